From an optimization exercise on the open Yosys and OpenROAD flow, aimed at small area and a short achievable clock period; shortcuts taken in it are not production practice.
RTL that was checked went through simulation tests only; none was proved equivalent to the original.
Runs are listed by start time; runs that overlapped did not see each other's results, and the first one shown may already differ from the original design.
Not every run is shown, and edits may drop behaviour that the tests do not exercise.
Only the layout flow was run in runs 2 and 3; the RTL was not checked for function there.

$ cat design/flow/config.mk
export PLATFORM = sky130hd
export DESIGN_NAME = mips_full_processor
export DESIGN_NICKNAME = mips_full_processor
export VERILOG_FILES = /design/flow/design.v
export SDC_FILE = /design/flow/constraint.sdc
export NUM_CORES = 4
export LEC_CHECK = 0
export CAP_MARGIN = 20
export CORE_MARGIN = 2
export CORE_UTILIZATION = 30
export SLEW_MARGIN = 20
$ cat design/flow/constraint.sdc
create_clock -name core_clock -period 25.0 [get_ports {i_clk}]
set_input_delay 5.0000 -clock core_clock [delete_from_list [all_inputs] [get_ports {i_clk}]]
set_output_delay 5.0000 -clock core_clock [all_outputs]
set_load 0.01 [all_outputs]
$ cat design/flow/design.v
module mips_full_processor(i_clk, i_reset,
			   o_imem_addr, i_imem_data,
			   o_dmem_addr, o_dmem_wdata, o_dmem_we, i_dmem_rdata);
input i_clk ;
input i_reset;
output [31:0] o_imem_addr;	 
input  [31:0] i_imem_data;	 
output [31:0] o_dmem_addr;	 
output [31:0] o_dmem_wdata;	 
output        o_dmem_we;	 
input  [31:0] i_dmem_rdata;	 
wire [31:0] I = i_imem_data;
wire [5:0] op    = I[31:26];
wire [4:0] rs    = I[25:21];
wire [4:0] rt    = I[20:16];
wire [4:0] rd    = I[15:11];
wire [5:0] funct = I[5:0];
wire [31:0] imm  = {{16{I[15]}}, I[15:0]};
wire is_r    = (op == 6'b000000);
wire is_addi = (op == 6'b001000);
wire is_lw   = (op == 6'b100011);
wire is_sw   = (op == 6'b101011);
wire is_beq  = (op == 6'b000100);
wire is_j    = (op == 6'b000010);
wire f_sll = (funct == 6'h00);
wire f_srl = (funct == 6'h02);
wire f_sra = (funct == 6'h03);
wire f_sub = (funct == 6'h22);
wire f_and = (funct == 6'h24);
wire f_or  = (funct == 6'h25);
wire f_xor = (funct == 6'h26);
wire f_nor = (funct == 6'h27);
wire f_slt = (funct == 6'h2A);
wire f_shift = f_sll | f_srl | f_sra;
wire f_logic = f_and | f_or | f_xor | f_nor;
wire f_arith = ~(f_shift | f_logic | f_slt);	 
reg  [31:2] pc;
wire [31:0] rf [0:31];
assign rf[0] = 32'd0;
reg [31:0] A, B;
integer k;
always @* begin
	A = 32'd0;
	B = 32'd0;
	for (k = 1; k < 32; k = k + 1) begin
		A = A | ({32{rs == k}} & rf[k]);
		B = B | ({32{rt == k}} & rf[k]);
	end
end
assign o_dmem_addr  = A + imm;
assign o_dmem_wdata = B;
assign o_dmem_we    = is_sw;
wire        sub_mode = f_sub | f_slt;
wire [32:0] addsub   = {1'b0, A} + {1'b0, B ^ {32{sub_mode}}} + {32'd0, sub_mode};
wire        a_lt_b   = ~addsub[32];		 
wire [4:0]  sh = B[4:0];
reg  [31:0] a_rev, y_rev;
wire [31:0] sh_in = f_sll ? a_rev : {A[31] & ~f_sra, A[30:0]};
wire [31:0] sh_y  = sh_in >> sh;
integer m;
always @* begin
	for (m = 0; m < 32; m = m + 1) begin
		a_rev[m] = A[31-m];
		y_rev[m] = sh_y[31-m];
	end
end
wire [31:0] shift_res = f_sll ? y_rev : {f_sra ? A[31] : sh_y[31], sh_y[30:0]};
reg [31:0] logic_res;
always @* begin
	case (funct[1:0])
		2'b00:   logic_res = A & B;
		2'b01:   logic_res = A | B;
		2'b10:   logic_res = A ^ B;
		default: logic_res = ~(A | B);
	endcase
end
wire [31:0] r_res = ({32{f_arith}} & addsub[31:0])
		  | ({32{f_shift}} & shift_res)
		  | ({32{f_logic}} & logic_res)
		  | {31'd0, f_slt & a_lt_b};
wire [31:0] wb   = is_lw ? i_dmem_rdata : (is_addi ? o_dmem_addr : r_res);
wire        wen  = is_r | is_addi | is_lw;
wire [4:0]  wa   = is_r ? rd : rt;
wire [31:0] wd   = i_reset ? 32'd0 : wb;
genvar g;
generate
	for (g = 1; g < 32; g = g + 1) begin : reg_g
		reg [31:0] r;
		wire we_g = i_reset | (wen & (wa == g));
		always @(posedge i_clk)
			if (we_g)
				r <= wd;
		assign rf[g] = r;
	end
endgenerate
wire [31:2] pc4    = pc + 30'd1;
wire [31:2] bt     = pc4 + imm[29:0];
wire        taken  = is_beq & (A == B);
wire [31:2] jt     = {pc4[31:28], I[25:0]};
always @(posedge i_clk) begin
	if (i_reset)
		pc <= 30'd0;
	else if (taken)
		pc <= bt;
	else if (is_j)
		pc <= jt;
	else
		pc <= pc4;
end
assign o_imem_addr = {pc, 2'b00};
endmodule
$ cat design/flow/run.sh
#!/bin/bash
# synth_recipe.tcl (not shown) runs the flow's synth.tcl, then flattens the netlist and writes it again
# the make line also repeats each setting of config.mk as NAME=value (left out here)
make -C /OpenROAD-flow-scripts/flow DESIGN_CONFIG=/design/flow/config.mk WORK_HOME=/design/flow/orfs CLKGATE_MAP_FILE= SYNTH_SCRIPT=/design/flow/synth_recipe.tcl finish
==> results by group, run 1 <==
Run status
  • Status: no timing/DRC/antenna violations

CTS
  • CTS tree: yes
  • Postcts setup bufs: 0
  • H-Tree Depth: 3
  • Max clock buf depth: 3
  • Clock buffer count from CTS: 104
  • Clock root cell: clkbuf_16
  • TritonCTS Sinks: 1022
  • PostCTS Resize Cnt: 0
  • Reg clk slew, reported paths: 60 ps
  • Hold_buf cts: 0
  • Clk Latency, worst-skew pair: 790 ps

Setup path
  • Worst Setup Start Kind: input port
  • Crit path capture type: output pin
  • Worst r2r dst: reg_g[24].r[0]
  • Crit Path Max Fanout: 22
  • Worst Path Arrival: 12520 ps
  • CP max-delay cell: clkdlybuf4s50_1
  • Buf+Inv Stages, Crit Path: 4
  • R2R setup slack: 17250 ps
  • R2R depth: 21
  • Worst-path cell chain: clkdlybuf4s50_1 > nand3b_2 > nor2_4 > buf_4 > a2111oi_0 > nand4_1 > nor4_4 > inv_1 > ha_1 > a21o_1 > a31oi_1 > o21ai_0 > or3b_2 > o21ba_2 > a211o_1 > a21oi_1 > nor2b_1 > o21ai_0 > nand2b_1 > a21oi_1 > xnor2_1 > clkdlybuf4s50_1
  • CP endpoint: o_dmem_addr[30]
  • RR Startpoint: reg_g[11].r[11]
  • Crit. Startpoint: i_imem_data[24]
  • WP depth: 22
  • Slowest cell delay on critical path: 930 ps
  • Crit path max-delay family: simple AND/OR/NAND/NOR gates
  • Required @ worst endpoint: 20000 ps
  • Critical path type: in2out

Synthesis
  • Synth Area in Simple Gates: 0.132
  • Cells after Synth: 4729
  • Post-synthesis sequential area ratio: 0.552
  • Synth top area share: 0.541
  • Mux contribution to synthesized area: 0.0319
  • Post-Synth Adder-Cell Area: 0.0365
  • Ys async rst share: 0
  • Count leader, synth: edfxtp_1
  • Synth Warn #: 1
  • Largest family of logic cells by synthesized area: compound AO/OA/AOI/OAI gates
  • Top cells by area, synth: edfxtp_1 54%, a22oi_1 7.7%, ha_1 3.5%
  • Synth Area in Compound Gates: 0.193
  • Synth cell count leaders: 992 x edfxtp_1, 564 x a22oi_1, 295 x and3_1
  • EDFF count, synth: 992
  • Mapped Area: 55100 sq um
  • Synth Area in XOR/XNOR: 0.0216
  • Yosys reg bits: 1022
  • Most common flop cell mapped by yosys: edfxtp_1
  • Synthesized area per cell: 11.6 sq um
  • Unique masters post-synth: 94
  • Synth area leader: edfxtp_1

Global route
  • Grt met3 use: 0.150
  • GRT Max-Usage Layer: met2
  • Largest net degree at the start of global routing: 65
  • Vias in the first global route: 46700
  • Tot GR Track Use: 0.302
  • Met1 usage: 0.370
  • GR Layer Usage met2: 0.415
  • First-pass GRT wire length: 392000 um
  • Antenna violations before repair: 10
  • Grt total ovfl: 0

STA
  • Final TNS setup: 0 ps
  • Max Slew Vio Count: 0
  • Final period utilization: 0.701
  • Rel. slew slack: 0.177
  • Worst slew pin tran: 1230 ps
  • RSZ-0062 raised after global routing: false
  • Minimum clock period after layout: 17520 ps
  • Hold Violations, Final: 0
  • Final setup fails: 0
  • Layout Skew: 96.5 ps
  • Fmax: 57.1 MHz

Floorplan
  • Area of the core: 183000 sq um
  • Die Y: 432 um
  • Die area: 187000 sq um
  • Initial Utilization: 0.301
  • Die X: 432 um
  • I/O pin count: 163
  • # rows: 157

Cells and area
  • Synth-to-layout area growth: 16.7%
  • Filler cells: 17800
  • Reg area: 30400 sq um
  • Layout cells sized above 1: 0.118
  • Area used by multi-input combinational logic: 23800 sq um
  • Fin util: 0.352
  • Nets@finish: 5083

Route
  • Vias per std cell: 7.05
  • DRC violations left: 0
  • Via count: 51800
  • Post-detailed-route wirelength per cell: 40.2 um
  • Starting DRT DRC Count: 12900
  • Drt total wl: 295000 um
  • First-pass DRT Iterations: 15
  • Post-DRT Antenna Nets: 0

Job
  • Max_cap viols: 0

Place
  • RD Place Congestion: 1.01
  • Dpl hpwl: 175000 um
  • Port buffer count: 160

Worst hold path
  • Hold crit path type: reg2reg
## cells in the final DEF (no fill, tap or decap), types with 16 or more instances in the layout
| master | n |
|---|---|
| a222oi_1 | 28 |
| edfxtp_1 | 992 |
| nor3_1 | 41 |
| a22o_1 | 86 |
| ha_1 | 156 |
| nor4_1 | 22 |
| a221oi_1 | 117 |
| and3_1 | 295 |
| a21o_1 | 48 |
| clkinv_2 | 20 |
| o21bai_1 | 16 |
| buf_4 | 197 |
| nand2_1 | 249 |
| o21a_1 | 16 |
| or3_1 | 19 |
| nor2_1 | 189 |
| nor2b_1 | 21 |
| bufinv_16 | 16 |
| clkdlybuf4s50_1 | 154 |
| dfxtp_1 | 30 |
| inv_1 | 111 |
| nand3_1 | 127 |
| mux2_2 | 16 |
| a21oi_1 | 147 |
| o22ai_1 | 29 |
| a211oi_1 | 17 |
| xor2_1 | 40 |
| clkbuf_1 | 19 |
| nand2b_1 | 23 |
| o21ai_0 | 151 |
| nand3b_1 | 26 |
| nand2_2 | 19 |
| nor2_4 | 51 |
| xnor2_1 | 96 |
| a2111oi_0 | 67 |
| clkbuf_16 | 105 |
| mux2i_1 | 154 |
| nand4_1 | 132 |
| a22oi_1 | 564 |
## layer usage
| layer | routed length [um] | up-vias |
|---|---|---|
| met5 | 515 | - |
| met4 | 27600 | 10 |
| met3 | 53500 | 1872 |
| met2 | 112000 | 5900 |
| met1 | 101000 | 24700 |
| li1 | - | 19200 |
## worst reg2reg max path, cell delays in order (launching register included)
cell and delay (ps):
edfxtp_1 450, nand3_1 120, o22ai_1 80, a221oi_1 460
nand3_1 200, nor4_2 830, inv_1 270, ha_1 460
and3_1 320, and3_1 230, a211o_1 270, a21oi_1 580
a211oi_1 230, a211o_1 370, or4_1 470, a221o_1 360
a21oi_1 430, nor2b_1 130, o211ai_1 180, nand3_1 250
a31oi_2 350, buf_4 390
## cell type report
class,instances,area share
sequential,1022,0.473
multi-input combinational,3254,0.370
timing repair buffer,358,0.0477
tap,2385,0.0464
clock buffer,124,0.0420
clock inverter,67,0.0137
inverter,118,0.00689
antenna,9,0.000351
## worst min-delay path by stage
stage / slack, ps / from / cells past startpoint / end
CTS: 660 / pc[31] / 3 / pc[31]
floorplan: 670 / pc[2] / 2 / pc[2]
global placement: 630 / pc[31] / 3 / pc[31]
global route: 700 / pc[31] / 3 / pc[31]
detailed placement: 640 / pc[31] / 3 / pc[31]
finish: 660 / pc[31] / 3 / pc[31]
## cell families (layout without fill, tap and decap cells)
logic type      after synthesis  after routing
buf+inv                     454            667
mux                         172            172
xor+xnor                    136            136
fa+ha+maj                   159            159
compound gates             1444           1444
simple gates               1341           1341
flops                      1022           1022
other cells                   1             11
## registers in the layout (all words and copies together), names as in the netlist
| register | cells |
|---|---|
| pc | 30 |
| reg_g.r | 992 |
## per-stage QoR
step / area (sq um) / std cells / hold slack, ps / setup WS, ps
finish: 64200 / 7337 / 660 / 7480
detailed placement: 60600 / 7136 / 640 / 7610
global route: 64200 / 7328 / 704 / 7310
floorplan: 55100 / 4730 / 668 / 10680
CTS: 64200 / 7327 / 659 / 7600
global placement: 60600 / 7136 / 632 / 7770
Power of run 1 is not shown: the default activity estimate is doubtful for this run.
==> run 2, diff against run 1 <==
--- a/design/flow/design.v
+++ b/design/flow/design.v
@@ -1 +1,30 @@
+module rf_wr_bit (we, nwe, wd, q, d);
+input we, nwe, wd, q;
+output d;
+assign d = (we & wd) | (nwe & q);
+endmodule
+module rf_aoi222 (s, d, y);
+input [2:0] s, d;
+output y;
+assign y = ~(|(s & d));
+endmodule
+module rf_nand2 (s, d, y);
+input s, d;
+output y;
+assign y = ~(s & d);
+endmodule
+module rf_rd_bit (sel, d, y);
+input [30:0] sel;	 
+input [30:0] d;
+output y;
+wire [10:0] n;
+genvar i;
+generate
+	for (i = 0; i < 10; i = i + 1) begin : t
+		rf_aoi222 g (.s(sel[3*i +: 3]), .d(d[3*i +: 3]), .y(n[i]));
+	end
+endgenerate
+rf_nand2 g30 (.s(sel[30]), .d(d[30]), .y(n[10]));
+assign y = ~&n;
+endmodule
 module mips_full_processor(i_clk, i_reset,
@@ -39,12 +68,22 @@
 assign rf[0] = 32'd0;
-reg [31:0] A, B;
+reg [30:0] sel_a, sel_b;
 integer k;
 always @* begin
-	A = 32'd0;
-	B = 32'd0;
 	for (k = 1; k < 32; k = k + 1) begin
-		A = A | ({32{rs == k}} & rf[k]);
-		B = B | ({32{rt == k}} & rf[k]);
+		sel_a[k-1] = (rs == k);
+		sel_b[k-1] = (rt == k);
 	end
 end
+wire [31:0] A, B;
+genvar g, b;
+generate
+	for (b = 0; b < 32; b = b + 1) begin : rd_g
+		wire [30:0] col;
+		for (g = 1; g < 32; g = g + 1) begin : c
+			assign col[g-1] = rf[g][b];
+		end
+		rf_rd_bit ra (.sel(sel_a), .d(col), .y(A[b]));
+		rf_rd_bit rb (.sel(sel_b), .d(col), .y(B[b]));
+	end
+endgenerate
 assign o_dmem_addr  = A + imm;
@@ -84,10 +123,13 @@
 wire [31:0] wd   = i_reset ? 32'd0 : wb;
-genvar g;
 generate
 	for (g = 1; g < 32; g = g + 1) begin : reg_g
-		reg [31:0] r;
+		reg  [31:0] r;
+		wire [31:0] d;
 		wire we_g = i_reset | (wen & (wa == g));
+		wire nwe_g = ~we_g;
+		for (b = 0; b < 32; b = b + 1) begin : bit_g
+			rf_wr_bit w (.we(we_g), .nwe(nwe_g), .wd(wd[b]), .q(r[b]), .d(d[b]));
+		end
 		always @(posedge i_clk)
-			if (we_g)
-				r <= wd;
+			r <= d;
 		assign rf[g] = r;
==> design/flow/flow/run.sh (new file) <==
#!/bin/bash
# The standard layout with two changes to how it is made:
# - the port buffers are buf_2 cells (the standard flow picks a slow delay
#   buffer, clkdlybuf4s50_1, for every input and output port);
# - timing repair is asked for a setup slack margin well above zero, so that
#   it sizes and buffers the critical paths instead of stopping once the
#   25 ns clock is met.
# The clock, the I/O delays and every other constraint are the design's.
set -euo pipefail
bash standard.sh "BUFFER_PORTS_ARGS=-buffer_cell sky130_fd_sc_hd__buf_2" \
	SETUP_SLACK_MARGIN=11 TNS_END_PERCENT=10 finish > run_standard.log 2>&1
==> design/flow/standard.sh (new file) <==
#!/bin/bash
# synth_recipe.tcl (not shown) runs the flow's synth.tcl, then flattens the netlist and writes it again
# the make line also repeats each setting of config.mk as NAME=value (left out here)
make -C /OpenROAD-flow-scripts/flow DESIGN_CONFIG=/design/flow/config.mk WORK_HOME=/design/flow/orfs CLKGATE_MAP_FILE= SYNTH_SCRIPT=/design/flow/synth_recipe.tcl "${@:-finish}"
--- a/design/flow/config.mk
+++ b/design/flow/config.mk
@@ -11 +11,3 @@
 export SLEW_MARGIN = 20
+export SYNTH_HIERARCHICAL = 1
+export SYNTH_MINIMUM_KEEP_SIZE = 0
removed: design/flow/run.sh
==> run 2 against run 1 <==
Compared with the run above:
- largest cell class is now multi-input combinational cells
- critical endpoint unchanged
- global-route usage is 0.61 points lower
- critical path depth is 2 lower
- wire length is 9.7% lower
- synthesized area is 9.3% lower
==> results by group, run 2 <==
Run status
  • Status: no timing/DRC/antenna violations (unchanged)

CTS
  • Clock root cell: clkbuf_16 (unchanged)
  • TritonCTS Sinks: 1022 (unchanged)
  • Clk Latency, worst-skew pair: 770 ps (was 790 ps)
  • Clock buffer count from CTS: 103 (was 104)
  • CTS tree: yes (unchanged)
  • Hold_buf cts: 0 (unchanged)
  • Reg clk slew, reported paths: 60 ps (about the same)
  • H-Tree Depth: 3 (unchanged)
  • Max clock buf depth: 3 (unchanged)

Synthesis
  • Mapped Area: 50000 sq um (was 55100 sq um)
  • Synth Area in XOR/XNOR: 0.0245 (was 0.0216)
  • EDFF count, synth: 0 (was 992)
  • Unique masters post-synth: 85 (was 94)
  • Synth area leader: dfxtp_1 (was edfxtp_1)
  • Synth Area in Compound Gates: 0.373 (was 0.193)
  • Synth Area in Simple Gates: 0.0977 (was 0.132)
  • Synth cell count leaders: 1022 x dfxtp_1, 993 x a22o_1, 641 x a222oi_1 (was 992 x edfxtp_1, 564 x a22oi_1, 295 x and3_1)
  • Post-synthesis sequential area ratio: 0.410 (was 0.552)
  • Synthesized area per cell: 10.2 sq um (was 11.6 sq um)
  • Mux contribution to synthesized area: 0.0311 (was 0.0319)
  • Ys async rst share: 0 (unchanged)
  • Post-Synth Adder-Cell Area: 0.0423 (was 0.0365)
  • Synth Warn #: 7 (was 1)
  • Yosys reg bits: 1022 (unchanged)
  • Count leader, synth: dfxtp_1 (was edfxtp_1)
  • Most common flop cell mapped by yosys: dfxtp_1 (was edfxtp_1)
  • Largest family of logic cells by synthesized area: compound AO/OA/AOI/OAI gates (unchanged)
  • Synth top area share: 0.410 (was 0.541)
  • Top cells by area, synth: dfxtp_1 41%, a22o_1 17%, a222oi_1 13% (was edfxtp_1 54%, a22oi_1 7.7%, ha_1 3.5%)
  • Cells after Synth: 4893 (was 4729)

STA
  • Fmax: 67.8 MHz (was 57.1 MHz)
  • Final TNS setup: 0 ps (unchanged)
  • Worst slew pin tran: 1270 ps (was 1230 ps)
  • Final period utilization: 0.590 (was 0.701)
  • Minimum clock period after layout: 14740 ps (was 17520 ps)
  • Hold Violations, Final: 0 (unchanged)
  • Max Slew Vio Count: 0 (unchanged)
  • Rel. slew slack: 0.152 (was 0.177)
  • Final hold slack: 494 ps (was 660 ps)
  • Layout Skew: 40.1 ps (was 96.5 ps)
  • Final setup fails: 0 (unchanged)
  • Final setup margin: 10260 ps (was 7480 ps)
  • RSZ-0062 raised after global routing: true (was false)

Floorplan
  • Die Y: 412 um (was 432 um)
  • # rows: 149 (was 157)
  • Initial Utilization: 0.302 (was 0.301)
  • Die area: 170000 sq um (was 187000 sq um)
  • Area of the core: 165000 sq um (was 183000 sq um)
  • I/O pin count: 163 (unchanged)
  • Die X: 412 um (was 432 um)

Global route
  • Grt total ovfl: 0 (unchanged)
  • Largest net degree at the start of global routing: 65 (unchanged)
  • Antenna violations before repair: 25 (was 10)
  • Vias in the first global route: 48900 (was 46700)
  • First-pass GRT wire length: 370000 um (was 392000 um)
  • Tot GR Track Use: 0.296 (was 0.302)

Place
  • Pre-CTS setup slack: 9100 ps (was 7610 ps)
  • Port buffer count: 160 (unchanged)
  • RD Place Congestion: 1.03 (was 1.01)
  • Dpl hpwl: 165000 um (was 175000 um)

Setup path
  • R2R depth: 17 (was 21)
  • Worst Path Arrival: 9740 ps (was 12520 ps)
  • Worst Setup Start Kind: input port (unchanged)
  • Buf+Inv Stages, Crit Path: 7 (was 4)
  • Required @ worst endpoint: 20000 ps (about the same)
  • Crit path max-delay family: simple AND/OR/NAND/NOR gates (unchanged)
  • Crit Path Max Fanout: 32 (was 22)
  • Worst-path cell chain: buf_16 > nand2b_4 > buf_12 > buf_12 > nor2_4 > buf_6 > a222oi_1 > nand4_1 > or3_1 > buf_6 > ha_4 > and3_1 > o2111ai_2 > o211ai_1 > buf_4 > o31a_1 > a311oi_2 > a21oi_2 > xor2_1 > buf_2 (was clkdlybuf4s50_1 > nand3b_2 > nor2_4 > buf_4 > a2111oi_0 > nand4_1 > nor4_4 > inv_1 > ha_1 > a21o_1 > a31oi_1 > o21ai_0 > or3b_2 > o21ba_2 > a211o_1 > a21oi_1 > nor2b_1 > o21ai_0 > nand2b_1 > a21oi_1 > xnor2_1 > clkdlybuf4s50_1)
  • Critical path type: in2out (unchanged)
  • WP depth: 20 (was 22)
  • Slowest cell delay on critical path: 580 ps (was 930 ps)
  • CP max-delay cell: nand4_1 (was clkdlybuf4s50_1)
  • Crit path capture type: output pin (unchanged)

Route
  • Starting DRT DRC Count: 13700 (was 12900)
  • Met2 wire length: 108000 um (was 112000 um)
  • Via count: 53500 (was 51800)
  • Metal-1 WL: 96800 um (was 101000 um)
  • First-pass DRT Iterations: 17 (was 15)
  • DRC violations left: 0 (unchanged)
  • Post-DRT Antenna Nets: 0 (unchanged)
  • Vias per std cell: 7.02 (was 7.05)
  • Drt total wl: 266000 um (was 295000 um)
  • Post-detailed-route wirelength per cell: 34.9 um (was 40.2 um)
  • Met3 WL: 38300 um (was 53500 um)
  • Top sig layer: met5 (unchanged)

Cells and area
  • Reg area: 20500 sq um (was 30400 sq um)
  • Synth-to-layout area growth: 21.9% (was 16.7%)
  • Nets@finish: 5562 (was 5083)
  • Commonest cells after routing, fill and taps aside: 1022 x dfxtp_1, 993 x a22o_1, 641 x a222oi_1 (was 992 x edfxtp_1, 564 x a22oi_1, 295 x and3_1)
  • Commonest non-fill, non-tap cell in the layout: dfxtp_1 (was edfxtp_1)
  • Register bank with the most flops: reg_g.r (unchanged)
  • Layout cells sized above 1: 0.163 (was 0.118)
  • Fin util: 0.369 (was 0.352)
  • Area used by multi-input combinational logic: 29800 sq um (was 23800 sq um)
  • Largest regs: reg_g.r (992), pc (30) (unchanged)
  • Max reg flops: 992 (unchanged)
  • Filler cells: 16300 (was 17800)

Job
  • Max_cap viols: 0 (unchanged)

Worst hold path
  • Hold path depth: 1 (was 3)
  • Hold crit path type: reg2reg (unchanged)
[run 2: cell count changes in the layout (fill, tap and decap cells not counted), moves of 41 or more]
cell             delta
and3_1            -278
clkdlybuf4s50_1   -154
a2111oi_0          -64
a221oi_1           -92
a22oi_1           -559
inv_1              +41
edfxtp_1          -992
buf_2             +149
a22o_1            +907
mux2i_1            -98
a222oi_1          +613
dfxtp_1           +992
[run 2: stage by stage]
stage | std cells | area, sq um
after global routing | 7611 | 60800
after global placement | 7317 | 55300
after detailed placement | 7318 | 55300
after CTS | 7580 | 60500
final | 7624 | 60900
after floorplan | 4894 | 50200
[run 2: area by class of cell]
cell class / instances / share of cell area
flip-flops and latches: 1022 / 0.336
inverters: 157 / 0.00968
multi-input cells: 3604 / 0.490
repair buffers: 441 / 0.0591
clock inverters: 46 / 0.00978
diodes: 19 / 0.000781
clock buffers: 146 / 0.0496
well taps: 2189 / 0.0450
[run 2: worst paths after layout]
path / end / start / slack (ps)
max: o_dmem_addr[30] / i_imem_data[24] / 10260
min: reg_g[2].r[26] / reg_g[2].r[26] / 490
max reg2reg: reg_g[3].r[0] / reg_g[28].r[15] / 18110
min reg2reg: reg_g[2].r[26] / reg_g[2].r[26] / 490
[run 2: repair_timing]
item                       CTS  global route
pin swaps                  105            68
cloned                      16             0
buffers inserted            54            25
setup endpoints to repair   30            23
resized for setup          168            34
[run 2: layer usage]
layer,global-route usage,vias up
li1,-,21900
met1,0.368,26000
met2,0.425,4602
met3,0.101,989
met4,0.207,26
met5,0.00876,-
[run 2: cell families (layout without fill, tap and decap cells)]
group / Yosys count / after routing
AO/OA/AOI/OAI: 2188 / 2188
flip-flops: 1022 / 1022
AND/OR/NAND/NOR: 994 / 1000
buffers and inverters: 274 / 790
adder cells (fa/ha/maj): 167 / 167
XOR/XNOR: 140 / 140
multiplexers: 107 / 107
other: 1 / 21
[run 2: worst reg2reg max path, cell delays in order, from the launching register on]
cell,delay (ps)
dfxtp_1,320
a222oi_1,440
nand4_1,730
or3_1,830
xnor2_1,260
ha_1,380
nor2_1,80
o31ai_1,890
a31oi_1,270
a31o_2,280
o21a_1,200
o21ai_0,270
a21o_1,200
a41oi_1,210
a221oi_1,750
nor4_2,60
buf_4,280
a22o_1,320
[run 2: modules after synthesis, one instance, submodules excluded]
module,cell area [sq um],copies in the design,flops+latches,cells inside
rf_rd_bit,23.8,64,0,4
rf_aoi222,10.0,640,0,1
mips_full_processor,33100,1,1022,2941
rf_nand2,3.75,64,0,1
rf_wr_bit,8.76,992,0,1
Power of run 2 is not shown: the default activity estimate is doubtful for this run.
==> run 3, diff against run 2 <==
--- a/design/flow/design.v
+++ b/design/flow/design.v
@@ -1 +1,95 @@
+module sh_mx2i (s, a, b, y);
+input s, a, b;
+output y;
+assign y = ~(s ? b : a);
+endmodule
+module barrel_shifter (a, sh, f_sll, f_sra, y);
+input  [31:0] a;
+input  [4:0]  sh;
+input         f_sll, f_sra;
+output [31:0] y;	 
+wire [31:0] st [0:5];	 
+genvar i, k;
+generate
+	for (i = 0; i < 31; i = i + 1) begin : in_g
+		sh_mx2i m (.s(f_sll), .a(a[i]), .b(a[31-i]), .y(st[0][i]));
+	end
+	assign st[0][31] = ~(f_sll ? a[0] : (a[31] & ~f_sra));
+	for (k = 0; k < 5; k = k + 1) begin : s_g
+		for (i = 0; i < 32; i = i + 1) begin : b_g
+			if (i + (1 << k) < 32) begin : m
+				sh_mx2i mm (.s(sh[k]), .a(st[k][i]), .b(st[k][i + (1 << k)]), .y(st[k+1][i]));
+			end else if (k % 2 == 0) begin : zi
+				assign st[k+1][i] = ~(st[k][i] | sh[k]);
+			end else begin : zt
+				assign st[k+1][i] = ~(st[k][i] & ~sh[k]);
+			end
+		end
+	end
+endgenerate
+assign y = st[5];
+endmodule
+module add_p (a_n, b, p);	 
+input a_n, b;
+output p;
+assign p = ~(a_n ^ b);
+endmodule
+module add_g (a_n, b, g);	 
+input a_n, b;
+output g;
+assign g = ~a_n & b;
+endmodule
+module add_gg (gh, ph, gl, g);	 
+input gh, ph, gl;
+output g;
+assign g = gh | (ph & gl);
+endmodule
+module add_pp (ph, pl, p);	 
+input ph, pl;
+output p;
+assign p = ph & pl;
+endmodule
+module add_x (p, c, s);		 
+input p, c;
+output s;
+assign s = p ^ c;
+endmodule
+module addr_adder (a_n, b, s);
+input  [31:0] a_n;
+input  [31:0] b;
+output [31:0] s;
+wire [31:0] p0, g0;
+wire [31:0] G [0:5];
+wire [31:0] P [0:5];
+genvar i, l;
+generate
+	for (i = 0; i < 32; i = i + 1) begin : pg
+		add_p up (.a_n(a_n[i]), .b(b[i]), .p(p0[i]));
+		add_g ug (.a_n(a_n[i]), .b(b[i]), .g(g0[i]));
+	end
+	assign G[0] = g0;
+	assign P[0] = p0;
+	for (l = 0; l < 5; l = l + 1) begin : lv
+		for (i = 0; i < 32; i = i + 1) begin : b
+			if ((i >> l) & 1) begin : n
+				localparam integer J = ((i >> l) << l) - 1;
+				localparam integer START = (i >> (l + 1)) << (l + 1);
+				add_gg ng (.gh(G[l][i]), .ph(P[l][i]), .gl(G[l][J]), .g(G[l+1][i]));
+				if (START > 0) begin : pp
+					add_pp np (.ph(P[l][i]), .pl(P[l][J]), .p(P[l+1][i]));
+				end else begin : np
+					assign P[l+1][i] = 1'b0;	 
+				end
+			end else begin : t
+				assign G[l+1][i] = G[l][i];
+				assign P[l+1][i] = P[l][i];
+			end
+		end
+	end
+	assign s[0] = p0[0];
+	for (i = 1; i < 32; i = i + 1) begin : sum
+		add_x ux (.p(p0[i]), .c(G[5][i-1]), .s(s[i]));
+	end
+endgenerate
+endmodule
 module rf_wr_bit (we, nwe, wd, q, d);
@@ -15,6 +109,6 @@
 endmodule
-module rf_rd_bit (sel, d, y);
+module rf_rd_bit (sel, d, y_n);
 input [30:0] sel;	 
 input [30:0] d;
-output y;
+output y_n;
 wire [10:0] n;
@@ -27,3 +121,116 @@
 rf_nand2 g30 (.s(sel[30]), .d(d[30]), .y(n[10]));
-assign y = ~&n;
+assign y_n = &n;
+endmodule
+module pc_fa (a, b, c, s, co);
+input a, b, c;
+output s, co;
+assign s  = a ^ b ^ c;
+assign co = (a & b) | (c & (a ^ b));
+endmodule
+module pc_ha (a, b, s, co);
+input a, b;
+output s, co;
+assign s  = a ^ b;
+assign co = a & b;
+endmodule
+module pc_xnor2 (a, b, y);
+input a, b;
+output y;
+assign y = ~(a ^ b);
+endmodule
+module pc_xor2 (a, b, y);
+input a, b;
+output y;
+assign y = a ^ b;
+endmodule
+module pc_or2 (a, b, y);
+input a, b;
+output y;
+assign y = a | b;
+endmodule
+module pc_andn (a, b, y);	 
+input a, b;
+output y;
+assign y = ~a & b;
+endmodule
+module pc_fa1 (a, b, s, co);
+input a, b;
+output s, co;
+pc_xnor2 x (.a(a), .b(b), .y(s));
+pc_or2   o (.a(a), .b(b), .y(co));
+endmodule
+module pc_rca #(parameter N = 8, parameter CIN = 0) (a, b, s, co);
+input  [N-1:0] a, b;
+output [N-1:0] s;
+output co;
+wire [N:0] c;
+genvar i;
+generate
+	if (CIN) begin : c1
+		pc_fa1 f0 (.a(a[0]), .b(b[0]), .s(s[0]), .co(c[1]));
+	end else begin : c0
+		pc_ha  h0 (.a(a[0]), .b(b[0]), .s(s[0]), .co(c[1]));
+	end
+	for (i = 1; i < N; i = i + 1) begin : r
+		pc_fa f (.a(a[i]), .b(b[i]), .c(c[i]), .s(s[i]), .co(c[i+1]));
+	end
+endgenerate
+assign co = c[N];
+endmodule
+module pc_inc #(parameter N = 8) (a, s, co);
+input  [N-1:0] a;
+output [N-1:0] s;
+output co;
+wire [N:0] c;
+assign s[0] = ~a[0];
+assign c[1] = a[0];
+genvar i;
+generate
+	for (i = 1; i < N; i = i + 1) begin : r
+		pc_ha h (.a(a[i]), .b(c[i]), .s(s[i]), .co(c[i+1]));
+	end
+endgenerate
+assign co = c[N];
+endmodule
+module pc_hs (a, b, d, bo);
+input a, b;
+output d, bo;
+pc_xor2 x (.a(a), .b(b), .y(d));
+pc_andn n (.a(a), .b(b), .y(bo));
+endmodule
+module pc_dec #(parameter N = 8) (a, s);
+input  [N-1:0] a;
+output [N-1:0] s;
+wire [N:0] b;
+assign s[0] = ~a[0];
+assign b[1] = ~a[0];
+genvar i;
+generate
+	for (i = 1; i < N; i = i + 1) begin : r
+		pc_hs h (.a(a[i]), .b(b[i]), .d(s[i]), .bo(b[i+1]));
+	end
+endgenerate
+endmodule
+module program_counter_mips (pc, imm, pc4, bt);
+input  [29:0] pc;
+input  [15:0] imm;
+output [29:0] pc4;
+output [29:0] bt;
+wire [15:0] inc_lo;
+wire        c_lo;
+wire [13:0] hi_p1, hi_m1;
+wire        unused_c;
+pc_inc #(.N(16)) u_inc_lo (.a(pc[15:0]),  .s(inc_lo), .co(c_lo));
+pc_inc #(.N(14)) u_inc_hi (.a(pc[29:16]), .s(hi_p1),  .co(unused_c));
+pc_dec #(.N(14)) u_dec_hi (.a(pc[29:16]), .s(hi_m1));
+assign pc4 = {c_lo ? hi_p1 : pc[29:16], inc_lo};
+wire [7:0] s0, s1a, s1b;
+wire       c8, c16a, c16b;
+pc_rca #(.N(8), .CIN(1)) u_a0 (.a(pc[7:0]),  .b(imm[7:0]),  .s(s0),  .co(c8));
+pc_rca #(.N(8), .CIN(0)) u_a1 (.a(pc[15:8]), .b(imm[15:8]), .s(s1a), .co(c16a));
+pc_rca #(.N(8), .CIN(1)) u_a2 (.a(pc[15:8]), .b(imm[15:8]), .s(s1b), .co(c16b));
+wire c16 = c8 ? c16b : c16a;
+wire up = c16 & ~imm[15];
+wire dn = ~c16 & imm[15];
+assign bt = {up ? hi_p1 : (dn ? hi_m1 : pc[29:16]), c8 ? s1b : s1a, s0};
 endmodule
@@ -62,8 +269,5 @@
 wire f_slt = (funct == 6'h2A);
-wire f_shift = f_sll | f_srl | f_sra;
-wire f_logic = f_and | f_or | f_xor | f_nor;
-wire f_arith = ~(f_shift | f_logic | f_slt);	 
+wire f_arith = ~(f_sll | f_srl | f_sra | f_and | f_or | f_xor | f_nor | f_slt);
 reg  [31:2] pc;
-wire [31:0] rf [0:31];
-assign rf[0] = 32'd0;
+wire [31:0] rf [1:31];
 reg [30:0] sel_a, sel_b;
@@ -76,3 +280,3 @@
 end
-wire [31:0] A, B;
+wire [31:0] A_n, B_n;	 
 genvar g, b;
@@ -84,7 +288,11 @@
 		end
-		rf_rd_bit ra (.sel(sel_a), .d(col), .y(A[b]));
-		rf_rd_bit rb (.sel(sel_b), .d(col), .y(B[b]));
-	end
-endgenerate
-assign o_dmem_addr  = A + imm;
+		rf_rd_bit ra (.sel(sel_a), .d(col), .y_n(A_n[b]));
+		rf_rd_bit rb (.sel(sel_b), .d(col), .y_n(B_n[b]));
+	end
+endgenerate
+wire [31:0] A = ~A_n;
+wire [31:0] B = ~B_n;
+wire [31:0] dsum;
+addr_adder dadd (.a_n(A_n), .b(imm), .s(dsum));
+assign o_dmem_addr  = dsum;
 assign o_dmem_wdata = B;
@@ -94,31 +302,32 @@
 wire        a_lt_b   = ~addsub[32];		 
-wire [4:0]  sh = B[4:0];
-reg  [31:0] a_rev, y_rev;
-wire [31:0] sh_in = f_sll ? a_rev : {A[31] & ~f_sra, A[30:0]};
-wire [31:0] sh_y  = sh_in >> sh;
+wire [31:0] sy;		 
+barrel_shifter shifter (.a(A), .sh(B[4:0]), .f_sll(f_sll), .f_sra(f_sra), .y(sy));
+reg [31:0] sy_rev;
 integer m;
-always @* begin
-	for (m = 0; m < 32; m = m + 1) begin
-		a_rev[m] = A[31-m];
-		y_rev[m] = sh_y[31-m];
-	end
-end
-wire [31:0] shift_res = f_sll ? y_rev : {f_sra ? A[31] : sh_y[31], sh_y[30:0]};
-reg [31:0] logic_res;
-always @* begin
-	case (funct[1:0])
-		2'b00:   logic_res = A & B;
-		2'b01:   logic_res = A | B;
-		2'b10:   logic_res = A ^ B;
-		default: logic_res = ~(A | B);
-	endcase
-end
-wire [31:0] r_res = ({32{f_arith}} & addsub[31:0])
-		  | ({32{f_shift}} & shift_res)
-		  | ({32{f_logic}} & logic_res)
-		  | {31'd0, f_slt & a_lt_b};
-wire [31:0] wb   = is_lw ? i_dmem_rdata : (is_addi ? o_dmem_addr : r_res);
-wire        wen  = is_r | is_addi | is_lw;
-wire [4:0]  wa   = is_r ? rd : rt;
-wire [31:0] wd   = i_reset ? 32'd0 : wb;
+always @* for (m = 0; m < 32; m = m + 1) sy_rev[m] = sy[31-m];
+wire rn = ~i_reset;
+wire s_r     = rn & is_r;
+wire s_add   = s_r & f_arith;
+wire s_slt   = s_r & f_slt;
+wire s_sll   = s_r & f_sll;
+wire s_sr    = s_r & (f_srl | f_sra);
+wire s_and   = s_r & f_and;
+wire s_or    = s_r & f_or;
+wire s_xor   = s_r & f_xor;
+wire s_nor   = s_r & f_nor;
+wire s_lw    = rn & is_lw;
+wire s_addi  = rn & is_addi;
+wire [31:0] sr_res = {(f_sra ? A[31] : sy[31]), sy[30:0]};
+wire [31:0] wd = ({32{s_add}}  & addsub[31:0])
+	       | {31'd0, s_slt & a_lt_b}
+	       | ({32{s_sll}}  & sy_rev)
+	       | ({32{s_sr}}   & sr_res)
+	       | ({32{s_and}}  & (A & B))
+	       | ({32{s_or}}   & (A | B))
+	       | ({32{s_xor}}  & (A ^ B))
+	       | ({32{s_nor}}  & ~(A | B))
+	       | ({32{s_lw}}   & i_dmem_rdata)
+	       | ({32{s_addi}} & dsum);
+wire       wen = is_r | is_addi | is_lw;
+wire [4:0] wa  = is_r ? rd : rt;
 generate
@@ -127,3 +336,3 @@
 		wire [31:0] d;
-		wire we_g = i_reset | (wen & (wa == g));
+		wire we_g  = i_reset | (wen & (wa == g));
 		wire nwe_g = ~we_g;
@@ -137,6 +346,5 @@
 endgenerate
-wire [31:2] pc4    = pc + 30'd1;
-wire [31:2] bt     = pc4 + imm[29:0];
-wire        taken  = is_beq & (A == B);
-wire [31:2] jt     = {pc4[31:28], I[25:0]};
+wire [31:2] pc4, bt;
+program_counter_mips pc_arith (.pc(pc), .imm(I[15:0]), .pc4(pc4), .bt(bt));
+wire taken = is_beq & (A == B);
 always @(posedge i_clk) begin
@@ -147,3 +355,3 @@
 	else if (is_j)
-		pc <= jt;
+		pc <= {pc4[31:28], I[25:0]};
 	else
--- a/design/flow/config.mk
+++ b/design/flow/config.mk
@@ -9,3 +9,4 @@
 export CORE_MARGIN = 2
-export CORE_UTILIZATION = 30
+export CORE_UTILIZATION = 50
+export CTS_BUF_LIST = sky130_fd_sc_hd__clkbuf_8
 export SLEW_MARGIN = 20
==> run 3 against run 2 <==
Compared with the run above:
- synthesized cell count shrank 4.6%
- setup slack better by 590 ps
- via count shrank 3.4%
- still clean on timing, DRC and antenna
- wire length shrank 7.9%
- first-iteration DRC count down 6.7%
- register-to-register slack gained 870 ps
- non-clock buffer count down 19
- sequential share of layout area is 0.91 points higher
==> results by group, run 3 <==
Route
  • Drt total wl: 245000 um (was 266000 um)
  • Via count: 51700 (was 53500)
  • Vias per std cell: 7.85 (was 7.02)
  • Starting DRT DRC Count: 12800 (was 13700)
  • Post-detailed-route wirelength per cell: 37.2 um (was 34.9 um)
  • First-pass DRT Iterations: 20 (was 17)
  • DRC violations left: 0 (unchanged)
  • Post-DRT Antenna Nets: 0 (unchanged)

Global route
  • Grt total ovfl: 0 (unchanged)
  • Vias in the first global route: 46800 (was 48900)
  • First-pass GRT wire length: 340000 um (was 370000 um)
  • Antenna violations before repair: 2 (was 25)
  • Largest net degree at the start of global routing: 66 (was 65)
  • Tot GR Track Use: 0.449 (was 0.296)

CTS
  • Max clock buf depth: 3 (unchanged)
  • Reg clk slew, reported paths: 60 ps (about the same)
  • Clock root cell: clkbuf_8 (was clkbuf_16)
  • Clk Latency, worst-skew pair: 920 ps (was 770 ps)
  • Clock buffer count from CTS: 168 (was 103)
  • H-Tree Depth: 4 (was 3)
  • TritonCTS Sinks: 1022 (unchanged)
  • CTS tree: yes (unchanged)

Cells and area
  • Area used by multi-input combinational logic: 30500 sq um (was 29800 sq um)
  • Commonest cells after routing, fill and taps aside: 1022 x dfxtp_1, 999 x a22o_1, 660 x a222oi_1 (was 1022 x dfxtp_1, 993 x a22o_1, 641 x a222oi_1)
  • Register bank with the most flops: reg_g.r (unchanged)
  • Filler cells: 8651 (was 16300)
  • Largest regs: reg_g.r (992), pc (30) (unchanged)
  • Nets@finish: 5374 (was 5562)
  • Commonest non-fill, non-tap cell in the layout: dfxtp_1 (unchanged)
  • Max reg flops: 992 (unchanged)
  • Synth-to-layout area growth: 17.6% (was 21.9%)
  • Reg area: 20500 sq um (unchanged)
  • Layout cells sized above 1: 0.183 (was 0.163)

STA
  • RSZ-0062 raised after global routing: true (unchanged)
  • Layout Skew: 73.9 ps (was 40.1 ps)
  • Rel. slew slack: 0.163 (was 0.152)
  • Fmax: 70.6 MHz (was 67.8 MHz)
  • Final period utilization: 0.566 (was 0.590)
  • Worst slew pin tran: 1250 ps (was 1270 ps)
  • Minimum clock period after layout: 14160 ps (was 14740 ps)
  • Final setup fails: 0 (unchanged)
  • Final TNS setup: 0 ps (unchanged)
  • Max Slew Vio Count: 0 (unchanged)
  • Hold Violations, Final: 0 (unchanged)

Synthesis
  • Mapped Area: 50400 sq um (was 50000 sq um)
  • Cells after Synth: 4668 (was 4893)
  • Synthesized area per cell: 10.8 sq um (was 10.2 sq um)
  • Synth Warn #: 9 (was 7)

Setup path
  • Worst Path Arrival: 9160 ps (was 9740 ps)
  • Crit Path Max Fanout: 32 (unchanged)
  • Required @ worst endpoint: 20000 ps (about the same)
  • Critical path type: in2out (unchanged)
  • R2R depth: 15 (was 17)
  • Crit path capture type: output pin (unchanged)
  • Worst Setup Start Kind: input port (unchanged)

Worst hold path
  • Hold path depth: 1 (unchanged)
  • Hold crit path type: reg2reg (unchanged)

Floorplan
  • Die X: 321 um (was 412 um)
  • # rows: 116 (was 149)
  • Die area: 103000 sq um (was 170000 sq um)
  • I/O pin count: 163 (unchanged)
  • Area of the core: 100000 sq um (was 165000 sq um)
  • Initial Utilization: 0.504 (was 0.302)
  • Die Y: 321 um (was 412 um)

Place
  • Dpl hpwl: 149000 um (was 165000 um)
  • RD Place Congestion: 1.02 (was 1.03)
  • Port buffer count: 160 (unchanged)

Job
  • Max_cap viols: 0 (unchanged)

Run status
  • Status: no timing/DRC/antenna violations (unchanged)
run 3: what timing repair did:
item,CTS,global route
gates cloned,4,2
setup buffers,41,40
setup endpoints to repair,27,22
hold buffers,0,0
gates resized for setup,55,38
pin swaps,45,43
run 3: final timing paths:
| check | from | endpoint | slack [ps] |
|---|---|---|---|
| hold / removal | reg_g[31].r[28] | reg_g[31].r[28] | 500 |
| hold reg to reg | reg_g[31].r[28] | reg_g[31].r[28] | 500 |
| setup / recovery | i_imem_data[21] | o_dmem_addr[28] | 10840 |
| setup reg to reg | reg_g[28].r[31] | reg_g[29].r[15] | 18980 |
run 3: final cells by class:
cell class | count | share of cell area
Multi-Input combinational cell | 3460 | 0.515
Sequential cell | 1022 | 0.345
Clock buffer | 213 | 0.0495
Tap cell | 1298 | 0.0274
Inverter | 88 | 0.00557
Clock inverter | 82 | 0.00692
Antenna cell | 1 | 0.0000422
Timing Repair Buffer | 422 | 0.0507
run 3: per-stage QoR:
stage	worst slack [ps]	instances	hold WS (ps)	utilization	cell area, sq um
after floorplan	11270	4669	460	-	50400
after global placement	9960	6198	472	0.547	54700
after detailed placement	9830	6201	475	0.548	54800
after CTS	11010	6541	497	0.587	58700
after global routing	10920	6586	507	0.593	59300
final	10840	6586	497	0.593	59300
run 3: per-layer routing:
layer	routed length, um	track usage
met2	96500	0.617
met3	38200	0.176
met5	333	0.000946
met1	91000	0.581
met4	18900	0.288
run 3: critical path: stages:
cell	delay, ps
buf_6	160
nand3b_1	170
buf_6	150
nor2_4	40
buf_12	190
a222oi_1	530
nand4_1	820
nor3_4	390
buf_6	170
buf_4	140
nor2b_4	40
a21o_1	150
a21o_1	190
a21o_4	270
a21o_1	170
a21o_1	180
xor2_2	180
buf_2	170
Power of run 3 is not shown: the default activity estimate is doubtful for this run.
==> run 4, diff against run 3 <==
--- a/design/flow/design.v
+++ b/design/flow/design.v
@@ -94,2 +94,83 @@
 endmodule
+module alu_fa (a, b, c, s, co);
+input a, b, c;
+output s, co;
+assign s  = a ^ b ^ c;
+assign co = (a & b) | (c & (a ^ b));
+endmodule
+module alu_ha (a, b, s, co);
+input a, b;
+output s, co;
+assign s  = a ^ b;
+assign co = a & b;
+endmodule
+module alu_and2 (a, b, y);
+input a, b;
+output y;
+assign y = a & b;
+endmodule
+module alu_xor2 (a, b, y);
+input a, b;
+output y;
+assign y = a ^ b;
+endmodule
+module alu_ao21 (a, b, c, y);	 
+input a, b, c;
+output y;
+assign y = a | (b & c);
+endmodule
+module alu_cib (a, b, ci, s, co);
+input  [7:0] a, b;
+input  ci;
+output [7:0] s;
+output co;
+wire [7:0] s0;
+wire [8:0] c;
+wire [8:1] pre;		 
+wire [7:1] inc;
+genvar i;
+generate
+	alu_ha h0 (.a(a[0]), .b(b[0]), .s(s0[0]), .co(c[1]));
+	for (i = 1; i < 8; i = i + 1) begin : r
+		alu_fa f (.a(a[i]), .b(b[i]), .c(c[i]), .s(s0[i]), .co(c[i+1]));
+	end
+	assign pre[1] = s0[0];
+	for (i = 2; i < 9; i = i + 1) begin : p
+		alu_and2 n (.a(pre[i-1]), .b(s0[i-1]), .y(pre[i]));
+	end
+	alu_xor2 x0 (.a(s0[0]), .b(ci), .y(s[0]));
+	for (i = 1; i < 8; i = i + 1) begin : x
+		alu_and2 n (.a(ci), .b(pre[i]), .y(inc[i]));
+		alu_xor2 x (.a(s0[i]), .b(inc[i]), .y(s[i]));
+	end
+endgenerate
+alu_ao21 o (.a(c[8]), .b(ci), .c(pre[8]), .y(co));
+endmodule
+module alu_addsub (a, b, ci, s, co);
+input  [31:0] a, b;
+input  ci;
+output [31:0] s;
+output co;
+wire [4:0] c;
+wire [8:0] r;
+assign c[0] = ci;
+genvar i;
+generate
+	assign r[0] = ci;
+	for (i = 0; i < 8; i = i + 1) begin : r0
+		alu_fa f (.a(a[i]), .b(b[i]), .c(r[i]), .s(s[i]), .co(r[i+1]));
+	end
+	assign c[1] = r[8];
+	for (i = 1; i < 4; i = i + 1) begin : blk
+		alu_cib u (.a(a[8*i +: 8]), .b(b[8*i +: 8]), .ci(c[i]), .s(s[8*i +: 8]), .co(c[i+1]));
+	end
+endgenerate
+assign co = c[4];
+endmodule
+module alu_lut2 (a, b, k, y);
+input a, b;
+input [3:0] k;
+output y;
+assign y = a ? (b ? k[3] : k[2]) : (b ? k[1] : k[0]);
+endmodule
 module rf_wr_bit (we, nwe, wd, q, d);
@@ -300,4 +381,6 @@
 wire        sub_mode = f_sub | f_slt;
-wire [32:0] addsub   = {1'b0, A} + {1'b0, B ^ {32{sub_mode}}} + {32'd0, sub_mode};
-wire        a_lt_b   = ~addsub[32];		 
+wire [31:0] addsub;
+wire        add_co;
+alu_addsub asu (.a(A), .b(B ^ {32{sub_mode}}), .ci(sub_mode), .s(addsub), .co(add_co));
+wire        a_lt_b   = ~add_co;		 
 wire [31:0] sy;		 
@@ -320,3 +403,10 @@
 wire [31:0] sr_res = {(f_sra ? A[31] : sy[31]), sy[30:0]};
-wire [31:0] wd = ({32{s_add}}  & addsub[31:0])
+wire [3:0] lk = {s_and | s_or, s_or | s_xor, s_or | s_xor, s_nor};
+wire [31:0] logic_res;
+generate
+	for (b = 0; b < 32; b = b + 1) begin : lg_g
+		alu_lut2 l (.a(A[b]), .b(B[b]), .k(lk), .y(logic_res[b]));
+	end
+endgenerate
+wire [31:0] wd = ({32{s_add}}  & addsub)
 	       | {31'd0, s_slt & a_lt_b}
@@ -324,6 +414,3 @@
 	       | ({32{s_sr}}   & sr_res)
-	       | ({32{s_and}}  & (A & B))
-	       | ({32{s_or}}   & (A | B))
-	       | ({32{s_xor}}  & (A ^ B))
-	       | ({32{s_nor}}  & ~(A | B))
+	       | logic_res
 	       | ({32{s_lw}}   & i_dmem_rdata)
--- a/design/flow/config.mk
+++ b/design/flow/config.mk
@@ -10,3 +10,5 @@
 export CORE_UTILIZATION = 50
-export CTS_BUF_LIST = sky130_fd_sc_hd__clkbuf_8
+export CTS_BUF_LIST = sky130_fd_sc_hd__clkbuf_16
+export CTS_CLUSTER_DIAMETER = 80
+export CTS_CLUSTER_SIZE = 30
 export SLEW_MARGIN = 20
==> run 4 against run 3 <==
Compared with the run above:
- cell count down 7.3%
- count of clock-buffer cells in the layout shrank 165
- global-route usage down 2.3 points
- clock skew grew 10 ps
- utilization decreased by 1.8 points
- first-iteration DRC count fell by 4.4%
- non-clock buffer count down 5
- cell area down 4.9%
==> results by group, run 4 <==
Place
  • RD Place Congestion: 0.951 (was 1.02)
  • Port buffer count: 160 (unchanged)
  • Dpl hpwl: 134000 um (was 149000 um)

Route
  • Drt total wl: 228000 um (was 245000 um)
  • DRC violations left: 0 (unchanged)
  • Vias per std cell: 7.92 (was 7.85)
  • Post-DRT Antenna Nets: 0 (unchanged)
  • Post-detailed-route wirelength per cell: 37.4 um (was 37.2 um)
  • First-pass DRT Iterations: 11 (was 20)
  • Starting DRT DRC Count: 12300 (was 12800)
  • Via count: 48400 (was 51700)

Setup path
  • Critical path type: in2out (unchanged)
  • CP max-delay cell: nand4_1 (unchanged)
  • Worst Setup Start Kind: input port (unchanged)
  • Crit path capture type: output pin (unchanged)
  • Required @ worst endpoint: 20000 ps (about the same)
  • Slowest cell delay on critical path: 590 ps (was 820 ps)
  • Crit Path Max Fanout: 32 (unchanged)
  • Worst-path cell chain: buf_4 > nor2_1 > nand2_4 > nor2_4 > buf_4 > a222oi_1 > nand4_1 > nor3_4 > xnor2_1 > and2_1 > a21o_1 > a21o_2 > a21o_2 > a21o_1 > xor2_1 > buf_2 (was buf_6 > nand3b_1 > buf_6 > nor2_4 > buf_12 > a222oi_1 > nand4_1 > nor3_4 > buf_6 > buf_4 > nor2b_4 > a21o_1 > a21o_1 > a21o_4 > a21o_1 > a21o_1 > xor2_2 > buf_2)
  • Worst Path Arrival: 9060 ps (was 9160 ps)

CTS
  • Max clock buf depth: 3 (unchanged)
  • H-Tree Depth: 2 (was 4)
  • Clock root cell: clkbuf_16 (was clkbuf_8)
  • Clock buffer count from CTS: 48 (was 168)
  • TritonCTS Sinks: 1022 (unchanged)
  • Reg clk slew, reported paths: 110 ps (was 60 ps)
  • Clk Latency, worst-skew pair: 750 ps (was 920 ps)
  • CTS tree: yes (unchanged)

STA
  • Minimum clock period after layout: 14060 ps (was 14160 ps)
  • Rel. slew slack: 0.264 (was 0.163)
  • Final TNS setup: 0 ps (unchanged)
  • Final hold slack: 509 ps (was 497 ps)
  • Layout Skew: 83.9 ps (was 73.9 ps)
  • Final setup fails: 0 (unchanged)
  • Worst slew pin tran: 1100 ps (was 1250 ps)
  • Hold Violations, Final: 0 (unchanged)
  • Final period utilization: 0.562 (was 0.566)
  • Fmax: 71.1 MHz (was 70.6 MHz)
  • Max Slew Vio Count: 0 (unchanged)
  • RSZ-0062 raised after global routing: false (was true)

Cells and area
  • Register bank with the most flops: reg_g.r (unchanged)
  • Max reg flops: 992 (unchanged)
  • Nets@finish: 4933 (was 5374)
  • Layout cells sized above 1: 0.176 (was 0.183)
  • Synth-to-layout area growth: 14.4% (was 17.6%)
  • Filler cells: 8460 (was 8651)
  • Commonest cells after routing, fill and taps aside: 1022 x dfxtp_1, 992 x a22o_1, 640 x a222oi_1 (was 1022 x dfxtp_1, 999 x a22o_1, 660 x a222oi_1)
  • Largest regs: reg_g.r (992), pc (30) (unchanged)
  • Commonest non-fill, non-tap cell in the layout: dfxtp_1 (unchanged)

Global route
  • Tot GR Track Use: 0.426 (was 0.449)
  • Antenna violations before repair: 5 (was 2)
  • Largest net degree at the start of global routing: 69 (was 66)
  • Grt total ovfl: 0 (unchanged)
  • First-pass GRT wire length: 320000 um (was 340000 um)
  • Vias in the first global route: 44300 (was 46800)

Synthesis
  • Cells after Synth: 4390 (was 4668)
  • Synthesized area per cell: 11.2 sq um (was 10.8 sq um)
  • Synth Warn #: 9 (unchanged)
  • Mapped Area: 49300 sq um (was 50400 sq um)

Floorplan
  • Die X: 318 um (was 321 um)
  • Area of the core: 98000 sq um (was 100000 sq um)
  • # rows: 115 (was 116)
  • Die Y: 318 um (was 321 um)
  • I/O pin count: 163 (unchanged)
  • Initial Utilization: 0.503 (was 0.504)
  • Die area: 101000 sq um (was 103000 sq um)

Worst hold path
  • Hold crit path type: reg2reg (unchanged)

Run status
  • Status: no timing/DRC/antenna violations (unchanged)

Job
  • Max_cap viols: 0 (unchanged)
[run 4: routing by layer]
metal  track usage  share of wire
met1         0.566           0.37
met2         0.593           0.40
met3         0.134           0.15
met4         0.276          0.075
met5       0.00236        0.00012
[run 4: cell type report]
cell class	instances	area [sq um]	share of cell area
diodes	1	2.50	0.0000444
clock buffers	48	1200	0.0213
clock inverters	32	405	0.00719
inverters	69	259	0.00460
multi-input cells	3227	29400	0.522
flip-flops and latches	1022	20500	0.363
well taps	1287	1610	0.0286
repair buffers	417	2990	0.0530
[run 4: through the flow]
stage	util	setup WS, ps	cell area [sq um]	cells
floorplan	-	11050	49300	4391
global placement	0.545	9950	53400	5920
detailed placement	0.546	9800	53500	5923
CTS	0.572	11020	56000	6077
global route	0.575	10970	56400	6102
finish	0.575	10940	56400	6103
[run 4: worst paths after layout]
check	slack [ps]	startpoint	depth (start not counted)	end
setup / recovery	10940	i_imem_data[24]	16	o_dmem_addr[17]
hold / removal	510	reg_g[20].r[13]	1	reg_g[20].r[13]
setup reg to reg	16780	reg_g[7].r[0]	22	reg_g[10].r[0]
hold reg to reg	510	reg_g[20].r[13]	1	reg_g[20].r[13]
[run 4: what timing repair did]
action	4_1_cts	5_1_grt
pin swaps	51	31
setup buffers	62	24
setup endpoints to repair	29	21
gates cloned	12	1
hold buffers	0	0
hold endpoints to repair	0	0
resized for setup	63	27
[run 4: worst max-delay path: cells and delay by family]
family	cells	cell delay (ps)
AND/OR/NAND/NOR	6	1520
AO/OA/AOI/OAI	5	1470
buffers and inverters	3	670
XOR/XNOR	2	350
Power of run 4 is not shown: the default activity estimate is doubtful for this run.
==> run 5, diff against run 4 <==
--- a/design/flow/flow/run.sh
+++ b/design/flow/flow/run.sh
@@ -10,2 +10,2 @@
 bash standard.sh "BUFFER_PORTS_ARGS=-buffer_cell sky130_fd_sc_hd__buf_2" \
-	SETUP_SLACK_MARGIN=11 TNS_END_PERCENT=10 finish > run_standard.log 2>&1
+	SETUP_SLACK_MARGIN=12.5 TNS_END_PERCENT=10 finish > run_standard.log 2>&1
==> run 5 against run 4 <==
Compared with the run above:
- still clean on timing, DRC and antenna
- hold slack about the same
- utilization increased by 2.7 points
- sequential share of layout area decreased by 1.6 points
- maximum frequency increased by 1.9%
- cell area increased by 4.6%
- clock skew decreased by 12 ps
- critical path depth increased by 1
- via count increased by 2.2%
- critical path type unchanged
==> results by group, run 5 <==
Route
  • Post-DRT Antenna Nets: 0 (unchanged)
  • Starting DRT DRC Count: 13200 (was 12300)
  • Drt total wl: 238000 um (was 228000 um)
  • Via count: 49400 (was 48400)
  • Post-detailed-route wirelength per cell: 38.3 um (was 37.4 um)
  • First-pass DRT Iterations: 17 (was 11)
  • DRC violations left: 0 (unchanged)
  • Vias per std cell: 7.95 (was 7.92)

Synthesis
  • Cells after Synth: 4390 (unchanged)
  • Synthesized area per cell: 11.2 sq um (unchanged)
  • Synth Warn #: 9 (unchanged)
  • Mapped Area: 49300 sq um (unchanged)

Cells and area
  • Fin util: 0.602 (was 0.575)
  • Register bank with the most flops: reg_g.r (unchanged)
  • Commonest non-fill, non-tap cell in the layout: dfxtp_1 (unchanged)
  • Antenna Cells: 0 (was 1)
  • Synth-to-layout area growth: 19.7% (was 14.4%)
  • Commonest cells after routing, fill and taps aside: 1022 x dfxtp_1, 992 x a22o_1, 640 x a222oi_1 (unchanged)
  • Max reg flops: 992 (unchanged)
  • Filler cells: 8160 (was 8460)
  • Layout cells sized above 1: 0.207 (was 0.176)
  • Largest regs: reg_g.r (992), pc (30) (unchanged)
  • Nets@finish: 5045 (was 4933)

Setup path
  • Worst r2r dst: reg_g[26].r[0] (was reg_g[10].r[0])
  • RR Startpoint: reg_g[28].r[0] (was reg_g[7].r[0])
  • Worst Path Arrival: 8800 ps (was 9060 ps)
  • Worst Setup Start Kind: input port (unchanged)
  • Crit path capture type: output pin (unchanged)
  • Crit. Startpoint: i_imem_data[22] (was i_imem_data[24])
  • R2R setup slack: 17010 ps (was 16780 ps)
  • R2R depth: 23 (was 22)
  • Required @ worst endpoint: 20000 ps (about the same)
  • Critical path type: in2out (unchanged)
  • Crit Path Max Fanout: 8 (was 32)

Floorplan
  • Die X: 318 um (unchanged)
  • Die Y: 318 um (unchanged)
  • Area of the core: 98000 sq um (unchanged)
  • Initial Utilization: 0.503 (unchanged)
  • # rows: 115 (unchanged)
  • I/O pin count: 163 (unchanged)
  • Die area: 101000 sq um (unchanged)

STA
  • RSZ-0062 raised after global routing: true (was false)
  • Max Slew Vio Count: 0 (unchanged)
  • Final setup fails: 0 (unchanged)
  • Hold Violations, Final: 0 (unchanged)
  • Layout Skew: 71.7 ps (was 83.9 ps)
  • Rel. slew slack: 0.288 (was 0.264)
  • Minimum clock period after layout: 13800 ps (was 14060 ps)
  • Fmax: 72.5 MHz (was 71.1 MHz)
  • Final TNS setup: 0 ps (unchanged)
  • Final period utilization: 0.552 (was 0.562)
  • Worst slew pin tran: 1070 ps (was 1100 ps)

Global route
  • Grt total ovfl: 0 (unchanged)
  • Tot GR Track Use: 0.444 (was 0.426)
  • Vias in the first global route: 45600 (was 44300)
  • First-pass GRT wire length: 332000 um (was 320000 um)
  • Largest net degree at the start of global routing: 82 (was 69)
  • Antenna violations before repair: 4 (was 5)

Place
  • Dpl hpwl: 136000 um (was 134000 um)
  • RD Place Congestion: 0.938 (was 0.951)
  • Port buffer count: 160 (unchanged)

Run status
  • Status: no timing/DRC/antenna violations (unchanged)

CTS
  • Hold_buf cts: 0 (unchanged)
  • Max clock buf depth: 3 (unchanged)
  • Reg clk slew, reported paths: 110 ps (about the same)
  • H-Tree Depth: 2 (unchanged)
  • Clock buffer count from CTS: 49 (was 48)
  • Clock root cell: clkbuf_16 (unchanged)
  • TritonCTS Sinks: 1022 (unchanged)
  • CTS tree: yes (unchanged)
  • Clk Latency, worst-skew pair: 730 ps (was 750 ps)

Worst hold path
  • Hold Crit Endpoint: reg_g[17].r[0] (was reg_g[20].r[13])
  • Hold path start: reg_g[17].r[0] (was reg_g[20].r[13])
  • Hold path depth: 1 (unchanged)
  • Hold crit path type: reg2reg (unchanged)

Job
  • Max_cap viols: 0 (unchanged)
==> run 5: stage by stage <==
stage,hold WS [ps],worst slack (ps),std cells,cell area [sq um]
detailed placement,475,10180,5931,53800
floorplan,460,12030,4391,50000
CTS,504,11470,6179,58400
global placement,473,10240,5928,53700
global route,514,11210,6213,59000
finish,509,11200,6213,59000
==> run 5: area by class of cell <==
| type | count | area, sq um | share of cell area |
|---|---|---|---|
| clock buffer | 49 | 1230 | 0.0208 |
| clock inverter | 31 | 459 | 0.00779 |
| inverter | 69 | 267 | 0.00452 |
| multi-input combinational | 3221 | 29900 | 0.507 |
| sequential | 1022 | 20500 | 0.347 |
| tap | 1287 | 1610 | 0.0273 |
| timing repair buffer | 534 | 5030 | 0.0853 |
==> run 5: worst max-delay path, stage by stage <==
cell and delay, ps:
buf_16 110, nand2b_4 170, nor3_4 80, buf_6 150
a222oi_1 590, nand4_1 590, nor3_2 370, buf_6 210
buf_6 140, nor2b_4 40, a21o_1 180, a21o_1 200
a21o_4 260, a21o_1 160, a21o_1 180, xor2_2 180
buf_2 160
==> run 5: worst max path at each step <==
stage                 endpoint  slack (ps)  cells after the start
6_report       o_dmem_addr[26]       11200                     17
2_1_floorplan  o_dmem_addr[18]       12030                     13
4_1_cts        o_dmem_addr[31]       11470                     17
3_3_place_gp   o_dmem_addr[31]       10240                     15
5_1_grt        o_dmem_addr[26]       11210                     17
3_5_place_dp   o_dmem_addr[31]       10180                     15
==> run 5: layer usage <==
metal,part of all wire,GRT usage,routed length [um],vias to the layer above
met5,0.00019,0.00426,45,-
met1,0.37,0.583,88200,24100
li1,-,-,-,20000
met3,0.15,0.152,36600,814
met4,0.073,0.276,17300,4
met2,0.40,0.623,95800,4430
==> run 5: timing repair <==
item	4_1_cts	5_1_grt
endpoints found under the setup margin	591	188
pin swaps	171	60
buffers inserted	143	29
gates cloned	25	3
resized for setup	224	43
Power of run 5 is not shown: the default activity estimate is doubtful for this run.
==> run 6, diff against run 5 <==
--- a/design/flow/design.v
+++ b/design/flow/design.v
@@ -190,2 +190,7 @@
 endmodule
+module rf_nor3 (a, b, c, y);
+input a, b, c;
+output y;
+assign y = ~(a | b | c);
+endmodule
 module rf_rd_bit (sel, d, y_n);
@@ -204,2 +209,20 @@
 endmodule
+module rf_rd_bit2 (sel, d, y_n, y2_n);
+input [30:0] sel;
+input [30:0] d;
+output y_n, y2_n;
+wire [10:0] n;
+genvar i;
+generate
+	for (i = 0; i < 10; i = i + 1) begin : t
+		rf_aoi222 g (.s(sel[3*i +: 3]), .d(d[3*i +: 3]), .y(n[i]));
+	end
+endgenerate
+rf_nand2 g30 (.s(sel[30]), .d(d[30]), .y(n[10]));
+wire h0 = ~&n[3:0];
+wire h1 = ~&n[7:4];
+wire h2 = ~&n[10:8];
+rf_nor3 o1 (.a(h0), .b(h1), .c(h2), .y(y_n));
+rf_nor3 o2 (.a(h0), .b(h1), .c(h2), .y(y2_n));
+endmodule
 module pc_fa (a, b, c, s, co);
@@ -362,2 +385,3 @@
 wire [31:0] A_n, B_n;	 
+wire [31:0] Aa_n;	 
 genvar g, b;
@@ -369,4 +393,4 @@
 		end
-		rf_rd_bit ra (.sel(sel_a), .d(col), .y_n(A_n[b]));
-		rf_rd_bit rb (.sel(sel_b), .d(col), .y_n(B_n[b]));
+		rf_rd_bit2 ra (.sel(sel_a), .d(col), .y_n(Aa_n[b]), .y2_n(A_n[b]));
+		rf_rd_bit  rb (.sel(sel_b), .d(col), .y_n(B_n[b]));
 	end
@@ -376,3 +400,3 @@
 wire [31:0] dsum;
-addr_adder dadd (.a_n(A_n), .b(imm), .s(dsum));
+addr_adder dadd (.a_n(Aa_n), .b(imm), .s(dsum));
 assign o_dmem_addr  = dsum;
--- a/design/flow/flow/run.sh
+++ b/design/flow/flow/run.sh
@@ -10,2 +10,2 @@
 bash standard.sh "BUFFER_PORTS_ARGS=-buffer_cell sky130_fd_sc_hd__buf_2" \
-	SETUP_SLACK_MARGIN=12.5 TNS_END_PERCENT=10 finish > run_standard.log 2>&1
+	SETUP_SLACK_MARGIN=11 TNS_END_PERCENT=10 finish > run_standard.log 2>&1
--- a/design/flow/config.mk
+++ b/design/flow/config.mk
@@ -11,4 +11,4 @@
 export CTS_BUF_LIST = sky130_fd_sc_hd__clkbuf_16
-export CTS_CLUSTER_DIAMETER = 80
-export CTS_CLUSTER_SIZE = 30
+export CTS_CLUSTER_DIAMETER = 70
+export CTS_CLUSTER_SIZE = 27
 export SLEW_MARGIN = 20
==> run 6 against run 5 <==
Compared with the run above:
- cell count is 1.3% lower
- synthesized cell count grew 0.73%
- via count decreased by 1.4%
- highest routed layer unchanged
- largest cell class unchanged
- first-iteration DRC count is 0.68% higher
- still clean on timing, DRC and antenna
==> results by group, run 6 <==
Run status
  • Status: no timing/DRC/antenna violations (unchanged)

CTS
  • Clk Latency, worst-skew pair: 730 ps (about the same)
  • Clock buffer count from CTS: 60 (was 49)
  • TritonCTS Sinks: 1022 (unchanged)
  • Clock root cell: clkbuf_16 (unchanged)
  • H-Tree Depth: 2 (unchanged)
  • Hold_buf cts: 0 (unchanged)
  • CTS tree: yes (unchanged)
  • Max clock buf depth: 3 (unchanged)
  • Reg clk slew, reported paths: 90 ps (was 110 ps)

STA
  • Final hold slack: 505 ps (was 509 ps)
  • Hold Violations, Final: 0 (unchanged)
  • Minimum clock period after layout: 14050 ps (was 13800 ps)
  • Rel. slew slack: 0.0675 (was 0.288)
  • Layout Skew: 39.6 ps (was 71.7 ps)
  • Final setup fails: 0 (unchanged)
  • Max Slew Vio Count: 0 (unchanged)
  • Fmax: 71.2 MHz (was 72.5 MHz)
  • Final period utilization: 0.562 (was 0.552)
  • Final TNS setup: 0 ps (unchanged)
  • Worst slew pin tran: 1400 ps (was 1070 ps)
  • RSZ-0062 raised after global routing: false (was true)

Route
  • Vias per std cell: 7.94 (was 7.95)
  • First-pass DRT Iterations: 17 (unchanged)
  • DRC violations left: 0 (unchanged)
  • Via count: 48700 (was 49400)
  • Post-DRT Antenna Nets: 0 (unchanged)
  • Post-detailed-route wirelength per cell: 38.1 um (was 38.3 um)
  • Starting DRT DRC Count: 13300 (was 13200)
  • Drt total wl: 233000 um (was 238000 um)

Setup path
  • Required @ worst endpoint: 20000 ps (about the same)
  • Worst Setup Start Kind: input port (unchanged)
  • Worst r2r dst: reg_g[3].r[0] (was reg_g[26].r[0])
  • Slowest cell delay on critical path: 630 ps (was 590 ps)
  • R2R setup slack: 16570 ps (was 17010 ps)
  • Buf+Inv Stages, Crit Path: 3 (was 5)
  • CP most frequent cell: a21o_1 (unchanged)
  • Crit. Startpoint: i_imem_data[25] (was i_imem_data[22])
  • Crit path max-delay family: simple AND/OR/NAND/NOR gates (was compound AO/OA/AOI/OAI gates)
  • WP depth: 15 (was 17)
  • Worst-path cell chain: buf_8 > or3_1 > nor2_2 > buf_4 > a222oi_1 > nand4_1 > nor3_2 > xnor2_1 > and2_1 > a21o_1 > a21o_1 > a21o_1 > a21o_1 > xor2_2 > buf_2 (was buf_16 > nand2b_4 > nor3_4 > buf_6 > a222oi_1 > nand4_1 > nor3_2 > buf_6 > buf_6 > nor2b_4 > a21o_1 > a21o_1 > a21o_4 > a21o_1 > a21o_1 > xor2_2 > buf_2)
  • Critical path type: in2out (unchanged)
  • R2R depth: 22 (was 23)
  • RR Startpoint: reg_g[19].r[0] (was reg_g[28].r[0])
  • Worst Path Arrival: 9050 ps (was 8800 ps)
  • Crit Path Max Fanout: 32 (was 8)
  • Crit path capture type: output pin (unchanged)
  • CP max-delay cell: a222oi_1 (unchanged)
  • CP endpoint: o_dmem_addr[31] (was o_dmem_addr[26])

Job
  • Max_cap viols: 0 (unchanged)

Cells and area
  • Synth-to-layout area growth: 13.9% (was 19.7%)
  • Max reg flops: 992 (unchanged)
  • Largest regs: reg_g.r (992), pc (30) (unchanged)
  • Commonest cells after routing, fill and taps aside: 1022 x dfxtp_1, 992 x a22o_1, 640 x a222oi_1 (unchanged)
  • Nets@finish: 4940 (was 5045)
  • Layout cells sized above 1: 0.183 (was 0.207)
  • Register bank with the most flops: reg_g.r (unchanged)
  • Commonest non-fill, non-tap cell in the layout: dfxtp_1 (unchanged)

Global route
  • Vias in the first global route: 43200 (was 45600)
  • First-pass GRT wire length: 327000 um (was 332000 um)
  • Grt total ovfl: 0 (unchanged)
  • Met1 usage: 0.577 (was 0.583)
  • GR Layer Usage met2: 0.635 (was 0.623)
  • Grt met3 use: 0.178 (was 0.152)
  • Antenna violations before repair: 6 (was 4)
  • Largest net degree at the start of global routing: 72 (was 82)
  • GRT Max-Usage Layer: met2 (unchanged)
  • Tot GR Track Use: 0.432 (was 0.444)

Floorplan
  • I/O pin count: 163 (unchanged)
  • Die X: 319 um (was 318 um)
  • Initial Utilization: 0.505 (was 0.503)
  • Area of the core: 98300 sq um (was 98000 sq um)
  • Die Y: 319 um (was 318 um)
  • Die area: 102000 sq um (was 101000 sq um)
  • # rows: 115 (unchanged)

Place
  • Port buffer count: 160 (unchanged)
  • Dpl hpwl: 154000 um (was 136000 um)
  • RD Place Congestion: 1.01 (was 0.938)

Worst hold path
  • Hold crit path type: reg2reg (unchanged)

Synthesis
  • Synth Warn #: 9 (unchanged)
  • Cells after Synth: 4422 (was 4390)
  • Mapped Area: 49600 sq um (was 49300 sq um)
  • Synthesized area per cell: 11.2 sq um (about the same)
run 6: cell count changes in the layout (fill, tap and decap cells not counted), sizes merged, moves of 6 or more:
cell / change
buf: -131
nor3: +32
clkbuf: +11
inv: +11
bufbuf: -9
diode: +6
run 6: what timing repair did:
| action | 4_1_cts | 5_1_grt |
|---|---|---|
| pin swaps | 41 | 41 |
| setup buffers | 36 | 34 |
| gates cloned | 0 | 1 |
| resized for setup | 35 | 42 |
| endpoints found under the setup margin | 28 | 26 |
run 6: layer usage:
metal,routed length [um],share of wire
met3,37900,0.16
met4,10200,0.044
met5,246,0.0011
met2,97100,0.42
met1,88000,0.38
run 6: how the worst min path moves through the flow:
| stage | from | end | slack [ps] | depth (start not counted) |
|---|---|---|---|---|
| final | reg_g[29].r[12] | reg_g[29].r[12] | 510 | 1 |
| after global routing | reg_g[26].r[26] | reg_g[26].r[26] | 520 | 1 |
| after CTS | reg_g[12].r[3] | reg_g[12].r[3] | 510 | 1 |
| after detailed placement | reg_g[19].r[15] | reg_g[19].r[15] | 470 | 1 |
| after global placement | reg_g[7].r[21] | reg_g[7].r[21] | 470 | 1 |
| after floorplan | reg_g[10].r[0] | reg_g[10].r[0] | 460 | 1 |
run 6: area by class of cell:
class / instances / area, sq um
antenna: 6 / 15.0
clock buffer: 62 / 1550
clock inverter: 46 / 609
fill: 8584 / 41800
inverter: 69 / 259
multi-input combinational: 3247 / 29400
sequential: 1022 / 20500
tap: 1287 / 1610
timing repair buffer: 392 / 2620
run 6: through the flow:
step | cells | instance area [sq um] | utilization | setup WS (ps)
after CTS | 6090 | 56000 | 0.570 | 10990
after global routing | 6126 | 56500 | 0.575 | 11000
after floorplan | 4423 | 49600 | - | 11040
final | 6131 | 56500 | 0.575 | 10950
after detailed placement | 5946 | 53400 | 0.543 | 10060
after global placement | 5946 | 53400 | 0.543 | 10140
Power of run 6 is not shown: the default activity estimate is doubtful for this run.
==> run 7, diff against run 6 <==
--- a/design/flow/design.v
+++ b/design/flow/design.v
@@ -190,7 +190,2 @@
 endmodule
-module rf_nor3 (a, b, c, y);
-input a, b, c;
-output y;
-assign y = ~(a | b | c);
-endmodule
 module rf_rd_bit (sel, d, y_n);
@@ -209,20 +204,2 @@
 endmodule
-module rf_rd_bit2 (sel, d, y_n, y2_n);
-input [30:0] sel;
-input [30:0] d;
-output y_n, y2_n;
-wire [10:0] n;
-genvar i;
-generate
-	for (i = 0; i < 10; i = i + 1) begin : t
-		rf_aoi222 g (.s(sel[3*i +: 3]), .d(d[3*i +: 3]), .y(n[i]));
-	end
-endgenerate
-rf_nand2 g30 (.s(sel[30]), .d(d[30]), .y(n[10]));
-wire h0 = ~&n[3:0];
-wire h1 = ~&n[7:4];
-wire h2 = ~&n[10:8];
-rf_nor3 o1 (.a(h0), .b(h1), .c(h2), .y(y_n));
-rf_nor3 o2 (.a(h0), .b(h1), .c(h2), .y(y2_n));
-endmodule
 module pc_fa (a, b, c, s, co);
@@ -385,3 +362,2 @@
 wire [31:0] A_n, B_n;	 
-wire [31:0] Aa_n;	 
 genvar g, b;
@@ -393,4 +369,4 @@
 		end
-		rf_rd_bit2 ra (.sel(sel_a), .d(col), .y_n(Aa_n[b]), .y2_n(A_n[b]));
-		rf_rd_bit  rb (.sel(sel_b), .d(col), .y_n(B_n[b]));
+		rf_rd_bit ra (.sel(sel_a), .d(col), .y_n(A_n[b]));
+		rf_rd_bit rb (.sel(sel_b), .d(col), .y_n(B_n[b]));
 	end
@@ -400,3 +376,3 @@
 wire [31:0] dsum;
-addr_adder dadd (.a_n(Aa_n), .b(imm), .s(dsum));
+addr_adder dadd (.a_n(A_n), .b(imm), .s(dsum));
 assign o_dmem_addr  = dsum;
--- a/design/flow/flow/run.sh
+++ b/design/flow/flow/run.sh
@@ -10,2 +10,2 @@
 bash standard.sh "BUFFER_PORTS_ARGS=-buffer_cell sky130_fd_sc_hd__buf_2" \
-	SETUP_SLACK_MARGIN=11 TNS_END_PERCENT=10 finish > run_standard.log 2>&1
+	SETUP_SLACK_MARGIN=11 TNS_END_PERCENT=5 finish > run_standard.log 2>&1
--- a/design/flow/config.mk
+++ b/design/flow/config.mk
@@ -7,3 +7,3 @@
 export LEC_CHECK = 0
-export CAP_MARGIN = 20
+export CAP_MARGIN = 10
 export CORE_MARGIN = 2
@@ -13,3 +13,3 @@
 export CTS_CLUSTER_SIZE = 27
-export SLEW_MARGIN = 20
+export SLEW_MARGIN = 10
 export SYNTH_HIERARCHICAL = 1
==> run 7 against run 6 <==
Compared with the run above:
- still clean on timing, DRC and antenna
- synthesized cell count is 0.72% lower
- hold slack worse by 1.1 ps
- count of clock-buffer cells in the layout is 1 higher
- critical endpoint is now o_dmem_addr[27]
- register-to-register slack better by 40 ps
==> results by group, run 7 <==
STA
  • Final TNS setup: 0 ps (unchanged)
  • Fmax: 71.1 MHz (was 71.2 MHz)
  • Hold Violations, Final: 0 (unchanged)
  • Final setup margin: 10930 ps (was 10950 ps)
  • Rel. slew slack: 0.213 (was 0.0675)
  • Worst slew pin tran: 1180 ps (was 1400 ps)
  • Max Slew Vio Count: 0 (unchanged)
  • Layout Skew: 32.9 ps (was 39.6 ps)
  • RSZ-0062 raised after global routing: false (unchanged)
  • Final setup fails: 0 (unchanged)
  • Final period utilization: 0.563 (was 0.562)
  • Minimum clock period after layout: 14070 ps (was 14050 ps)

Floorplan
  • Die X: 318 um (was 319 um)
  • # rows: 115 (unchanged)
  • Die area: 101000 sq um (was 102000 sq um)
  • Initial Utilization: 0.503 (was 0.505)
  • Die Y: 318 um (was 319 um)
  • Area of the core: 98000 sq um (was 98300 sq um)
  • I/O pin count: 163 (unchanged)

Run status
  • Status: no timing/DRC/antenna violations (unchanged)

Global route
  • Largest net degree at the start of global routing: 69 (was 72)
  • Grt total ovfl: 0 (unchanged)
  • First-pass GRT wire length: 323000 um (was 327000 um)
  • Tot GR Track Use: 0.430 (was 0.432)
  • Antenna violations before repair: 1 (was 6)
  • Vias in the first global route: 44400 (was 43200)

Setup path
  • Crit path capture type: output pin (unchanged)
  • Required @ worst endpoint: 20000 ps (about the same)
  • Critical path type: in2out (unchanged)
  • Worst Setup Start Kind: input port (unchanged)
  • Worst Path Arrival: 9070 ps (was 9050 ps)
  • CP max-delay cell: nand4_1 (was a222oi_1)
  • Worst-path cell chain: buf_8 > nand3b_1 > buf_4 > nor2_4 > buf_4 > buf_4 > a222oi_1 > nand4_1 > nor3_2 > buf_6 > xnor2_2 > and2_1 > a21o_1 > a21o_4 > a21o_1 > a21o_1 > xor2_1 > buf_2 (was buf_8 > or3_1 > nor2_2 > buf_4 > a222oi_1 > nand4_1 > nor3_2 > xnor2_1 > and2_1 > a21o_1 > a21o_1 > a21o_1 > a21o_1 > xor2_2 > buf_2)
  • Crit Path Max Fanout: 10 (was 32)
  • Slowest cell delay on critical path: 650 ps (was 630 ps)
  • R2R setup slack: 16610 ps (was 16570 ps)

CTS
  • Clk Latency, worst-skew pair: 740 ps (was 730 ps)
  • Reg clk slew, reported paths: 90 ps (about the same)
  • H-Tree Depth: 2 (unchanged)
  • TritonCTS Sinks: 1022 (unchanged)
  • Clock root cell: clkbuf_16 (unchanged)
  • Max clock buf depth: 3 (unchanged)
  • CTS tree: yes (unchanged)
  • Clock buffer count from CTS: 61 (was 60)
  • Hold_buf cts: 0 (unchanged)

Cells and area
  • Max reg flops: 992 (unchanged)
  • Layout cells sized above 1: 0.186 (was 0.183)
  • Antenna Cells: 0 (was 6)
  • Synth-to-layout area growth: 16.2% (was 13.9%)
  • Nets@finish: 4965 (was 4940)
  • Final cell count without fillers: 6153 (was 6131)
  • Register bank with the most flops: reg_g.r (unchanged)
  • Largest regs: reg_g.r (992), pc (30) (unchanged)
  • Commonest non-fill, non-tap cell in the layout: dfxtp_1 (unchanged)
  • Commonest cells after routing, fill and taps aside: 1022 x dfxtp_1, 992 x a22o_1, 640 x a222oi_1 (unchanged)
  • Fin util: 0.584 (was 0.575)
  • Filler cells: 8340 (was 8584)

Place
  • Pre-CTS setup slack: 9820 ps (was 10060 ps)
  • Dpl hpwl: 134000 um (was 154000 um)
  • Dpl cells: 5920 (was 5946)
  • Port buffer count: 160 (unchanged)
  • RD Place Congestion: 0.951 (was 1.01)

Job
  • Max_cap viols: 0 (unchanged)

Synthesis
  • Mapped Area: 49300 sq um (was 49600 sq um)
  • Cells after Synth: 4390 (was 4422)
  • Synth Warn #: 9 (unchanged)
  • Synthesized area per cell: 11.2 sq um (about the same)

Route
  • Drt total wl: 230000 um (was 233000 um)
  • Post-detailed-route wirelength per cell: 37.4 um (was 38.1 um)
  • Via count: 48500 (was 48700)
  • Starting DRT DRC Count: 13000 (was 13300)
  • DRC violations left: 0 (unchanged)
  • Metal-1 WL: 86000 um (was 88000 um)
  • Top sig layer: met4 (was met5)
  • Vias per std cell: 7.88 (was 7.94)
  • Met2 wire length: 92700 um (was 97100 um)
  • Post-DRT Antenna Nets: 0 (unchanged)
  • First-pass DRT Iterations: 15 (was 17)
  • Met3 WL: 34800 um (was 37900 um)

Worst hold path
  • Hold crit path type: reg2reg (unchanged)
==> run 7: critical path: cells and delay by family <==
| family | cells | cell delay (ps) |
|---|---|---|
| AND/OR/NAND/NOR | 5 | 1470 |
| AO/OA/AOI/OAI | 5 | 1240 |
| buffers and inverters | 6 | 1020 |
| XOR/XNOR | 2 | 310 |
==> run 7: per-stage QoR <==
step           hold WS (ps)  instance area [sq um]
3_3_place_gp            474                  53400
3_5_place_dp            477                  53400
5_1_grt                 514                  57200
2_1_floorplan           460                  49300
4_1_cts                 503                  56800
6_report                504                  57200
==> run 7: layout make-up <==
class	count	area, sq um	area share
Tap cell	1287	1610	0.0281
Clock buffer	63	1580	0.0275
Timing Repair Buffer	435	3160	0.0551
Clock inverter	49	686	0.0120
Multi-Input combinational cell	3228	29500	0.515
Sequential cell	1022	20500	0.357
Inverter	69	259	0.00453
==> run 7: path summary, 6_finish.rpt <==
kind / endpoint / start / depth (start not counted)
min: reg_g[29].r[26] / reg_g[29].r[26] / 1
max reg2reg: reg_g[20].r[0] / reg_g[7].r[0] / 22
max: o_dmem_addr[27] / i_imem_data[21] / 18
min reg2reg: reg_g[29].r[26] / reg_g[29].r[26] / 1
==> run 7: per-layer routing <==
| metal | vias to the layer above | global-route usage |
|---|---|---|
| met1 | 23600 | 0.569 |
| met2 | 4186 | 0.600 |
| met5 | - | 0.00142 |
| met4 | 0 | 0.265 |
| li1 | 19900 | - |
| met3 | 781 | 0.144 |
==> run 7: what timing repair did <==
action,in CTS,in global routing
cloned,13,1
resized for setup,63,43
setup endpoints to repair,28,19
pin swaps,52,26
buffers inserted,76,31
Power of run 7 is not shown: the default activity estimate is doubtful for this run.
==> run 8, diff against run 7 <==
--- a/design/flow/design.v
+++ b/design/flow/design.v
@@ -1 +1,561 @@
+module ad_p (a_n, b, y);
+input a_n, b;
+output y;
+assign y = ~(a_n ^ b);
+endmodule
+module ad_g (a_n, b, y);
+input a_n, b;
+output y;
+assign y = ~a_n & b;
+endmodule
+module ad_aoi (gh, ph, gl, y);
+input gh, ph, gl;
+output y;
+assign y = ~(gh | (ph & gl));
+endmodule
+module ad_oai (gh, ph, gl, y);
+input gh, ph, gl;
+output y;
+assign y = ~(gh & (ph | gl));
+endmodule
+module ad_nand (a, b, y);
+input a, b;
+output y;
+assign y = ~(a & b);
+endmodule
+module ad_nor (a, b, y);
+input a, b;
+output y;
+assign y = ~(a | b);
+endmodule
+module ad_inv (a, y);
+input a;
+output y;
+assign y = ~a;
+endmodule
+module ad_xor (a, b, y);
+input a, b;
+output y;
+assign y = a ^ b;
+endmodule
+module ad_xnor (a, b, y);
+input a, b;
+output y;
+assign y = ~(a ^ b);
+endmodule
+module addr_adder (a_n, b, s);
+input  [31:0] a_n;
+input  [31:0] b;
+output [31:0] s;
+wire p0_0;
+wire g0_0;
+wire p0_1;
+wire g0_1;
+wire p0_2;
+wire g0_2;
+wire p0_3;
+wire g0_3;
+wire p0_4;
+wire g0_4;
+wire p0_5;
+wire g0_5;
+wire p0_6;
+wire g0_6;
+wire p0_7;
+wire g0_7;
+wire p0_8;
+wire g0_8;
+wire p0_9;
+wire g0_9;
+wire p0_10;
+wire g0_10;
+wire p0_11;
+wire g0_11;
+wire p0_12;
+wire g0_12;
+wire p0_13;
+wire g0_13;
+wire p0_14;
+wire g0_14;
+wire p0_15;
+wire g0_15;
+wire p0_16;
+wire g0_16;
+wire p0_17;
+wire g0_17;
+wire p0_18;
+wire g0_18;
+wire p0_19;
+wire g0_19;
+wire p0_20;
+wire g0_20;
+wire p0_21;
+wire g0_21;
+wire p0_22;
+wire g0_22;
+wire p0_23;
+wire g0_23;
+wire p0_24;
+wire g0_24;
+wire p0_25;
+wire g0_25;
+wire p0_26;
+wire g0_26;
+wire p0_27;
+wire g0_27;
+wire p0_28;
+wire g0_28;
+wire p0_29;
+wire g0_29;
+wire p0_30;
+wire g0_30;
+wire p0_31;
+wire g0_31;
+wire w65;
+wire w67;
+wire w69;
+wire w71;
+wire w73;
+wire w75;
+wire w77;
+wire w79;
+wire w81;
+wire w83;
+wire w85;
+wire w87;
+wire w89;
+wire w91;
+wire w93;
+wire w95;
+wire w97;
+wire w99;
+wire w101;
+wire w103;
+wire w105;
+wire w107;
+wire w109;
+wire w111;
+wire w113;
+wire w115;
+wire w117;
+wire w119;
+wire w121;
+wire w123;
+wire w125;
+wire w127;
+wire w129;
+wire w131;
+wire w133;
+wire w135;
+wire w137;
+wire w139;
+wire w141;
+wire w143;
+wire w145;
+wire w147;
+wire w149;
+wire w151;
+wire w153;
+wire w155;
+wire w157;
+wire w159;
+wire w161;
+wire w163;
+wire w165;
+wire w167;
+wire w169;
+wire w171;
+wire w173;
+wire w175;
+wire w177;
+wire w179;
+wire w181;
+wire w183;
+wire w185;
+wire w187;
+wire w189;
+wire w191;
+wire w193;
+wire w195;
+wire w197;
+wire w199;
+wire w201;
+wire w203;
+wire w205;
+wire w207;
+wire w209;
+wire w211;
+wire w213;
+wire w215;
+wire w217;
+wire w219;
+wire w221;
+wire w223;
+wire w225;
+wire w227;
+wire w229;
+wire w231;
+wire w233;
+wire w235;
+wire w237;
+wire w239;
+wire w241;
+wire w243;
+wire w245;
+wire w247;
+wire w249;
+wire w251;
+wire w253;
+wire w255;
+wire w257;
+wire w259;
+wire w261;
+wire w263;
+wire w265;
+wire w267;
+wire w269;
+wire w271;
+wire w273;
+wire w275;
+wire w277;
+wire w279;
+wire w281;
+wire w283;
+wire w285;
+wire w287;
+wire w289;
+wire w291;
+wire w293;
+wire w295;
+wire w297;
+wire w299;
+wire w301;
+wire w303;
+wire w305;
+wire w307;
+wire w309;
+wire w311;
+wire w313;
+wire w315;
+wire w317;
+wire w319;
+wire w321;
+wire w323;
+wire w325;
+wire w327;
+wire w329;
+wire w331;
+wire w333;
+wire w335;
+wire w337;
+wire w339;
+wire w341;
+wire w343;
+wire w345;
+wire w347;
+wire w349;
+wire w351;
+wire w353;
+wire w355;
+wire w357;
+wire w359;
+wire w361;
+wire w363;
+wire w365;
+wire w367;
+wire w369;
+wire w371;
+wire w373;
+wire w375;
+wire w377;
+wire w379;
+wire w381;
+wire w383;
+wire w385;
+wire w387;
+wire w389;
+wire w391;
+wire w393;
+wire w395;
+wire w397;
+wire w399;
+wire w401;
+wire w403;
+wire w405;
+wire w407;
+wire w409;
+wire w411;
+wire w413;
+ad_p u1 (.a_n(a_n[0]), .b(b[0]), .y(p0_0));
+ad_g u2 (.a_n(a_n[0]), .b(b[0]), .y(g0_0));
+ad_p u3 (.a_n(a_n[1]), .b(b[1]), .y(p0_1));
+ad_g u4 (.a_n(a_n[1]), .b(b[1]), .y(g0_1));
+ad_p u5 (.a_n(a_n[2]), .b(b[2]), .y(p0_2));
+ad_g u6 (.a_n(a_n[2]), .b(b[2]), .y(g0_2));
+ad_p u7 (.a_n(a_n[3]), .b(b[3]), .y(p0_3));
+ad_g u8 (.a_n(a_n[3]), .b(b[3]), .y(g0_3));
+ad_p u9 (.a_n(a_n[4]), .b(b[4]), .y(p0_4));
+ad_g u10 (.a_n(a_n[4]), .b(b[4]), .y(g0_4));
+ad_p u11 (.a_n(a_n[5]), .b(b[5]), .y(p0_5));
+ad_g u12 (.a_n(a_n[5]), .b(b[5]), .y(g0_5));
+ad_p u13 (.a_n(a_n[6]), .b(b[6]), .y(p0_6));
+ad_g u14 (.a_n(a_n[6]), .b(b[6]), .y(g0_6));
+ad_p u15 (.a_n(a_n[7]), .b(b[7]), .y(p0_7));
+ad_g u16 (.a_n(a_n[7]), .b(b[7]), .y(g0_7));
+ad_p u17 (.a_n(a_n[8]), .b(b[8]), .y(p0_8));
+ad_g u18 (.a_n(a_n[8]), .b(b[8]), .y(g0_8));
+ad_p u19 (.a_n(a_n[9]), .b(b[9]), .y(p0_9));
+ad_g u20 (.a_n(a_n[9]), .b(b[9]), .y(g0_9));
+ad_p u21 (.a_n(a_n[10]), .b(b[10]), .y(p0_10));
+ad_g u22 (.a_n(a_n[10]), .b(b[10]), .y(g0_10));
+ad_p u23 (.a_n(a_n[11]), .b(b[11]), .y(p0_11));
+ad_g u24 (.a_n(a_n[11]), .b(b[11]), .y(g0_11));
+ad_p u25 (.a_n(a_n[12]), .b(b[12]), .y(p0_12));
+ad_g u26 (.a_n(a_n[12]), .b(b[12]), .y(g0_12));
+ad_p u27 (.a_n(a_n[13]), .b(b[13]), .y(p0_13));
+ad_g u28 (.a_n(a_n[13]), .b(b[13]), .y(g0_13));
+ad_p u29 (.a_n(a_n[14]), .b(b[14]), .y(p0_14));
+ad_g u30 (.a_n(a_n[14]), .b(b[14]), .y(g0_14));
+ad_p u31 (.a_n(a_n[15]), .b(b[15]), .y(p0_15));
+ad_g u32 (.a_n(a_n[15]), .b(b[15]), .y(g0_15));
+ad_p u33 (.a_n(a_n[16]), .b(b[16]), .y(p0_16));
+ad_g u34 (.a_n(a_n[16]), .b(b[16]), .y(g0_16));
+ad_p u35 (.a_n(a_n[17]), .b(b[17]), .y(p0_17));
+ad_g u36 (.a_n(a_n[17]), .b(b[17]), .y(g0_17));
+ad_p u37 (.a_n(a_n[18]), .b(b[18]), .y(p0_18));
+ad_g u38 (.a_n(a_n[18]), .b(b[18]), .y(g0_18));
+ad_p u39 (.a_n(a_n[19]), .b(b[19]), .y(p0_19));
+ad_g u40 (.a_n(a_n[19]), .b(b[19]), .y(g0_19));
+ad_p u41 (.a_n(a_n[20]), .b(b[20]), .y(p0_20));
+ad_g u42 (.a_n(a_n[20]), .b(b[20]), .y(g0_20));
+ad_p u43 (.a_n(a_n[21]), .b(b[21]), .y(p0_21));
+ad_g u44 (.a_n(a_n[21]), .b(b[21]), .y(g0_21));
+ad_p u45 (.a_n(a_n[22]), .b(b[22]), .y(p0_22));
+ad_g u46 (.a_n(a_n[22]), .b(b[22]), .y(g0_22));
+ad_p u47 (.a_n(a_n[23]), .b(b[23]), .y(p0_23));
+ad_g u48 (.a_n(a_n[23]), .b(b[23]), .y(g0_23));
+ad_p u49 (.a_n(a_n[24]), .b(b[24]), .y(p0_24));
+ad_g u50 (.a_n(a_n[24]), .b(b[24]), .y(g0_24));
+ad_p u51 (.a_n(a_n[25]), .b(b[25]), .y(p0_25));
+ad_g u52 (.a_n(a_n[25]), .b(b[25]), .y(g0_25));
+ad_p u53 (.a_n(a_n[26]), .b(b[26]), .y(p0_26));
+ad_g u54 (.a_n(a_n[26]), .b(b[26]), .y(g0_26));
+ad_p u55 (.a_n(a_n[27]), .b(b[27]), .y(p0_27));
+ad_g u56 (.a_n(a_n[27]), .b(b[27]), .y(g0_27));
+ad_p u57 (.a_n(a_n[28]), .b(b[28]), .y(p0_28));
+ad_g u58 (.a_n(a_n[28]), .b(b[28]), .y(g0_28));
+ad_p u59 (.a_n(a_n[29]), .b(b[29]), .y(p0_29));
+ad_g u60 (.a_n(a_n[29]), .b(b[29]), .y(g0_29));
+ad_p u61 (.a_n(a_n[30]), .b(b[30]), .y(p0_30));
+ad_g u62 (.a_n(a_n[30]), .b(b[30]), .y(g0_30));
+ad_p u63 (.a_n(a_n[31]), .b(b[31]), .y(p0_31));
+ad_g u64 (.a_n(a_n[31]), .b(b[31]), .y(g0_31));
+ad_aoi u66 (.gh(g0_1), .ph(p0_1), .gl(g0_0), .y(w65));
+ad_aoi u68 (.gh(g0_3), .ph(p0_3), .gl(g0_2), .y(w67));
+ad_nand u70 (.a(p0_3), .b(p0_2), .y(w69));
+ad_aoi u72 (.gh(g0_5), .ph(p0_5), .gl(g0_4), .y(w71));
+ad_nand u74 (.a(p0_5), .b(p0_4), .y(w73));
+ad_aoi u76 (.gh(g0_7), .ph(p0_7), .gl(g0_6), .y(w75));
+ad_nand u78 (.a(p0_7), .b(p0_6), .y(w77));
+ad_aoi u80 (.gh(g0_9), .ph(p0_9), .gl(g0_8), .y(w79));
+ad_nand u82 (.a(p0_9), .b(p0_8), .y(w81));
+ad_aoi u84 (.gh(g0_11), .ph(p0_11), .gl(g0_10), .y(w83));
+ad_nand u86 (.a(p0_11), .b(p0_10), .y(w85));
+ad_aoi u88 (.gh(g0_13), .ph(p0_13), .gl(g0_12), .y(w87));
+ad_nand u90 (.a(p0_13), .b(p0_12), .y(w89));
+ad_aoi u92 (.gh(g0_15), .ph(p0_15), .gl(g0_14), .y(w91));
+ad_nand u94 (.a(p0_15), .b(p0_14), .y(w93));
+ad_aoi u96 (.gh(g0_17), .ph(p0_17), .gl(g0_16), .y(w95));
+ad_nand u98 (.a(p0_17), .b(p0_16), .y(w97));
+ad_aoi u100 (.gh(g0_19), .ph(p0_19), .gl(g0_18), .y(w99));
+ad_nand u102 (.a(p0_19), .b(p0_18), .y(w101));
+ad_aoi u104 (.gh(g0_21), .ph(p0_21), .gl(g0_20), .y(w103));
+ad_nand u106 (.a(p0_21), .b(p0_20), .y(w105));
+ad_aoi u108 (.gh(g0_23), .ph(p0_23), .gl(g0_22), .y(w107));
+ad_nand u110 (.a(p0_23), .b(p0_22), .y(w109));
+ad_aoi u112 (.gh(g0_25), .ph(p0_25), .gl(g0_24), .y(w111));
+ad_nand u114 (.a(p0_25), .b(p0_24), .y(w113));
+ad_aoi u116 (.gh(g0_27), .ph(p0_27), .gl(g0_26), .y(w115));
+ad_nand u118 (.a(p0_27), .b(p0_26), .y(w117));
+ad_aoi u120 (.gh(g0_29), .ph(p0_29), .gl(g0_28), .y(w119));
+ad_nand u122 (.a(p0_29), .b(p0_28), .y(w121));
+ad_aoi u124 (.gh(g0_31), .ph(p0_31), .gl(g0_30), .y(w123));
+ad_nand u126 (.a(p0_31), .b(p0_30), .y(w125));
+ad_inv u128 (.a(g0_2), .y(w127));
+ad_inv u130 (.a(p0_2), .y(w129));
+ad_oai u132 (.gh(w127), .ph(w129), .gl(w65), .y(w131));
+ad_oai u134 (.gh(w67), .ph(w69), .gl(w65), .y(w133));
+ad_inv u136 (.a(g0_6), .y(w135));
+ad_inv u138 (.a(p0_6), .y(w137));
+ad_oai u140 (.gh(w135), .ph(w137), .gl(w71), .y(w139));
+ad_nor u142 (.a(w137), .b(w73), .y(w141));
+ad_oai u144 (.gh(w75), .ph(w77), .gl(w71), .y(w143));
+ad_nor u146 (.a(w77), .b(w73), .y(w145));
+ad_inv u148 (.a(g0_10), .y(w147));
+ad_inv u150 (.a(p0_10), .y(w149));
+ad_oai u152 (.gh(w147), .ph(w149), .gl(w79), .y(w151));
+ad_nor u154 (.a(w149), .b(w81), .y(w153));
+ad_oai u156 (.gh(w83), .ph(w85), .gl(w79), .y(w155));
+ad_nor u158 (.a(w85), .b(w81), .y(w157));
+ad_inv u160 (.a(g0_14), .y(w159));
+ad_inv u162 (.a(p0_14), .y(w161));
+ad_oai u164 (.gh(w159), .ph(w161), .gl(w87), .y(w163));
+ad_nor u166 (.a(w161), .b(w89), .y(w165));
+ad_oai u168 (.gh(w91), .ph(w93), .gl(w87), .y(w167));
+ad_nor u170 (.a(w93), .b(w89), .y(w169));
+ad_inv u172 (.a(g0_18), .y(w171));
+ad_inv u174 (.a(p0_18), .y(w173));
+ad_oai u176 (.gh(w171), .ph(w173), .gl(w95), .y(w175));
+ad_nor u178 (.a(w173), .b(w97), .y(w177));
+ad_oai u180 (.gh(w99), .ph(w101), .gl(w95), .y(w179));
+ad_nor u182 (.a(w101), .b(w97), .y(w181));
+ad_inv u184 (.a(g0_22), .y(w183));
+ad_inv u186 (.a(p0_22), .y(w185));
+ad_oai u188 (.gh(w183), .ph(w185), .gl(w103), .y(w187));
+ad_nor u190 (.a(w185), .b(w105), .y(w189));
+ad_oai u192 (.gh(w107), .ph(w109), .gl(w103), .y(w191));
+ad_nor u194 (.a(w109), .b(w105), .y(w193));
+ad_inv u196 (.a(g0_26), .y(w195));
+ad_inv u198 (.a(p0_26), .y(w197));
+ad_oai u200 (.gh(w195), .ph(w197), .gl(w111), .y(w199));
+ad_nor u202 (.a(w197), .b(w113), .y(w201));
+ad_oai u204 (.gh(w115), .ph(w117), .gl(w111), .y(w203));
+ad_nor u206 (.a(w117), .b(w113), .y(w205));
+ad_inv u208 (.a(g0_30), .y(w207));
+ad_inv u210 (.a(p0_30), .y(w209));
+ad_oai u212 (.gh(w207), .ph(w209), .gl(w119), .y(w211));
+ad_nor u214 (.a(w209), .b(w121), .y(w213));
+ad_oai u216 (.gh(w123), .ph(w125), .gl(w119), .y(w215));
+ad_nor u218 (.a(w125), .b(w121), .y(w217));
+ad_aoi u220 (.gh(g0_4), .ph(p0_4), .gl(w133), .y(w219));
+ad_inv u222 (.a(w71), .y(w221));
+ad_inv u224 (.a(w73), .y(w223));
+ad_aoi u226 (.gh(w221), .ph(w223), .gl(w133), .y(w225));
+ad_aoi u228 (.gh(w139), .ph(w141), .gl(w133), .y(w227));
+ad_aoi u230 (.gh(w143), .ph(w145), .gl(w133), .y(w229));
+ad_aoi u232 (.gh(g0_12), .ph(p0_12), .gl(w155), .y(w231));
+ad_nand u234 (.a(p0_12), .b(w157), .y(w233));
+ad_inv u236 (.a(w87), .y(w235));
+ad_inv u238 (.a(w89), .y(w237));
+ad_aoi u240 (.gh(w235), .ph(w237), .gl(w155), .y(w239));
+ad_nand u242 (.a(w237), .b(w157), .y(w241));
+ad_aoi u244 (.gh(w163), .ph(w165), .gl(w155), .y(w243));
+ad_nand u246 (.a(w165), .b(w157), .y(w245));
+ad_aoi u248 (.gh(w167), .ph(w169), .gl(w155), .y(w247));
+ad_nand u250 (.a(w169), .b(w157), .y(w249));
+ad_aoi u252 (.gh(g0_20), .ph(p0_20), .gl(w179), .y(w251));
+ad_nand u254 (.a(p0_20), .b(w181), .y(w253));
+ad_inv u256 (.a(w103), .y(w255));
+ad_inv u258 (.a(w105), .y(w257));
+ad_aoi u260 (.gh(w255), .ph(w257), .gl(w179), .y(w259));
+ad_nand u262 (.a(w257), .b(w181), .y(w261));
+ad_aoi u264 (.gh(w187), .ph(w189), .gl(w179), .y(w263));
+ad_nand u266 (.a(w189), .b(w181), .y(w265));
+ad_aoi u268 (.gh(w191), .ph(w193), .gl(w179), .y(w267));
+ad_nand u270 (.a(w193), .b(w181), .y(w269));
+ad_aoi u272 (.gh(g0_28), .ph(p0_28), .gl(w203), .y(w271));
+ad_nand u274 (.a(p0_28), .b(w205), .y(w273));
+ad_inv u276 (.a(w119), .y(w275));
+ad_inv u278 (.a(w121), .y(w277));
+ad_aoi u280 (.gh(w275), .ph(w277), .gl(w203), .y(w279));
+ad_nand u282 (.a(w277), .b(w205), .y(w281));
+ad_aoi u284 (.gh(w211), .ph(w213), .gl(w203), .y(w283));
+ad_nand u286 (.a(w213), .b(w205), .y(w285));
+ad_aoi u288 (.gh(w215), .ph(w217), .gl(w203), .y(w287));
+ad_nand u290 (.a(w217), .b(w205), .y(w289));
+ad_inv u292 (.a(g0_8), .y(w291));
+ad_inv u294 (.a(p0_8), .y(w293));
+ad_oai u296 (.gh(w291), .ph(w293), .gl(w229), .y(w295));
+ad_oai u298 (.gh(w79), .ph(w81), .gl(w229), .y(w297));
+ad_inv u300 (.a(w151), .y(w299));
+ad_inv u302 (.a(w153), .y(w301));
+ad_oai u304 (.gh(w299), .ph(w301), .gl(w229), .y(w303));
+ad_inv u306 (.a(w155), .y(w305));
+ad_inv u308 (.a(w157), .y(w307));
+ad_oai u310 (.gh(w305), .ph(w307), .gl(w229), .y(w309));
+ad_oai u312 (.gh(w231), .ph(w233), .gl(w229), .y(w311));
+ad_oai u314 (.gh(w239), .ph(w241), .gl(w229), .y(w313));
+ad_oai u316 (.gh(w243), .ph(w245), .gl(w229), .y(w315));
+ad_oai u318 (.gh(w247), .ph(w249), .gl(w229), .y(w317));
+ad_inv u320 (.a(g0_24), .y(w319));
+ad_inv u322 (.a(p0_24), .y(w321));
+ad_oai u324 (.gh(w319), .ph(w321), .gl(w267), .y(w323));
+ad_nor u326 (.a(w321), .b(w269), .y(w325));
+ad_oai u328 (.gh(w111), .ph(w113), .gl(w267), .y(w327));
+ad_nor u330 (.a(w113), .b(w269), .y(w329));
+ad_inv u332 (.a(w199), .y(w331));
+ad_inv u334 (.a(w201), .y(w333));
+ad_oai u336 (.gh(w331), .ph(w333), .gl(w267), .y(w335));
+ad_nor u338 (.a(w333), .b(w269), .y(w337));
+ad_inv u340 (.a(w203), .y(w339));
+ad_inv u342 (.a(w205), .y(w341));
+ad_oai u344 (.gh(w339), .ph(w341), .gl(w267), .y(w343));
+ad_nor u346 (.a(w341), .b(w269), .y(w345));
+ad_oai u348 (.gh(w271), .ph(w273), .gl(w267), .y(w347));
+ad_nor u350 (.a(w273), .b(w269), .y(w349));
+ad_oai u352 (.gh(w279), .ph(w281), .gl(w267), .y(w351));
+ad_nor u354 (.a(w281), .b(w269), .y(w353));
+ad_oai u356 (.gh(w283), .ph(w285), .gl(w267), .y(w355));
+ad_nor u358 (.a(w285), .b(w269), .y(w357));
+ad_oai u360 (.gh(w287), .ph(w289), .gl(w267), .y(w359));
+ad_nor u362 (.a(w289), .b(w269), .y(w361));
+ad_aoi u364 (.gh(g0_16), .ph(p0_16), .gl(w317), .y(w363));
+ad_inv u366 (.a(w95), .y(w365));
+ad_inv u368 (.a(w97), .y(w367));
+ad_aoi u370 (.gh(w365), .ph(w367), .gl(w317), .y(w369));
+ad_aoi u372 (.gh(w175), .ph(w177), .gl(w317), .y(w371));
+ad_aoi u374 (.gh(w179), .ph(w181), .gl(w317), .y(w373));
+ad_inv u376 (.a(w251), .y(w375));
+ad_inv u378 (.a(w253), .y(w377));
+ad_aoi u380 (.gh(w375), .ph(w377), .gl(w317), .y(w379));
+ad_inv u382 (.a(w259), .y(w381));
+ad_inv u384 (.a(w261), .y(w383));
+ad_aoi u386 (.gh(w381), .ph(w383), .gl(w317), .y(w385));
+ad_inv u388 (.a(w263), .y(w387));
+ad_inv u390 (.a(w265), .y(w389));
+ad_aoi u392 (.gh(w387), .ph(w389), .gl(w317), .y(w391));
+ad_inv u394 (.a(w267), .y(w393));
+ad_inv u396 (.a(w269), .y(w395));
+ad_aoi u398 (.gh(w393), .ph(w395), .gl(w317), .y(w397));
+ad_aoi u400 (.gh(w323), .ph(w325), .gl(w317), .y(w399));
+ad_aoi u402 (.gh(w327), .ph(w329), .gl(w317), .y(w401));
+ad_aoi u404 (.gh(w335), .ph(w337), .gl(w317), .y(w403));
+ad_aoi u406 (.gh(w343), .ph(w345), .gl(w317), .y(w405));
+ad_aoi u408 (.gh(w347), .ph(w349), .gl(w317), .y(w407));
+ad_aoi u410 (.gh(w351), .ph(w353), .gl(w317), .y(w409));
+ad_aoi u412 (.gh(w355), .ph(w357), .gl(w317), .y(w411));
+ad_aoi u414 (.gh(w359), .ph(w361), .gl(w317), .y(w413));
+assign s[0] = p0_0;
+ad_xor u415 (.a(p0_1), .b(g0_0), .y(s[1]));
+ad_xnor u416 (.a(p0_2), .b(w65), .y(s[2]));
+ad_xor u417 (.a(p0_3), .b(w131), .y(s[3]));
+ad_xor u418 (.a(p0_4), .b(w133), .y(s[4]));
+ad_xnor u419 (.a(p0_5), .b(w219), .y(s[5]));
+ad_xnor u420 (.a(p0_6), .b(w225), .y(s[6]));
+ad_xnor u421 (.a(p0_7), .b(w227), .y(s[7]));
+ad_xnor u422 (.a(p0_8), .b(w229), .y(s[8]));
+ad_xor u423 (.a(p0_9), .b(w295), .y(s[9]));
+ad_xor u424 (.a(p0_10), .b(w297), .y(s[10]));
+ad_xor u425 (.a(p0_11), .b(w303), .y(s[11]));
+ad_xor u426 (.a(p0_12), .b(w309), .y(s[12]));
+ad_xor u427 (.a(p0_13), .b(w311), .y(s[13]));
+ad_xor u428 (.a(p0_14), .b(w313), .y(s[14]));
+ad_xor u429 (.a(p0_15), .b(w315), .y(s[15]));
+ad_xor u430 (.a(p0_16), .b(w317), .y(s[16]));
+ad_xnor u431 (.a(p0_17), .b(w363), .y(s[17]));
+ad_xnor u432 (.a(p0_18), .b(w369), .y(s[18]));
+ad_xnor u433 (.a(p0_19), .b(w371), .y(s[19]));
+ad_xnor u434 (.a(p0_20), .b(w373), .y(s[20]));
+ad_xnor u435 (.a(p0_21), .b(w379), .y(s[21]));
+ad_xnor u436 (.a(p0_22), .b(w385), .y(s[22]));
+ad_xnor u437 (.a(p0_23), .b(w391), .y(s[23]));
+ad_xnor u438 (.a(p0_24), .b(w397), .y(s[24]));
+ad_xnor u439 (.a(p0_25), .b(w399), .y(s[25]));
+ad_xnor u440 (.a(p0_26), .b(w401), .y(s[26]));
+ad_xnor u441 (.a(p0_27), .b(w403), .y(s[27]));
+ad_xnor u442 (.a(p0_28), .b(w405), .y(s[28]));
+ad_xnor u443 (.a(p0_29), .b(w407), .y(s[29]));
+ad_xnor u444 (.a(p0_30), .b(w409), .y(s[30]));
+ad_xnor u445 (.a(p0_31), .b(w411), .y(s[31]));
+endmodule
 module sh_mx2i (s, a, b, y);
@@ -31,65 +591,2 @@
 endmodule
-module add_p (a_n, b, p);	 
-input a_n, b;
-output p;
-assign p = ~(a_n ^ b);
-endmodule
-module add_g (a_n, b, g);	 
-input a_n, b;
-output g;
-assign g = ~a_n & b;
-endmodule
-module add_gg (gh, ph, gl, g);	 
-input gh, ph, gl;
-output g;
-assign g = gh | (ph & gl);
-endmodule
-module add_pp (ph, pl, p);	 
-input ph, pl;
-output p;
-assign p = ph & pl;
-endmodule
-module add_x (p, c, s);		 
-input p, c;
-output s;
-assign s = p ^ c;
-endmodule
-module addr_adder (a_n, b, s);
-input  [31:0] a_n;
-input  [31:0] b;
-output [31:0] s;
-wire [31:0] p0, g0;
-wire [31:0] G [0:5];
-wire [31:0] P [0:5];
-genvar i, l;
-generate
-	for (i = 0; i < 32; i = i + 1) begin : pg
-		add_p up (.a_n(a_n[i]), .b(b[i]), .p(p0[i]));
-		add_g ug (.a_n(a_n[i]), .b(b[i]), .g(g0[i]));
-	end
-	assign G[0] = g0;
-	assign P[0] = p0;
-	for (l = 0; l < 5; l = l + 1) begin : lv
-		for (i = 0; i < 32; i = i + 1) begin : b
-			if ((i >> l) & 1) begin : n
-				localparam integer J = ((i >> l) << l) - 1;
-				localparam integer START = (i >> (l + 1)) << (l + 1);
-				add_gg ng (.gh(G[l][i]), .ph(P[l][i]), .gl(G[l][J]), .g(G[l+1][i]));
-				if (START > 0) begin : pp
-					add_pp np (.ph(P[l][i]), .pl(P[l][J]), .p(P[l+1][i]));
-				end else begin : np
-					assign P[l+1][i] = 1'b0;	 
-				end
-			end else begin : t
-				assign G[l+1][i] = G[l][i];
-				assign P[l+1][i] = P[l][i];
-			end
-		end
-	end
-	assign s[0] = p0[0];
-	for (i = 1; i < 32; i = i + 1) begin : sum
-		add_x ux (.p(p0[i]), .c(G[5][i-1]), .s(s[i]));
-	end
-endgenerate
-endmodule
 module alu_fa (a, b, c, s, co);
--- a/design/flow/flow/run.sh
+++ b/design/flow/flow/run.sh
@@ -10,2 +10,2 @@
 bash standard.sh "BUFFER_PORTS_ARGS=-buffer_cell sky130_fd_sc_hd__buf_2" \
-	SETUP_SLACK_MARGIN=11 TNS_END_PERCENT=5 finish > run_standard.log 2>&1
+	SETUP_SLACK_MARGIN=11 TNS_END_PERCENT=10 finish > run_standard.log 2>&1
--- a/design/flow/config.mk
+++ b/design/flow/config.mk
@@ -7,3 +7,3 @@
 export LEC_CHECK = 0
-export CAP_MARGIN = 10
+export CAP_MARGIN = 20
 export CORE_MARGIN = 2
@@ -11,5 +11,5 @@
 export CTS_BUF_LIST = sky130_fd_sc_hd__clkbuf_16
-export CTS_CLUSTER_DIAMETER = 70
-export CTS_CLUSTER_SIZE = 27
-export SLEW_MARGIN = 10
+export CTS_CLUSTER_DIAMETER = 80
+export CTS_CLUSTER_SIZE = 30
+export SLEW_MARGIN = 20
 export SYNTH_HIERARCHICAL = 1
==> run 8 against run 7 <==
Compared with the run above:
- sequential cell count stayed put
- critical path depth decreased by 2
- first-iteration DRC count shrank 5.4%
- synthesized cell count increased by 1.0%
- utilization is 1.1 points lower
- critical endpoint unchanged
- cell area down 1.7%
- hold slack better by 5.0 ps
- wire length fell by 2.6%
- via count fell by 1.4%
- setup slack improved by 99 ps
- largest cell class unchanged
- sequential share of layout area rose by 0.63 points
- global-route usage down 0.90 points
==> results by group, run 8 <==
STA
  • Layout Skew: 62.3 ps (was 32.9 ps)
  • Max Slew Vio Count: 0 (unchanged)
  • Rel. slew slack: 0.142 (was 0.213)
  • Fmax: 71.6 MHz (was 71.1 MHz)
  • RSZ-0062 raised after global routing: true (was false)
  • Final hold slack: 509 ps (was 504 ps)
  • Final TNS setup: 0 ps (unchanged)
  • Final setup fails: 0 (unchanged)
  • Worst slew pin tran: 1280 ps (was 1180 ps)
  • Hold Violations, Final: 0 (unchanged)
  • Minimum clock period after layout: 13970 ps (was 14070 ps)
  • Final period utilization: 0.559 (was 0.563)

Setup path
  • Worst Setup Start Kind: input port (unchanged)
  • R2R depth: 22 (unchanged)
  • R2R setup slack: 16790 ps (was 16610 ps)
  • Crit path capture type: output pin (unchanged)
  • Worst Path Arrival: 8970 ps (was 9070 ps)
  • Crit Path Max Fanout: 32 (was 10)
  • Required @ worst endpoint: 20000 ps (about the same)
  • Worst r2r dst: reg_g[31].r[0] (was reg_g[20].r[0])
  • Critical path type: in2out (unchanged)
  • RR Startpoint: reg_g[19].r[0] (was reg_g[7].r[0])

Cells and area
  • Filler cells: 8466 (was 8340)
  • Layout cells sized above 1: 0.180 (was 0.186)
  • Reg area: 20500 sq um (unchanged)
  • Antenna Cells: 0 (unchanged)
  • Area used by multi-input combinational logic: 29300 sq um (was 29500 sq um)
  • Commonest cells after routing, fill and taps aside: 1022 x dfxtp_1, 992 x a22o_1, 640 x a222oi_1 (unchanged)
  • Register bank with the most flops: reg_g.r (unchanged)
  • Synth-to-layout area growth: 14.1% (was 16.2%)
  • Nets@finish: 4950 (was 4965)
  • Max reg flops: 992 (unchanged)
  • Largest regs: reg_g.r (992), pc (30) (unchanged)
  • Commonest non-fill, non-tap cell in the layout: dfxtp_1 (unchanged)
  • Final cell count without fillers: 6118 (was 6153)

Route
  • Starting DRT DRC Count: 12300 (was 13000)
  • Post-DRT Antenna Nets: 0 (unchanged)
  • Vias per std cell: 7.82 (was 7.88)
  • DRC violations left: 0 (unchanged)
  • First-pass DRT Iterations: 17 (was 15)
  • Drt total wl: 224000 um (was 230000 um)
  • Post-detailed-route wirelength per cell: 36.6 um (was 37.4 um)
  • Via count: 47800 (was 48500)

CTS
  • Clk Latency, worst-skew pair: 720 ps (was 740 ps)
  • H-Tree Depth: 2 (unchanged)
  • Clock root cell: clkbuf_16 (unchanged)
  • Reg clk slew, reported paths: 110 ps (was 90 ps)
  • Clock buffer count from CTS: 49 (was 61)
  • Max clock buf depth: 3 (unchanged)
  • Hold_buf cts: 0 (unchanged)
  • TritonCTS Sinks: 1022 (unchanged)
  • CTS tree: yes (unchanged)

Floorplan
  • # rows: 115 (unchanged)
  • Area of the core: 98100 sq um (was 98000 sq um)
  • I/O pin count: 163 (unchanged)
  • Die X: 318 um (about the same)
  • Die area: 101000 sq um (about the same)
  • Initial Utilization: 0.502 (was 0.503)
  • Die Y: 318 um (about the same)

Global route
  • Tot GR Track Use: 0.421 (was 0.430)
  • First-pass GRT wire length: 317000 um (was 323000 um)
  • Antenna violations before repair: 0 (was 1)
  • Vias in the first global route: 44500 (was 44400)
  • Grt total ovfl: 0 (unchanged)
  • Largest net degree at the start of global routing: 90 (was 69)

Worst hold path
  • Hold crit path type: reg2reg (unchanged)
  • Hold path depth: 1 (unchanged)
  • Hold path start: reg_g[26].r[24] (was reg_g[29].r[26])
  • Hold Crit Endpoint: reg_g[26].r[24] (was reg_g[29].r[26])

Place
  • Dpl hpwl: 133000 um (was 134000 um)
  • RD Place Congestion: 0.985 (was 0.951)
  • Port buffer count: 160 (unchanged)
  • Dpl cells: 5972 (was 5920)

Job
  • Max_cap viols: 0 (unchanged)

Run status
  • Status: no timing/DRC/antenna violations (unchanged)

Synthesis
  • Cells after Synth: 4436 (was 4390)
  • Mapped Area: 49300 sq um (about the same)
  • Synthesized area per cell: 11.1 sq um (was 11.2 sq um)
  • Synth Warn #: 8 (was 9)
-- run 8: cell count changes in the layout (fill, tap and decap cells not counted), sizes merged, moves of 25 or more --
cell,before,now
inv,89,125
o21ai,6,36
a21oi,69,114
and2,91,46
a21o,111,35
buf,435,395
nand2,128,153
-- run 8: final cells by class --
cell class / instances / share of cell area
clock buffers: 50 / 0.0222
clock inverters: 30 / 0.00814
inverters: 115 / 0.00768
multi-input cells: 3218 / 0.521
flip-flops and latches: 1022 / 0.364
well taps: 1287 / 0.0286
repair buffers: 396 / 0.0489
-- run 8: stage by stage --
step                cell area, sq um  worst slack, ps  utilization
floorplan                      49400            11090            -
global placement               53500             9900        0.545
detailed placement             53500             9840        0.545
CTS                            55800            11000        0.569
global route                   56200            10960        0.573
finish                         56200            11030        0.573
-- run 8: how the worst max path moves through the flow --
stage / start / end / slack (ps) / cells after the start
final: i_imem_data[22] / o_dmem_addr[27] / 11030 / 16
after global routing: i_imem_data[21] / o_dmem_addr[27] / 10960 / 19
after CTS: i_imem_data[25] / o_dmem_addr[23] / 11000 / 16
after detailed placement: i_imem_data[25] / o_dmem_addr[31] / 9840 / 15
after global placement: i_imem_data[24] / o_dmem_addr[31] / 9900 / 15
after floorplan: i_imem_data[25] / o_dmem_addr[17] / 11090 / 14
-- run 8: what timing repair did --
action / in CTS / in global routing
setup buffers: 39 / 22
pin swaps: 29 / 36
resized for setup: 49 / 36
gates cloned: 4 / 0
endpoints found under the setup margin: 28 / 23
-- run 8: critical path: stages --
cell,delay (ps)
buf_4,240
nand3b_1,330
nor2_4,40
buf_4,310
a222oi_1,380
nand4_1,620
nor3_4,360
buf_4,210
xnor2_1,240
nand2_1,200
nor2_2,220
nand2_2,160
nor2_1,170
a21oi_2,80
xnor2_1,220
buf_2,170
-- run 8: metal layers --
| layer | vias up | GRT usage | part of all wire |
|---|---|---|---|
| met5 | - | 0.00757 | 0.00021 |
| met4 | 2 | 0.239 | 0.065 |
| met3 | 679 | 0.144 | 0.15 |
| met2 | 4011 | 0.600 | 0.41 |
| met1 | 23300 | 0.553 | 0.38 |
| li1 | 19900 | - | - |
Power of run 8 is not shown: the default activity estimate is doubtful for this run.
==> run 9, diff against run 8 <==
==> design/flow/design.v: back to that of run 6 <==
==> design/flow/flow/run.sh (replaced) <==
#!/bin/bash
# The standard layout with two changes to how it is made:
# - the port buffers are buf_1 cells (the standard flow picks a slow delay
#   buffer, clkdlybuf4s50_1, for every input and output port);
# - timing repair is asked for a setup slack margin well above zero, so that
#   it sizes and buffers the critical paths instead of stopping once the
#   25 ns clock is met.
# The clock, the I/O delays and every other constraint are the design's.
set -euo pipefail
bash standard.sh "BUFFER_PORTS_ARGS=-buffer_cell sky130_fd_sc_hd__buf_1" \
	SETUP_SLACK_MARGIN=11.3 TNS_END_PERCENT=10 finish > run_standard.log 2>&1
--- a/design/flow/config.mk
+++ b/design/flow/config.mk
@@ -11,4 +11,4 @@
 export CTS_BUF_LIST = sky130_fd_sc_hd__clkbuf_16
-export CTS_CLUSTER_DIAMETER = 80
-export CTS_CLUSTER_SIZE = 30
+export CTS_CLUSTER_DIAMETER = 70
+export CTS_CLUSTER_SIZE = 27
 export SLEW_MARGIN = 20
==> run 9 against run 8 <==
Compared with the run above:
- non-clock buffer count rose by 36
- maximum frequency rose by 0.47%
- die area rose by 0.56%
- largest cell class unchanged
==> results by group, run 9 <==
Job
  • Max_cap viols: 0 (unchanged)

Cells and area
  • Max reg flops: 992 (unchanged)
  • Nets@finish: 4980 (was 4950)
  • Filler cells: 8477 (was 8466)
  • Commonest cells after routing, fill and taps aside: 1022 x dfxtp_1, 992 x a22o_1, 640 x a222oi_1 (unchanged)
  • Final instance area: 57000 sq um (was 56200 sq um)
  • Commonest non-fill, non-tap cell in the layout: dfxtp_1 (unchanged)
  • Largest regs: reg_g.r (992), pc (30) (unchanged)
  • Reg area: 20500 sq um (unchanged)
  • Register bank with the most flops: reg_g.r (unchanged)
  • Area used by multi-input combinational logic: 29500 sq um (was 29300 sq um)
  • Layout cells sized above 1: 0.165 (was 0.180)
  • Synth-to-layout area growth: 15.0% (was 14.1%)
  • Fin util: 0.580 (was 0.573)

Route
  • Drt total wl: 233000 um (was 224000 um)
  • Post-detailed-route wirelength per cell: 37.7 um (was 36.6 um)
  • Via count: 49000 (was 47800)
  • DRC violations left: 0 (unchanged)
  • Starting DRT DRC Count: 12900 (was 12300)
  • Vias per std cell: 7.95 (was 7.82)
  • Post-DRT Antenna Nets: 0 (unchanged)
  • First-pass DRT Iterations: 17 (unchanged)

Floorplan
  • Die area: 102000 sq um (was 101000 sq um)
  • # rows: 115 (unchanged)
  • Die X: 319 um (was 318 um)
  • I/O pin count: 163 (unchanged)
  • Initial Utilization: 0.505 (was 0.502)
  • Area of the core: 98300 sq um (was 98100 sq um)
  • Die Y: 319 um (was 318 um)

STA
  • Rel. slew slack: 0.0882 (was 0.142)
  • Fmax: 71.9 MHz (was 71.6 MHz)
  • Max Slew Vio Count: 0 (unchanged)
  • Final period utilization: 0.556 (was 0.559)
  • Hold Violations, Final: 0 (unchanged)
  • RSZ-0062 raised after global routing: true (unchanged)
  • Worst slew pin tran: 1370 ps (was 1280 ps)
  • Final setup margin: 11090 ps (was 11030 ps)
  • Final setup fails: 0 (unchanged)
  • Final TNS setup: 0 ps (unchanged)
  • Minimum clock period after layout: 13910 ps (was 13970 ps)
  • Layout Skew: 62.7 ps (was 62.3 ps)

Synthesis
  • Synthesized area per cell: 11.2 sq um (was 11.1 sq um)
  • Synth Warn #: 9 (was 8)
  • Mapped Area: 49600 sq um (was 49300 sq um)
  • Cells after Synth: 4422 (was 4436)

Place
  • Dpl hpwl: 154000 um (was 133000 um)
  • Pre-CTS setup slack: 9930 ps (was 9840 ps)
  • RD Place Congestion: 1.06 (was 0.985)
  • DP Area: 53200 sq um (was 53500 sq um)
  • Port buffer count: 160 (unchanged)

Setup path
  • CP max-delay cell: a222oi_1 (was nand4_1)
  • Crit path capture type: output pin (unchanged)
  • Buf+Inv Stages, Crit Path: 4 (unchanged)
  • Worst Setup Start Kind: input port (unchanged)
  • Critical path type: in2out (unchanged)
  • Slowest cell delay on critical path: 530 ps (was 620 ps)
  • Crit path max-delay family: simple AND/OR/NAND/NOR gates (unchanged)
  • Required @ worst endpoint: 20000 ps (about the same)
  • Crit Path Max Fanout: 8 (was 32)
  • Worst Path Arrival: 8910 ps (was 8970 ps)
  • Worst-path cell chain: buf_8 > buf_12 > or3_4 > nor2_4 > clkbuf_16 > a222oi_1 > nand4_1 > nor3_2 > xnor2_1 > and2_1 > and2_1 > a21o_4 > a21o_4 > a21o_1 > xor2_2 > clkbuf_2 (was buf_4 > nand3b_1 > nor2_4 > buf_4 > a222oi_1 > nand4_1 > nor3_4 > buf_4 > xnor2_1 > nand2_1 > nor2_2 > nand2_2 > nor2_1 > a21oi_2 > xnor2_1 > buf_2)

CTS
  • Hold_buf cts: 0 (unchanged)
  • H-Tree Depth: 2 (unchanged)
  • TritonCTS Sinks: 1022 (unchanged)
  • Clock buffer count from CTS: 60 (was 49)
  • CTS tree: yes (unchanged)
  • Clock root cell: clkbuf_16 (unchanged)
  • Clk Latency, worst-skew pair: 750 ps (was 720 ps)
  • Max clock buf depth: 3 (unchanged)
  • Reg clk slew, reported paths: 90 ps (was 110 ps)

Global route
  • Largest net degree at the start of global routing: 69 (was 90)
  • Tot GR Track Use: 0.429 (was 0.421)
  • Grt total ovfl: 0 (unchanged)
  • Antenna violations before repair: 6 (was 0)
  • Vias in the first global route: 43500 (was 44500)
  • First-pass GRT wire length: 326000 um (was 317000 um)

Worst hold path
  • Hold crit path type: reg2reg (unchanged)

Run status
  • Status: no timing/DRC/antenna violations (unchanged)
## run 9: cell count changes in the layout (fill, tap and decap cells not counted), sizes merged, moves of 18 or more
cell and delta:
inv -43, xnor2 -20, nor2 -24, nand2 -25
buf +18, xor2 +20, and2 +45, nor3 +32
a21oi -45, o21ai -30, clkbuf +29, a21o +76
## run 9: per-stage QoR
step                cells  hold slack, ps
floorplan            4423             460
global placement     5949             474
detailed placement   5949             477
CTS                  6133             505
global route         6167             514
finish               6170             508
## run 9: cell type report
| type | instances | share of cell area |
|---|---|---|
| diodes | 3 | 0.000132 |
| clock buffers | 61 | 0.0268 |
| clock inverters | 49 | 0.0122 |
| inverters | 69 | 0.00461 |
| multi-input cells | 3247 | 0.518 |
| flip-flops and latches | 1022 | 0.359 |
| well taps | 1287 | 0.0283 |
| repair buffers | 432 | 0.0510 |
## run 9: timing repair
item | CTS | global route
cloned | 0 | 5
gates resized for setup | 77 | 65
pin swaps | 79 | 44
endpoints found under the setup margin | 32 | 159
setup buffers | 74 | 23
## run 9: metal layers
layer / GRT usage / part of all wire / wire (um)
met1: 0.572 / 0.38 / 87700
met2: 0.636 / 0.42 / 97100
met3: 0.169 / 0.16 / 37000
met4: 0.127 / 0.046 / 10700
met5: 0.0113 / 0.00079 / 183
## run 9: worst paths after layout
path | startpoint | end | slack (ps) | cells after the start
setup / recovery | i_imem_data[25] | o_dmem_addr[19] | 11090 | 16
hold / removal | reg_g[8].r[0] | reg_g[8].r[0] | 510 | 1
setup reg to reg | reg_g[13].r[0] | reg_g[24].r[0] | 16740 | 22
hold reg to reg | reg_g[8].r[0] | reg_g[8].r[0] | 510 | 1
Power of run 9 is not shown: the default activity estimate is doubtful for this run.
==> run 10, diff against run 9 <==
--- a/design/flow/design.v
+++ b/design/flow/design.v
@@ -1 +1,561 @@
+module ad_p (a_n, b, y);
+input a_n, b;
+output y;
+assign y = ~(a_n ^ b);
+endmodule
+module ad_g (a_n, b, y);
+input a_n, b;
+output y;
+assign y = ~a_n & b;
+endmodule
+module ad_aoi (gh, ph, gl, y);
+input gh, ph, gl;
+output y;
+assign y = ~(gh | (ph & gl));
+endmodule
+module ad_oai (gh, ph, gl, y);
+input gh, ph, gl;
+output y;
+assign y = ~(gh & (ph | gl));
+endmodule
+module ad_nand (a, b, y);
+input a, b;
+output y;
+assign y = ~(a & b);
+endmodule
+module ad_nor (a, b, y);
+input a, b;
+output y;
+assign y = ~(a | b);
+endmodule
+module ad_inv (a, y);
+input a;
+output y;
+assign y = ~a;
+endmodule
+module ad_xor (a, b, y);
+input a, b;
+output y;
+assign y = a ^ b;
+endmodule
+module ad_xnor (a, b, y);
+input a, b;
+output y;
+assign y = ~(a ^ b);
+endmodule
+module addr_adder (a_n, b, s);
+input  [31:0] a_n;
+input  [31:0] b;
+output [31:0] s;
+wire p0_0;
+wire g0_0;
+wire p0_1;
+wire g0_1;
+wire p0_2;
+wire g0_2;
+wire p0_3;
+wire g0_3;
+wire p0_4;
+wire g0_4;
+wire p0_5;
+wire g0_5;
+wire p0_6;
+wire g0_6;
+wire p0_7;
+wire g0_7;
+wire p0_8;
+wire g0_8;
+wire p0_9;
+wire g0_9;
+wire p0_10;
+wire g0_10;
+wire p0_11;
+wire g0_11;
+wire p0_12;
+wire g0_12;
+wire p0_13;
+wire g0_13;
+wire p0_14;
+wire g0_14;
+wire p0_15;
+wire g0_15;
+wire p0_16;
+wire g0_16;
+wire p0_17;
+wire g0_17;
+wire p0_18;
+wire g0_18;
+wire p0_19;
+wire g0_19;
+wire p0_20;
+wire g0_20;
+wire p0_21;
+wire g0_21;
+wire p0_22;
+wire g0_22;
+wire p0_23;
+wire g0_23;
+wire p0_24;
+wire g0_24;
+wire p0_25;
+wire g0_25;
+wire p0_26;
+wire g0_26;
+wire p0_27;
+wire g0_27;
+wire p0_28;
+wire g0_28;
+wire p0_29;
+wire g0_29;
+wire p0_30;
+wire g0_30;
+wire p0_31;
+wire g0_31;
+wire w65;
+wire w67;
+wire w69;
+wire w71;
+wire w73;
+wire w75;
+wire w77;
+wire w79;
+wire w81;
+wire w83;
+wire w85;
+wire w87;
+wire w89;
+wire w91;
+wire w93;
+wire w95;
+wire w97;
+wire w99;
+wire w101;
+wire w103;
+wire w105;
+wire w107;
+wire w109;
+wire w111;
+wire w113;
+wire w115;
+wire w117;
+wire w119;
+wire w121;
+wire w123;
+wire w125;
+wire w127;
+wire w129;
+wire w131;
+wire w133;
+wire w135;
+wire w137;
+wire w139;
+wire w141;
+wire w143;
+wire w145;
+wire w147;
+wire w149;
+wire w151;
+wire w153;
+wire w155;
+wire w157;
+wire w159;
+wire w161;
+wire w163;
+wire w165;
+wire w167;
+wire w169;
+wire w171;
+wire w173;
+wire w175;
+wire w177;
+wire w179;
+wire w181;
+wire w183;
+wire w185;
+wire w187;
+wire w189;
+wire w191;
+wire w193;
+wire w195;
+wire w197;
+wire w199;
+wire w201;
+wire w203;
+wire w205;
+wire w207;
+wire w209;
+wire w211;
+wire w213;
+wire w215;
+wire w217;
+wire w219;
+wire w221;
+wire w223;
+wire w225;
+wire w227;
+wire w229;
+wire w231;
+wire w233;
+wire w235;
+wire w237;
+wire w239;
+wire w241;
+wire w243;
+wire w245;
+wire w247;
+wire w249;
+wire w251;
+wire w253;
+wire w255;
+wire w257;
+wire w259;
+wire w261;
+wire w263;
+wire w265;
+wire w267;
+wire w269;
+wire w271;
+wire w273;
+wire w275;
+wire w277;
+wire w279;
+wire w281;
+wire w283;
+wire w285;
+wire w287;
+wire w289;
+wire w291;
+wire w293;
+wire w295;
+wire w297;
+wire w299;
+wire w301;
+wire w303;
+wire w305;
+wire w307;
+wire w309;
+wire w311;
+wire w313;
+wire w315;
+wire w317;
+wire w319;
+wire w321;
+wire w323;
+wire w325;
+wire w327;
+wire w329;
+wire w331;
+wire w333;
+wire w335;
+wire w337;
+wire w339;
+wire w341;
+wire w343;
+wire w345;
+wire w347;
+wire w349;
+wire w351;
+wire w353;
+wire w355;
+wire w357;
+wire w359;
+wire w361;
+wire w363;
+wire w365;
+wire w367;
+wire w369;
+wire w371;
+wire w373;
+wire w375;
+wire w377;
+wire w379;
+wire w381;
+wire w383;
+wire w385;
+wire w387;
+wire w389;
+wire w391;
+wire w393;
+wire w395;
+wire w397;
+wire w399;
+wire w401;
+wire w403;
+wire w405;
+wire w407;
+wire w409;
+wire w411;
+wire w413;
+ad_p u1 (.a_n(a_n[0]), .b(b[0]), .y(p0_0));
+ad_g u2 (.a_n(a_n[0]), .b(b[0]), .y(g0_0));
+ad_p u3 (.a_n(a_n[1]), .b(b[1]), .y(p0_1));
+ad_g u4 (.a_n(a_n[1]), .b(b[1]), .y(g0_1));
+ad_p u5 (.a_n(a_n[2]), .b(b[2]), .y(p0_2));
+ad_g u6 (.a_n(a_n[2]), .b(b[2]), .y(g0_2));
+ad_p u7 (.a_n(a_n[3]), .b(b[3]), .y(p0_3));
+ad_g u8 (.a_n(a_n[3]), .b(b[3]), .y(g0_3));
+ad_p u9 (.a_n(a_n[4]), .b(b[4]), .y(p0_4));
+ad_g u10 (.a_n(a_n[4]), .b(b[4]), .y(g0_4));
+ad_p u11 (.a_n(a_n[5]), .b(b[5]), .y(p0_5));
+ad_g u12 (.a_n(a_n[5]), .b(b[5]), .y(g0_5));
+ad_p u13 (.a_n(a_n[6]), .b(b[6]), .y(p0_6));
+ad_g u14 (.a_n(a_n[6]), .b(b[6]), .y(g0_6));
+ad_p u15 (.a_n(a_n[7]), .b(b[7]), .y(p0_7));
+ad_g u16 (.a_n(a_n[7]), .b(b[7]), .y(g0_7));
+ad_p u17 (.a_n(a_n[8]), .b(b[8]), .y(p0_8));
+ad_g u18 (.a_n(a_n[8]), .b(b[8]), .y(g0_8));
+ad_p u19 (.a_n(a_n[9]), .b(b[9]), .y(p0_9));
+ad_g u20 (.a_n(a_n[9]), .b(b[9]), .y(g0_9));
+ad_p u21 (.a_n(a_n[10]), .b(b[10]), .y(p0_10));
+ad_g u22 (.a_n(a_n[10]), .b(b[10]), .y(g0_10));
+ad_p u23 (.a_n(a_n[11]), .b(b[11]), .y(p0_11));
+ad_g u24 (.a_n(a_n[11]), .b(b[11]), .y(g0_11));
+ad_p u25 (.a_n(a_n[12]), .b(b[12]), .y(p0_12));
+ad_g u26 (.a_n(a_n[12]), .b(b[12]), .y(g0_12));
+ad_p u27 (.a_n(a_n[13]), .b(b[13]), .y(p0_13));
+ad_g u28 (.a_n(a_n[13]), .b(b[13]), .y(g0_13));
+ad_p u29 (.a_n(a_n[14]), .b(b[14]), .y(p0_14));
+ad_g u30 (.a_n(a_n[14]), .b(b[14]), .y(g0_14));
+ad_p u31 (.a_n(a_n[15]), .b(b[15]), .y(p0_15));
+ad_g u32 (.a_n(a_n[15]), .b(b[15]), .y(g0_15));
+ad_p u33 (.a_n(a_n[16]), .b(b[16]), .y(p0_16));
+ad_g u34 (.a_n(a_n[16]), .b(b[16]), .y(g0_16));
+ad_p u35 (.a_n(a_n[17]), .b(b[17]), .y(p0_17));
+ad_g u36 (.a_n(a_n[17]), .b(b[17]), .y(g0_17));
+ad_p u37 (.a_n(a_n[18]), .b(b[18]), .y(p0_18));
+ad_g u38 (.a_n(a_n[18]), .b(b[18]), .y(g0_18));
+ad_p u39 (.a_n(a_n[19]), .b(b[19]), .y(p0_19));
+ad_g u40 (.a_n(a_n[19]), .b(b[19]), .y(g0_19));
+ad_p u41 (.a_n(a_n[20]), .b(b[20]), .y(p0_20));
+ad_g u42 (.a_n(a_n[20]), .b(b[20]), .y(g0_20));
+ad_p u43 (.a_n(a_n[21]), .b(b[21]), .y(p0_21));
+ad_g u44 (.a_n(a_n[21]), .b(b[21]), .y(g0_21));
+ad_p u45 (.a_n(a_n[22]), .b(b[22]), .y(p0_22));
+ad_g u46 (.a_n(a_n[22]), .b(b[22]), .y(g0_22));
+ad_p u47 (.a_n(a_n[23]), .b(b[23]), .y(p0_23));
+ad_g u48 (.a_n(a_n[23]), .b(b[23]), .y(g0_23));
+ad_p u49 (.a_n(a_n[24]), .b(b[24]), .y(p0_24));
+ad_g u50 (.a_n(a_n[24]), .b(b[24]), .y(g0_24));
+ad_p u51 (.a_n(a_n[25]), .b(b[25]), .y(p0_25));
+ad_g u52 (.a_n(a_n[25]), .b(b[25]), .y(g0_25));
+ad_p u53 (.a_n(a_n[26]), .b(b[26]), .y(p0_26));
+ad_g u54 (.a_n(a_n[26]), .b(b[26]), .y(g0_26));
+ad_p u55 (.a_n(a_n[27]), .b(b[27]), .y(p0_27));
+ad_g u56 (.a_n(a_n[27]), .b(b[27]), .y(g0_27));
+ad_p u57 (.a_n(a_n[28]), .b(b[28]), .y(p0_28));
+ad_g u58 (.a_n(a_n[28]), .b(b[28]), .y(g0_28));
+ad_p u59 (.a_n(a_n[29]), .b(b[29]), .y(p0_29));
+ad_g u60 (.a_n(a_n[29]), .b(b[29]), .y(g0_29));
+ad_p u61 (.a_n(a_n[30]), .b(b[30]), .y(p0_30));
+ad_g u62 (.a_n(a_n[30]), .b(b[30]), .y(g0_30));
+ad_p u63 (.a_n(a_n[31]), .b(b[31]), .y(p0_31));
+ad_g u64 (.a_n(a_n[31]), .b(b[31]), .y(g0_31));
+ad_aoi u66 (.gh(g0_1), .ph(p0_1), .gl(g0_0), .y(w65));
+ad_aoi u68 (.gh(g0_3), .ph(p0_3), .gl(g0_2), .y(w67));
+ad_nand u70 (.a(p0_3), .b(p0_2), .y(w69));
+ad_aoi u72 (.gh(g0_5), .ph(p0_5), .gl(g0_4), .y(w71));
+ad_nand u74 (.a(p0_5), .b(p0_4), .y(w73));
+ad_aoi u76 (.gh(g0_7), .ph(p0_7), .gl(g0_6), .y(w75));
+ad_nand u78 (.a(p0_7), .b(p0_6), .y(w77));
+ad_aoi u80 (.gh(g0_9), .ph(p0_9), .gl(g0_8), .y(w79));
+ad_nand u82 (.a(p0_9), .b(p0_8), .y(w81));
+ad_aoi u84 (.gh(g0_11), .ph(p0_11), .gl(g0_10), .y(w83));
+ad_nand u86 (.a(p0_11), .b(p0_10), .y(w85));
+ad_aoi u88 (.gh(g0_13), .ph(p0_13), .gl(g0_12), .y(w87));
+ad_nand u90 (.a(p0_13), .b(p0_12), .y(w89));
+ad_aoi u92 (.gh(g0_15), .ph(p0_15), .gl(g0_14), .y(w91));
+ad_nand u94 (.a(p0_15), .b(p0_14), .y(w93));
+ad_aoi u96 (.gh(g0_17), .ph(p0_17), .gl(g0_16), .y(w95));
+ad_nand u98 (.a(p0_17), .b(p0_16), .y(w97));
+ad_aoi u100 (.gh(g0_19), .ph(p0_19), .gl(g0_18), .y(w99));
+ad_nand u102 (.a(p0_19), .b(p0_18), .y(w101));
+ad_aoi u104 (.gh(g0_21), .ph(p0_21), .gl(g0_20), .y(w103));
+ad_nand u106 (.a(p0_21), .b(p0_20), .y(w105));
+ad_aoi u108 (.gh(g0_23), .ph(p0_23), .gl(g0_22), .y(w107));
+ad_nand u110 (.a(p0_23), .b(p0_22), .y(w109));
+ad_aoi u112 (.gh(g0_25), .ph(p0_25), .gl(g0_24), .y(w111));
+ad_nand u114 (.a(p0_25), .b(p0_24), .y(w113));
+ad_aoi u116 (.gh(g0_27), .ph(p0_27), .gl(g0_26), .y(w115));
+ad_nand u118 (.a(p0_27), .b(p0_26), .y(w117));
+ad_aoi u120 (.gh(g0_29), .ph(p0_29), .gl(g0_28), .y(w119));
+ad_nand u122 (.a(p0_29), .b(p0_28), .y(w121));
+ad_aoi u124 (.gh(g0_31), .ph(p0_31), .gl(g0_30), .y(w123));
+ad_nand u126 (.a(p0_31), .b(p0_30), .y(w125));
+ad_inv u128 (.a(g0_2), .y(w127));
+ad_inv u130 (.a(p0_2), .y(w129));
+ad_oai u132 (.gh(w127), .ph(w129), .gl(w65), .y(w131));
+ad_oai u134 (.gh(w67), .ph(w69), .gl(w65), .y(w133));
+ad_inv u136 (.a(g0_6), .y(w135));
+ad_inv u138 (.a(p0_6), .y(w137));
+ad_oai u140 (.gh(w135), .ph(w137), .gl(w71), .y(w139));
+ad_nor u142 (.a(w137), .b(w73), .y(w141));
+ad_oai u144 (.gh(w75), .ph(w77), .gl(w71), .y(w143));
+ad_nor u146 (.a(w77), .b(w73), .y(w145));
+ad_inv u148 (.a(g0_10), .y(w147));
+ad_inv u150 (.a(p0_10), .y(w149));
+ad_oai u152 (.gh(w147), .ph(w149), .gl(w79), .y(w151));
+ad_nor u154 (.a(w149), .b(w81), .y(w153));
+ad_oai u156 (.gh(w83), .ph(w85), .gl(w79), .y(w155));
+ad_nor u158 (.a(w85), .b(w81), .y(w157));
+ad_inv u160 (.a(g0_14), .y(w159));
+ad_inv u162 (.a(p0_14), .y(w161));
+ad_oai u164 (.gh(w159), .ph(w161), .gl(w87), .y(w163));
+ad_nor u166 (.a(w161), .b(w89), .y(w165));
+ad_oai u168 (.gh(w91), .ph(w93), .gl(w87), .y(w167));
+ad_nor u170 (.a(w93), .b(w89), .y(w169));
+ad_inv u172 (.a(g0_18), .y(w171));
+ad_inv u174 (.a(p0_18), .y(w173));
+ad_oai u176 (.gh(w171), .ph(w173), .gl(w95), .y(w175));
+ad_nor u178 (.a(w173), .b(w97), .y(w177));
+ad_oai u180 (.gh(w99), .ph(w101), .gl(w95), .y(w179));
+ad_nor u182 (.a(w101), .b(w97), .y(w181));
+ad_inv u184 (.a(g0_22), .y(w183));
+ad_inv u186 (.a(p0_22), .y(w185));
+ad_oai u188 (.gh(w183), .ph(w185), .gl(w103), .y(w187));
+ad_nor u190 (.a(w185), .b(w105), .y(w189));
+ad_oai u192 (.gh(w107), .ph(w109), .gl(w103), .y(w191));
+ad_nor u194 (.a(w109), .b(w105), .y(w193));
+ad_inv u196 (.a(g0_26), .y(w195));
+ad_inv u198 (.a(p0_26), .y(w197));
+ad_oai u200 (.gh(w195), .ph(w197), .gl(w111), .y(w199));
+ad_nor u202 (.a(w197), .b(w113), .y(w201));
+ad_oai u204 (.gh(w115), .ph(w117), .gl(w111), .y(w203));
+ad_nor u206 (.a(w117), .b(w113), .y(w205));
+ad_inv u208 (.a(g0_30), .y(w207));
+ad_inv u210 (.a(p0_30), .y(w209));
+ad_oai u212 (.gh(w207), .ph(w209), .gl(w119), .y(w211));
+ad_nor u214 (.a(w209), .b(w121), .y(w213));
+ad_oai u216 (.gh(w123), .ph(w125), .gl(w119), .y(w215));
+ad_nor u218 (.a(w125), .b(w121), .y(w217));
+ad_aoi u220 (.gh(g0_4), .ph(p0_4), .gl(w133), .y(w219));
+ad_inv u222 (.a(w71), .y(w221));
+ad_inv u224 (.a(w73), .y(w223));
+ad_aoi u226 (.gh(w221), .ph(w223), .gl(w133), .y(w225));
+ad_aoi u228 (.gh(w139), .ph(w141), .gl(w133), .y(w227));
+ad_aoi u230 (.gh(w143), .ph(w145), .gl(w133), .y(w229));
+ad_aoi u232 (.gh(g0_12), .ph(p0_12), .gl(w155), .y(w231));
+ad_nand u234 (.a(p0_12), .b(w157), .y(w233));
+ad_inv u236 (.a(w87), .y(w235));
+ad_inv u238 (.a(w89), .y(w237));
+ad_aoi u240 (.gh(w235), .ph(w237), .gl(w155), .y(w239));
+ad_nand u242 (.a(w237), .b(w157), .y(w241));
+ad_aoi u244 (.gh(w163), .ph(w165), .gl(w155), .y(w243));
+ad_nand u246 (.a(w165), .b(w157), .y(w245));
+ad_aoi u248 (.gh(w167), .ph(w169), .gl(w155), .y(w247));
+ad_nand u250 (.a(w169), .b(w157), .y(w249));
+ad_aoi u252 (.gh(g0_20), .ph(p0_20), .gl(w179), .y(w251));
+ad_nand u254 (.a(p0_20), .b(w181), .y(w253));
+ad_inv u256 (.a(w103), .y(w255));
+ad_inv u258 (.a(w105), .y(w257));
+ad_aoi u260 (.gh(w255), .ph(w257), .gl(w179), .y(w259));
+ad_nand u262 (.a(w257), .b(w181), .y(w261));
+ad_aoi u264 (.gh(w187), .ph(w189), .gl(w179), .y(w263));
+ad_nand u266 (.a(w189), .b(w181), .y(w265));
+ad_aoi u268 (.gh(w191), .ph(w193), .gl(w179), .y(w267));
+ad_nand u270 (.a(w193), .b(w181), .y(w269));
+ad_aoi u272 (.gh(g0_28), .ph(p0_28), .gl(w203), .y(w271));
+ad_nand u274 (.a(p0_28), .b(w205), .y(w273));
+ad_inv u276 (.a(w119), .y(w275));
+ad_inv u278 (.a(w121), .y(w277));
+ad_aoi u280 (.gh(w275), .ph(w277), .gl(w203), .y(w279));
+ad_nand u282 (.a(w277), .b(w205), .y(w281));
+ad_aoi u284 (.gh(w211), .ph(w213), .gl(w203), .y(w283));
+ad_nand u286 (.a(w213), .b(w205), .y(w285));
+ad_aoi u288 (.gh(w215), .ph(w217), .gl(w203), .y(w287));
+ad_nand u290 (.a(w217), .b(w205), .y(w289));
+ad_inv u292 (.a(g0_8), .y(w291));
+ad_inv u294 (.a(p0_8), .y(w293));
+ad_oai u296 (.gh(w291), .ph(w293), .gl(w229), .y(w295));
+ad_oai u298 (.gh(w79), .ph(w81), .gl(w229), .y(w297));
+ad_inv u300 (.a(w151), .y(w299));
+ad_inv u302 (.a(w153), .y(w301));
+ad_oai u304 (.gh(w299), .ph(w301), .gl(w229), .y(w303));
+ad_inv u306 (.a(w155), .y(w305));
+ad_inv u308 (.a(w157), .y(w307));
+ad_oai u310 (.gh(w305), .ph(w307), .gl(w229), .y(w309));
+ad_oai u312 (.gh(w231), .ph(w233), .gl(w229), .y(w311));
+ad_oai u314 (.gh(w239), .ph(w241), .gl(w229), .y(w313));
+ad_oai u316 (.gh(w243), .ph(w245), .gl(w229), .y(w315));
+ad_oai u318 (.gh(w247), .ph(w249), .gl(w229), .y(w317));
+ad_inv u320 (.a(g0_24), .y(w319));
+ad_inv u322 (.a(p0_24), .y(w321));
+ad_oai u324 (.gh(w319), .ph(w321), .gl(w267), .y(w323));
+ad_nor u326 (.a(w321), .b(w269), .y(w325));
+ad_oai u328 (.gh(w111), .ph(w113), .gl(w267), .y(w327));
+ad_nor u330 (.a(w113), .b(w269), .y(w329));
+ad_inv u332 (.a(w199), .y(w331));
+ad_inv u334 (.a(w201), .y(w333));
+ad_oai u336 (.gh(w331), .ph(w333), .gl(w267), .y(w335));
+ad_nor u338 (.a(w333), .b(w269), .y(w337));
+ad_inv u340 (.a(w203), .y(w339));
+ad_inv u342 (.a(w205), .y(w341));
+ad_oai u344 (.gh(w339), .ph(w341), .gl(w267), .y(w343));
+ad_nor u346 (.a(w341), .b(w269), .y(w345));
+ad_oai u348 (.gh(w271), .ph(w273), .gl(w267), .y(w347));
+ad_nor u350 (.a(w273), .b(w269), .y(w349));
+ad_oai u352 (.gh(w279), .ph(w281), .gl(w267), .y(w351));
+ad_nor u354 (.a(w281), .b(w269), .y(w353));
+ad_oai u356 (.gh(w283), .ph(w285), .gl(w267), .y(w355));
+ad_nor u358 (.a(w285), .b(w269), .y(w357));
+ad_oai u360 (.gh(w287), .ph(w289), .gl(w267), .y(w359));
+ad_nor u362 (.a(w289), .b(w269), .y(w361));
+ad_aoi u364 (.gh(g0_16), .ph(p0_16), .gl(w317), .y(w363));
+ad_inv u366 (.a(w95), .y(w365));
+ad_inv u368 (.a(w97), .y(w367));
+ad_aoi u370 (.gh(w365), .ph(w367), .gl(w317), .y(w369));
+ad_aoi u372 (.gh(w175), .ph(w177), .gl(w317), .y(w371));
+ad_aoi u374 (.gh(w179), .ph(w181), .gl(w317), .y(w373));
+ad_inv u376 (.a(w251), .y(w375));
+ad_inv u378 (.a(w253), .y(w377));
+ad_aoi u380 (.gh(w375), .ph(w377), .gl(w317), .y(w379));
+ad_inv u382 (.a(w259), .y(w381));
+ad_inv u384 (.a(w261), .y(w383));
+ad_aoi u386 (.gh(w381), .ph(w383), .gl(w317), .y(w385));
+ad_inv u388 (.a(w263), .y(w387));
+ad_inv u390 (.a(w265), .y(w389));
+ad_aoi u392 (.gh(w387), .ph(w389), .gl(w317), .y(w391));
+ad_inv u394 (.a(w267), .y(w393));
+ad_inv u396 (.a(w269), .y(w395));
+ad_aoi u398 (.gh(w393), .ph(w395), .gl(w317), .y(w397));
+ad_aoi u400 (.gh(w323), .ph(w325), .gl(w317), .y(w399));
+ad_aoi u402 (.gh(w327), .ph(w329), .gl(w317), .y(w401));
+ad_aoi u404 (.gh(w335), .ph(w337), .gl(w317), .y(w403));
+ad_aoi u406 (.gh(w343), .ph(w345), .gl(w317), .y(w405));
+ad_aoi u408 (.gh(w347), .ph(w349), .gl(w317), .y(w407));
+ad_aoi u410 (.gh(w351), .ph(w353), .gl(w317), .y(w409));
+ad_aoi u412 (.gh(w355), .ph(w357), .gl(w317), .y(w411));
+ad_aoi u414 (.gh(w359), .ph(w361), .gl(w317), .y(w413));
+assign s[0] = p0_0;
+ad_xor u415 (.a(p0_1), .b(g0_0), .y(s[1]));
+ad_xnor u416 (.a(p0_2), .b(w65), .y(s[2]));
+ad_xor u417 (.a(p0_3), .b(w131), .y(s[3]));
+ad_xor u418 (.a(p0_4), .b(w133), .y(s[4]));
+ad_xnor u419 (.a(p0_5), .b(w219), .y(s[5]));
+ad_xnor u420 (.a(p0_6), .b(w225), .y(s[6]));
+ad_xnor u421 (.a(p0_7), .b(w227), .y(s[7]));
+ad_xnor u422 (.a(p0_8), .b(w229), .y(s[8]));
+ad_xor u423 (.a(p0_9), .b(w295), .y(s[9]));
+ad_xor u424 (.a(p0_10), .b(w297), .y(s[10]));
+ad_xor u425 (.a(p0_11), .b(w303), .y(s[11]));
+ad_xor u426 (.a(p0_12), .b(w309), .y(s[12]));
+ad_xor u427 (.a(p0_13), .b(w311), .y(s[13]));
+ad_xor u428 (.a(p0_14), .b(w313), .y(s[14]));
+ad_xor u429 (.a(p0_15), .b(w315), .y(s[15]));
+ad_xor u430 (.a(p0_16), .b(w317), .y(s[16]));
+ad_xnor u431 (.a(p0_17), .b(w363), .y(s[17]));
+ad_xnor u432 (.a(p0_18), .b(w369), .y(s[18]));
+ad_xnor u433 (.a(p0_19), .b(w371), .y(s[19]));
+ad_xnor u434 (.a(p0_20), .b(w373), .y(s[20]));
+ad_xnor u435 (.a(p0_21), .b(w379), .y(s[21]));
+ad_xnor u436 (.a(p0_22), .b(w385), .y(s[22]));
+ad_xnor u437 (.a(p0_23), .b(w391), .y(s[23]));
+ad_xnor u438 (.a(p0_24), .b(w397), .y(s[24]));
+ad_xnor u439 (.a(p0_25), .b(w399), .y(s[25]));
+ad_xnor u440 (.a(p0_26), .b(w401), .y(s[26]));
+ad_xnor u441 (.a(p0_27), .b(w403), .y(s[27]));
+ad_xnor u442 (.a(p0_28), .b(w405), .y(s[28]));
+ad_xnor u443 (.a(p0_29), .b(w407), .y(s[29]));
+ad_xnor u444 (.a(p0_30), .b(w409), .y(s[30]));
+ad_xnor u445 (.a(p0_31), .b(w411), .y(s[31]));
+endmodule
 module sh_mx2i (s, a, b, y);
@@ -31,65 +591,2 @@
 endmodule
-module add_p (a_n, b, p);	 
-input a_n, b;
-output p;
-assign p = ~(a_n ^ b);
-endmodule
-module add_g (a_n, b, g);	 
-input a_n, b;
-output g;
-assign g = ~a_n & b;
-endmodule
-module add_gg (gh, ph, gl, g);	 
-input gh, ph, gl;
-output g;
-assign g = gh | (ph & gl);
-endmodule
-module add_pp (ph, pl, p);	 
-input ph, pl;
-output p;
-assign p = ph & pl;
-endmodule
-module add_x (p, c, s);		 
-input p, c;
-output s;
-assign s = p ^ c;
-endmodule
-module addr_adder (a_n, b, s);
-input  [31:0] a_n;
-input  [31:0] b;
-output [31:0] s;
-wire [31:0] p0, g0;
-wire [31:0] G [0:5];
-wire [31:0] P [0:5];
-genvar i, l;
-generate
-	for (i = 0; i < 32; i = i + 1) begin : pg
-		add_p up (.a_n(a_n[i]), .b(b[i]), .p(p0[i]));
-		add_g ug (.a_n(a_n[i]), .b(b[i]), .g(g0[i]));
-	end
-	assign G[0] = g0;
-	assign P[0] = p0;
-	for (l = 0; l < 5; l = l + 1) begin : lv
-		for (i = 0; i < 32; i = i + 1) begin : b
-			if ((i >> l) & 1) begin : n
-				localparam integer J = ((i >> l) << l) - 1;
-				localparam integer START = (i >> (l + 1)) << (l + 1);
-				add_gg ng (.gh(G[l][i]), .ph(P[l][i]), .gl(G[l][J]), .g(G[l+1][i]));
-				if (START > 0) begin : pp
-					add_pp np (.ph(P[l][i]), .pl(P[l][J]), .p(P[l+1][i]));
-				end else begin : np
-					assign P[l+1][i] = 1'b0;	 
-				end
-			end else begin : t
-				assign G[l+1][i] = G[l][i];
-				assign P[l+1][i] = P[l][i];
-			end
-		end
-	end
-	assign s[0] = p0[0];
-	for (i = 1; i < 32; i = i + 1) begin : sum
-		add_x ux (.p(p0[i]), .c(G[5][i-1]), .s(s[i]));
-	end
-endgenerate
-endmodule
 module alu_fa (a, b, c, s, co);
==> run 10 against run 9 <==
Compared with the run above:
- sequential cell count unchanged
- global-route usage decreased by 1.9 points
- setup slack improved by 200 ps
- register-to-register slack improved by 170 ps
- synthesized cell count increased by 1.0%
- non-clock buffer count decreased by 6
- critical path type unchanged
- count of clock-buffer cells in the layout increased by 7
- highest routed layer unchanged
- clock skew increased by 8.2 ps
- cell count increased by 0.73%
- critical endpoint is now o_dmem_wdata[20]
- maximum frequency increased by 1.4%
- still clean
- critical path depth decreased by 7
==> results by group, run 10 <==
Synthesis
  • Synthesized area per cell: 11.1 sq um (was 11.2 sq um)
  • Cells after Synth: 4468 (was 4422)
  • Mapped Area: 49600 sq um (about the same)
  • Synth Warn #: 8 (was 9)

Cells and area
  • Register bank with the most flops: reg_g.r (unchanged)
  • Reg area: 20500 sq um (unchanged)
  • Synth-to-layout area growth: 15.0% (about the same)
  • Area used by multi-input combinational logic: 29300 sq um (was 29500 sq um)
  • Max reg flops: 992 (unchanged)
  • Commonest cells after routing, fill and taps aside: 1022 x dfxtp_1, 992 x a22o_1, 640 x a222oi_1 (unchanged)
  • Filler cells: 8431 (was 8477)
  • Fin util: 0.580 (about the same)
  • Nets@finish: 5028 (was 4980)
  • Layout cells sized above 1: 0.173 (was 0.165)
  • Largest regs: reg_g.r (992), pc (30) (unchanged)
  • Commonest non-fill, non-tap cell in the layout: dfxtp_1 (unchanged)

CTS
  • Clk Latency, worst-skew pair: 700 ps (was 750 ps)
  • CTS tree: yes (unchanged)
  • Hold_buf cts: 0 (unchanged)
  • Max clock buf depth: 3 (unchanged)
  • TritonCTS Sinks: 1022 (unchanged)
  • Clock root cell: clkbuf_16 (unchanged)
  • H-Tree Depth: 3 (was 2)
  • Clock buffer count from CTS: 67 (was 60)
  • Reg clk slew, reported paths: 80 ps (was 90 ps)

STA
  • Final setup fails: 0 (unchanged)
  • Final period utilization: 0.548 (was 0.556)
  • Final TNS setup: 0 ps (unchanged)
  • Max Slew Vio Count: 0 (unchanged)
  • Final hold slack: 505 ps (was 508 ps)
  • Layout Skew: 70.9 ps (was 62.7 ps)
  • Worst slew pin tran: 1290 ps (was 1370 ps)
  • RSZ-0062 raised after global routing: true (unchanged)
  • Rel. slew slack: 0.141 (was 0.0882)
  • Minimum clock period after layout: 13710 ps (was 13910 ps)
  • Hold Violations, Final: 0 (unchanged)
  • Fmax: 72.9 MHz (was 71.9 MHz)

Setup path
  • Worst Path Arrival: 8710 ps (was 8910 ps)
  • Worst Setup Start Kind: input port (unchanged)
  • Crit path capture type: output pin (unchanged)
  • Critical path type: in2out (unchanged)
  • Required @ worst endpoint: 20000 ps (about the same)
  • Crit Path Max Fanout: 32 (was 8)

Global route
  • Tot GR Track Use: 0.410 (was 0.429)
  • First-pass GRT wire length: 313000 um (was 326000 um)
  • Vias in the first global route: 42500 (was 43500)
  • Grt total ovfl: 0 (unchanged)
  • Largest net degree at the start of global routing: 66 (was 69)
  • Antenna violations before repair: 2 (was 6)

Floorplan
  • Die Y: 319 um (about the same)
  • Initial Utilization: 0.504 (was 0.505)
  • I/O pin count: 163 (unchanged)
  • Area of the core: 98400 sq um (was 98300 sq um)
  • # rows: 115 (unchanged)
  • Die area: 102000 sq um (about the same)
  • Die X: 319 um (about the same)

Job
  • Max_cap viols: 0 (unchanged)

Route
  • Vias per std cell: 7.77 (was 7.95)
  • Drt total wl: 220000 um (was 233000 um)
  • Post-DRT Antenna Nets: 0 (unchanged)
  • Starting DRT DRC Count: 11500 (was 12900)
  • First-pass DRT Iterations: 12 (was 17)
  • DRC violations left: 0 (unchanged)
  • Via count: 48300 (was 49000)
  • Post-detailed-route wirelength per cell: 35.4 um (was 37.7 um)

Worst hold path
  • Hold crit path type: reg2reg (unchanged)

Place
  • Port buffer count: 160 (unchanged)
  • Dpl hpwl: 145000 um (was 154000 um)
  • RD Place Congestion: 0.960 (was 1.06)

Run status
  • Status: no timing/DRC/antenna violations (unchanged)
run 10: cell type report:
cell class,count,area share
multi-input cells,3246,0.514
flip-flops and latches,1022,0.358
repair buffers,426,0.0494
clock buffers,68,0.0298
well taps,1287,0.0282
clock inverters,48,0.0124
inverters,115,0.00763
repair inverters,2,0.000175
diodes,1,0.0000438
run 10: routing by layer:
metal  GRT usage  vias up  routed length, um
li1            -    20100                  -
met3       0.145      411              34000
met2       0.598     3879              92200
met4      0.0894        2               6420
met5           0        -                 12
met1       0.579    23800              87500
run 10: timing repair:
| item | CTS | global route |
|---|---|---|
| buffers inserted | 69 | 32 |
| resized for setup | 63 | 43 |
| endpoints found under the hold margin | 0 | 0 |
| endpoints found under the setup margin | 285 | 87 |
| cloned | 2 | 0 |
| pin swaps | 76 | 67 |
run 10: metrics by stage:
stage / cells / setup slack [ps] / instance area, sq um
6_report: 6215 / 11290 / 57100
5_1_grt: 6214 / 11180 / 57100
4_1_cts: 6175 / 11270 / 56500
3_5_place_dp: 5988 / 9910 / 53200
3_3_place_gp: 5988 / 9960 / 53200
2_1_floorplan: 4469 / 11310 / 49800
run 10: critical path, stage by stage:
cell,delay [ps]
buf_1,380
nand3b_1,450
nor2_2,60
buf_4,320
a222oi_1,1100
nand4_1,540
nor3_2,400
inv_1,220
buf_1,180
run 10: final timing paths:
kind | start | end | cells after the start | slack (ps)
setup / recovery | i_imem_data[17] | o_dmem_wdata[20] | 9 | 11290
hold / removal | reg_g[29].r[27] | reg_g[29].r[27] | 1 | 510
setup reg to reg | reg_g[28].r[0] | reg_g[17].r[0] | 22 | 16910
hold reg to reg | reg_g[29].r[27] | reg_g[29].r[27] | 1 | 510
Power of run 10 is not shown: the default activity estimate is doubtful for this run.

==> port drivers added, routing unchanged <==
Ports are ideal in the flow. The routed layouts listed here were re-timed in OpenROAD. Step 1, drivers: a clkbuf_16 drives i_clk and a buf_2 each remaining input, both assumed. Step 2 also shifts input and output timing later by t, the mid clock arrival at the registers, as if the neighbouring blocks saw the same clock. Three values: no drivers, after step 1, after step 2; two values: the first two.
run	t (ns)	setup slack, ns	worst setup path at the end	latest minus earliest clock arrival (ns)
run 1	0.825	7.478 / 7.422 / 7.422	input to output	0.097 / 0.096
run 2	0.845	10.255 / 10.052 / 10.052	input to output	0.040 / 0.040
run 3	0.948	10.843 / 10.805 / 10.805	input to output	0.074 / 0.074
run 4	0.784	10.939 / 10.911 / 10.664	input to register	0.084 / 0.084
run 5	0.772	11.199 / 10.950 / 10.950	input to output	0.072 / 0.072
run 6	0.790	10.952 / 10.894 / 10.546	input to register	0.039 / 0.039
run 7	0.798	10.928 / 10.874 / 10.444	input to register	0.033 / 0.033
run 8	0.760	11.026 / 10.997 / 10.645	input to register	0.062 / 0.062
run 9	0.793	11.091 / 11.036 / 10.714	input to register	0.062 / 0.063
run 10	0.742	11.288 / 11.252 / 10.932	input to register	0.071 / 0.071
After both steps every run listed still meets setup and hold. For run 7, which loses most, drivers alone change the setup slack by -0.054 ns; drivers and shift together by -0.484 ns.
